From an optimization exercise on the open Yosys and OpenROAD flow, aimed at small area and a short achievable clock period; shortcuts taken in it are not production practice. RTL that was checked went through simulation tests only; none was proved equivalent to the original. Runs are listed by start time; runs that overlapped did not see each other's results, and the first one shown may already differ from the original design. Some runs may be left out. An edit can pass the tests and still lose a function that they never use. Only the layout flow was run in run 2; the RTL was not checked for function there. The flow treats the clock pin as an ideal source, which a real chip does not have.

### design/flow/design.v
module adder_N_bits #(parameter N=8)
(input [N-1:0] A, B, input cin,
output [N-1:0] s, output cout);
	assign {cout, s} = A+B+cin;
endmodule
module register_N_bits_aclr_ena
#(parameter N=8)
(input clk,aclr,ena,input [N-1:0] D,
output reg[N-1:0] Q);
always @(posedge clk,negedge aclr)
if (~aclr) 
Q <= {N{1'b0}};
else if (ena)
Q <= D;
else
                              Q <= Q;
endmodule
module multiplier_N_bits #(parameter N=8)
(input [N-1:0] a,b, output [2*N-1:0] p);
	wire [7:0] m[7:0];
	wire [7:0] s[1:7];
	wire cout[1:7];
	genvar i;
	generate
		for(i=0; i<N; i=i+1) begin:bl1
		assign m[i] = a & {N{b[i]}};
		end
	endgenerate
	adder_N_bits #(N) ex1({1'b0,m[0][N-1:1]},m[1],1'b0,s[1],cout[1]);
	generate
		for(i=2; i<N; i=i+1) begin:bl2
		adder_N_bits #(N) 
		exi({cout[i-1],s[i-1][N-1:1]},m[i],1'b0,s[i],cout[i]);
		end
	endgenerate
	assign p[0] = m[0][0];
	generate
		for(i=1;i<N-1;i=i+1) begin:bl3
		assign p[i] = s[i][0];
		end
	endgenerate
	assign p[2*N-2:N-1] = s[N-1];
	assign p[2*N-1] = cout[N-1];
endmodule
module decoder_hex_10(
	input [3:0]x,
	output reg [0:6]h);
	always @(x)
		case (x)
			0: h = 7'b1000000;
			1: h = 7'b1111001;
			2: h = 7'b0100100;
			3: h = 7'b0110000;
			4: h = 7'b0011001;
			5: h = 7'b0010010;
			6: h = 7'b0000010;
			7: h = 7'b1111000;
			8: h = 7'b0000000;
			9: h = 7'b0011000;
			default: h = 7'b1111111;
		endcase
endmodule
module decoder_hex_10_normal(
	input [3:0]x,
	output reg [0:6]h);
	always @(x)
		case (x)
			0: h = 7'b0000000;
			1: h = 7'b0000001;
			2: h = 7'b0000010;
			3: h = 7'b0000011;
			4: h = 7'b0000100;
			5: h = 7'b0000101;
			6: h = 7'b0000110;
			7: h = 7'b0000111;
			8: h = 7'b0001000;
			9: h = 7'b0001001;
			default: h = 7'b1111111;
		endcase
endmodule
module zad4
(input clk,
 input aclr,
 input [9:0]SW,
 output [0:6] HEX3, HEX2, HEX1, HEX0,
 output reg [7:0] LEDR);
 wire EA, EB;
 assign EA = SW[9];
 assign EB = SW[8];
 wire [7:0] A,B, Data;
 wire [15:0] M,P;
 assign Data = SW[7:0];
  always @(*)
	if(SW[9] && !SW[8]) LEDR = A;
	else if(SW[8] && !SW[9]) LEDR = B;
	else LEDR = 8'b00000000;
 register_N_bits_aclr_ena #(8) register_1(clk, aclr, EA, Data, A);
 register_N_bits_aclr_ena #(8) register_2(clk, aclr, EB, Data, B);
 multiplier_N_bits #(8) exM(A,B,M);
 register_N_bits_aclr_ena #(16) exP(clk,aclr,1'b1,M,P);
 decoder_hex_10_normal d1(P%10,HEX0);
 decoder_hex_10_normal d2((P%100)/10,HEX1);
 decoder_hex_10_normal d3((P%1000)/100,HEX2);
 decoder_hex_10_normal d4((P%10000)/1000,HEX3);
endmodule
### design/flow/constraint.sdc
create_clock -name core_clock -period 18.0 [get_ports {clk}]
set_input_delay 3.6000 -clock core_clock [delete_from_list [all_inputs] [get_ports {clk}]]
set_output_delay 3.6000 -clock core_clock [all_outputs]
set_load 0.01 [all_outputs]
### design/flow/run.sh
#!/bin/bash
# synth_recipe.tcl (not shown) runs the flow's synth.tcl, then flattens the netlist and writes it again
# the make line also repeats each setting of config.mk as NAME=value (left out here)
make -C /OpenROAD-flow-scripts/flow DESIGN_CONFIG=/design/flow/config.mk WORK_HOME=/design/flow/orfs CLKGATE_MAP_FILE= SYNTH_SCRIPT=/design/flow/synth_recipe.tcl finish
### design/flow/config.mk
export PLATFORM = sky130hd
export DESIGN_NAME = zad4
export DESIGN_NICKNAME = zad4
export VERILOG_FILES = /design/flow/design.v
export SDC_FILE = /design/flow/constraint.sdc
export NUM_CORES = 4
export LEC_CHECK = 0
export CAP_MARGIN = 20
export CORE_MARGIN = 2
export CORE_UTILIZATION = 40
export SLEW_MARGIN = 20
==> impl_metrics.toml, run 1 <==
[status]
status = "finished clean"

[worst_hold_path]
hp-class = "register to register"
worstHoldEndpoint = "exP.Q[0]"
min_from = "register_2.Q[0]"
holdPathStages = 1

[routing]
vias = 17400
ant_nets = 0
dr.pass1.iters = 8
dr.first_iter.drc_count = 1462
drc = 0
viasPerCell = 6.25
routedWlPerCell_um = 16.8
routed_wl_mm = 46.7

[setup_path]
slowest_delay_ps = 650
slowest_stage = "nor3_2"
path_common_cell = "xnor2_1"
critPathLaunchType = "register"
crit-reg2reg-capture = "exP.Q[14]"
cp_data_required_time_ps = 14400
worstPathArrival_ps = 13450
crit_family = "compound AO/OA/AOI/OAI gates"
worst-path-max-fanout = 24
regToRegStartpoint = "register_1.Q[1]"
crit_type = "register to primary output"
rr_worst_depth = 27
rrSetupSlack_ps = 10830
worstSetupEndpointType = "primary output"
critical_path_buf_inv_count = 2

[placed_design]
place_ws_ps = 742
placed_cells = 2763
io_buffers = 47
hpwl_mm = 35.8
place_congestion = 0.900

[clock_network]
cts_hold_buf = 0
clockRootBuffer = "clkbuf_16"
clock_sinks = 32
numCtsBuffers = 5
max-clock-path-buffers = 2
clkTransAtPathRegs_ps = 50
cts_tree = "yes"
cts.htree.levels = 2
clock_latency_ps = 280

[run]
maxCapViolations = 0

[sta]
max_slew_margin_pct = 25.6
hold_viol = 0
skew_ps = 4.50
fin_ws_ps = 954
drv_slew = 0
max_clock_freq_mhz = 58.7
tightest_slew_ps = 1090
min_period_ps = 17050
finalSetupViolCount = 0
period_share_pct = 94.7

[cells_and_area]
fin_nets = 2335
synthToLayoutAreaGrowth_pct = 6.54
final_layout_size_suffix_gt1_share_pct = 8.46
instances_no_fill = 2775
diodes = 0

[global_routing]
grt_max_degree = 46
overflow = 0
grt_pass1_vias = 16200
antenna_found_initial = 0
grt_usage_pct = 22.0
grt_pass1_wl_mm = 78.7

[yosys]
yosysTopAreaCell = "xnor2_1"
synthTopCellsByCount = "nand2_1, nor2_1, a21oi_1"
synth_warnings = 9
netlist_instances = 2300
yosys.area.top_type_share_pct = 8.56
syn_avg_cell_area_sq_um = 6.85
synth.most_common_cell = "nand2_1"
ys_seq_elements = 32
ys_seq_area_share_pct = 5.08
ys_async_sr_fraction_pct = 100
ys_types = 130
synth-edff-count = 0
synth_ff_type = "dfrtp_1"
synthesis.area_sq_um = 15700
synthTopCellsByArea = "xnor2_1, a21oi_1, nand2_1"

[floorplan]
die-width_um = 202
row_count = 72
initial_utilization_pct = 40.7
die-area_sq_um = 41000
fp.coreArea_sq_um = 38700
die_y_um = 202
io_pins = 48
## kinds of logic (layout without fill, tap and decap cells)
| family | after synthesis | after routing | share of synthesized area [%] |
|---|---|---|---|
| buffers and inverters | 221 | 178 | 6.11 |
| multiplexers | 65 | 65 | 4.58 |
| adder cells (fa/ha/maj) | 88 | 88 | 7.01 |
| AND/OR/NAND/NOR | 893 | 893 | 29.0 |
| XOR/XNOR | 203 | 203 | 11.4 |
| AO/OA/AOI/OAI | 798 | 798 | 36.9 |
| flip-flops | 32 | 32 | 5.08 |
## per-layer routing
layer | vias to the layer above | share of wire (%) | global-route usage (%)
met5 | - | 0 | 0
met4 | 0 | 2.3 | 5.50
met3 | 93 | 4.9 | 1.18
met2 | 570 | 48 | 39.1
met1 | 8153 | 45 | 28.9
li1 | 8538 | - | -
## flip-flops by register name, indices dropped and copies added, names as in the netlist
signal and count:
exP.Q 16, register_2.Q 8, register_1.Q 8
## through the flow
stage | cell area, sq um | setup TNS, ps | utilization [%] | hold WS [ps]
after floorplan | 15700 | 0 | - | 564
after global placement | 16500 | 0 | 42.5 | 692
after detailed placement | 16500 | 0 | 42.5 | 692
after CTS | 16600 | 0 | 43.0 | 700
after global routing | 16800 | -76.6 | 43.3 | 742
final | 16800 | 0 | 43.3 | 702
## layout by cell type (no fill, tap or decap), types with 12 or more instances in the layout
cell type          n
nand2_1          215
nor2_1           199
a21oi_1          161
xnor2_1          151
o21ai_0          121
and2_1            95
inv_1             85
nand3_1           82
nor3_1            66
ha_1              60
clkdlybuf4s50_1   47
xor2_1            46
a21o_1            37
o211ai_1          36
and3_1            33
nand2b_1          32
mux2i_1           32
a31oi_1           29
dfrtp_1           29
buf_4             29
mux2_2            27
o21bai_1          24
or3_1             24
a211oi_1          24
o21a_1            23
o31ai_1           23
o22ai_1           22
nand4_1           22
maj3_1            19
a21boi_0          19
o21ai_1           17
a211o_1           17
nor4_1            16
nor2b_1           16
or2_2             15
o221ai_1          13
o31a_1            12
o2111ai_1         12
## what timing repair did
item	CTS	global route
setup endpoints to repair	0	13
buffers inserted	0	4
hold endpoints to repair	0	0
gates resized for setup	0	20
## worst max-delay path by stage
| stage | cells past startpoint | slack (ps) | from | end |
|---|---|---|---|---|
| 4_1_cts | 42 | 440 | exP.Q[13] | HEX1[6] |
| 2_1_floorplan | 47 | 3280 | exP.Q[12] | HEX1[6] |
| 5_1_grt | 44 | -60 | exP.Q[12] | HEX1[6] |
| 6_report | 43 | 950 | exP.Q[12] | HEX1[6] |
| 3_5_place_dp | 42 | 740 | exP.Q[13] | HEX1[6] |
| 3_3_place_gp | 42 | 1120 | exP.Q[13] | HEX1[6] |
## layout make-up
cell class                      instances  area, sq um
Fill cell                            4036        22000
Clock buffer                            7          153
Multi-Input combinational cell       2047        14100
Sequential cell                        32          805
Tap cell                              518          648
Timing Repair Buffer                   76          688
Inverter                               94          353
Clock inverter                          1         30.0
Power of run 1 is not shown: default switching activity piles up to over one toggle a cycle in this logic, so the estimate is an artifact.
==> run 2, diff against run 1 <==
==> design/flow/design.v (replaced) <==
module zad4
(input clk,
 input aclr,
 input [9:0] SW,
 output [0:6] HEX3, HEX2, HEX1, HEX0,
 output reg [7:0] LEDR);
  reg [7:0] A, B;
  reg [9:0] PL;     
  reg [6:0] PH;     
  always @(*)
    if (SW[9] && !SW[8]) LEDR = A;
    else if (SW[8] && !SW[9]) LEDR = B;
    else LEDR = 8'b00000000;
  function [1:0] fa(input a, input b, input c);
    fa = {(a & b) | (c & (a ^ b)), a ^ b ^ c};
  endfunction
  function [1:0] ha(input a, input b);
    ha = {a & b, a ^ b};
  endfunction
  wire [15:0] M;
  wire w1, w2, w3, w4, w5, w6, w7, w8, w9, w10, w11, w12, w13, w14, w15, w16, w17, w18, w19, w20, w21, w22, w23, w24, w25, w26, w27, w28, w29, w30, w31, w32, w33, w34, w35, w36, w37, w38, w39, w40, w41, w42, w43, w44, w45, w46, w47, w48, w49, w50, w51, w52, w53, w54, w55, w56, w57, w58, w59, w60, w61, w62, w63, w64, w65, w66, w67, w68, w69, w70, w71, w72, w73, w74, w75, w76, w77, w78, w79, w80, w81, w82, w83, w84, w85, w86, w87, w88, w89, w90, w91, w92, w93, w94, w95, w96, w97, w98, w99, w100, w101, w102, w103, w104, w105, w106, w107, w108, w109, w110, w111, w112;
  assign {w2, w1} = ha((A[6] & B[0]), (A[5] & B[1]));
  assign {w4, w3} = fa((A[7] & B[0]), (A[6] & B[1]), (A[5] & B[2]));
  assign {w6, w5} = ha((A[4] & B[3]), (A[3] & B[4]));
  assign {w8, w7} = fa((A[7] & B[1]), (A[6] & B[2]), (A[5] & B[3]));
  assign {w10, w9} = ha((A[4] & B[4]), (A[3] & B[5]));
  assign {w12, w11} = fa((A[7] & B[2]), (A[6] & B[3]), (A[5] & B[4]));
  assign {w14, w13} = ha((A[4] & B[0]), (A[3] & B[1]));
  assign {w16, w15} = fa((A[5] & B[0]), (A[4] & B[1]), (A[3] & B[2]));
  assign {w18, w17} = ha((A[2] & B[3]), (A[1] & B[4]));
  assign {w20, w19} = fa(w1, (A[4] & B[2]), (A[3] & B[3]));
  assign {w22, w21} = fa((A[2] & B[4]), (A[1] & B[5]), (A[0] & B[6]));
  assign {w24, w23} = fa(w2, w3, w5);
  assign {w26, w25} = fa((A[2] & B[5]), (A[1] & B[6]), (A[0] & B[7]));
  assign {w28, w27} = fa(w4, w6, w7);
  assign {w30, w29} = fa(w9, (A[2] & B[6]), (A[1] & B[7]));
  assign {w32, w31} = fa(w8, w10, w11);
  assign {w34, w33} = fa((A[4] & B[5]), (A[3] & B[6]), (A[2] & B[7]));
  assign {w36, w35} = fa(w12, (A[7] & B[3]), (A[6] & B[4]));
  assign {w38, w37} = fa((A[5] & B[5]), (A[4] & B[6]), (A[3] & B[7]));
  assign {w40, w39} = fa((A[7] & B[4]), (A[6] & B[5]), (A[5] & B[6]));
  assign {w42, w41} = ha((A[3] & B[0]), (A[2] & B[1]));
  assign {w44, w43} = fa(w13, (A[2] & B[2]), (A[1] & B[3]));
  assign {w46, w45} = fa(w14, w15, w17);
  assign {w48, w47} = fa(w16, w18, w19);
  assign {w50, w49} = fa(w20, w22, w23);
  assign {w52, w51} = fa(w24, w26, w27);
  assign {w54, w53} = fa(w28, w30, w31);
  assign {w56, w55} = fa(w32, w34, w35);
  assign {w58, w57} = fa(w36, w38, w39);
  assign {w60, w59} = fa(w40, (A[7] & B[5]), (A[6] & B[6]));
  assign {w62, w61} = ha((A[2] & B[0]), (A[1] & B[1]));
  assign {w64, w63} = fa(w41, (A[1] & B[2]), (A[0] & B[3]));
  assign {w66, w65} = fa(w42, w43, (A[0] & B[4]));
  assign {w68, w67} = fa(w44, w45, (A[0] & B[5]));
  assign {w70, w69} = fa(w46, w47, w21);
  assign {w72, w71} = fa(w48, w49, w25);
  assign {w74, w73} = fa(w50, w51, w29);
  assign {w76, w75} = fa(w52, w53, w33);
  assign {w78, w77} = fa(w54, w55, w37);
  assign {w80, w79} = fa(w56, w57, (A[4] & B[7]));
  assign {w82, w81} = fa(w58, w59, (A[5] & B[7]));
  assign {w84, w83} = fa(w60, (A[7] & B[6]), (A[6] & B[7]));
  assign {w86, w85} = ha((A[1] & B[0]), (A[0] & B[1]));
  assign {w88, w87} = fa(w61, (A[0] & B[2]), w86);
  assign {w90, w89} = fa(w62, w63, w88);
  assign {w92, w91} = fa(w64, w65, w90);
  assign {w94, w93} = fa(w66, w67, w92);
  assign {w96, w95} = fa(w68, w69, w94);
  assign {w98, w97} = fa(w70, w71, w96);
  assign {w100, w99} = fa(w72, w73, w98);
  assign {w102, w101} = fa(w74, w75, w100);
  assign {w104, w103} = fa(w76, w77, w102);
  assign {w106, w105} = fa(w78, w79, w104);
  assign {w108, w107} = fa(w80, w81, w106);
  assign {w110, w109} = fa(w82, w83, w108);
  assign {w112, w111} = fa(w84, (A[7] & B[7]), w110);
  assign M = {w112, w111, w109, w107, w105, w103, w101, w99, w97, w95, w93, w91, w89, w87, w85, (A[0] & B[0])};
  function [3:0] dcell(input [3:0] x);
    dcell = {~((~x[1]) | (x[0] & x[2] & ~x[3]) | (~x[0] & x[3])),
             (x[1] & ~x[3]) | (~x[0] & ~x[1] & x[2]) | (x[0] & x[1]),
             (x[0] & ~x[3]) | (~x[0] & x[2]),
             ~((~x[0] & ~x[1]) | (~x[2]))};
  endfunction
  function [2:0] qbin(input [2:0] x);
    qbin = {(x[1] & ~x[2]),
            (x[2]),
            ~((~x[0]) | (x[1] & ~x[2]))};
  endfunction
  reg [7:0] hg;
  reg [3:0] h0, h1;
  reg [6:0] hd;
  integer m;
  always @(*) begin
    hg = 8'd0;
    for (m = 15; m >= 10; m = m - 1) begin
      h0 = dcell(hg[3:0]);
      h1 = dcell(hg[7:4]);
      hg = {h1[3:1], h0[0], h0[3:1], M[m]};
    end
    hd = hg[6:0];
  end
  always @(posedge clk, negedge aclr)
    if (~aclr) begin
      A <= 8'd0; B <= 8'd0; PL <= 10'd0; PH <= 7'd0;
    end else begin
      if (SW[9]) A <= SW[7:0];
      if (SW[8]) B <= SW[7:0];
      PL <= M[9:0];
      PH <= {hd[6:4], hd[3:0]};
    end
  reg [15:0] dg;
  reg [3:0] u0, u1, u2, u3;
  integer k;
  always @(*) begin
    dg = {8'd0, PH[6], PH};
    for (k = 9; k >= 0; k = k - 1) begin
      u0 = dcell(dg[3:0]);
      u1 = dcell(dg[7:4]);
      u2 = dcell(dg[11:8]);
      u3 = dcell(dg[15:12]);
      dg = {u3[3:1], u2[0], u2[3:1], u1[0], u1[3:1], u0[0], u0[3:1], PL[k]};
    end
  end
  assign HEX0 = {3'b000, qbin(dg[3:1]), dg[0]};
  assign HEX1 = {3'b000, qbin(dg[7:5]), dg[4]};
  assign HEX2 = {3'b000, qbin(dg[11:9]), dg[8]};
  assign HEX3 = {3'b000, qbin(dg[15:13]), dg[12]};
endmodule
==> design/flow/flow/run.sh (new file) <==
#!/bin/bash
# The standard ORFS layout with two changes:
#  - synthesis maps the logic with an area-oriented ABC script (flow/abc_area_map.script);
#    everything else in synthesis is synth_recipe.tcl unchanged;
#  - the port buffers are sky130_fd_sc_hd__buf_2 instead of the default delay buffer;
#  - the clock tree is built from clkbuf_4 with larger sink clusters and no dummy loads.
set -euo pipefail
here=$(pwd)
export BUFFER_PORTS_ARGS="-buffer_cell sky130_fd_sc_hd__buf_2"
export CTS_ARGS="-sink_clustering_enable -repair_clock_nets -dont_use_dummy_load -buf_list sky130_fd_sc_hd__clkbuf_4 -sink_clustering_size 32 -sink_clustering_max_diameter 200"
export MY_ABC_SCRIPT=$here/flow/abc_area_map.script
export FLOW_SYNTH_TCL=$here/synth_recipe.tcl
sed "s#SYNTH_SCRIPT=[^ ]*#SYNTH_SCRIPT=$here/flow/synth.tcl#" standard.sh > own_standard.sh
bash own_standard.sh > standard.log 2>&1
==> design/flow/flow/abc_area_map.script (new file) <==
strash
dch
amap
==> design/flow/flow/synth.tcl (new file) <==
# The standard synthesis (synth_recipe.tcl), with only the final ABC mapping
# run from the script in $MY_ABC_SCRIPT (area-oriented mapping).
proc abc {args} {
  set i [lsearch -exact $args -script]
  if {$i >= 0 && [info exists ::env(MY_ABC_SCRIPT)]} {
    lset args [expr {$i + 1}] $::env(MY_ABC_SCRIPT)
  }
  yosys abc {*}$args
}
source $::env(FLOW_SYNTH_TCL)
==> design/flow/standard.sh (new file) <==
#!/bin/bash
# synth_recipe.tcl (not shown) runs the flow's synth.tcl, then flattens the netlist and writes it again
# the make line also repeats each setting of config.mk as NAME=value (left out here)
make -C /OpenROAD-flow-scripts/flow DESIGN_CONFIG=/design/flow/config.mk WORK_HOME=/design/flow/orfs CLKGATE_MAP_FILE= SYNTH_SCRIPT=/design/flow/synth_recipe.tcl "${@:-finish}"
--- a/design/flow/config.mk
+++ b/design/flow/config.mk
@@ -5,6 +5,7 @@
 export SDC_FILE = /design/flow/constraint.sdc
 export NUM_CORES = 4
 export LEC_CHECK = 0
+export ABC_AREA = 1
 export CAP_MARGIN = 20
 export CORE_MARGIN = 2
 export CORE_UTILIZATION = 40
removed: design/flow/run.sh
==> run 2 against run 1 <==
- still clean
- synthesized area shrank 74%
- non-clock buffer count is 41 lower
- flip-flop and latch count up 1
- global-route usage decreased by 6.7 points
- maximum frequency up 99%
- sequential share of layout area is 14 points higher
- clock skew up 22 ps
- critical path depth shrank 20
- count of clock-buffer cells in the layout down 2
- via count is 79% lower
- setup slack improved by 8500 ps
- highest routed layer unchanged
==> impl_metrics.toml, run 2 <==
[setup_path]
worstSetupEndpointType = "primary output"
crit_type = "register to primary output"
worstPathArrival_ps = 4950
worst-path-max-fanout = 5
critPathLaunchType = "register"
cp_data_required_time_ps = 14400

[sta]
tns_ps = 0
skew_ps = 27.0
min_period_ps = 8550
period_share_pct = 47.5
finalSetupViolCount = 0
drv_slew = 0
hold_viol = 0
fin_ws_ps = 9450
max_clock_freq_mhz = 117
tightest_slew_ps = 738
max_slew_margin_pct = 50.8
rsz0062_at_grt = "no"

[cells_and_area]
final_common_cell = "nor2_1"
largest_reg_flops = 10
reg_top3 = "PL x10, A x8, B x8"
layout_common_cells = "nor2_1, clkinv_1, o21ai_0, fa_1, nand2_1"
synthToLayoutAreaGrowth_pct = 8.03
fin_nets = 644
diodes = 0
final_layout_size_suffix_gt1_share_pct = 7.01
largest_register = "PL"

[yosys]
ys_types = 29
synthesis.area_sq_um = 4020
synth.most_common_cell = "nor2_1"
ys_async_sr_fraction_pct = 100
synth-edff-count = 0
syn_avg_cell_area_sq_um = 7.54
ys_seq_area_share_pct = 20.5
synth_ff_type = "dfrtp_1"
synthTopCellsByArea = "fa_1, dfrtp_1, nor2_1"
yosys.area.top_type_share_pct = 23.9
synth_warnings = 1
ys_seq_elements = 33
netlist_instances = 533
yosysTopAreaCell = "fa_1"
synthTopCellsByCount = "nor2_1, clkinv_1, o21ai_0"

[run]
maxCapViolations = 0

[global_routing]
grt_usage_pct = 15.3
grt_pass1_wl_mm = 14.0
grt_max_degree = 34
overflow = 0
grt_pass1_vias = 3383
antenna_found_initial = 0

[routing]
dr.pass1.iters = 4
dr.first_iter.drc_count = 150
routedWlPerCell_um = 11.2
routed_wl_mm = 7.88
vias = 3570
viasPerCell = 5.07
drc = 0
ant_nets = 0

[placed_design]
io_buffers = 35
place_congestion = 0.828
place_ws_ps = 9800
hpwl_mm = 6.39

[clock_network]
clock_latency_ps = 340
clkTransAtPathRegs_ps = 110
cts_resized = 0
cts_setup_buffers = 0
clockRootBuffer = "clkbuf_4"
numCtsBuffers = 5
cts_tree = "yes"
cts.htree.levels = 2
cts_hold_buf = 0
max-clock-path-buffers = 2
clock_sinks = 33

[floorplan]
initial_utilization_pct = 41.1
fp.coreArea_sq_um = 9770
die-width_um = 104
die-area_sq_um = 10900
io_pins = 48
die_y_um = 104
row_count = 36

[worst_hold_path]
hp-class = "register to register"

[status]
status = "finished clean"
[run 2: cell families (layout without fill, tap and decap cells)]
| logic type | count (synthesis) | count (layout) | share of synthesized area [%] |
|---|---|---|---|
| other | 1 | 12 | 0.0933 |
| adders and majority gates | 59 | 59 | 27.3 |
| DFF | 33 | 33 | 20.5 |
| AOI/OAI and AO/OA | 147 | 147 | 23.0 |
| and+or+nand+nor | 172 | 172 | 16.6 |
| buffers and inverters | 121 | 148 | 12.5 |
[run 2: layout make-up]
| class | count | area (sq um) |
|---|---|---|
| multi-input cells | 390 | 2730 |
| flip-flops and latches | 33 | 826 |
| well taps | 133 | 166 |
| fillers | 1026 | 5430 |
| inverters | 108 | 405 |
| clock buffers | 5 | 37.5 |
| repair buffers | 35 | 175 |
[run 2: path summary, 6_finish.rpt]
kind / from / endpoint / slack [ps] / depth (start not counted)
min in group asynchronous: aclr / A[7] / 3320 / 1
min reg2reg: B[0] / PL[0] / 690 / 2
max in group asynchronous: aclr / PL[8] / 14190 / 1
min: B[0] / PL[0] / 690 / 2
max: PH[0] / HEX2[5] / 9450 / 23
max reg2reg: A[4] / PH[2] / 10630 / 27
[run 2: layer usage]
metal	GRT usage [%]	wire [um]	vias to the layer above	part of all wire [%]
met1	18.6	3630	1673	46
met5	0	0	-	0
met3	2.38	331	10	4.2
li1	-	-	1803	-
met4	4.05	119	0	1.5
met2	27.9	3800	84	48
[run 2: worst max-delay path, cell delays in order, from the launching register on]
cell,delay (ps)
dfrtp_1,390
clkinv_1,110
o311ai_0,600
nor2_1,110
a311o_1,310
o21ai_0,210
o31ai_1,160
o21ai_0,210
clkinv_1,170
nor2_1,170
a21oi_1,120
or2_0,250
nor2_1,140
nor2_1,80
o31ai_1,290
clkinv_1,160
o21ai_0,290
nor2_1,70
nor2_1,250
nor2_1,120
a31oi_1,150
nor2_1,70
nor2_1,90
buf_2,130
[run 2: per-stage QoR]
step	utilization (%)	hold slack (ps)	instance area [sq um]	std cells
3_5_place_dp	44.1	664	4310	699
3_3_place_gp	44.1	664	4310	699
5_1_grt	44.4	761	4340	704
4_1_cts	44.4	691	4340	704
2_1_floorplan	-	571	4060	544
6_report	44.4	689	4340	704
Power of run 2 is left out for the same reason.
==> run 3, diff against run 2 <==
==> design/flow/design.v (replaced) <==
module fa_cell(input a, input b, input c, output [1:0] y);
  assign y = {(a & b) | (c & (a ^ b)), a ^ b ^ c};
endmodule
module ha_cell(input a, input b, output [1:0] y);
  assign y = {a & b, a ^ b};
endmodule
module zad4
(input clk,
 input aclr,
 input [9:0] SW,
 output [0:6] HEX3, HEX2, HEX1, HEX0,
 output reg [7:0] LEDR);
  reg [7:0] A, B;
  reg [8:0] PL;     
  reg [8:0] PH;     
  always @(*)
    if (SW[9] && !SW[8]) LEDR = A;
    else if (SW[8] && !SW[9]) LEDR = B;
    else LEDR = 8'b00000000;
  wire [15:0] M;
  wire w1, w2, w3, w4, w5, w6, w7, w8, w9, w10, w11, w12, w13, w14, w15, w16, w17, w18, w19, w20, w21, w22, w23, w24, w25, w26, w27, w28, w29, w30, w31, w32, w33, w34, w35, w36, w37, w38, w39, w40, w41, w42, w43, w44, w45, w46, w47, w48, w49, w50, w51, w52, w53, w54, w55, w56, w57, w58, w59, w60, w61, w62, w63, w64, w65, w66, w67, w68, w69, w70, w71, w72, w73, w74, w75, w76, w77, w78, w79, w80, w81, w82, w83, w84, w85, w86, w87, w88, w89, w90, w91, w92, w93, w94, w95, w96, w97, w98, w99, w100, w101, w102, w103, w104, w105, w106, w107, w108, w109, w110, w111, w112;
  ha_cell add1 ((A[6] & B[0]), (A[5] & B[1]), {w2, w1});
  fa_cell add2 ((A[7] & B[0]), (A[6] & B[1]), (A[5] & B[2]), {w4, w3});
  ha_cell add3 ((A[4] & B[3]), (A[3] & B[4]), {w6, w5});
  fa_cell add4 ((A[7] & B[1]), (A[6] & B[2]), (A[5] & B[3]), {w8, w7});
  ha_cell add5 ((A[4] & B[4]), (A[3] & B[5]), {w10, w9});
  fa_cell add6 ((A[7] & B[2]), (A[6] & B[3]), (A[5] & B[4]), {w12, w11});
  ha_cell add7 ((A[4] & B[0]), (A[3] & B[1]), {w14, w13});
  fa_cell add8 ((A[5] & B[0]), (A[4] & B[1]), (A[3] & B[2]), {w16, w15});
  ha_cell add9 ((A[2] & B[3]), (A[1] & B[4]), {w18, w17});
  fa_cell add10 (w1, (A[4] & B[2]), (A[3] & B[3]), {w20, w19});
  fa_cell add11 ((A[2] & B[4]), (A[1] & B[5]), (A[0] & B[6]), {w22, w21});
  fa_cell add12 (w2, w3, w5, {w24, w23});
  fa_cell add13 ((A[2] & B[5]), (A[1] & B[6]), (A[0] & B[7]), {w26, w25});
  fa_cell add14 (w4, w6, w7, {w28, w27});
  fa_cell add15 (w9, (A[2] & B[6]), (A[1] & B[7]), {w30, w29});
  fa_cell add16 (w8, w10, w11, {w32, w31});
  fa_cell add17 ((A[4] & B[5]), (A[3] & B[6]), (A[2] & B[7]), {w34, w33});
  fa_cell add18 (w12, (A[7] & B[3]), (A[6] & B[4]), {w36, w35});
  fa_cell add19 ((A[5] & B[5]), (A[4] & B[6]), (A[3] & B[7]), {w38, w37});
  fa_cell add20 ((A[7] & B[4]), (A[6] & B[5]), (A[5] & B[6]), {w40, w39});
  ha_cell add21 ((A[3] & B[0]), (A[2] & B[1]), {w42, w41});
  fa_cell add22 (w13, (A[2] & B[2]), (A[1] & B[3]), {w44, w43});
  fa_cell add23 (w14, w15, w17, {w46, w45});
  fa_cell add24 (w16, w18, w19, {w48, w47});
  fa_cell add25 (w20, w22, w23, {w50, w49});
  fa_cell add26 (w24, w26, w27, {w52, w51});
  fa_cell add27 (w28, w30, w31, {w54, w53});
  fa_cell add28 (w32, w34, w35, {w56, w55});
  fa_cell add29 (w36, w38, w39, {w58, w57});
  fa_cell add30 (w40, (A[7] & B[5]), (A[6] & B[6]), {w60, w59});
  ha_cell add31 ((A[2] & B[0]), (A[1] & B[1]), {w62, w61});
  fa_cell add32 (w41, (A[1] & B[2]), (A[0] & B[3]), {w64, w63});
  fa_cell add33 (w42, w43, (A[0] & B[4]), {w66, w65});
  fa_cell add34 (w44, w45, (A[0] & B[5]), {w68, w67});
  fa_cell add35 (w46, w47, w21, {w70, w69});
  fa_cell add36 (w48, w49, w25, {w72, w71});
  fa_cell add37 (w50, w51, w29, {w74, w73});
  fa_cell add38 (w52, w53, w33, {w76, w75});
  fa_cell add39 (w54, w55, w37, {w78, w77});
  fa_cell add40 (w56, w57, (A[4] & B[7]), {w80, w79});
  fa_cell add41 (w58, w59, (A[5] & B[7]), {w82, w81});
  fa_cell add42 (w60, (A[7] & B[6]), (A[6] & B[7]), {w84, w83});
  ha_cell add43 ((A[1] & B[0]), (A[0] & B[1]), {w86, w85});
  fa_cell add44 (w61, (A[0] & B[2]), w86, {w88, w87});
  fa_cell add45 (w62, w63, w88, {w90, w89});
  fa_cell add46 (w64, w65, w90, {w92, w91});
  fa_cell add47 (w66, w67, w92, {w94, w93});
  fa_cell add48 (w68, w69, w94, {w96, w95});
  fa_cell add49 (w70, w71, w96, {w98, w97});
  fa_cell add50 (w72, w73, w98, {w100, w99});
  fa_cell add51 (w74, w75, w100, {w102, w101});
  fa_cell add52 (w76, w77, w102, {w104, w103});
  fa_cell add53 (w78, w79, w104, {w106, w105});
  fa_cell add54 (w80, w81, w106, {w108, w107});
  fa_cell add55 (w82, w83, w108, {w110, w109});
  fa_cell add56 (w84, (A[7] & B[7]), w110, {w112, w111});
  assign M = {w112, w111, w109, w107, w105, w103, w101, w99, w97, w95, w93, w91, w89, w87, w85, (A[0] & B[0])};
  function [3:0] dcell(input [3:0] x);
    dcell = {~((~x[1]) | (x[0] & x[2] & ~x[3]) | (~x[0] & x[3])),
             (x[1] & ~x[3]) | (~x[0] & ~x[1] & x[2]) | (x[0] & x[1]),
             (x[0] & ~x[3]) | (~x[0] & x[2]),
             ~((~x[0] & ~x[1]) | (~x[2]))};
  endfunction
  function [2:0] qbin(input [2:0] x);
    qbin = {(x[1] & ~x[2]),
            (x[2]),
            ~((~x[0]) | (x[1] & ~x[2]))};
  endfunction
  reg [11:0] hg;
  reg [3:0] h0, h1, h2;
  reg [8:0] hd;
  integer m;
  always @(*) begin
    hg = 12'd0;
    for (m = 15; m >= 9; m = m - 1) begin
      h0 = dcell(hg[3:0]);
      h1 = dcell(hg[7:4]);
      h2 = dcell(hg[11:8]);
      hg = {h2[3:1], h1[0], h1[3:1], h0[0], h0[3:1], M[m]};
    end
    hd = hg[8:0];
  end
  always @(posedge clk, negedge aclr)
    if (~aclr) begin
      A <= 8'd0; B <= 8'd0; PL <= 9'd0; PH <= 9'd0;
    end else begin
      if (SW[9]) A <= SW[7:0];
      if (SW[8]) B <= SW[7:0];
      PL <= M[8:0];
      PH <= hd;
    end
  reg [15:0] dg;
  reg [3:0] u0, u1, u2, u3;
  integer k;
  always @(*) begin
    dg = {7'd0, PH};
    for (k = 8; k >= 0; k = k - 1) begin
      u0 = dcell(dg[3:0]);
      u1 = dcell(dg[7:4]);
      u2 = dcell(dg[11:8]);
      u3 = dcell(dg[15:12]);
      dg = {u3[3:1], u2[0], u2[3:1], u1[0], u1[3:1], u0[0], u0[3:1], PL[k]};
    end
  end
  assign HEX0 = {3'b000, qbin(dg[3:1]), dg[0]};
  assign HEX1 = {3'b000, qbin(dg[7:5]), dg[4]};
  assign HEX2 = {3'b000, qbin(dg[11:9]), dg[8]};
  assign HEX3 = {3'b000, qbin(dg[15:13]), dg[12]};
endmodule
--- a/design/flow/flow/run.sh
+++ b/design/flow/flow/run.sh
@@ -1,5 +1,5 @@
 #!/bin/bash
-# The standard ORFS layout with two changes:
+# The standard ORFS layout with these changes:
 #  - synthesis maps the logic with an area-oriented ABC script (flow/abc_area_map.script);
 #    everything else in synthesis is synth_recipe.tcl unchanged;
 #  - the port buffers are sky130_fd_sc_hd__buf_2 instead of the default delay buffer;
--- a/design/flow/config.mk
+++ b/design/flow/config.mk
@@ -10,3 +10,4 @@
 export CORE_MARGIN = 2
 export CORE_UTILIZATION = 40
 export SLEW_MARGIN = 20
+export SYNTH_HIERARCHICAL = 1
==> run 3 against run 2 <==
- first-iteration DRC count down 47%
- synthesized cell count down 9.9%
- cell count down 8.1%
- critical path type is now input port to primary output
- wire length down 4.6%
- still clean
- critical path depth down 18
==> impl_metrics.toml, run 3 <==
[global_routing]
grt_usage_pct = 15.8
grt_max_degree = 35
overflow = 0
grt_pass1_wl_mm = 13.3
grt_pass1_vias = 3201
antenna_found_initial = 0

[yosys]
ys_async_sr_fraction_pct = 100
syn_avg_cell_area_sq_um = 7.95
synth_ff_type = "dfrtp_1"
ys_seq_area_share_pct = 22.3
synth.most_common_cell = "nor2_1"
synthesis.area_sq_um = 3810
synthTopCellsByArea = "fa_1, dfrtp_1, nor2_1"
synth_warnings = 7
ys_seq_elements = 34
netlist_instances = 480
synth-edff-count = 0
ys_types = 24
synthTopCellsByCount = "nor2_1, clkinv_1, fa_1, o21ai_0, dfrtp_1"
yosysTopAreaCell = "fa_1"
yosys.area.top_type_share_pct = 25.2

[sta]
skew_ps = 28.7
min_period_ps = 8250
drv_slew = 0
hold_viol = 0
finalSetupViolCount = 0
tns_ps = 0
tightest_slew_ps = 780
rsz0062_at_grt = "no"
period_share_pct = 45.8
max_clock_freq_mhz = 121
max_slew_margin_pct = 48.0

[setup_path]
worstSetupEndpointType = "primary output"
path_common_cell = "buf_2"
crit_type = "input port to primary output"
cp_data_required_time_ps = 14400
rrSetupSlack_ps = 9900
worst-path-max-fanout = 10
worstPathArrival_ps = 4650
crit_family = "buffers and inverters"
path_cells = "buf_2 > clkinv_1 > nand2_1 > o22ai_1 > buf_2"
critical_path_buf_inv_count = 3
slowest_stage = "nand2_1"
slowest_delay_ps = 290
critPathLaunchType = "input port"

[floorplan]
fp.coreArea_sq_um = 9240
row_count = 35
initial_utilization_pct = 41.3
io_pins = 48
die_y_um = 102
die-width_um = 102
die-area_sq_um = 10300

[clock_network]
clockRootBuffer = "clkbuf_4"
cts_tree = "yes"
cts_resized = 0
clock_latency_ps = 330
cts_setup_buffers = 0
clock_sinks = 34
max-clock-path-buffers = 2
cts.htree.levels = 2
clkTransAtPathRegs_ps = 100
cts_hold_buf = 0
numCtsBuffers = 5

[routing]
viasPerCell = 5.14
routedWlPerCell_um = 11.6
route.met2.wl_mm = 3.81
routed.top_layer = "met4"
dr_wl_met3_um = 194
dr.first_iter.drc_count = 80
routed_wl_mm = 7.52
ant_nets = 0
wl_met1_mm = 3.49
vias = 3323
drc = 0
dr.pass1.iters = 7

[status]
status = "finished clean"

[placed_design]
place_congestion = 0.863
io_buffers = 35
hpwl_mm = 6.01

[cells_and_area]
reg_top3 = "PH x9, PL x9"
fin_nets = 589
final_layout_size_suffix_gt1_share_pct = 7.72
synthToLayoutAreaGrowth_pct = 8.33
final_common_cell = "nor2_1"
layout_common_cells = "nor2_1, clkinv_1, o21ai_0, fa_1, buf_2"
fillers = 918
diodes = 0

[run]
maxCapViolations = 0

[worst_hold_path]
hp-class = "register to register"
-- run 3: cell types whose count changed in the layout (fill, tap and decap cells not counted), moves of 2 or more --
cell and delta:
a21boi_0 +2, a21oi_1 +4, a31oi_1 -3, clkinv_1 -56, ha_1 -2, nand2_1 -12
nor2_1 +18, o21a_1 -3, o31a_1 +3
-- run 3: through the flow --
stage	setup slack (ps)	utilization (%)	area, sq um	cells	hold slack (ps)
CTS	9780	44.7	4130	647	635
finish	9750	44.7	4130	647	638
floorplan	10280	-	3850	491	564
global route	9430	44.7	4130	647	671
detailed placement	9790	44.3	4090	642	637
global placement	9900	44.3	4090	642	642
-- run 3: metal layers --
metal	GRT usage (%)	vias to the layer above
met5	0	-
met4	3.74	0
met3	2.00	2
met2	29.4	50
met1	19.4	1585
li1	-	1686
-- run 3: cell families after synthesis --
| family | after synthesis | share of synthesized area (%) |
|---|---|---|
| AND/OR/NAND/NOR | 177 | 17.9 |
| AO/OA/AOI/OAI | 146 | 23.9 |
| buffers and inverters | 65 | 7.68 |
| adder cells (fa/ha/maj) | 57 | 28.1 |
| flip-flops | 34 | 22.3 |
| other | 1 | 0.0983 |
-- run 3: layout make-up --
cell class	instances	area (sq um)	share of cell area (%)
flip-flops and latches	34	851	20.6
multi-input cells	392	2710	65.6
clock buffers	5	37.5	0.909
inverters	52	195	4.72
well taps	129	161	3.91
repair buffers	35	175	4.24
-- run 3: modules after synthesis (local to each module, per instance) --
module   cells inside  copies in the design
zad4              424                     1
fa_cell             1                    48
ha_cell             1                     8
-- run 3: path summary, 6_finish.rpt --
kind / start / endpoint / depth (start not counted)
worst max-delay path: SW[9] / LEDR[6] / 5
worst min-delay path: B[0] / PL[0] / 2
worst max register to register: A[4] / PH[2] / 25
worst min register to register: B[0] / PL[0] / 2
max in group asynchronous: aclr / PH[2] / 1
min in group asynchronous: aclr / A[6] / 1
-- run 3: worst min-delay path, stage by stage (launching register included) --
cell and delay, ps:
dfrtp_1 370, clkinv_1 180, nor2_1 70
Power of run 3 is left out for the same reason.
==> run 4, diff against run 3 <==
--- a/design/flow/design.v
+++ b/design/flow/design.v
@@ -11,8 +11,8 @@
  output [0:6] HEX3, HEX2, HEX1, HEX0,
  output reg [7:0] LEDR);
   reg [7:0] A, B;
-  reg [8:0] PL;     
-  reg [8:0] PH;     
+  reg [9:0] PL;     
+  reg [6:0] PH;     
   always @(*)
     if (SW[9] && !SW[8]) LEDR = A;
     else if (SW[8] && !SW[9]) LEDR = B;
@@ -87,35 +87,34 @@
             (x[2]),
             ~((~x[0]) | (x[1] & ~x[2]))};
   endfunction
-  reg [11:0] hg;
-  reg [3:0] h0, h1, h2;
-  reg [8:0] hd;
+  reg [7:0] hg;
+  reg [3:0] h0, h1;
+  reg [6:0] hd;
   integer m;
   always @(*) begin
-    hg = 12'd0;
-    for (m = 15; m >= 9; m = m - 1) begin
+    hg = 8'd0;
+    for (m = 15; m >= 10; m = m - 1) begin
       h0 = dcell(hg[3:0]);
       h1 = dcell(hg[7:4]);
-      h2 = dcell(hg[11:8]);
-      hg = {h2[3:1], h1[0], h1[3:1], h0[0], h0[3:1], M[m]};
+      hg = {h1[3:1], h0[0], h0[3:1], M[m]};
     end
-    hd = hg[8:0];
+    hd = hg[6:0];
   end
   always @(posedge clk, negedge aclr)
     if (~aclr) begin
-      A <= 8'd0; B <= 8'd0; PL <= 9'd0; PH <= 9'd0;
+      A <= 8'd0; B <= 8'd0; PL <= 10'd0; PH <= 7'd0;
     end else begin
       if (SW[9]) A <= SW[7:0];
       if (SW[8]) B <= SW[7:0];
-      PL <= M[8:0];
-      PH <= hd;
+      PL <= M[9:0];
+      PH <= {hd[6:4], hd[3:0]};
     end
   reg [15:0] dg;
   reg [3:0] u0, u1, u2, u3;
   integer k;
   always @(*) begin
-    dg = {7'd0, PH};
-    for (k = 8; k >= 0; k = k - 1) begin
+    dg = {8'd0, PH[6], PH};
+    for (k = 9; k >= 0; k = k - 1) begin
       u0 = dcell(dg[3:0]);
       u1 = dcell(dg[7:4]);
       u2 = dcell(dg[11:8]);
==> run 4 against run 3 <==
- via count decreased by 0.54%
- count of clock-buffer cells in the layout unchanged
- still clean on timing, DRC and antenna
- synthesized cell count shrank 0.21%
- cell area shrank 0.42%
- critical path depth grew 16
==> impl_metrics.toml, run 4 <==
[status]
status = "finished clean"

[sta]
max_slew_margin_pct = 50.7
min_period_ps = 8280
tightest_slew_ps = 739
skew_ps = 32.4
finalSetupViolCount = 0
rsz0062_at_grt = "no"
tns_ps = 0
drv_slew = 0
holdWs_ps = 656
max_clock_freq_mhz = 121
hold_viol = 0
period_share_pct = 46.0

[routing]
routedWlPerCell_um = 11.4
ant_nets = 0
viasPerCell = 5.12
vias = 3305
dr.pass1.iters = 4
drc = 0
routed_wl_mm = 7.39
dr.first_iter.drc_count = 122

[clock_network]
cts_hold_buf = 0
cts_setup_buffers = 0
cts.htree.levels = 2
clkTransAtPathRegs_ps = 100
cts_resized = 0
numCtsBuffers = 5
clock_latency_ps = 350
cts_tree = "yes"
clockRootBuffer = "clkbuf_4"
max-clock-path-buffers = 2
clock_sinks = 33

[yosys]
synth.most_common_cell = "nor2_1"
synth_warnings = 7
synthTopCellsByCount = "nor2_1, clkinv_1, fa_1"
ys_async_sr_fraction_pct = 100
synthesis.area_sq_um = 3800
synthTopCellsByArea = "fa_1, dfrtp_1, nor2_1"
synth-edff-count = 0
ys_types = 28
ys_seq_elements = 33
syn_avg_cell_area_sq_um = 7.93
ys_seq_area_share_pct = 21.8
synth_ff_type = "dfrtp_1"
yosys.area.top_type_share_pct = 25.3
netlist_instances = 479
yosysTopAreaCell = "fa_1"

[global_routing]
grt_max_degree = 34
antenna_found_initial = 0
overflow = 0
grt_pass1_wl_mm = 13.4
grt_usage_pct = 16.1
grt_pass1_vias = 3169

[floorplan]
fp.coreArea_sq_um = 9240
initial_utilization_pct = 41.1
io_pins = 48
die_y_um = 101
row_count = 35
die-area_sq_um = 10300
die-width_um = 101

[cells_and_area]
fillers = 944
final_layout_size_suffix_gt1_share_pct = 7.74
layout_common_cells = "nor2_1, clkinv_1, fa_1, o21ai_0, buf_2"
largest_reg_flops = 10
final_common_cell = "nor2_1"
reg_top3 = "PL x10, A x8, B x8"
synthToLayoutAreaGrowth_pct = 8.37
fin_nets = 590
diodes = 0
largest_register = "PL"

[setup_path]
crit_type = "register to primary output"
worst-path-max-fanout = 6
critPathLaunchType = "register"
worstPathArrival_ps = 4680
worstSetupEndpointType = "primary output"
cp_data_required_time_ps = 14400
rr_worst_depth = 22

[placed_design]
hpwl_mm = 5.90
place_congestion = 0.845
io_buffers = 35

[worst_hold_path]
hp-class = "register to register"
holdPathStages = 2

[run]
maxCapViolations = 0
==> run 4: final cells by class <==
cell class	count	area, sq um	share of cell area (%)
multi-input cells	393	2720	66.2
flip-flops and latches	33	826	20.1
clock buffers	5	37.5	0.912
inverters	51	191	4.65
repair buffers	35	175	4.26
well taps	129	161	3.92
==> run 4: per-layer routing <==
layer / wire (um) / part of all wire [%] / GRT usage, % / vias to the layer above
li1: - / - / - / 1695
met1: 3340 / 45 / 19.2 / 1547
met2: 3660 / 50 / 29.4 / 57
met3: 290 / 3.9 / 2.21 / 6
met4: 97 / 1.3 / 5.72 / 0
met5: 0 / 0 / 0 / -
==> run 4: cells by family after synthesis <==
family          synth area share [%]
flops                           21.8
fa+ha+maj                       28.9
simple gates                    18.2
buf+inv                         7.61
compound gates                  23.4
other cells                   0.0988
==> run 4: worst paths after layout <==
| check | slack [ps] | endpoint | start |
|---|---|---|---|
| max | 9720 | HEX2[5] | PH[4] |
| min | 660 | PL[0] | A[0] |
| max reg2reg | 10440 | PH[3] | A[3] |
| min reg2reg | 660 | PL[0] | A[0] |
| max in group asynchronous | 14190 | PH[1] | aclr |
| min in group asynchronous | 3310 | A[6] | aclr |
==> run 4: critical path: stages (launching register included) <==
cell      delay, ps
dfrtp_1         400
o21ai_0         440
o22ai_1         210
o21ai_0         280
o21a_1          180
o21ai_0         110
o21ai_0         250
o31a_1          220
nor2b_1          80
a21oi_1         260
o21ai_0         190
o31ai_1         320
clkinv_1        140
nor2_1          270
o21ai_0         170
o31a_1          150
or2_0           250
nor2_1           90
nor2_1           50
nor2_1          120
a21oi_1          50
buf_2           140
==> run 4: modules after synthesis (local to each module, per instance) <==
module | cells inside | copies in the design | flip-flops and latches | area [sq um]
fa_cell | 1 | 48 | 0 | 20.0
zad4 | 423 | 1 | 33 | 2740
ha_cell | 1 | 8 | 0 | 12.5
==> run 4: metrics by stage <==
step / instances / area, sq um / utilization, % / worst slack, ps
finish: 646 / 4110 / 44.5 / 9720
global route: 646 / 4110 / 44.5 / 9000
CTS: 646 / 4110 / 44.5 / 9640
detailed placement: 641 / 4080 / 44.1 / 9810
global placement: 641 / 4080 / 44.1 / 9910
floorplan: 490 / 3840 / - / 10280
Power of run 4 is left out for the same reason.
==> run 5, diff against run 4 <==
--- a/design/flow/flow/run.sh
+++ b/design/flow/flow/run.sh
@@ -6,6 +6,7 @@
 #  - the clock tree is built from clkbuf_4 with larger sink clusters and no dummy loads.
 set -euo pipefail
 here=$(pwd)
+export SETUP_SLACK_MARGIN=9.9
 export BUFFER_PORTS_ARGS="-buffer_cell sky130_fd_sc_hd__buf_2"
 export CTS_ARGS="-sink_clustering_enable -repair_clock_nets -dont_use_dummy_load -buf_list sky130_fd_sc_hd__clkbuf_4 -sink_clustering_size 32 -sink_clustering_max_diameter 200"
 export MY_ABC_SCRIPT=$here/flow/abc_area_map.script
==> run 5 against run 4 <==
- non-clock buffer count up 15
- clock skew up 3.1 ps
- wire length up 10%
- largest cell class unchanged
==> impl_metrics.toml, run 5 <==
[status]
status = "finished clean"

[setup_path]
worstSetupEndpointType = "primary output"
cp_data_required_time_ps = 14400
worstPathArrival_ps = 4450
regToRegStartpoint = "A[3]"
critPathLaunchType = "input port"
worst-path-max-fanout = 10
setup.worst_path.start = "SW[8]"
crit_type = "input port to primary output"

[clock_network]
numCtsBuffers = 5
clock_sinks = 33
cts_tree = "yes"
clkTransAtPathRegs_ps = 100
clock_latency_ps = 350
max-clock-path-buffers = 2
cts_hold_buf = 0
clockRootBuffer = "clkbuf_4"
cts.htree.levels = 2

[global_routing]
grt_pass1_vias = 3179
overflow = 0
grt_max_degree = 34
antenna_found_initial = 0
grt_pass1_wl_mm = 13.4
grt_usage_pct = 16.1

[routing]
ant_nets = 0
routed_wl_mm = 8.13
viasPerCell = 5.20
dr.first_iter.drc_count = 95
routedWlPerCell_um = 12.3
dr.pass1.iters = 4
drc = 0
vias = 3438

[sta]
finalSetupViolCount = 0
skew_ps = 35.5
max_slew_margin_pct = 50.1
period_share_pct = 44.7
max_clock_freq_mhz = 124
fin_ws_ps = 9950
rsz0062_at_grt = "yes"
hold_viol = 0
tns_ps = 0
drv_slew = 0
tightest_slew_ps = 748
min_period_ps = 8050

[placed_design]
place_ws_ps = 9810
hpwl_mm = 5.90
place_congestion = 0.845
io_buffers = 35
placed_cells = 641

[cells_and_area]
fillers = 874
layout_common_cells = "nor2_1, fa_1, clkinv_1, buf_2, dfrtp_1"
synthToLayoutAreaGrowth_pct = 25.6
fin_nets = 605
reg_top3 = "PL x10, A x8, B x8"
largest_reg_flops = 10
instances_no_fill = 661
final_layout_size_suffix_gt1_share_pct = 29.7
diodes = 0
final_common_cell = "nor2_1"
largest_register = "PL"

[floorplan]
die-width_um = 101
row_count = 35
die-area_sq_um = 10300
fp.coreArea_sq_um = 9240
io_pins = 48
die_y_um = 101
initial_utilization_pct = 41.1

[yosys]
synth_warnings = 7
ys_seq_area_share_pct = 21.8
ys_async_sr_fraction_pct = 100
yosysTopAreaCell = "fa_1"
ys_types = 28
synthesis.area_sq_um = 3800
yosys.area.top_type_share_pct = 25.3
ys_seq_elements = 33
synth.most_common_cell = "nor2_1"
syn_avg_cell_area_sq_um = 7.93
synthTopCellsByArea = "fa_1, dfrtp_1, nor2_1"
synthTopCellsByCount = "nor2_1, clkinv_1, fa_1"
synth-edff-count = 0
synth_ff_type = "dfrtp_1"
netlist_instances = 479

[run]
maxCapViolations = 0

[worst_hold_path]
hp-class = "register to register"
min_from = "A[0]"
run 5: worst max-delay path, cell delays in order:
cell and delay (ps):
buf_2 220, clkinvlp_4 190, nand2_2 170, o22ai_1 100
buf_2 160
run 5: worst paths after layout:
path	cells past startpoint	slack, ps	endpoint
min in group asynchronous	1	3300	A[6]
max in group asynchronous	1	14140	PH[3]
hold reg to reg	2	660	PL[0]
setup reg to reg	22	10380	PH[3]
hold / removal	2	660	PL[0]
setup / recovery	5	9950	LEDR[3]
run 5: cell families (layout without fill, tap and decap cells):
| family | Yosys count | count (layout) | synth area share, % |
|---|---|---|---|
| other | 1 | 12 | 0.0988 |
| adders and majority gates | 59 | 59 | 28.9 |
| buffers and inverters | 64 | 106 | 7.61 |
| DFF | 33 | 33 | 21.8 |
| AOI/OAI and AO/OA | 145 | 145 | 23.4 |
| and+or+nand+nor | 177 | 177 | 18.2 |
run 5: area by class of cell:
cell class,instances,area (sq um),area share [%]
flip-flops and latches,33,831,17.4
clock buffers,5,37.5,0.787
well taps,129,161,3.39
inverters,51,196,4.12
repair buffers,50,288,6.04
multi-input cells,393,3250,68.2
run 5: what timing repair did:
action / in CTS / in global routing
buffers inserted: 1 / 14
setup endpoints to repair: 16 / 23
pin swaps: 1 / 30
hold endpoints to repair: 0 / 0
gates resized for setup: 13 / 158
run 5: per-stage QoR:
step	area [sq um]	utilization (%)	hold WS (ps)
2_1_floorplan	3840	-	565
3_3_place_gp	4080	44.1	645
3_5_place_dp	4080	44.1	656
4_1_cts	4150	44.9	652
5_1_grt	4770	51.6	711
6_report	4770	51.6	659
run 5: per-layer routing:
metal	GRT usage [%]	part of all wire [%]	vias up
li1	-	-	1714
met1	19.5	44	1646
met2	29.6	51	60
met3	1.66	3.0	18
met4	5.72	2.0	0
met5	0	0	-
run 5: modules after synthesis, one instance, submodules excluded:
module | cell area (sq um) | cells | flip-flops and latches | times used
zad4 | 2740 | 423 | 33 | 1
fa_cell | 20.0 | 1 | 0 | 48
ha_cell | 12.5 | 1 | 0 | 8
Power of run 5 is left out for the same reason.
==> run 6, diff against run 5 <==
--- a/design/flow/design.v
+++ b/design/flow/design.v
@@ -11,8 +11,8 @@
  output [0:6] HEX3, HEX2, HEX1, HEX0,
  output reg [7:0] LEDR);
   reg [7:0] A, B;
-  reg [9:0] PL;     
-  reg [6:0] PH;     
+  reg [8:0] PL;     
+  reg [8:0] PH;     
   always @(*)
     if (SW[9] && !SW[8]) LEDR = A;
     else if (SW[8] && !SW[9]) LEDR = B;
@@ -87,34 +87,35 @@
             (x[2]),
             ~((~x[0]) | (x[1] & ~x[2]))};
   endfunction
-  reg [7:0] hg;
-  reg [3:0] h0, h1;
-  reg [6:0] hd;
+  reg [11:0] hg;
+  reg [3:0] h0, h1, h2;
+  reg [8:0] hd;
   integer m;
   always @(*) begin
-    hg = 8'd0;
-    for (m = 15; m >= 10; m = m - 1) begin
+    hg = 12'd0;
+    for (m = 15; m >= 9; m = m - 1) begin
       h0 = dcell(hg[3:0]);
       h1 = dcell(hg[7:4]);
-      hg = {h1[3:1], h0[0], h0[3:1], M[m]};
+      h2 = dcell(hg[11:8]);
+      hg = {h2[3:1], h1[0], h1[3:1], h0[0], h0[3:1], M[m]};
     end
-    hd = hg[6:0];
+    hd = hg[8:0];
   end
   always @(posedge clk, negedge aclr)
     if (~aclr) begin
-      A <= 8'd0; B <= 8'd0; PL <= 10'd0; PH <= 7'd0;
+      A <= 8'd0; B <= 8'd0; PL <= 9'd0; PH <= 9'd0;
     end else begin
       if (SW[9]) A <= SW[7:0];
       if (SW[8]) B <= SW[7:0];
-      PL <= M[9:0];
-      PH <= {hd[6:4], hd[3:0]};
+      PL <= M[8:0];
+      PH <= hd;
     end
   reg [15:0] dg;
   reg [3:0] u0, u1, u2, u3;
   integer k;
   always @(*) begin
-    dg = {8'd0, PH[6], PH};
-    for (k = 9; k >= 0; k = k - 1) begin
+    dg = {7'd0, PH};
+    for (k = 8; k >= 0; k = k - 1) begin
       u0 = dcell(dg[3:0]);
       u1 = dcell(dg[7:4]);
       u2 = dcell(dg[11:8]);
--- a/design/flow/flow/run.sh
+++ b/design/flow/flow/run.sh
@@ -6,8 +6,8 @@
 #  - the clock tree is built from clkbuf_4 with larger sink clusters and no dummy loads.
 set -euo pipefail
 here=$(pwd)
-export SETUP_SLACK_MARGIN=9.9
-export BUFFER_PORTS_ARGS="-buffer_cell sky130_fd_sc_hd__buf_2"
+export SKIP_REPAIR_TIE_FANOUT=1
+export BUFFER_PORTS_ARGS="-buffer_cell sky130_fd_sc_hd__buf_1"
 export CTS_ARGS="-sink_clustering_enable -repair_clock_nets -dont_use_dummy_load -buf_list sky130_fd_sc_hd__clkbuf_4 -sink_clustering_size 32 -sink_clustering_max_diameter 200"
 export MY_ABC_SCRIPT=$here/flow/abc_area_map.script
 export FLOW_SYNTH_TCL=$here/synth_recipe.tcl
==> run 6 against run 5 <==
- critical path type unchanged
- cell count is 3.8% lower
- clock skew is 1.3 ps higher
- register-to-register slack worse by 620 ps
- count of clock-buffer cells in the layout stayed put
- critical endpoint is now LEDR[5]
- core utilization is 7.8 points lower
- setup slack worse by 440 ps
- still clean on timing, DRC and antenna
- first-iteration DRC count is 7.4% lower
- wire length is 4.5% lower
==> impl_metrics.toml, run 6 <==
[cells_and_area]
layout_common_cells = "nor2_1, clkinv_1, o21ai_0, fa_1"
synthToLayoutAreaGrowth_pct = 6.14
final_layout_size_suffix_gt1_share_pct = 1.18
diodes = 0
reg_top3 = "PH x9, PL x9"
final_common_cell = "nor2_1"
instances_no_fill = 636
fin_nets = 578

[routing]
routed_wl_mm = 7.77
dr.pass1.iters = 4
routedWlPerCell_um = 12.2
dr.first_iter.drc_count = 88
vias = 3333
viasPerCell = 5.24
ant_nets = 0
drc = 0

[setup_path]
cp_data_required_time_ps = 14400
crit_type = "input port to primary output"
critPathLaunchType = "input port"
worstPathArrival_ps = 4880
worstSetupEndpointType = "primary output"
worst-path-max-fanout = 10

[yosys]
synth.most_common_cell = "nor2_1"
ys_types = 24
synthTopCellsByCount = "nor2_1, clkinv_1, fa_1, o21ai_0, dfrtp_1"
yosys.area.top_type_share_pct = 25.2
netlist_instances = 480
yosysTopAreaCell = "fa_1"
synth_ff_type = "dfrtp_1"
synthTopCellsByArea = "fa_1, dfrtp_1, nor2_1"
synth_warnings = 7
ys_seq_elements = 34
ys_seq_area_share_pct = 22.3
synthesis.area_sq_um = 3810
syn_avg_cell_area_sq_um = 7.95
synth-edff-count = 0
ys_async_sr_fraction_pct = 100

[run]
maxCapViolations = 0

[floorplan]
die-width_um = 102
io_pins = 48
die-area_sq_um = 10300
die_y_um = 102
row_count = 35
initial_utilization_pct = 41.3
fp.coreArea_sq_um = 9240

[global_routing]
grt_pass1_vias = 3146
grt_pass1_wl_mm = 13.6
antenna_found_initial = 0
grt_max_degree = 35
overflow = 0
grt_usage_pct = 16.1

[clock_network]
numCtsBuffers = 5
clockRootBuffer = "clkbuf_4"
cts.htree.levels = 2
clock_sinks = 34
cts_resized = 0
cts_tree = "yes"
clkTransAtPathRegs_ps = 100
clock_latency_ps = 340
cts_setup_buffers = 0
cts_hold_buf = 0
max-clock-path-buffers = 2

[placed_design]
placed_cells = 631
hpwl_mm = 6.18
place_congestion = 0.855
io_buffers = 35

[status]
status = "finished clean"

[sta]
min_period_ps = 8480
skew_ps = 36.8
drv_slew = 0
max_slew_margin_pct = 43.9
period_share_pct = 47.1
rsz0062_at_grt = "no"
hold_viol = 0
tns_ps = 0
max_clock_freq_mhz = 118
finalSetupViolCount = 0
tightest_slew_ps = 842

[worst_hold_path]
hp-class = "register to register"
run 6: cell count changes after synthesis, sizes merged, moves of 2 or more:
| cell | change |
|---|---|
| a21oi | -7 |
| o31a | +2 |
| o21a | -3 |
| ha | -2 |
| a21boi | +3 |
| nor2 | +3 |
| o21bai | +2 |
| o31ai | +2 |
| o22ai | +2 |
| nor2b | -2 |
| a31oi | -2 |
| o21ai | +3 |
run 6: layout make-up:
| cell class | count | area, sq um |
|---|---|---|
| tap | 129 | 161 |
| timing repair buffer | 35 | 133 |
| sequential | 34 | 851 |
| multi-input combinational | 381 | 2670 |
| clock buffer | 5 | 37.5 |
| inverter | 52 | 195 |
| fill | 955 | 5190 |
run 6: logic make-up (layout without fill, tap and decap cells):
kind of cell	count (synthesis)	after routing	share of synthesized area [%]
simple gates	177	177	17.9
compound gates	146	146	23.9
buf+inv	65	92	7.68
fa+ha+maj	57	57	28.1
flops	34	34	22.3
other cells	1	1	0.0983
run 6: critical path, stage by stage:
cell and delay [ps]:
buf_1 320, clkinv_1 340, nand2_1 340, o22ai_1 130, buf_1 150
run 6: per-layer routing:
layer / wire length, um / vias up / GRT usage (%)
met2: 3960 / 50 / 29.2
met3: 199 / 7 / 1.79
met1: 3510 / 1599 / 20.5
met5: 0 / - / 0
met4: 93 / 0 / 3.85
li1: - / 1677 / -
run 6: Yosys stat by module, one instance, submodules excluded:
module,copies in the design,cells
zad4,1,424
ha_cell,8,1
fa_cell,48,1
run 6: final timing paths:
kind / start / to / slack, ps / depth (start not counted)
setup / recovery: SW[8] / LEDR[5] / 9520 / 5
hold / removal: A[0] / PL[0] / 660 / 2
setup reg to reg: A[4] / PH[2] / 9760 / 25
hold reg to reg: A[0] / PL[0] / 660 / 2
max in group asynchronous: aclr / PH[1] / 14100 / 1
min in group asynchronous: aclr / B[6] / 3340 / 1
run 6: stage by stage:
step	area, sq um	hold WS [ps]	setup slack, ps	util (%)
finish	4050	660	9520	43.8
global placement	4010	651	9700	43.4
CTS	4050	659	9580	43.8
global route	4050	711	9220	43.8
floorplan	3810	564	10280	-
detailed placement	4010	651	9580	43.4
Power of run 6 is left out for the same reason.
==> run 7, diff against run 6 <==
==> design/flow/flow/run.sh (replaced) <==
#!/bin/bash
# The standard ORFS layout with these changes:
#  - synthesis maps the logic with an area-oriented ABC script (flow/abc_area_map.script);
#    everything else in synthesis is synth_recipe.tcl unchanged;
#  - the port buffers are sky130_fd_sc_hd__buf_2 instead of the default delay buffer;
#  - the clock tree is built from clkbuf_8 with larger sink clusters and no dummy loads.
#  - one tie cell drives all constant outputs (no tie fanout repair).
set -euo pipefail
here=$(pwd)
export SKIP_REPAIR_TIE_FANOUT=1
export BUFFER_PORTS_ARGS="-buffer_cell sky130_fd_sc_hd__buf_2"
export CTS_ARGS="-sink_clustering_enable -repair_clock_nets -dont_use_dummy_load -buf_list sky130_fd_sc_hd__clkbuf_8 -sink_clustering_size 32 -sink_clustering_max_diameter 200"
export MY_ABC_SCRIPT=$here/flow/abc_area_map.script
export FLOW_SYNTH_TCL=$here/synth_recipe.tcl
sed "s#SYNTH_SCRIPT=[^ ]*#SYNTH_SCRIPT=$here/flow/synth.tcl#" standard.sh > own_standard.sh
bash own_standard.sh > standard.log 2>&1
==> run 7 against run 6 <==
- still clean on timing, DRC and antenna
- clock skew is 17 ps lower
- non-clock buffer count stayed put
- register-to-register slack gained 90 ps
- synthesized area is the same
- worst hold slack worse by 11 ps
- critical path depth is the same
- flip-flop and latch count is the same
- count of clock-buffer cells in the layout unchanged
- die area unchanged
- via count down 0.81%
- wire length shrank 1.7%
- first-iteration DRC count shrank 10%
- largest cell class unchanged
==> impl_metrics.toml, run 7 <==
[status]
status = "finished clean"

[floorplan]
die_y_um = 102
row_count = 35
initial_utilization_pct = 41.3
io_pins = 48
die-width_um = 102
die-area_sq_um = 10300
fp.coreArea_sq_um = 9240

[yosys]
synth_warnings = 7
synthesis.area_sq_um = 3810
yosysTopAreaCell = "fa_1"
syn_avg_cell_area_sq_um = 7.95
synthTopCellsByArea = "fa_1, dfrtp_1, nor2_1"
synth.most_common_cell = "nor2_1"
synth_ff_type = "dfrtp_1"
yosys.area.top_type_share_pct = 25.2
ys_async_sr_fraction_pct = 100
netlist_instances = 480
synth-edff-count = 0
synthTopCellsByCount = "nor2_1, clkinv_1, fa_1, o21ai_0, dfrtp_1"
ys_seq_elements = 34
ys_types = 24
ys_seq_area_share_pct = 22.3

[setup_path]
worstPathArrival_ps = 4620
cp_data_required_time_ps = 14400
worstSetupEndpointType = "primary output"
crit_type = "input port to primary output"
worst-path-max-fanout = 10
critPathLaunchType = "input port"

[sta]
drv_slew = 0
max_slew_margin_pct = 47.9
max_clock_freq_mhz = 122
min_period_ps = 8220
rsz0062_at_grt = "no"
period_share_pct = 45.6
skew_ps = 19.4
hold_viol = 0
tns_ps = 0
finalSetupViolCount = 0
tightest_slew_ps = 782

[cells_and_area]
synthToLayoutAreaGrowth_pct = 8.07
reg_top3 = "PH x9, PL x9"
final_common_cell = "nor2_1"
fin_nets = 578
layout_common_cells = "nor2_1, clkinv_1, o21ai_0, fa_1, buf_2"
final_layout_size_suffix_gt1_share_pct = 7.89
diodes = 0

[global_routing]
use_met3_pct = 1.31
overflow = 0
grt-busiest-layer = "met2"
antenna_found_initial = 0
grt_max_degree = 35
grt_pass1_wl_mm = 13.8
grt_pass1_vias = 3235
met1_usage_pct = 20.8
use_met2_pct = 30.3
grt_usage_pct = 16.3

[clock_network]
cts_setup_buffers = 0
cts_resized = 0
clock_sinks = 34
clkTransAtPathRegs_ps = 60
cts_hold_buf = 0
clockRootBuffer = "clkbuf_8"
cts_tree = "yes"
numCtsBuffers = 5
max-clock-path-buffers = 2
clock_latency_ps = 290
cts.htree.levels = 2

[placed_design]
place_congestion = 0.859
io_buffers = 35
hpwl_mm = 6.10

[routing]
viasPerCell = 5.20
vias = 3306
routed_wl_mm = 7.64
routedWlPerCell_um = 12.0
drc = 0
ant_nets = 0
dr.pass1.iters = 4
dr.first_iter.drc_count = 79

[worst_hold_path]
hp-class = "register to register"

[run]
maxCapViolations = 0
==> run 7: area by class of cell <==
class	instances	area [sq um]
Clock buffer	5	68.8
Inverter	52	195
Sequential cell	34	851
Fill cell	953	5120
Multi-Input combinational cell	381	2670
Tap cell	129	161
Timing Repair Buffer	35	175
==> run 7: cells by family after synthesis <==
group | Yosys count | share of synthesized area [%]
AOI/OAI and AO/OA | 146 | 23.9
adders and majority gates | 57 | 28.1
buffers and inverters | 65 | 7.68
DFF | 34 | 22.3
other | 1 | 0.0983
and+or+nand+nor | 177 | 17.9
==> run 7: worst paths after layout <==
path / from / to / slack, ps / depth (start not counted)
worst min register to register: A[0] / PL[0] / 650 / 2
max in group asynchronous: aclr / PH[2] / 14110 / 1
worst min-delay path: A[0] / PL[0] / 650 / 2
worst max-delay path: SW[9] / LEDR[6] / 9780 / 5
worst max register to register: A[4] / PH[2] / 9850 / 25
min in group asynchronous: aclr / B[7] / 3390 / 1
==> run 7: per-module statistics from Yosys, one instance, submodules excluded <==
module / copies in the design / cell area (sq um) / cells inside / flip-flops and latches
ha_cell: 8 / 12.5 / 1 / 0
fa_cell: 48 / 20.0 / 1 / 0
zad4: 1 / 2750 / 424 / 34
==> run 7: critical path: stages <==
cell      delay [ps]
buf_2            190
clkinv_1         250
nand2_1          300
o22ai_1          120
buf_2            160
==> run 7: layer usage <==
layer,vias to the layer above,wire length (um),part of all wire [%]
li1,1673,-,-
met1,1583,3480,46
met2,45,3870,51
met3,5,221,2.9
met4,0,59,0.77
met5,-,0,0
==> run 7: through the flow <==
stage                     std cells  area [sq um]  hold WS (ps)  worst slack [ps]  util [%]
after detailed placement        631          4050           648              9810      43.9
final                           636          4120           648              9780      44.6
after global placement          631          4050           654              9890      43.9
after CTS                       636          4120           657              9800      44.6
after floorplan                 480          3810           564             10280         -
after global routing            636          4120           721              9210      44.6
Power of run 7 is left out for the same reason.
==> run 8, diff against run 7 <==
==> design/flow/flow/run.sh (replaced) <==
#!/bin/bash
# The standard ORFS layout with these changes:
#  - synthesis maps the logic with an area-oriented ABC script (flow/abc_area_map.script);
#    everything else in synthesis is synth_recipe.tcl unchanged;
#  - the port buffers are sky130_fd_sc_hd__buf_2 instead of the default delay buffer;
#  - the clock: before CTS, flow/manual_clk.tcl splits the registers into two groups by x
#    and drives each group from one clkbuf_8 at its centroid, fed by the clk port;
#    CTS then finds no net left to build a tree for;
#  - one tie cell drives all constant outputs (no tie fanout repair).
set -euo pipefail
here=$(pwd)
export SKIP_REPAIR_TIE_FANOUT=1
export BUFFER_PORTS_ARGS="-buffer_cell sky130_fd_sc_hd__buf_2"
export PRE_CTS_TCL=$here/flow/manual_clk.tcl
export MANUAL_CLK_BUF=sky130_fd_sc_hd__clkbuf_8
export MANUAL_CLK_GROUPS=2
export CTS_ARGS="-sink_clustering_enable -repair_clock_nets -dont_use_dummy_load -buf_list sky130_fd_sc_hd__clkbuf_8 -clk_nets clk"
export MY_ABC_SCRIPT=$here/flow/abc_area_map.script
export FLOW_SYNTH_TCL=$here/synth_recipe.tcl
sed "s#SYNTH_SCRIPT=[^ ]*#SYNTH_SCRIPT=$here/flow/synth.tcl#" standard.sh > own_standard.sh
bash own_standard.sh > standard.log 2>&1
==> design/flow/flow/manual_clk.tcl (new file) <==
# Clock distribution for a design with a few dozen registers: the register clock
# pins are split into $::env(MANUAL_CLK_GROUPS) groups by x position, and each group
# is driven by one $::env(MANUAL_CLK_BUF) placed at the group's centroid, itself
# driven by the clk port. CTS then finds no net left to build a tree for.
set block [ord::get_db_block]
set clknet [$block findNet clk]
set master [[ord::get_db] findMaster $::env(MANUAL_CLK_BUF)]
set ngroups $::env(MANUAL_CLK_GROUPS)
set pins {}
foreach it [$clknet getITerms] {
  set bb [[$it getInst] getBBox]
  lappend pins [list [expr {([$bb xMin] + [$bb xMax]) / 2}] [expr {([$bb yMin] + [$bb yMax]) / 2}] $it]
}
set pins [lsort -integer -index 0 $pins]
set n [llength $pins]
for {set g 0} {$g < $ngroups} {incr g} {
  set lo [expr {$g * $n / $ngroups}]
  set hi [expr {($g + 1) * $n / $ngroups - 1}]
  set inst [odb::dbInst_create $block $master clkbuf_manual_$g]
  set net [odb::dbNet_create $block clknet_manual_$g]
  $net setSigType CLOCK
  set sx 0; set sy 0
  foreach p [lrange $pins $lo $hi] {
    lassign $p x y it
    set sx [expr {$sx + $x}]; set sy [expr {$sy + $y}]
    $it disconnect
    $it connect $net
  }
  set k [expr {$hi - $lo + 1}]
  [$inst findITerm A] connect $clknet
  [$inst findITerm X] connect $net
  $inst setLocation [expr {$sx / $k}] [expr {$sy / $k}]
  $inst setPlacementStatus PLACED
  puts "manual clock buffer $g ([$master getName]) drives $k clock pins"
}
==> run 8 against run 7 <==
- register-to-register slack is essentially flat
- via count grew 0.30%
- sequential share of layout area is the same
- critical endpoint unchanged
- wire length shrank 0.13%
- maximum frequency is essentially flat
- critical path type unchanged
- synthesized cell count is the same
- largest cell class unchanged
- synthesized area is the same
==> impl_metrics.toml, run 8 <==
[status]
status = "finished clean"

[yosys]
synth_warnings = 7
synthTopCellsByArea = "fa_1, dfrtp_1, nor2_1"
synth_ff_type = "dfrtp_1"
ys_seq_area_share_pct = 22.3
netlist_instances = 480
synthTopCellsByCount = "nor2_1, clkinv_1, fa_1, o21ai_0, dfrtp_1"
synthesis.area_sq_um = 3810
synth.most_common_cell = "nor2_1"
ys_types = 24
yosys.area.top_type_share_pct = 25.2
syn_avg_cell_area_sq_um = 7.95
ys_async_sr_fraction_pct = 100
ys_seq_elements = 34
yosysTopAreaCell = "fa_1"
synth-edff-count = 0

[routing]
viasPerCell = 5.21
drc = 0
route.met2.wl_mm = 3.89
wl_met1_mm = 3.45
routedWlPerCell_um = 12.0
vias = 3316
dr_wl_met3_um = 210
routed.top_layer = "met4"
dr.first_iter.drc_count = 92
ant_nets = 0
dr.pass1.iters = 4
routed_wl_mm = 7.63

[setup_path]
worstSetupEndpointType = "primary output"
regToRegStartpoint = "A[4]"
crit_type = "input port to primary output"
worstPathArrival_ps = 4610
rr_worst_depth = 25
setup.worst_path.start = "SW[9]"
crit_path_end = "LEDR[6]"
cp_data_required_time_ps = 14400
rrSetupSlack_ps = 9850
worst-path-max-fanout = 10
critPathLaunchType = "input port"
crit-reg2reg-capture = "PH[2]"

[sta]
fin_ws_ps = 9790
period_share_pct = 45.6
tightest_slew_ps = 787
skew_ps = 12.8
drv_slew = 0
min_period_ps = 8210
max_clock_freq_mhz = 122
rsz0062_at_grt = "no"
hold_viol = 0
max_slew_margin_pct = 47.5
finalSetupViolCount = 0
tns_ps = 0

[floorplan]
die-width_um = 102
die-area_sq_um = 10300
initial_utilization_pct = 41.3
row_count = 35
fp.coreArea_sq_um = 9240
io_pins = 48
die_y_um = 102

[cells_and_area]
reg_top3 = "PH x9, PL x9"
synthToLayoutAreaGrowth_pct = 8.07
diodes = 0
fin_nets = 578
final_common_cell = "nor2_1"
layout_common_cells = "nor2_1, clkinv_1, o21ai_0, fa_1, buf_2"
instances_no_fill = 636
post-route-util_pct = 44.6
final_layout_size_suffix_gt1_share_pct = 7.89

[global_routing]
antenna_found_initial = 0
grt_pass1_wl_mm = 13.8
grt_pass1_vias = 3256
grt_usage_pct = 16.3
overflow = 0
grt_max_degree = 35

[clock_network]
numCtsBuffers = 3
clkTransAtPathRegs_ps = 120
cts_hold_buf = 0
cts_setup_buffers = 0
cts_resized = 0
clock_latency_ps = 400
cts_tree = "yes"

[worst_hold_path]
hp-class = "register to register"

[placed_design]
place_ws_ps = 9810
io_buffers = 35
placed_cells = 631
place_congestion = 0.859
hpwl_mm = 6.10

[run]
maxCapViolations = 0
-- run 8: cell counts after synthesis --
No cell type changed its count.
-- run 8: layer usage --
layer | up-vias | track usage [%]
met4 | 0 | 3.74
met5 | - | 0
li1 | 1671 | -
met1 | 1596 | 20.6
met2 | 43 | 29.8
met3 | 6 | 1.79
-- run 8: worst max-delay path, cell delays in order --
cell      delay (ps)
buf_2            190
clkinv_1         250
nand2_1          300
o22ai_1          120
buf_2            160
-- run 8: per-module statistics from Yosys (local to each module, per instance) --
module,cells inside,area (sq um),copies in the design
ha_cell,1,12.5,8
fa_cell,1,20.0,48
zad4,424,2750,1
-- run 8: cell families after synthesis --
family / share of synthesized area, %
other: 0.0983
AOI/OAI and AO/OA: 23.9
adders and majority gates: 28.1
and+or+nand+nor: 17.9
DFF: 22.3
buffers and inverters: 7.68
-- run 8: worst min path at each step --
stage / start / to / slack (ps) / cells past startpoint
6_report: A[0] / PL[0] / 680 / 2
5_1_grt: B[0] / PL[0] / 740 / 2
4_1_cts: A[0] / PL[0] / 680 / 2
3_5_place_dp: A[0] / PL[0] / 650 / 2
3_3_place_gp: A[0] / PL[0] / 650 / 2
2_1_floorplan: A[0] / PL[0] / 560 / 2
-- run 8: through the flow --
step / area, sq um / hold WS (ps)
finish: 4120 / 677
global placement: 4050 / 654
global route: 4120 / 741
CTS: 4120 / 677
detailed placement: 4050 / 648
floorplan: 3810 / 564
-- run 8: final cells by class, clock buffers not listed --
class,count,area [sq um]
tap,129,161
timing repair buffer,35,175
inverter,52,195
fill,951,5120
sequential,34,851
multi-input combinational,381,2670
buffer,2,27.5
Power of run 8 is left out for the same reason.
==> run 9, diff against run 8 <==
--- a/design/flow/flow/run.sh
+++ b/design/flow/flow/run.sh
@@ -12,8 +12,8 @@
 export SKIP_REPAIR_TIE_FANOUT=1
 export BUFFER_PORTS_ARGS="-buffer_cell sky130_fd_sc_hd__buf_2"
 export PRE_CTS_TCL=$here/flow/manual_clk.tcl
-export MANUAL_CLK_BUF=sky130_fd_sc_hd__clkbuf_8
-export MANUAL_CLK_GROUPS=2
+export MANUAL_CLK_BUF=sky130_fd_sc_hd__clkbuf_16
+export MANUAL_CLK_GROUPS=1
 export CTS_ARGS="-sink_clustering_enable -repair_clock_nets -dont_use_dummy_load -buf_list sky130_fd_sc_hd__clkbuf_8 -clk_nets clk"
 export MY_ABC_SCRIPT=$here/flow/abc_area_map.script
 export FLOW_SYNTH_TCL=$here/synth_recipe.tcl
--- a/design/flow/config.mk
+++ b/design/flow/config.mk
@@ -8,6 +8,6 @@
 export ABC_AREA = 1
 export CAP_MARGIN = 20
 export CORE_MARGIN = 2
-export CORE_UTILIZATION = 40
+export CORE_UTILIZATION = 60
 export SLEW_MARGIN = 20
 export SYNTH_HIERARCHICAL = 1
==> run 9 against run 8 <==
- worst hold slack got worse by 6.0 ps
- still clean
- global-route usage rose by 5.9 points
- synthesized cell count did not move
- core utilization rose by 20 points
- via count fell by 0.93%
==> impl_metrics.toml, run 9 <==
[status]
status = "finished clean"

[yosys]
synth_warnings = 7
ys_seq_elements = 34
synth_ff_type = "dfrtp_1"
yosys.area.top_type_share_pct = 25.2
synth-edff-count = 0
ys_async_sr_fraction_pct = 100
synth.most_common_cell = "nor2_1"
synthesis.area_sq_um = 3810
synthTopCellsByArea = "fa_1, dfrtp_1, nor2_1"
yosysTopAreaCell = "fa_1"
syn_avg_cell_area_sq_um = 7.95
ys_seq_area_share_pct = 22.3
synthTopCellsByCount = "nor2_1, clkinv_1, fa_1, o21ai_0, dfrtp_1"
ys_types = 24
netlist_instances = 480

[placed_design]
place_congestion = 0.868
hpwl_mm = 5.95
io_buffers = 35

[setup_path]
rr_worst_depth = 25
critPathLaunchType = "input port"
rrSetupSlack_ps = 9870
worst-path-max-fanout = 10
setup.worst_path.start = "SW[8]"
regToRegStartpoint = "A[3]"
worstSetupEndpointType = "primary output"
crit_type = "input port to primary output"
crit_path_end = "LEDR[0]"
worstPathArrival_ps = 4550
crit-reg2reg-capture = "PH[2]"
cp_data_required_time_ps = 14400

[cells_and_area]
layout_common_cells = "nor2_1, clkinv_1, o21ai_0, fa_1, buf_2"
synthToLayoutAreaGrowth_pct = 5.22
final_layout_size_suffix_gt1_share_pct = 7.16
final_common_cell = "nor2_1"
reg_top3 = "PH x9, PL x9"
fillers = 547
fin_nets = 574
diodes = 0

[floorplan]
row_count = 29
die-width_um = 83.7
fp.coreArea_sq_um = 6240
initial_utilization_pct = 61.1
io_pins = 48
die_y_um = 83.7
die-area_sq_um = 7010

[worst_hold_path]
hp-class = "register to register"

[sta]
tightest_slew_ps = 718
rsz0062_at_grt = "no"
drv_slew = 0
period_share_pct = 45.3
hold_viol = 0
tns_ps = 0
finalSetupViolCount = 0
min_period_ps = 8150
skew_ps = 2.56
max_slew_margin_pct = 52.1
max_clock_freq_mhz = 123

[global_routing]
grt_max_degree = 35
grt_pass1_vias = 3218
grt_pass1_wl_mm = 13.4
overflow = 0
grt_usage_pct = 22.1
antenna_found_initial = 0

[clock_network]
cts_resized = 0
cts_setup_buffers = 0
clkTransAtPathRegs_ps = 120
cts_hold_buf = 0
clock_latency_ps = 180

[routing]
routed_wl_mm = 7.32
viasPerCell = 5.66
ant_nets = 0
dr.first_iter.drc_count = 72
dr.pass1.iters = 4
drc = 0
vias = 3285
routedWlPerCell_um = 12.6

[run]
maxCapViolations = 0
-- run 9: changes by cell type in the layout (fill, tap and decap cells not counted), sizes merged --
cell / delta
clkbuf: -4
-- run 9: layer usage --
metal	wire length [um]	share of wire (%)	track usage [%]
met4	52	0.71	1.76
met5	0	0	0
met1	3230	44	28.7
met2	3790	52	42.8
met3	259	3.5	0.890
-- run 9: critical path, cell delays in order --
cell,delay [ps]
buf_2,180
clkinv_1,240
nand2_1,280
o22ai_1,110
buf_2,150
-- run 9: cells by family (layout without fill, tap and decap cells) --
| kind of cell | Yosys count | in the layout | synth area share, % |
|---|---|---|---|
| AND/OR/NAND/NOR | 177 | 177 | 17.9 |
| AO/OA/AOI/OAI | 146 | 146 | 23.9 |
| buffers and inverters | 65 | 88 | 7.68 |
| adder cells (fa/ha/maj) | 57 | 57 | 28.1 |
| flip-flops | 34 | 34 | 22.3 |
| other | 1 | 1 | 0.0983 |
-- run 9: cell type report --
cell class              count  area [sq um]  share of cell area [%]
multi-input cells         381          2670                    66.5
flip-flops and latches     34           851                    21.2
inverters                  52           195                    4.86
repair buffers             35           175                    4.37
well taps                  77          96.3                    2.40
plain buffers               1          25.0                   0.624
-- run 9: Yosys stat by module (local to each module, per instance) --
module	flip-flops and latches	area, sq um	cells inside	times used
zad4	34	2750	424	1
fa_cell	0	20.0	1	48
ha_cell	0	12.5	1	8
-- run 9: worst min path at each step --
stage / startpoint / to / cells past startpoint
floorplan: A[0] / PL[0] / 2
global placement: A[0] / PL[0] / 2
detailed placement: A[0] / PL[0] / 2
CTS: A[0] / PL[0] / 2
global route: B[0] / PL[0] / 2
finish: B[0] / PL[0] / 2
-- run 9: per-stage QoR --
stage	instance area [sq um]	std cells	worst slack, ps	util [%]	hold WS [ps]
final	4010	580	9850	64.3	671
after global routing	4010	580	9370	64.3	709
after CTS	4010	580	9860	64.3	663
after detailed placement	3990	579	9840	63.9	663
after global placement	3990	579	9940	63.9	658
after floorplan	3810	480	10280	-	564
Power of run 9 is left out for the same reason.
==> run 10, diff against run 9 <==
--- a/design/flow/config.mk
+++ b/design/flow/config.mk
@@ -8,6 +8,6 @@
 export ABC_AREA = 1
 export CAP_MARGIN = 20
 export CORE_MARGIN = 2
-export CORE_UTILIZATION = 60
+export CORE_UTILIZATION = 75
 export SLEW_MARGIN = 20
 export SYNTH_HIERARCHICAL = 1
==> run 10 against run 9 <==
- still clean on timing, DRC and antenna
- core utilization grew 19 points
- worst hold slack gained 35 ps
- first-iteration DRC count grew 120%
- synthesized area is the same
- largest cell class unchanged
==> impl_metrics.toml, run 10 <==
[setup_path]
regToRegStartpoint = "A[3]"
rrSetupSlack_ps = 9640
rr_worst_depth = 25
cp_data_required_time_ps = 18060
crit-reg2reg-capture = "PH[2]"
critPathLaunchType = "register"
worstSetupEndpointType = "register"
worst-path-max-fanout = 10
crit_type = "register to register"
worstPathArrival_ps = 8420

[yosys]
yosysTopAreaCell = "fa_1"
synthesis.area_sq_um = 3810
synth_warnings = 7
synth-edff-count = 0
synth.most_common_cell = "nor2_1"
ys_seq_area_share_pct = 22.3
synth_ff_type = "dfrtp_1"
synthTopCellsByArea = "fa_1, dfrtp_1, nor2_1"
ys_seq_elements = 34
yosys.area.top_type_share_pct = 25.2
ys_async_sr_fraction_pct = 100
netlist_instances = 480
syn_avg_cell_area_sq_um = 7.95
synthTopCellsByCount = "nor2_1, clkinv_1, fa_1, o21ai_0, dfrtp_1"
ys_types = 24

[sta]
min_period_ps = 8360
max_slew_margin_pct = 49.7
drv_slew = 0
tns_ps = 0
period_share_pct = 46.4
max_clock_freq_mhz = 120
rsz0062_at_grt = "no"
tightest_slew_ps = 755
fin_ws_ps = 9640
skew_ps = 3.41
finalSetupViolCount = 0
hold_viol = 0

[global_routing]
grt_pass1_wl_mm = 13.9
grt_usage_pct = 31.5
antenna_found_initial = 0
grt_max_degree = 35
overflow = 0
grt_pass1_vias = 3305

[placed_design]
place_area_sq_um = 3980
place_congestion = 0.853
place_ws_ps = 9710
hpwl_mm = 6.55
io_buffers = 35

[clock_network]
cts_hold_buf = 0
clkTransAtPathRegs_ps = 120
cts_resized = 0
clock_latency_ps = 180
cts_setup_buffers = 0

[routing]
drc = 0
viasPerCell = 6.04
dr.pass1.iters = 5
ant_nets = 0
routedWlPerCell_um = 14.6
dr.first_iter.drc_count = 161
routed_wl_mm = 8.29
vias = 3440

[floorplan]
row_count = 25
fp.coreArea_sq_um = 4820
die-area_sq_um = 5670
die-width_um = 75.3
io_pins = 48
initial_utilization_pct = 79.2
die_y_um = 75.3

[worst_hold_path]
hp-class = "register to register"
worstHoldEndpoint = "A[7]"
min_from = "A[7]"
holdPathStages = 2

[cells_and_area]
final_layout_size_suffix_gt1_share_pct = 7.16
reg_top3 = "PH x9, PL x9"
final_cell_area_sq_um = 4000
final_common_cell = "nor2_1"
synthToLayoutAreaGrowth_pct = 4.89
fin_nets = 574
layout_common_cells = "nor2_1, clkinv_1, o21ai_0, fa_1, buf_2"
diodes = 0

[run]
maxCapViolations = 0

[status]
status = "finished clean"
-- run 10: worst max-delay path: stages (launching register included) --
cell and delay, ps:
dfrtp_1 350, clkinv_1 300, nor2_1 230, ha_1 270
fa_1 580, fa_1 450, fa_1 430, fa_1 410
fa_1 390, fa_1 400, fa_1 410, fa_1 420
fa_1 410, fa_1 390, fa_1 390, fa_1 390
fa_1 460, nor2_1 160, clkinv_1 100, o21ai_0 260
clkinv_1 140, o22ai_1 210, o21ai_0 160, o21bai_1 190
o21ai_0 220, o31ai_1 110
-- run 10: modules after synthesis, one instance, submodules excluded --
module   cells  copies in the design
fa_cell      1                    48
zad4       424                     1
ha_cell      1                     8
-- run 10: how the worst max path moves through the flow --
| stage | start | endpoint | slack [ps] | depth (start not counted) |
|---|---|---|---|---|
| after floorplan | SW[9] | LEDR[0] | 10280 | 3 |
| after global placement | SW[8] | LEDR[6] | 9940 | 5 |
| after detailed placement | A[3] | PH[2] | 9710 | 25 |
| after CTS | A[3] | PH[2] | 9690 | 25 |
| after global routing | A[4] | PH[2] | 9240 | 25 |
| final | A[3] | PH[2] | 9640 | 25 |
-- run 10: cells by family (layout without fill, tap and decap cells) --
family	count (synthesis)	after routing	synth area share, %
and+or+nand+nor	177	177	17.9
AOI/OAI and AO/OA	146	146	23.9
buffers and inverters	65	88	7.68
adders and majority gates	57	57	28.1
DFF	34	34	22.3
other	1	1	0.0983
-- run 10: final cells by class --
cell class | instances | area, sq um
buffer | 1 | 25.0
fill | 335 | 817
inverter | 52 | 195
multi-input combinational | 381 | 2670
sequential | 34 | 851
tap | 67 | 83.8
timing repair buffer | 35 | 175
-- run 10: metrics by stage --
stage	util, %	instances	hold slack, ps
2_1_floorplan	-	480	564
3_3_place_gp	82.5	569	648
3_5_place_dp	82.5	569	682
4_1_cts	83.0	570	686
5_1_grt	83.0	570	736
6_report	83.0	570	707
-- run 10: layer usage --
layer  wire length (um)  vias up  global-route usage [%]
li1                   -     1667                       -
met1               3190     1621                    37.7
met2               4530      139                    62.0
met3                446       13                    1.72
met4                122        0                    7.21
met5                  0        -                       0
Power of run 10 is left out for the same reason.
==> run 11, diff against run 10 <==
--- a/design/flow/design.v
+++ b/design/flow/design.v
@@ -11,8 +11,8 @@
  output [0:6] HEX3, HEX2, HEX1, HEX0,
  output reg [7:0] LEDR);
   reg [7:0] A, B;
-  reg [8:0] PL;     
-  reg [8:0] PH;     
+  reg [9:0] PL;     
+  reg [6:0] PH;     
   always @(*)
     if (SW[9] && !SW[8]) LEDR = A;
     else if (SW[8] && !SW[9]) LEDR = B;
@@ -87,35 +87,34 @@
             (x[2]),
             ~((~x[0]) | (x[1] & ~x[2]))};
   endfunction
-  reg [11:0] hg;
-  reg [3:0] h0, h1, h2;
-  reg [8:0] hd;
+  reg [7:0] hg;
+  reg [3:0] h0, h1;
+  reg [6:0] hd;
   integer m;
   always @(*) begin
-    hg = 12'd0;
-    for (m = 15; m >= 9; m = m - 1) begin
+    hg = 8'd0;
+    for (m = 15; m >= 10; m = m - 1) begin
       h0 = dcell(hg[3:0]);
       h1 = dcell(hg[7:4]);
-      h2 = dcell(hg[11:8]);
-      hg = {h2[3:1], h1[0], h1[3:1], h0[0], h0[3:1], M[m]};
+      hg = {h1[3:1], h0[0], h0[3:1], M[m]};
     end
-    hd = hg[8:0];
+    hd = hg[6:0];
   end
   always @(posedge clk, negedge aclr)
     if (~aclr) begin
-      A <= 8'd0; B <= 8'd0; PL <= 9'd0; PH <= 9'd0;
+      A <= 8'd0; B <= 8'd0; PL <= 10'd0; PH <= 7'd0;
     end else begin
       if (SW[9]) A <= SW[7:0];
       if (SW[8]) B <= SW[7:0];
-      PL <= M[8:0];
-      PH <= hd;
+      PL <= M[9:0];
+      PH <= {hd[6:4], hd[3:0]};
     end
   reg [15:0] dg;
   reg [3:0] u0, u1, u2, u3;
   integer k;
   always @(*) begin
-    dg = {7'd0, PH};
-    for (k = 8; k >= 0; k = k - 1) begin
+    dg = {8'd0, PH[6], PH};
+    for (k = 9; k >= 0; k = k - 1) begin
       u0 = dcell(dg[3:0]);
       u1 = dcell(dg[7:4]);
       u2 = dcell(dg[11:8]);
--- a/design/flow/config.mk
+++ b/design/flow/config.mk
@@ -8,6 +8,6 @@
 export ABC_AREA = 1
 export CAP_MARGIN = 20
 export CORE_MARGIN = 2
-export CORE_UTILIZATION = 75
+export CORE_UTILIZATION = 60
 export SLEW_MARGIN = 20
 export SYNTH_HIERARCHICAL = 1
==> run 11 against run 10 <==
- largest cell class unchanged
- maximum frequency rose by 1.8%
- die area rose by 23%
- wire length fell by 11%
- cell area fell by 0.19%
- via count fell by 4.4%
- global-route usage fell by 9.6 points
- clock skew rose by 5.0 ps
- cell count rose by 1.2%
- critical path depth fell by 20
- setup slack improved by 150 ps
- still clean on timing, DRC and antenna
==> impl_metrics.toml, run 11 <==
[status]
status = "finished clean"

[sta]
period_share_pct = 45.6
min_period_ps = 8200
tightest_slew_ps = 694
max_slew_margin_pct = 53.7
finalSetupViolCount = 0
tns_ps = 0
max_clock_freq_mhz = 122
skew_ps = 8.44
drv_slew = 0
rsz0062_at_grt = "no"
hold_viol = 0
holdWs_ps = 681
fin_ws_ps = 9800

[cells_and_area]
synthToLayoutAreaGrowth_pct = 5.17
final_layout_size_suffix_gt1_share_pct = 7.17
layout_common_cells = "nor2_1, clkinv_1, fa_1, o21ai_0, buf_2"
fin_nets = 575
largest_reg_flops = 10
diodes = 0
largest_register = "PL"
final_common_cell = "nor2_1"
reg_top3 = "PL x10, A x8, B x8"

[routing]
drc = 0
routedWlPerCell_um = 12.8
dr.first_iter.drc_count = 94
viasPerCell = 5.70
dr.pass1.iters = 4
ant_nets = 0
routed_wl_mm = 7.40
vias = 3289

[yosys]
synth_ff_type = "dfrtp_1"
netlist_instances = 479
ys_seq_elements = 33
synth_top_family_by_area = "adder cells"
synth_xor_area_share_pct = 0
yosys.area.top_type_share_pct = 25.3
yosys.area_share.simple_pct = 18.2
synth_compound_area_share_pct = 23.4
ys_types = 28
yosysTopAreaCell = "fa_1"
synth_warnings = 7
ys_async_sr_fraction_pct = 100
synthesis.area_sq_um = 3800
synthTopCellsByCount = "nor2_1, clkinv_1, fa_1"
synth-edff-count = 0
synth.area.mux_share_pct = 0
synthAdderAreaFrac_pct = 28.9
synthTopCellsByArea = "fa_1, dfrtp_1, nor2_1"
syn_avg_cell_area_sq_um = 7.93
synth.most_common_cell = "nor2_1"
ys_seq_area_share_pct = 21.8

[setup_path]
regToRegStartpoint = "A[4]"
cp_data_required_time_ps = 14400
worst-path-max-fanout = 10
worstPathArrival_ps = 4600
critPathLaunchType = "input port"
worstSetupEndpointType = "primary output"
rr_worst_depth = 22
crit_type = "input port to primary output"
rrSetupSlack_ps = 10410
crit-reg2reg-capture = "PH[3]"

[placed_design]
hpwl_mm = 5.96
place_ws_ps = 9860
place_congestion = 0.861
io_buffers = 35

[clock_network]
cts_resized = 0
clkTransAtPathRegs_ps = 120
cts_setup_buffers = 0
cts_hold_buf = 0
clock_latency_ps = 180

[global_routing]
antenna_found_initial = 0
grt_pass1_wl_mm = 13.1
grt_max_degree = 34
grt_pass1_vias = 3139
grt_usage_pct = 21.9
overflow = 0

[floorplan]
die-width_um = 83.5
die-area_sq_um = 6980
io_pins = 48
fp.coreArea_sq_um = 6030
initial_utilization_pct = 63.0
die_y_um = 83.5
row_count = 28

[worst_hold_path]
min_from = "B[0]"
worstHoldEndpoint = "PL[0]"
hp-class = "register to register"
holdPathStages = 2

[run]
maxCapViolations = 0
run 11: cell types whose count changed after synthesis, moves of 3 or more:
cell,previous run,this run
o21ai_0,48,45
nor2_1,138,135
a21boi_0,4,1
o21a_1,11,14
a21oi_1,16,23
run 11: worst max path at each step:
stage,startpoint,endpoint,slack [ps],depth (start not counted)
3_5_place_dp,SW[8],LEDR[1],9860,5
4_1_cts,SW[8],LEDR[1],9850,5
5_1_grt,PH[6],HEX2[5],9010,22
2_1_floorplan,SW[9],LEDR[0],10280,3
6_report,SW[8],LEDR[1],9800,5
3_3_place_gp,SW[8],LEDR[1],9910,5
run 11: stage by stage:
stage | instances | utilization, % | cell area (sq um)
6_report | 577 | 66.3 | 3990
5_1_grt | 577 | 66.3 | 3990
4_1_cts | 577 | 66.3 | 3990
3_5_place_dp | 576 | 65.8 | 3970
3_3_place_gp | 576 | 65.8 | 3970
2_1_floorplan | 479 | - | 3800
run 11: area by class of cell:
class | count | area [sq um]
multi-input combinational | 382 | 2680
fill | 536 | 2030
sequential | 33 | 826
inverter | 51 | 191
timing repair buffer | 35 | 175
tap | 75 | 93.8
buffer | 1 | 25.0
run 11: worst max-delay path: stages:
cell,delay (ps)
buf_2,190
clkinv_1,250
nand2_1,300
o22ai_1,110
buf_2,150
run 11: modules after synthesis, one instance, submodules excluded:
| module | area [sq um] | copies in the design | cells |
|---|---|---|---|
| zad4 | 2740 | 1 | 423 |
| fa_cell | 20.0 | 48 | 1 |
| ha_cell | 12.5 | 8 | 1 |
run 11: cell families (layout without fill, tap and decap cells):
logic type,after synthesis,after routing
and+or+nand+nor,177,177
adders and majority gates,59,59
DFF,33,33
buffers and inverters,64,87
other,1,1
AOI/OAI and AO/OA,145,145
run 11: routing by layer:
metal | GRT usage [%] | wire length (um) | up-vias
met5 | 0 | 0 | -
met4 | 3.67 | 75 | 0
met3 | 1.68 | 389 | 6
met2 | 41.9 | 3760 | 67
met1 | 27.5 | 3170 | 1554
li1 | - | - | 1662
Power of run 11 is left out for the same reason.
==> run 12, diff against run 11 <==
--- a/design/flow/design.v
+++ b/design/flow/design.v
@@ -11,8 +11,8 @@
  output [0:6] HEX3, HEX2, HEX1, HEX0,
  output reg [7:0] LEDR);
   reg [7:0] A, B;
-  reg [9:0] PL;     
-  reg [6:0] PH;     
+  reg [8:0] PL;     
+  reg [8:0] PH;     
   always @(*)
     if (SW[9] && !SW[8]) LEDR = A;
     else if (SW[8] && !SW[9]) LEDR = B;
@@ -87,34 +87,35 @@
             (x[2]),
             ~((~x[0]) | (x[1] & ~x[2]))};
   endfunction
-  reg [7:0] hg;
-  reg [3:0] h0, h1;
-  reg [6:0] hd;
+  reg [11:0] hg;
+  reg [3:0] h0, h1, h2;
+  reg [8:0] hd;
   integer m;
   always @(*) begin
-    hg = 8'd0;
-    for (m = 15; m >= 10; m = m - 1) begin
+    hg = 12'd0;
+    for (m = 15; m >= 9; m = m - 1) begin
       h0 = dcell(hg[3:0]);
       h1 = dcell(hg[7:4]);
-      hg = {h1[3:1], h0[0], h0[3:1], M[m]};
+      h2 = dcell(hg[11:8]);
+      hg = {h2[3:1], h1[0], h1[3:1], h0[0], h0[3:1], M[m]};
     end
-    hd = hg[6:0];
+    hd = hg[8:0];
   end
   always @(posedge clk, negedge aclr)
     if (~aclr) begin
-      A <= 8'd0; B <= 8'd0; PL <= 10'd0; PH <= 7'd0;
+      A <= 8'd0; B <= 8'd0; PL <= 9'd0; PH <= 9'd0;
     end else begin
       if (SW[9]) A <= SW[7:0];
       if (SW[8]) B <= SW[7:0];
-      PL <= M[9:0];
-      PH <= {hd[6:4], hd[3:0]};
+      PL <= M[8:0];
+      PH <= hd;
     end
   reg [15:0] dg;
   reg [3:0] u0, u1, u2, u3;
   integer k;
   always @(*) begin
-    dg = {8'd0, PH[6], PH};
-    for (k = 9; k >= 0; k = k - 1) begin
+    dg = {7'd0, PH};
+    for (k = 8; k >= 0; k = k - 1) begin
       u0 = dcell(dg[3:0]);
       u1 = dcell(dg[7:4]);
       u2 = dcell(dg[11:8]);
--- a/design/flow/flow/run.sh
+++ b/design/flow/flow/run.sh
@@ -3,9 +3,8 @@
 #  - synthesis maps the logic with an area-oriented ABC script (flow/abc_area_map.script);
 #    everything else in synthesis is synth_recipe.tcl unchanged;
 #  - the port buffers are sky130_fd_sc_hd__buf_2 instead of the default delay buffer;
-#  - the clock: before CTS, flow/manual_clk.tcl splits the registers into two groups by x
-#    and drives each group from one clkbuf_8 at its centroid, fed by the clk port;
-#    CTS then finds no net left to build a tree for;
+#  - the clock: before CTS, flow/manual_clk.tcl drives all registers' clock pins from one
+#    clkbuf_16 at their centroid, fed by the clk port; CTS then finds no net left to build;
 #  - one tie cell drives all constant outputs (no tie fanout repair).
 set -euo pipefail
 here=$(pwd)
==> run 12 against run 11 <==
- critical path type unchanged
- synthesized cell count up 0.21%
- cell area up 0.50%
- highest routed layer unchanged
- maximum frequency up 0.63%
- flip-flop and latch count up 1
- setup slack better by 51 ps
==> impl_metrics.toml, run 12 <==
[setup_path]
crit_type = "input port to primary output"
rr_worst_depth = 25
cp_data_required_time_ps = 14400
worst-path-max-fanout = 10
critPathLaunchType = "input port"
worstPathArrival_ps = 4550
worstSetupEndpointType = "primary output"

[yosys]
ys_types = 24
syn_avg_cell_area_sq_um = 7.95
yosysTopAreaCell = "fa_1"
synthTopCellsByArea = "fa_1, dfrtp_1, nor2_1"
ys_seq_area_share_pct = 22.3
ys_seq_elements = 34
synth_ff_type = "dfrtp_1"
synth-edff-count = 0
synth.most_common_cell = "nor2_1"
yosys.area.top_type_share_pct = 25.2
synthTopCellsByCount = "nor2_1, clkinv_1, fa_1, o21ai_0, dfrtp_1"
synth_warnings = 7
netlist_instances = 480
ys_async_sr_fraction_pct = 100
synthesis.area_sq_um = 3810

[routing]
drc = 0
viasPerCell = 5.66
routed_wl_mm = 7.32
vias = 3285
routedWlPerCell_um = 12.6
dr.first_iter.drc_count = 72
ant_nets = 0
dr.pass1.iters = 4

[global_routing]
grt_pass1_vias = 3218
antenna_found_initial = 0
grt_max_degree = 35
grt_pass1_wl_mm = 13.4
grt_usage_pct = 22.1
overflow = 0

[cells_and_area]
layout_common_cells = "nor2_1, clkinv_1, o21ai_0, fa_1, buf_2"
reg_top3 = "PH x9, PL x9"
synthToLayoutAreaGrowth_pct = 5.22
diodes = 0
final_layout_size_suffix_gt1_share_pct = 7.16
final_common_cell = "nor2_1"
fin_nets = 574
fillers = 547

[floorplan]
die-width_um = 83.7
fp.coreArea_sq_um = 6240
initial_utilization_pct = 61.1
die_y_um = 83.7
io_pins = 48
row_count = 29
die-area_sq_um = 7010

[clock_network]
cts_setup_buffers = 0
clock_latency_ps = 180
clkTransAtPathRegs_ps = 120
cts_resized = 0
cts_hold_buf = 0

[placed_design]
hpwl_mm = 5.95
io_buffers = 35
place_congestion = 0.868

[sta]
period_share_pct = 45.3
min_period_ps = 8150
rsz0062_at_grt = "no"
skew_ps = 2.56
max_clock_freq_mhz = 123
finalSetupViolCount = 0
tightest_slew_ps = 718
max_slew_margin_pct = 52.1
drv_slew = 0
hold_viol = 0
tns_ps = 0

[worst_hold_path]
hp-class = "register to register"
holdPathStages = 2

[run]
maxCapViolations = 0

[status]
status = "finished clean"
==> run 12: per-module statistics from Yosys (local to each module, per instance) <==
module / flops+latches / cells
fa_cell: 0 / 1
ha_cell: 0 / 1
zad4: 34 / 424
==> run 12: routing by layer <==
| layer | wire (um) | vias to the layer above | share of wire, % | GRT usage, % |
|---|---|---|---|---|
| met4 | 52 | 0 | 0.71 | 1.76 |
| met5 | 0 | - | 0 | 0 |
| met2 | 3790 | 55 | 52 | 42.8 |
| li1 | - | 1666 | - | - |
| met3 | 259 | 2 | 3.5 | 0.890 |
| met1 | 3230 | 1562 | 44 | 28.7 |
==> run 12: cell families (layout without fill, tap and decap cells) <==
group | after synthesis | in the layout | share of synthesized area [%]
flops | 34 | 34 | 22.3
fa+ha+maj | 57 | 57 | 28.1
other cells | 1 | 1 | 0.0983
buf+inv | 65 | 88 | 7.68
compound gates | 146 | 146 | 23.9
simple gates | 177 | 177 | 17.9
==> run 12: path summary, 6_finish.rpt <==
kind,start,endpoint,slack (ps)
min reg2reg,B[0],PL[0],670
min in group asynchronous,aclr,A[1],3460
max,SW[8],LEDR[0],9850
min,B[0],PL[0],670
max in group asynchronous,aclr,PH[7],14080
max reg2reg,A[3],PH[2],9870
==> run 12: area by class of cell <==
| class | instances | area, sq um | share of cell area, % |
|---|---|---|---|
| sequential | 34 | 851 | 21.2 |
| multi-input combinational | 381 | 2670 | 66.5 |
| buffer | 1 | 25.0 | 0.624 |
| timing repair buffer | 35 | 175 | 4.37 |
| inverter | 52 | 195 | 4.86 |
| tap | 77 | 96.3 | 2.40 |
==> run 12: worst max-delay path, cell delays in order <==
cell and delay (ps):
buf_2 180, clkinv_1 240, nand2_1 280, o22ai_1 110
buf_2 150
==> run 12: metrics by stage <==
stage                     worst slack, ps  hold slack, ps  utilization, %  area [sq um]  cells
final                                9850             671            64.3          4010    580
after global routing                 9370             709            64.3          4010    580
after CTS                            9860             663            64.3          4010    580
after detailed placement             9840             663            63.9          3990    579
after global placement               9940             658            63.9          3990    579
after floorplan                     10280             564               -          3810    480
Power of run 12 is left out for the same reason.
==> run 13, diff against run 12 <==
--- a/design/flow/flow/run.sh
+++ b/design/flow/flow/run.sh
@@ -9,6 +9,10 @@
 set -euo pipefail
 here=$(pwd)
 export SKIP_REPAIR_TIE_FANOUT=1
+export SETUP_SLACK_MARGIN=9.9
+export SETUP_MOVE_SEQUENCE=sizeup,swap
+export SKIP_GATE_CLONING=1
+export SKIP_LAST_GASP=1
 export BUFFER_PORTS_ARGS="-buffer_cell sky130_fd_sc_hd__buf_2"
 export PRE_CTS_TCL=$here/flow/manual_clk.tcl
 export MANUAL_CLK_BUF=sky130_fd_sc_hd__clkbuf_16
==> run 13 against run 12 <==
- maximum frequency up 1.2%
- via count fell by 0.15%
- cell area up 3.1%
- clock skew is 0.85 ps higher
- largest cell class unchanged
==> impl_metrics.toml, run 13 <==
[status]
status = "finished clean"

[yosys]
synthesis.area_sq_um = 3810
synth_warnings = 7
synth-edff-count = 0
ys_seq_elements = 34
synthAdderAreaFrac_pct = 28.1
yosys.area_share.simple_pct = 17.9
synth.most_common_cell = "nor2_1"
synthTopCellsByArea = "fa_1, dfrtp_1, nor2_1"
yosysTopAreaCell = "fa_1"
yosys.area.top_type_share_pct = 25.2
synth_ff_type = "dfrtp_1"
synth_xor_area_share_pct = 0
ys_types = 24
syn_avg_cell_area_sq_um = 7.95
ys_async_sr_fraction_pct = 100
synth_compound_area_share_pct = 23.9
synthTopCellsByCount = "nor2_1, clkinv_1, fa_1, o21ai_0, dfrtp_1"
synth.area.mux_share_pct = 0
ys_seq_area_share_pct = 22.3
netlist_instances = 480
synth_top_family_by_area = "adder cells"

[global_routing]
antenna_found_initial = 0
grt_max_degree = 35
grt_pass1_vias = 3218
grt_pass1_wl_mm = 13.4
grt_usage_pct = 22.1
overflow = 0

[placed_design]
hpwl_mm = 5.95
io_buffers = 35
place_congestion = 0.868

[sta]
skew_ps = 3.41
rsz0062_at_grt = "yes"
max_clock_freq_mhz = 124
drv_slew = 0
holdWs_ps = 613
min_period_ps = 8060
period_share_pct = 44.8
tns_ps = 0
max_slew_margin_pct = 52.2
finalSetupViolCount = 0
tightest_slew_ps = 716
hold_viol = 0

[cells_and_area]
multi_input_area_sq_um = 2770
fin_nets = 574
synthToLayoutAreaGrowth_pct = 8.46
seq_area_sq_um = 851
final_layout_size_suffix_gt1_share_pct = 13.5
layout_common_cells = "nor2_1, fa_1, clkinv_1, dfrtp_1, buf_2"
diodes = 0
fillers = 531
reg_top3 = "PH x9, PL x9"
final_common_cell = "nor2_1"

[routing]
drc = 0
vias = 3280
viasPerCell = 5.66
routedWlPerCell_um = 12.8
routed_wl_mm = 7.44
dr.pass1.iters = 4
ant_nets = 0
dr.first_iter.drc_count = 74

[clock_network]
clkTransAtPathRegs_ps = 120
cts_hold_buf = 0
clock_latency_ps = 180

[floorplan]
fp.coreArea_sq_um = 6240
io_pins = 48
die-area_sq_um = 7010
die-width_um = 83.7
row_count = 29
initial_utilization_pct = 61.1
die_y_um = 83.7

[setup_path]
crit_path_end = "LEDR[0]"
worst-path-max-fanout = 10
critPathLaunchType = "input port"
rr_worst_depth = 25
setup.worst_path.start = "SW[8]"
worstPathArrival_ps = 4460
worstSetupEndpointType = "primary output"
cp_data_required_time_ps = 14400
regToRegStartpoint = "A[2]"
crit_type = "input port to primary output"
crit-reg2reg-capture = "PH[2]"
rrSetupSlack_ps = 10290

[worst_hold_path]
hp-class = "register to register"

[run]
maxCapViolations = 0
[run 13: cell types whose count changed in the layout (fill, tap and decap cells not counted), moves of 9 or more]
| cell | before | now |
|---|---|---|
| o21ai_0 | 48 | 30 |
| o21ai_1 | 0 | 17 |
| nor2_1 | 138 | 128 |
| nor2_2 | 0 | 10 |
| clkinv_1 | 52 | 43 |
[run 13: cell families (layout without fill, tap and decap cells)]
family | count (synthesis) | after routing
compound gates | 146 | 146
fa+ha+maj | 57 | 57
buf+inv | 65 | 88
flops | 34 | 34
other cells | 1 | 1
simple gates | 177 | 177
[run 13: Yosys stat by module, one instance, submodules excluded]
module / flip-flops and latches / area, sq um
zad4: 34 / 2750
ha_cell: 0 / 12.5
fa_cell: 0 / 20.0
[run 13: what timing repair did]
item | CTS | global route
resized for setup | 6 | 51
setup endpoints to repair | 9 | 28
endpoints found under the hold margin | 0 | 0
buffers inserted | 0 | 0
[run 13: how the worst min path moves through the flow]
stage / startpoint / slack (ps) / to / cells past startpoint
after CTS: B[0] / 610 / PL[0] / 2
after global placement: A[0] / 660 / PL[0] / 2
after detailed placement: A[0] / 660 / PL[0] / 2
after global routing: B[0] / 640 / PL[0] / 2
after floorplan: A[0] / 560 / PL[0] / 2
final: B[0] / 610 / PL[0] / 2
[run 13: per-stage QoR]
stage | util, % | cells | setup WS (ps) | area (sq um)
global route | 66.3 | 580 | 9850 | 4140
global placement | 63.9 | 579 | 9940 | 3990
floorplan | - | 480 | 10280 | 3810
CTS | 64.5 | 580 | 9930 | 4020
finish | 66.3 | 580 | 9940 | 4140
detailed placement | 63.9 | 579 | 9840 | 3990
[run 13: area by class of cell]
class,count,share of cell area [%]
multi-input combinational,381,66.9
buffer,1,0.605
timing repair buffer,35,4.30
tap,77,2.33
inverter,52,5.26
sequential,34,20.6
[run 13: worst max-delay path, stage by stage]
cell and delay [ps]:
buf_2 220, clkinvlp_4 240, nand2_4 160, o22ai_1 80
buf_2 150
[run 13: metal layers]
metal | global-route usage (%) | routed length (um) | up-vias
li1 | - | - | 1659
met1 | 28.7 | 3190 | 1565
met2 | 42.8 | 3940 | 54
met3 | 0.890 | 247 | 2
met4 | 1.76 | 52 | 0
met5 | 0 | 0 | -
Power of run 13 is left out for the same reason.
==> run 14, diff against run 13 <==
--- a/design/flow/flow/run.sh
+++ b/design/flow/flow/run.sh
@@ -9,7 +9,7 @@
 set -euo pipefail
 here=$(pwd)
 export SKIP_REPAIR_TIE_FANOUT=1
-export SETUP_SLACK_MARGIN=9.9
+export SETUP_SLACK_MARGIN=10.1
 export SETUP_MOVE_SEQUENCE=sizeup,swap
 export SKIP_GATE_CLONING=1
 export SKIP_LAST_GASP=1
==> run 14 against run 13 <==
- flip-flop and latch count stayed put
- die area stayed put
- synthesized area unchanged
- clock skew about the same
- largest cell class unchanged
==> impl_metrics.toml, run 14 <==
[setup_path]
worstSetupEndpointType = "primary output"
rr_worst_depth = 25
crit_family = "buffers and inverters"
cp_data_required_time_ps = 14400
rrSetupSlack_ps = 10500
worstPathArrival_ps = 4260
slowest_stage = "buf_4"
critical_path_buf_inv_count = 3
slowest_delay_ps = 160
critPathLaunchType = "input port"
crit_cells = 5
path_cells = "buf_4 > clkinv_4 > nand2_2 > o22ai_1 > buf_2"
crit_type = "input port to primary output"
worst-path-max-fanout = 10

[global_routing]
grt_max_degree = 35
antenna_found_initial = 0
grt_pass1_wl_mm = 13.4
grt_usage_pct = 22.3
grt_pass1_vias = 3226
overflow = 0

[routing]
dr.first_iter.drc_count = 60
drc = 0
routed_wl_mm = 7.56
viasPerCell = 5.74
routedWlPerCell_um = 13.0
vias = 3328
ant_nets = 0
dr.pass1.iters = 4

[yosys]
synthTopCellsByCount = "nor2_1, clkinv_1, fa_1, o21ai_0, dfrtp_1"
synthesis.area_sq_um = 3810
synthTopCellsByArea = "fa_1, dfrtp_1, nor2_1"
netlist_instances = 480
ys_async_sr_fraction_pct = 100
yosysTopAreaCell = "fa_1"
synth_ff_type = "dfrtp_1"
yosys.area.top_type_share_pct = 25.2
synth.most_common_cell = "nor2_1"
ys_types = 24
synth-edff-count = 0
syn_avg_cell_area_sq_um = 7.95
synth_warnings = 7
ys_seq_area_share_pct = 22.3
ys_seq_elements = 34

[placed_design]
io_buffers = 35
place_area_sq_um = 3990
placed_cells = 579
place_congestion = 0.868
hpwl_mm = 5.95

[floorplan]
die-width_um = 83.7
row_count = 29
initial_utilization_pct = 61.1
fp.coreArea_sq_um = 6240
die-area_sq_um = 7010
die_y_um = 83.7
io_pins = 48

[clock_network]
clkTransAtPathRegs_ps = 120
cts_hold_buf = 0
clock_latency_ps = 180

[sta]
hold_viol = 0
tightest_slew_ps = 714
finalSetupViolCount = 0
period_share_pct = 43.6
max_slew_margin_pct = 52.4
tns_ps = 0
max_clock_freq_mhz = 127
min_period_ps = 7860
drv_slew = 0
skew_ps = 3.42
rsz0062_at_grt = "yes"

[cells_and_area]
fin_nets = 574
synthToLayoutAreaGrowth_pct = 11.2
diodes = 0
final_common_cell = "nor2_1"
final_layout_size_suffix_gt1_share_pct = 19.7
reg_top3 = "PH x9, PL x9"
layout_common_cells = "nor2_1, fa_1, clkinv_1, dfrtp_1, buf_2"
final_cell_area_sq_um = 4240
instances_no_fill = 580
post-route-util_pct = 67.9

[worst_hold_path]
holdPathStages = 2
hp-class = "register to register"

[run]
maxCapViolations = 0

[status]
status = "finished clean"
## run 14: final timing paths
check                      startpoint       to
min in group asynchronous        aclr     A[0]
setup / recovery                SW[8]  LEDR[0]
hold / removal                   B[0]    PL[0]
max in group asynchronous        aclr    PH[7]
hold reg to reg                  B[0]    PL[0]
setup reg to reg                 A[4]    PH[2]
## run 14: layout make-up
| type | instances | area, sq um |
|---|---|---|
| multi-input combinational | 381 | 2860 |
| fill | 525 | 2000 |
| sequential | 34 | 851 |
| inverter | 52 | 226 |
| timing repair buffer | 35 | 180 |
| tap | 77 | 96.3 |
| buffer | 1 | 25.0 |
## run 14: metal layers
metal	track usage, %	part of all wire, %	up-vias
met3	1.09	4.0	4
met2	42.9	54	71
li1	-	-	1666
met4	2.49	1.1	0
met1	28.5	41	1587
met5	0	0	-
## run 14: repair_timing
item / in CTS / in global routing
endpoints found under the setup margin: 12 / 29
gates cloned: 0 / 0
gates resized for setup: 14 / 87
setup buffers: 0 / 0
pin swaps: 0 / 7
## run 14: cells by family (layout without fill, tap and decap cells)
logic type               after synthesis  in the layout  synth area share (%)
AND/OR/NAND/NOR                      177            177                  17.9
AO/OA/AOI/OAI                        146            146                  23.9
buffers and inverters                 65             88                  7.68
adder cells (fa/ha/maj)               57             57                  28.1
flip-flops                            34             34                  22.3
other                                  1              1                0.0983
## run 14: through the flow
stage	hold WS [ps]	worst slack [ps]
floorplan	564	10280
global placement	658	9940
detailed placement	663	9840
CTS	608	10100
global route	641	10030
finish	611	10140
## run 14: per-module statistics from Yosys, one instance, submodules excluded
| module | times used | flops+latches | cell area, sq um | cells |
|---|---|---|---|---|
| fa_cell | 48 | 0 | 20.0 | 1 |
| zad4 | 1 | 34 | 2750 | 424 |
| ha_cell | 8 | 0 | 12.5 | 1 |
## run 14: worst reg2reg max path: stages, from the launching register on
cell and delay [ps]:
dfrtp_1 410, inv_4 120, nor2_1 70, ha_1 320
fa_1 570, fa_1 440, fa_1 430, fa_2 360
fa_1 400, fa_1 400, fa_2 360, fa_1 380
fa_1 390, fa_1 380, fa_1 390, fa_1 390
fa_1 470, nor2_2 140, clkinv_1 100, o21ai_2 150
inv_2 50, o22ai_2 130, o21ai_1 110, o21bai_1 170
o21ai_1 180, o31ai_1 90
Power of run 14 is left out for the same reason.
==> run 15, diff against run 14 <==
--- a/design/flow/flow/run.sh
+++ b/design/flow/flow/run.sh
@@ -9,10 +9,6 @@
 set -euo pipefail
 here=$(pwd)
 export SKIP_REPAIR_TIE_FANOUT=1
-export SETUP_SLACK_MARGIN=10.1
-export SETUP_MOVE_SEQUENCE=sizeup,swap
-export SKIP_GATE_CLONING=1
-export SKIP_LAST_GASP=1
 export BUFFER_PORTS_ARGS="-buffer_cell sky130_fd_sc_hd__buf_2"
 export PRE_CTS_TCL=$here/flow/manual_clk.tcl
 export MANUAL_CLK_BUF=sky130_fd_sc_hd__clkbuf_16
--- a/design/flow/config.mk
+++ b/design/flow/config.mk
@@ -9,5 +9,6 @@
 export CAP_MARGIN = 20
 export CORE_MARGIN = 2
 export CORE_UTILIZATION = 60
+export GPL_TIMING_DRIVEN = 1
 export SLEW_MARGIN = 20
 export SYNTH_HIERARCHICAL = 1
==> run 15 against run 14 <==
- cell area is 5.4% lower
- flip-flop and latch count stayed put
- wire length is 3.1% lower
- synthesized area stayed put
- register-to-register slack worse by 630 ps
- clock skew is 0.86 ps lower
- die area stayed put
- sequential share of layout area is 1.1 points higher
- first-iteration DRC count is 20% higher
- setup slack worse by 300 ps
- global-route usage is 0.13 points lower
- critical endpoint unchanged
- highest routed layer unchanged
==> impl_metrics.toml, run 15 <==
[yosys]
ys_seq_area_share_pct = 22.3
ys_seq_elements = 34
synth_ff_type = "dfrtp_1"
yosys.area.top_type_share_pct = 25.2
synthTopCellsByArea = "fa_1, dfrtp_1, nor2_1"
netlist_instances = 480
ys_async_sr_fraction_pct = 100
yosysTopAreaCell = "fa_1"
synth.most_common_cell = "nor2_1"
synthTopCellsByCount = "nor2_1, clkinv_1, fa_1, o21ai_0, dfrtp_1"
syn_avg_cell_area_sq_um = 7.95
ys_types = 24
synthesis.area_sq_um = 3810
synth-edff-count = 0
synth_warnings = 7

[cells_and_area]
reg_top3 = "PH x9, PL x9"
multi_input_area_sq_um = 2670
seq_area_sq_um = 851
diodes = 0
fin_nets = 574
final_layout_size_suffix_gt1_share_pct = 7.16
final_common_cell = "nor2_1"
synthToLayoutAreaGrowth_pct = 5.22
layout_common_cells = "nor2_1, clkinv_1, o21ai_0, fa_1, buf_2"
fillers = 547

[sta]
tightest_slew_ps = 718
skew_ps = 2.56
finalSetupViolCount = 0
rsz0062_at_grt = "no"
min_period_ps = 8150
max_slew_margin_pct = 52.1
max_clock_freq_mhz = 123
tns_ps = 0
period_share_pct = 45.3
hold_viol = 0
drv_slew = 0

[placed_design]
io_buffers = 35
hpwl_mm = 5.95
place_congestion = 0.868

[routing]
ant_nets = 0
drc = 0
routed_wl_mm = 7.32
viasPerCell = 5.66
dr.first_iter.drc_count = 72
vias = 3285
dr.pass1.iters = 4
routedWlPerCell_um = 12.6

[global_routing]
grt_pass1_wl_mm = 13.4
antenna_found_initial = 0
grt_max_degree = 35
grt_pass1_vias = 3218
overflow = 0
grt_usage_pct = 22.1

[worst_hold_path]
hp-class = "register to register"
min_from = "B[0]"

[setup_path]
critical_path_buf_inv_count = 3
worstPathArrival_ps = 4550
crit_type = "input port to primary output"
worstSetupEndpointType = "primary output"
setup.worst_path.start = "SW[8]"
critPathLaunchType = "input port"
path_cells = "buf_2 > clkinv_1 > nand2_1 > o22ai_1 > buf_2"
cp_data_required_time_ps = 14400
slowest_delay_ps = 280
crit_family = "buffers and inverters"
worst-path-max-fanout = 10
path_common_cell = "buf_2"
slowest_stage = "nand2_1"
regToRegStartpoint = "A[3]"

[floorplan]
die_y_um = 83.7
die-width_um = 83.7
io_pins = 48
initial_utilization_pct = 61.1
fp.coreArea_sq_um = 6240
row_count = 29
die-area_sq_um = 7010

[clock_network]
cts_hold_buf = 0
clock_latency_ps = 180
cts_setup_buffers = 0
clkTransAtPathRegs_ps = 120
cts_resized = 0

[status]
status = "finished clean"

[run]
maxCapViolations = 0
run 15: through the flow:
step	hold slack (ps)	std cells	setup slack, ps	util [%]	area, sq um
floorplan	564	480	10280	-	3810
global placement	658	579	9940	63.9	3990
detailed placement	663	579	9840	63.9	3990
CTS	663	580	9860	64.3	4010
global route	709	580	9370	64.3	4010
finish	671	580	9850	64.3	4010
run 15: worst paths after layout:
check                      slack (ps)  endpoint  cells after the start
max                              9850   LEDR[0]                      5
min                               670     PL[0]                      2
max reg2reg                      9870     PH[2]                     25
min reg2reg                       670     PL[0]                      2
max in group asynchronous       14080     PH[7]                      1
min in group asynchronous        3460      A[1]                      1
run 15: layer usage:
| metal | GRT usage (%) | part of all wire, % | up-vias |
|---|---|---|---|
| met5 | 0 | 0 | - |
| met4 | 1.76 | 0.71 | 0 |
| met3 | 0.890 | 3.5 | 2 |
| met2 | 42.8 | 52 | 55 |
| met1 | 28.7 | 44 | 1562 |
| li1 | - | - | 1666 |
run 15: kinds of logic after synthesis:
group / Yosys count / synth area share [%]
adders and majority gates: 57 / 28.1
buffers and inverters: 65 / 7.68
AOI/OAI and AO/OA: 146 / 23.9
other: 1 / 0.0983
and+or+nand+nor: 177 / 17.9
DFF: 34 / 22.3
run 15: area by class of cell:
| type | instances | share of cell area, % |
|---|---|---|
| buffer | 1 | 0.624 |
| multi-input combinational | 381 | 66.5 |
| timing repair buffer | 35 | 4.37 |
| sequential | 34 | 21.2 |
| tap | 77 | 2.40 |
| inverter | 52 | 4.86 |
run 15: worst register-to-register path, cell delays in order (launching register included):
cell and delay, ps:
dfrtp_1 350, clkinv_1 280, nor2_1 210, ha_1 270, fa_1 570, fa_1 440, fa_1 420, fa_1 410
fa_1 400, fa_1 400, fa_1 400, fa_1 390, fa_1 390, fa_1 380, fa_1 390, fa_1 390
fa_1 460, nor2_1 160, clkinv_1 90, o21ai_0 220, clkinv_1 120, o22ai_1 200, o21ai_0 160, o21bai_1 190
o21ai_0 220, o31ai_1 110
run 15: per-module statistics from Yosys (local to each module, per instance):
module   area (sq um)  flip-flops and latches  copies in the design  cells
fa_cell          20.0                       0                    48      1
zad4             2750                      34                     1    424
ha_cell          12.5                       0                     8      1
Power of run 15 is left out for the same reason.
==> run 16, diff against run 15 <==
--- a/design/flow/config.mk
+++ b/design/flow/config.mk
@@ -9,6 +9,6 @@
 export CAP_MARGIN = 20
 export CORE_MARGIN = 2
 export CORE_UTILIZATION = 60
-export GPL_TIMING_DRIVEN = 1
+export PLACE_DENSITY = 0.85
 export SLEW_MARGIN = 20
 export SYNTH_HIERARCHICAL = 1
==> run 16 against run 15 <==
- clock skew increased by 2.1 ps
- die area unchanged
- setup slack got worse by 61 ps
- cell count unchanged
- largest cell class unchanged
- core utilization unchanged
- critical path depth unchanged
==> impl_metrics.toml, run 16 <==
[run]
maxCapViolations = 0

[setup_path]
critical_path_buf_inv_count = 3
worstSetupEndpointType = "primary output"
critPathLaunchType = "input port"
slowest_delay_ps = 290
crit_family = "buffers and inverters"
crit_type = "input port to primary output"
worst-path-max-fanout = 10
path_common_cell = "buf_2"
worstPathArrival_ps = 4610
cp_data_required_time_ps = 14400
slowest_stage = "nand2_1"
path_cells = "buf_2 > clkinv_1 > nand2_1 > o22ai_1 > buf_2"

[cells_and_area]
synthToLayoutAreaGrowth_pct = 5.22
final_layout_size_suffix_gt1_share_pct = 7.16
fin_nets = 574
multi_input_area_sq_um = 2670
final_common_cell = "nor2_1"
diodes = 0
fillers = 524
layout_common_cells = "nor2_1, clkinv_1, o21ai_0, fa_1, buf_2"
seq_area_sq_um = 851
reg_top3 = "PH x9, PL x9"

[global_routing]
overflow = 0
grt_usage_pct = 22.3
grt-busiest-layer = "met2"
use_met2_pct = 42.0
antenna_found_initial = 0
grt_max_degree = 35
met1_usage_pct = 29.6
grt_pass1_wl_mm = 13.4
use_met3_pct = 1.29
grt_pass1_vias = 3236

[clock_network]
clock_latency_ps = 180
cts_hold_buf = 0
cts_setup_buffers = 0
cts_resized = 0
clkTransAtPathRegs_ps = 120

[yosys]
synth.most_common_cell = "nor2_1"
ys_seq_elements = 34
synth_ff_type = "dfrtp_1"
synth_compound_area_share_pct = 23.9
synth.area.mux_share_pct = 0
yosys.area.top_type_share_pct = 25.2
synth_top_family_by_area = "adder cells"
synthTopCellsByCount = "nor2_1, clkinv_1, fa_1, o21ai_0, dfrtp_1"
ys_async_sr_fraction_pct = 100
synthAdderAreaFrac_pct = 28.1
synth_xor_area_share_pct = 0
yosys.area_share.simple_pct = 17.9
ys_types = 24
synth-edff-count = 0
synth_warnings = 7
synthesis.area_sq_um = 3810
synthTopCellsByArea = "fa_1, dfrtp_1, nor2_1"
ys_seq_area_share_pct = 22.3
netlist_instances = 480
yosysTopAreaCell = "fa_1"
syn_avg_cell_area_sq_um = 7.95

[placed_design]
place_congestion = 0.873
io_buffers = 35
hpwl_mm = 5.88

[floorplan]
die-width_um = 83.7
die-area_sq_um = 7010
die_y_um = 83.7
initial_utilization_pct = 61.1
io_pins = 48
fp.coreArea_sq_um = 6240
row_count = 29

[sta]
hold_viol = 0
finalSetupViolCount = 0
min_period_ps = 8210
drv_slew = 0
max_slew_margin_pct = 50.5
tns_ps = 0
rsz0062_at_grt = "no"
skew_ps = 4.67
max_clock_freq_mhz = 122
period_share_pct = 45.6
tightest_slew_ps = 742

[routing]
vias = 3334
drc = 0
routedWlPerCell_um = 12.5
dr.pass1.iters = 5
ant_nets = 0
routed_wl_mm = 7.27
dr.first_iter.drc_count = 130
viasPerCell = 5.75

[worst_hold_path]
hp-class = "register to register"

[status]
status = "finished clean"
-- run 16: cell counts after synthesis --
No cell type changed its count.
-- run 16: per-module statistics from Yosys (local to each module, per instance) --
module   cell area, sq um  cells
fa_cell              20.0      1
ha_cell              12.5      1
zad4                 2750    424
-- run 16: final timing paths --
kind | depth (start not counted) | slack [ps] | end | start
setup / recovery | 5 | 9790 | LEDR[4] | SW[9]
hold / removal | 2 | 660 | PL[0] | B[0]
setup reg to reg | 25 | 9860 | PH[2] | A[3]
hold reg to reg | 2 | 660 | PL[0] | B[0]
max in group asynchronous | 1 | 14060 | PH[8] | aclr
min in group asynchronous | 1 | 3460 | B[7] | aclr
-- run 16: metrics by stage --
step                hold WS [ps]  cell area, sq um  util (%)  cells  setup WS [ps]
detailed placement           633              3990      63.9    579           9840
CTS                          636              4010      64.3    580           9840
floorplan                    564              3810         -    480          10280
global placement             633              3990      63.9    579           9930
global route                 690              4010      64.3    580           9350
finish                       663              4010      64.3    580           9790
-- run 16: per-layer routing --
metal  share of wire (%)  up-vias
met4                 1.0        0
met5                   0        -
li1                    -     1664
met1                  41     1568
met2                  53       94
met3                 4.7        8
-- run 16: logic make-up after synthesis --
group,Yosys count
buffers and inverters,65
AND/OR/NAND/NOR,177
adder cells (fa/ha/maj),57
other,1
AO/OA/AOI/OAI,146
flip-flops,34
-- run 16: area by class of cell --
type / count / share of cell area, %
flip-flops and latches: 34 / 21.2
repair buffers: 35 / 4.37
inverters: 52 / 4.86
multi-input cells: 381 / 66.5
well taps: 77 / 2.40
plain buffers: 1 / 0.624
-- run 16: worst reg2reg max path: stages, from the launching register on --
cell and delay (ps):
dfrtp_1 360, clkinv_1 270, nor2_1 190, ha_1 270, fa_1 560, fa_1 440
fa_1 410, fa_1 390, fa_1 380, fa_1 390, fa_1 390, fa_1 390
fa_1 400, fa_1 400, fa_1 390, fa_1 390, fa_1 450, nor2_1 170
clkinv_1 90, o21ai_0 250, clkinv_1 140, o22ai_1 220, o21ai_0 160, o21bai_1 190
o21ai_0 210, o31ai_1 110
Power of run 16 is left out for the same reason.
==> run 17, diff against run 16 <==
--- a/design/flow/flow/run.sh
+++ b/design/flow/flow/run.sh
@@ -5,12 +5,13 @@
 #  - the port buffers are sky130_fd_sc_hd__buf_2 instead of the default delay buffer;
 #  - the clock: before CTS, flow/manual_clk.tcl drives all registers' clock pins from one
 #    clkbuf_16 at their centroid, fed by the clk port; CTS then finds no net left to build;
-#  - one tie cell drives all constant outputs (no tie fanout repair).
+#  - one tie cell drives all constant outputs (no tie fanout repair);
+#  - before CTS, flow/small_port_bufs.tcl makes the SW[7:0] and HEX port buffers buf_1.
 set -euo pipefail
 here=$(pwd)
 export SKIP_REPAIR_TIE_FANOUT=1
 export BUFFER_PORTS_ARGS="-buffer_cell sky130_fd_sc_hd__buf_2"
-export PRE_CTS_TCL=$here/flow/manual_clk.tcl
+export PRE_CTS_TCL=$here/flow/pre_cts.tcl
 export MANUAL_CLK_BUF=sky130_fd_sc_hd__clkbuf_16
 export MANUAL_CLK_GROUPS=1
 export CTS_ARGS="-sink_clustering_enable -repair_clock_nets -dont_use_dummy_load -buf_list sky130_fd_sc_hd__clkbuf_8 -clk_nets clk"
==> design/flow/flow/pre_cts.tcl (new file) <==
source [file join [file dirname [info script]] small_port_bufs.tcl]
source [file join [file dirname [info script]] manual_clk.tcl]
==> design/flow/flow/small_port_bufs.tcl (new file) <==
# The data inputs SW[7:0] and the HEX outputs have timing to spare: their port
# buffers (inserted as buf_2 by buffer_ports) are made buf_1.
set block [ord::get_db_block]
set buf1 [[ord::get_db] findMaster sky130_fd_sc_hd__buf_1]
set n 0
foreach bt [$block getBTerms] {
  set name [$bt getName]
  if {![regexp {^(SW\[[0-7]\]|HEX[0-3]\[[0-6]\])$} $name]} { continue }
  foreach it [[$bt getNet] getITerms] {
    set inst [$it getInst]
    if {[[$inst getMaster] getName] eq "sky130_fd_sc_hd__buf_2"} {
      $inst swapMaster $buf1
      incr n
    }
  }
}
puts "small_port_bufs: $n port buffers made buf_1"
--- a/design/flow/config.mk
+++ b/design/flow/config.mk
@@ -9,6 +9,5 @@
 export CAP_MARGIN = 20
 export CORE_MARGIN = 2
 export CORE_UTILIZATION = 60
-export PLACE_DENSITY = 0.85
 export SLEW_MARGIN = 20
 export SYNTH_HIERARCHICAL = 1
==> run 17 against run 16 <==
- worst hold slack improved by 8.2 ps
- flip-flop and latch count unchanged
- wire length increased by 0.80%
- synthesized cell count unchanged
- cell area decreased by 0.75%
- register-to-register slack improved by 20 ps
- cell count unchanged
- first-iteration DRC count decreased by 36%
- critical endpoint is now LEDR[3]
==> impl_metrics.toml, run 17 <==
[run]
maxCapViolations = 0

[yosys]
synth_top_family_by_area = "adder cells"
yosysTopAreaCell = "fa_1"
synthesis.area_sq_um = 3810
synthTopCellsByArea = "fa_1, dfrtp_1, nor2_1"
synth-edff-count = 0
ys_seq_area_share_pct = 22.3
yosys.area.top_type_share_pct = 25.2
netlist_instances = 480
ys_async_sr_fraction_pct = 100
synth_compound_area_share_pct = 23.9
synthTopCellsByCount = "nor2_1, clkinv_1, fa_1, o21ai_0, dfrtp_1"
synth_ff_type = "dfrtp_1"
syn_avg_cell_area_sq_um = 7.95
synth.most_common_cell = "nor2_1"
synth_warnings = 7
ys_types = 24
synth_xor_area_share_pct = 0
synth.area.mux_share_pct = 0
synthAdderAreaFrac_pct = 28.1
yosys.area_share.simple_pct = 17.9
ys_seq_elements = 34

[global_routing]
grt_pass1_wl_mm = 13.4
grt_pass1_vias = 3217
grt_max_degree = 35
overflow = 0
grt_usage_pct = 22.1
antenna_found_initial = 0

[cells_and_area]
post-route-util_pct = 63.8
synthToLayoutAreaGrowth_pct = 4.43
final_layout_size_suffix_gt1_share_pct = 2.39
fin_nets = 574
reg_top3 = "PH x9, PL x9"
layout_common_cells = "nor2_1, clkinv_1, o21ai_0, fa_1, dfrtp_1"
diodes = 0
final_common_cell = "nor2_1"
fillers = 558
final_cell_area_sq_um = 3980

[sta]
skew_ps = 3.48
min_period_ps = 8160
period_share_pct = 45.3
finalSetupViolCount = 0
tns_ps = 0
max_slew_margin_pct = 52.4
tightest_slew_ps = 714
max_clock_freq_mhz = 123
rsz0062_at_grt = "no"
hold_viol = 0
drv_slew = 0

[routing]
routedWlPerCell_um = 12.6
dr.pass1.iters = 4
drc = 0
viasPerCell = 5.68
ant_nets = 0
dr.first_iter.drc_count = 83
vias = 3297
routed_wl_mm = 7.33

[worst_hold_path]
hp-class = "register to register"

[clock_network]
clkTransAtPathRegs_ps = 120
clock_latency_ps = 180
cts_resized = 0
cts_setup_buffers = 0
cts_hold_buf = 0

[floorplan]
die_y_um = 83.7
die-width_um = 83.7
io_pins = 48
fp.coreArea_sq_um = 6240
initial_utilization_pct = 61.1
row_count = 29
die-area_sq_um = 7010

[setup_path]
crit_type = "input port to primary output"
cp_data_required_time_ps = 14400
worstSetupEndpointType = "primary output"
worst-path-max-fanout = 10
worstPathArrival_ps = 4560
critPathLaunchType = "input port"

[placed_design]
io_buffers = 35
place_congestion = 0.868
hpwl_mm = 5.95
place_area_sq_um = 3990

[status]
status = "finished clean"
[run 17: kinds of logic (layout without fill, tap and decap cells)]
kind of cell,count (synthesis),in the layout
AO/OA/AOI/OAI,146,146
adder cells (fa/ha/maj),57,57
buffers and inverters,65,88
flip-flops,34,34
other,1,1
AND/OR/NAND/NOR,177,177
[run 17: modules after synthesis, one instance, submodules excluded]
module / flops+latches / copies in the design / cell area, sq um
ha_cell: 0 / 8 / 12.5
fa_cell: 0 / 48 / 20.0
zad4: 34 / 1 / 2750
[run 17: routing by layer]
layer	vias up	global-route usage, %	wire [um]
met5	-	0	0
met2	70	42.8	3830
met3	2	0.890	284
li1	1662	-	-
met4	0	1.76	52
met1	1563	28.7	3170
[run 17: final cells by class]
| type | instances | area [sq um] | share of cell area [%] |
|---|---|---|---|
| Buffer | 1 | 25.0 | 0.628 |
| Tap cell | 77 | 96.3 | 2.42 |
| Multi-Input combinational cell | 381 | 2670 | 67.0 |
| Inverter | 52 | 195 | 4.90 |
| Timing Repair Buffer | 35 | 145 | 3.64 |
| Sequential cell | 34 | 851 | 21.4 |
[run 17: path summary, 6_finish.rpt]
kind | from | endpoint | slack [ps] | cells after the start
max | SW[9] | LEDR[3] | 9840 | 5
min | B[0] | PL[0] | 670 | 2
max reg2reg | A[3] | PH[2] | 9880 | 25
min reg2reg | B[0] | PL[0] | 670 | 2
max in group asynchronous | aclr | PH[7] | 14090 | 1
min in group asynchronous | aclr | A[1] | 3450 | 1
[run 17: critical path: stages]
cell      delay (ps)
buf_2            180
clkinv_1         240
nand2_1          270
o22ai_1          120
buf_2            150
[run 17: stage by stage]
stage | hold slack (ps) | worst slack [ps] | instances
3_3_place_gp | 658 | 9940 | 579
4_1_cts | 663 | 9860 | 580
5_1_grt | 709 | 9370 | 580
6_report | 672 | 9840 | 580
2_1_floorplan | 564 | 10280 | 480
3_5_place_dp | 663 | 9840 | 579
Power of run 17 is left out for the same reason.
==> run 18, diff against run 17 <==
==> design/flow/flow/abc_area_map.script (replaced) <==
strash
dch
amap -Q 0.3
==> run 18 against run 17 <==
- core utilization unchanged
- flip-flop and latch count unchanged
- largest cell class unchanged
- still clean on timing, DRC and antenna
- highest routed layer unchanged
- first-iteration DRC count up 12%
==> impl_metrics.toml, run 18 <==
[status]
status = "finished clean"

[floorplan]
die-area_sq_um = 7010
die-width_um = 83.7
die_y_um = 83.7
fp.coreArea_sq_um = 6240
io_pins = 48
row_count = 29
initial_utilization_pct = 61.1

[global_routing]
grt_usage_pct = 21.9
grt_max_degree = 35
grt_pass1_wl_mm = 13.1
overflow = 0
grt_pass1_vias = 3095
antenna_found_initial = 0

[yosys]
ys_types = 26
ys_seq_area_share_pct = 22.3
ys_async_sr_fraction_pct = 100
netlist_instances = 470
synthTopCellsByArea = "fa_1, dfrtp_1, nor2_1"
ys_seq_elements = 34
yosysTopAreaCell = "fa_1"
synth_ff_type = "dfrtp_1"
syn_avg_cell_area_sq_um = 8.11
synth-edff-count = 0
synth_warnings = 7
synth.most_common_cell = "nor2_1"
synthTopCellsByCount = "nor2_1, clkinv_1, fa_1, o21ai_0, dfrtp_1"
synthesis.area_sq_um = 3810
yosys.area.top_type_share_pct = 25.2

[setup_path]
worstPathArrival_ps = 4680
crit_type = "input port to primary output"
worst-path-max-fanout = 10
worstSetupEndpointType = "primary output"
cp_data_required_time_ps = 14400
critPathLaunchType = "input port"

[cells_and_area]
diodes = 0
layout_common_cells = "nor2_1, clkinv_1, o21ai_0, fa_1, dfrtp_1"
final_layout_size_suffix_gt1_share_pct = 2.43
post-route-util_pct = 63.8
fin_nets = 564
final_common_cell = "nor2_1"
reg_top3 = "PH x9, PL x9"
fillers = 552
synthToLayoutAreaGrowth_pct = 4.43

[clock_network]
cts_hold_buf = 0
clkTransAtPathRegs_ps = 120
cts_resized = 0
cts_setup_buffers = 0
clock_latency_ps = 180

[routing]
routed_wl_mm = 7.22
viasPerCell = 5.77
dr.first_iter.drc_count = 93
vias = 3288
routedWlPerCell_um = 12.7
drc = 0
ant_nets = 0
dr.pass1.iters = 4

[sta]
rsz0062_at_grt = "no"
tns_ps = 0
period_share_pct = 46.0
finalSetupViolCount = 0
min_period_ps = 8280
fin_ws_ps = 9720
hold_viol = 0
drv_slew = 0
max_slew_margin_pct = 51.1
tightest_slew_ps = 734
max_clock_freq_mhz = 121
skew_ps = 6.15

[run]
maxCapViolations = 0

[placed_design]
hpwl_mm = 5.80
io_buffers = 35
place_congestion = 0.844
place_ws_ps = 9760

[worst_hold_path]
hp-class = "register to register"
## run 18: per-layer routing
layer  global-route usage [%]  up-vias  part of all wire, %
li1                         -     1648                    -
met1                     29.1     1560                   44
met2                     41.6       76                   51
met3                    0.495        4                  3.8
met4                     2.05        0                 0.83
met5                        0        -                    0
## run 18: cell type report
type | instances | area (sq um) | share of cell area [%]
Tap cell | 77 | 96.3 | 2.42
Inverter | 49 | 184 | 4.62
Timing Repair Buffer | 35 | 145 | 3.64
Sequential cell | 34 | 851 | 21.4
Multi-Input combinational cell | 374 | 2680 | 67.3
Buffer | 1 | 25.0 | 0.628
## run 18: critical path, cell delays in order
cell	delay, ps
buf_2	190
clkinv_1	290
nand2_1	300
o22ai_1	130
buf_2	160
## run 18: final timing paths
kind / startpoint / to / cells past startpoint / slack (ps)
max in group asynchronous: aclr / PH[6] / 1 / 14070
max reg2reg: A[4] / PH[2] / 24 / 9860
min in group asynchronous: aclr / A[5] / 1 / 3460
min: B[0] / PL[0] / 2 / 650
min reg2reg: B[0] / PL[0] / 2 / 650
max: SW[9] / LEDR[1] / 5 / 9720
## run 18: logic make-up after synthesis
group / count (synthesis) / share of synthesized area, %
compound gates: 152 / 25.2
buf+inv: 62 / 7.38
flops: 34 / 22.3
fa+ha+maj: 57 / 28.1
other cells: 1 / 0.0983
xor+xnor: 1 / 0.230
simple gates: 163 / 16.7
## run 18: metrics by stage
step           instances  instance area [sq um]  hold WS (ps)
2_1_floorplan        470                   3810           564
3_3_place_gp         569                   3990           628
3_5_place_dp         569                   3990           643
4_1_cts              570                   3980           642
5_1_grt              570                   3980           713
6_report             570                   3980           652
## run 18: Yosys stat by module (local to each module, per instance)
module / cells / copies in the design
ha_cell: 1 / 8
fa_cell: 1 / 48
zad4: 414 / 1
Power of run 18 is left out for the same reason.

## re-timing with driven ports
No port has a modelled driver above. Below, the same layouts with a new extraction and two added sets of constraints.
Step 1 assumes that a clkbuf_16 drives the clock port and a buf_2 every other input.
Step 2 also shifts input and output timing later by t, the mid clock arrival at the registers, as if the neighbouring blocks saw the same clock.
Slacks: ideal ports / drivers / drivers and shift; pairs: ideal ports / drivers.
| run | shift t [ns] | slack for setup (ns) | hold slack, ns | worst setup path after step 2 | worst register clock-pin slew, ns |
|---|---|---|---|---|---|
| run 1 | 0.316 | 0.954 / 0.915 / 1.231 | 0.702 / 0.702 / 0.702 | register to output | 0.05 / 0.05 |
| run 2 | 0.350 | 9.454 / 9.426 / 9.770 | 0.689 / 0.689 / 0.689 | input to output | 0.11 / 0.11 |
| run 3 | 0.343 | 9.753 / 9.729 / 9.729 | 0.638 / 0.638 / 0.638 | input to output | 0.12 / 0.12 |
| run 4 | 0.358 | 9.719 / 9.691 / 9.742 | 0.656 / 0.656 / 0.656 | input to output | 0.11 / 0.11 |
| run 5 | 0.362 | 9.955 / 9.935 / 9.935 | 0.659 / 0.659 / 0.659 | input to output | 0.11 / 0.11 |
| run 6 | 0.350 | 9.519 / 9.498 / 9.498 | 0.660 / 0.660 / 0.660 | input to output | 0.12 / 0.12 |
| run 7 | 0.307 | 9.784 / 9.761 / 9.761 | 0.648 / 0.648 / 0.648 | input to output | 0.08 / 0.08 |
| run 8 | 0.421 | 9.786 / 9.763 / 9.763 | 0.677 / 0.677 / 0.677 | input to output | 0.12 / 0.12 |
| run 9 | 0.211 | 9.847 / 9.819 / 9.819 | 0.671 / 0.671 / 0.671 | input to output | 0.12 / 0.12 |
| run 10 | 0.212 | 9.645 / 9.645 / 9.645 | 0.707 / 0.707 / 0.707 | register to register | 0.12 / 0.12 |
| run 11 | 0.204 | 9.796 / 9.772 / 9.772 | 0.681 / 0.681 / 0.681 | input to output | 0.12 / 0.12 |
| run 12 | 0.211 | 9.847 / 9.819 / 9.819 | 0.671 / 0.671 / 0.671 | input to output | 0.12 / 0.12 |
| run 13 | 0.211 | 9.940 / 9.912 / 9.912 | 0.613 / 0.613 / 0.613 | input to output | 0.12 / 0.12 |
| run 14 | 0.210 | 10.143 / 10.111 / 10.111 | 0.611 / 0.611 / 0.611 | input to output | 0.12 / 0.12 |
| run 15 | 0.211 | 9.847 / 9.819 / 9.819 | 0.671 / 0.671 / 0.671 | input to output | 0.12 / 0.12 |
| run 16 | 0.207 | 9.786 / 9.766 / 9.766 | 0.663 / 0.663 / 0.663 | input to output | 0.12 / 0.12 |
| run 17 | 0.213 | 9.841 / 9.816 / 9.816 | 0.672 / 0.672 / 0.672 | input to output | 0.12 / 0.12 |
| run 18 | 0.213 | 9.725 / 9.703 / 9.703 | 0.652 / 0.652 / 0.652 | input to output | 0.12 / 0.12 |
After both steps every run listed still meets setup and hold. For run 14, which loses most, drivers alone change the setup slack by -0.032 ns; drivers and shift together by -0.032 ns.
